Background: an optimization exercise with open tools, aiming at small area. Do not read the settings as production practice.
At most, simulation tests tie the RTL to the original design; equivalence was not proved.
The runs stand in the order in which they began. Some may have run side by side, so a run need not build on the results above it, and the first need not be the original design.
Not every run is shown, and edits may drop behaviour that the tests do not exercise.
Only the layout flow was run in runs 3 to 5; the RTL was not checked for function there.
Power figures rest on the tool's default switching activity, not on a simulated workload.

$ cat design/flow/design.v
package dm;
  localparam logic [3:0] DbgVersion013 = 4'h2;
  localparam logic [4:0] ProgBufSize   = 5'h8;
  localparam logic [3:0] DataCount     = 4'h2;
  localparam logic [63:0] HaltAddress = 64'h800;
  localparam logic [63:0] ResumeAddress = HaltAddress + 8;
  localparam logic [63:0] ExceptionAddress = HaltAddress + 16;
  localparam logic [11:0] DataAddr = 12'h380;  
  typedef enum logic [7:0] {
    Data0        = 8'h04,
    Data1        = 8'h05,
    Data2        = 8'h06,
    Data3        = 8'h07,
    Data4        = 8'h08,
    Data5        = 8'h09,
    Data6        = 8'h0A,
    Data7        = 8'h0B,
    Data8        = 8'h0C,
    Data9        = 8'h0D,
    Data10       = 8'h0E,
    Data11       = 8'h0F,
    DMControl    = 8'h10,
    DMStatus     = 8'h11,  
    Hartinfo     = 8'h12,
    HaltSum1     = 8'h13,
    HAWindowSel  = 8'h14,
    HAWindow     = 8'h15,
    AbstractCS   = 8'h16,
    Command      = 8'h17,
    AbstractAuto = 8'h18,
    DevTreeAddr0 = 8'h19,
    DevTreeAddr1 = 8'h1A,
    DevTreeAddr2 = 8'h1B,
    DevTreeAddr3 = 8'h1C,
    NextDM       = 8'h1D,
    ProgBuf0     = 8'h20,
    ProgBuf1     = 8'h21,
    ProgBuf2     = 8'h22,
    ProgBuf3     = 8'h23,
    ProgBuf4     = 8'h24,
    ProgBuf5     = 8'h25,
    ProgBuf6     = 8'h26,
    ProgBuf7     = 8'h27,
    ProgBuf8     = 8'h28,
    ProgBuf9     = 8'h29,
    ProgBuf10    = 8'h2A,
    ProgBuf11    = 8'h2B,
    ProgBuf12    = 8'h2C,
    ProgBuf13    = 8'h2D,
    ProgBuf14    = 8'h2E,
    ProgBuf15    = 8'h2F,
    AuthData     = 8'h30,
    HaltSum2     = 8'h34,
    HaltSum3     = 8'h35,
    SBAddress3   = 8'h37,
    SBCS         = 8'h38,
    SBAddress0   = 8'h39,
    SBAddress1   = 8'h3A,
    SBAddress2   = 8'h3B,
    SBData0      = 8'h3C,
    SBData1      = 8'h3D,
    SBData2      = 8'h3E,
    SBData3      = 8'h3F,
    HaltSum0     = 8'h40
  } dm_csr_e;
  localparam logic [2:0] CauseBreakpoint = 3'h1;
  localparam logic [2:0] CauseTrigger    = 3'h2;
  localparam logic [2:0] CauseRequest    = 3'h3;
  localparam logic [2:0] CauseSingleStep = 3'h4;
  typedef struct packed {
    logic [31:23] zero1;
    logic         impebreak;
    logic [21:20] zero0;
    logic         allhavereset;
    logic         anyhavereset;
    logic         allresumeack;
    logic         anyresumeack;
    logic         allnonexistent;
    logic         anynonexistent;
    logic         allunavail;
    logic         anyunavail;
    logic         allrunning;
    logic         anyrunning;
    logic         allhalted;
    logic         anyhalted;
    logic         authenticated;
    logic         authbusy;
    logic         hasresethaltreq;
    logic         devtreevalid;
    logic [3:0]   version;
  } dmstatus_t;
  typedef struct packed {
    logic         haltreq;
    logic         resumereq;
    logic         hartreset;
    logic         ackhavereset;
    logic         zero1;
    logic         hasel;
    logic [25:16] hartsello;
    logic [15:6]  hartselhi;
    logic [5:4]   zero0;
    logic         setresethaltreq;
    logic         clrresethaltreq;
    logic         ndmreset;
    logic         dmactive;
  } dmcontrol_t;
  typedef struct packed {
    logic [31:24] zero1;
    logic [23:20] nscratch;
    logic [19:17] zero0;
    logic         dataaccess;
    logic [15:12] datasize;
    logic [11:0]  dataaddr;
  } hartinfo_t;
  typedef enum logic [2:0] {
    CmdErrNone, CmdErrBusy, CmdErrNotSupported,
    CmdErrorException, CmdErrorHaltResume,
    CmdErrorBus, CmdErrorOther = 7
  } cmderr_e;
  typedef struct packed {
    logic [31:29] zero3;
    logic [28:24] progbufsize;
    logic [23:13] zero2;
    logic         busy;
    logic         zero1;
    cmderr_e      cmderr;
    logic [7:4]   zero0;
    logic [3:0]   datacount;
  } abstractcs_t;
  typedef enum logic [7:0] {
    AccessRegister = 8'h0,
    QuickAccess    = 8'h1,
    AccessMemory   = 8'h2
  } cmd_e;
  typedef struct packed {
    cmd_e        cmdtype;
    logic [23:0] control;
  } command_t;
  typedef struct packed {
    logic [31:16] autoexecprogbuf;
    logic [15:12] zero0;
    logic [11:0]  autoexecdata;
  } abstractauto_t;
  typedef struct packed {
    logic         zero1;
    logic [22:20] aarsize;
    logic         aarpostincrement;
    logic         postexec;
    logic         transfer;
    logic         write;
    logic [15:0]  regno;
  } ac_ar_cmd_t;
  typedef enum logic [1:0] {
    DTM_NOP   = 2'h0,
    DTM_READ  = 2'h1,
    DTM_WRITE = 2'h2
  } dtm_op_e;
  typedef enum logic [1:0] {
    DTM_SUCCESS = 2'h0,
    DTM_ERR     = 2'h2,
    DTM_BUSY    = 2'h3
  } dtm_op_status_e;
  typedef struct packed {
    logic [31:29] sbversion;
    logic [28:23] zero0;
    logic         sbbusyerror;
    logic         sbbusy;
    logic         sbreadonaddr;
    logic [19:17] sbaccess;
    logic         sbautoincrement;
    logic         sbreadondata;
    logic [14:12] sberror;
    logic [11:5]  sbasize;
    logic         sbaccess128;
    logic         sbaccess64;
    logic         sbaccess32;
    logic         sbaccess16;
    logic         sbaccess8;
  } sbcs_t;
  typedef struct packed {
    logic [6:0]  addr;
    dtm_op_e     op;
    logic [31:0] data;
  } dmi_req_t;
  typedef struct packed  {
    logic [31:0] data;
    dtm_op_status_e  resp;  
  } dmi_resp_t;
  typedef struct packed {
    logic [31:18] zero1;
    logic         dmihardreset;
    logic         dmireset;
    logic         zero0;
    logic [14:12] idle;
    logic [11:10] dmistat;
    logic [9:4]   abits;
    logic [3:0]   version;
  } dtmcs_t;
  typedef enum logic[1:0] {
    PRIV_LVL_M = 2'b11,
    PRIV_LVL_S = 2'b01,
    PRIV_LVL_U = 2'b00
  } priv_lvl_t;
  typedef struct packed {
    logic [31:28]     xdebugver;
    logic [27:16]     zero2;
    logic             ebreakm;
    logic             zero1;
    logic             ebreaks;
    logic             ebreaku;
    logic             stepie;
    logic             stopcount;
    logic             stoptime;
    logic [8:6]       cause;
    logic             zero0;
    logic             mprven;
    logic             nmip;
    logic             step;
    priv_lvl_t        prv;
  } dcsr_t;
  typedef enum logic [11:0] {
    CSR_FFLAGS         = 12'h001,
    CSR_FRM            = 12'h002,
    CSR_FCSR           = 12'h003,
    CSR_FTRAN          = 12'h800,
    CSR_SSTATUS        = 12'h100,
    CSR_SIE            = 12'h104,
    CSR_STVEC          = 12'h105,
    CSR_SCOUNTEREN     = 12'h106,
    CSR_SSCRATCH       = 12'h140,
    CSR_SEPC           = 12'h141,
    CSR_SCAUSE         = 12'h142,
    CSR_STVAL          = 12'h143,
    CSR_SIP            = 12'h144,
    CSR_SATP           = 12'h180,
    CSR_MSTATUS        = 12'h300,
    CSR_MISA           = 12'h301,
    CSR_MEDELEG        = 12'h302,
    CSR_MIDELEG        = 12'h303,
    CSR_MIE            = 12'h304,
    CSR_MTVEC          = 12'h305,
    CSR_MCOUNTEREN     = 12'h306,
    CSR_MSCRATCH       = 12'h340,
    CSR_MEPC           = 12'h341,
    CSR_MCAUSE         = 12'h342,
    CSR_MTVAL          = 12'h343,
    CSR_MIP            = 12'h344,
    CSR_PMPCFG0        = 12'h3A0,
    CSR_PMPADDR0       = 12'h3B0,
    CSR_MVENDORID      = 12'hF11,
    CSR_MARCHID        = 12'hF12,
    CSR_MIMPID         = 12'hF13,
    CSR_MHARTID        = 12'hF14,
    CSR_MCYCLE         = 12'hB00,
    CSR_MINSTRET       = 12'hB02,
    CSR_DCACHE         = 12'h701,
    CSR_ICACHE         = 12'h700,
    CSR_TSELECT        = 12'h7A0,
    CSR_TDATA1         = 12'h7A1,
    CSR_TDATA2         = 12'h7A2,
    CSR_TDATA3         = 12'h7A3,
    CSR_TINFO          = 12'h7A4,
    CSR_DCSR           = 12'h7b0,
    CSR_DPC            = 12'h7b1,
    CSR_DSCRATCH0      = 12'h7b2,  
    CSR_DSCRATCH1      = 12'h7b3,  
    CSR_CYCLE          = 12'hC00,
    CSR_TIME           = 12'hC01,
    CSR_INSTRET        = 12'hC02
  } csr_reg_t;
  typedef enum logic [2:0] {
    Idle,
    Read,
    Write,
    WaitRead,
    WaitWrite
  } sba_state_e;
endpackage : dm
module cdc_stage_req (
  input  logic         clk_i,
  input  logic         rst_ni,
  input  dm::dmi_req_t dmi_req_i,
  input  logic         dmi_req_valid_i,
  output logic         dmi_req_ready_o,
  output dm::dmi_req_t dmi_req_o,
  output logic         dmi_req_valid_o,
  input  logic         dmi_req_ready_i
);
  dm::dmi_req_t req_q;
  logic         valid_q;
  assign dmi_req_ready_o = ~valid_q || (valid_q && dmi_req_ready_i);
  assign dmi_req_o       = req_q;
  assign dmi_req_valid_o = valid_q;
  always_ff @(posedge clk_i) begin
    if (!rst_ni) begin
      valid_q <= 1'b0;
      req_q   <= '0;
    end else begin
      if (dmi_req_ready_o && dmi_req_valid_i) begin
        req_q   <= dmi_req_i;
        valid_q <= 1'b1;
      end else if (dmi_req_ready_i && valid_q) begin
        valid_q <= 1'b0;
      end
    end
  end
endmodule
module cdc_stage_resp (
  input  logic          tck_i,
  input  logic          trst_ni,
  input  dm::dmi_resp_t dmi_resp_i,
  input  logic          dmi_resp_valid_i,
  output logic          dmi_resp_ready_o,
  output dm::dmi_resp_t dmi_resp_o,
  output logic          dmi_resp_valid_o,
  input  logic          dmi_resp_ready_i
);
  dm::dmi_resp_t resp_q;
  logic          valid_q;
  assign dmi_resp_ready_o = ~valid_q || (valid_q && dmi_resp_ready_i);
  assign dmi_resp_o       = resp_q;
  assign dmi_resp_valid_o = valid_q;
  always_ff @(posedge tck_i) begin
    if (!trst_ni) begin
      valid_q <= 1'b0;
      resp_q  <= '0;
    end else begin
      if (dmi_resp_ready_o && dmi_resp_valid_i) begin
        resp_q  <= dmi_resp_i;
        valid_q <= 1'b1;
      end else if (dmi_resp_ready_i && valid_q) begin
        valid_q <= 1'b0;
      end
    end
  end
endmodule
module dtm_cdc (
  input  logic         tck,
  input  logic         trst_ni,
  input  logic         clk,
  input  logic         rst_ni,
  input  logic             jtag_dmi_clear_i,
  input  dm::dmi_req_t     jtag_dmi_req_i,
  input  logic             jtag_dmi_req_valid_i,
  output logic             jtag_dmi_req_ready_o,
  output dm::dmi_resp_t    jtag_dmi_resp_o,
  input  logic             jtag_dmi_resp_ready_i,
  output logic             jtag_dmi_resp_valid_o,
  output logic             dbg_dmi_clear_o,
  output dm::dmi_req_t     dbg_dmi_req_o,
  output logic             dbg_dmi_req_valid_o,
  input  logic             dbg_dmi_req_ready_i,
  input  dm::dmi_resp_t    dbg_dmi_resp_i,
  output logic             dbg_dmi_resp_ready_o,
  input  logic             dbg_dmi_resp_valid_i
);
  logic [1:0] dmi_clear_sync;
  always_ff @(posedge clk or negedge rst_ni) begin
    if (!rst_ni)
      dmi_clear_sync <= 2'b00;
    else
      dmi_clear_sync <= {dmi_clear_sync[0], jtag_dmi_clear_i};
  end
  assign dbg_dmi_clear_o = dmi_clear_sync[1];
  dm::dmi_req_t dmi_req_mid;
  logic         dmi_req_valid_mid, dmi_req_ready_mid;
  dm::dmi_resp_t dmi_resp_mid_1, dmi_resp_mid_2;
  logic          dmi_resp_valid_mid_1, dmi_resp_ready_mid_1;
  logic          dmi_resp_valid_mid_2, dmi_resp_ready_mid_2;
  cdc_stage_req stage_req_0 (
    .clk_i           (clk),
    .rst_ni          (rst_ni),
    .dmi_req_i       (jtag_dmi_req_i),
    .dmi_req_valid_i (jtag_dmi_req_valid_i),
    .dmi_req_ready_o (jtag_dmi_req_ready_o),
    .dmi_req_o       (dmi_req_mid),
    .dmi_req_valid_o (dmi_req_valid_mid),
    .dmi_req_ready_i (dmi_req_ready_mid)
  );
  cdc_stage_req stage_req_1 (
    .clk_i           (clk),
    .rst_ni          (rst_ni),
    .dmi_req_i       (dmi_req_mid),
    .dmi_req_valid_i (dmi_req_valid_mid),
    .dmi_req_ready_o (dmi_req_ready_mid),
    .dmi_req_o       (dbg_dmi_req_o),
    .dmi_req_valid_o (dbg_dmi_req_valid_o),
    .dmi_req_ready_i (dbg_dmi_req_ready_i)
  );
  cdc_stage_resp stage_resp_0 (
    .tck_i            (tck),
    .trst_ni          (trst_ni),
    .dmi_resp_i       (dbg_dmi_resp_i),
    .dmi_resp_valid_i (dbg_dmi_resp_valid_i),
    .dmi_resp_ready_o (dbg_dmi_resp_ready_o),
    .dmi_resp_o       (dmi_resp_mid_1),
    .dmi_resp_valid_o (dmi_resp_valid_mid_1),
    .dmi_resp_ready_i (dmi_resp_ready_mid_1)
  );
  cdc_stage_resp stage_resp_1 (
    .tck_i            (tck),
    .trst_ni          (trst_ni),
    .dmi_resp_i       (dmi_resp_mid_1),
    .dmi_resp_valid_i (dmi_resp_valid_mid_1),
    .dmi_resp_ready_o (dmi_resp_ready_mid_1),
    .dmi_resp_o       (dmi_resp_mid_2),
    .dmi_resp_valid_o (dmi_resp_valid_mid_2),
    .dmi_resp_ready_i (dmi_resp_ready_mid_2)
  );
  cdc_stage_resp stage_resp_2 (
    .tck_i            (tck),
    .trst_ni          (trst_ni),
    .dmi_resp_i       (dmi_resp_mid_2),
    .dmi_resp_valid_i (dmi_resp_valid_mid_2),
    .dmi_resp_ready_o (dmi_resp_ready_mid_2),
    .dmi_resp_o       (jtag_dmi_resp_o),
    .dmi_resp_valid_o (jtag_dmi_resp_valid_o),
    .dmi_resp_ready_i (jtag_dmi_resp_ready_i)
  );
endmodule
module dtm_jtag_tap  #(
    parameter [31:0] IdCodeValue = 32'h00000001
)
(
    input logic tck_i,
    input logic tms_i,
    input logic td_i,
    input logic trst_ni,
    output logic td_o,
    output logic tdo_oe_o,
    output logic dmi_clear_o,
    output logic update_o,
    output logic capture_o,
    output logic shift_o,
    output logic tdi_o,
    output logic tck_o,
    output logic dtmcs_select_o,
    input logic dtmcs_tdo_i,
    output logic dmi_select_o,
    input logic dmi_tdo_i
);
typedef enum logic [3:0] {
    TestLogicReset, RunTestIdle, SelectDrScan, CaptureDr, 
    ShiftDr, Exit1Dr, PauseDr, Exit2Dr, UpdateDr, SelectIrScan, 
    CaptureIr, ShiftIr, Exit1Ir, PauseIr, Exit2Ir, UpdateIr
} tap_state_e;
typedef enum logic [4:0] {
    BYPASS0 = 'h0,
    IDCODE = 'h1,
    DTMCSR = 'h10,
    DMIACCESS = 'h11,
    BYPASS1 = 'h1f  
} ir_reg_e;
logic [4:0] jtag_ir_shift_d, jtag_ir_shift_q;
ir_reg_e jtag_ir_d, jtag_ir_q;
logic shift_ir, capture_ir, test_logic_reset, update_ir;
logic bypass_select, idcode_select;
logic shift_dr, capture_dr, update_dr;
logic tdo_sel;
tap_state_e tap_state_d, tap_state_q;
always_comb begin : ir_update
    jtag_ir_shift_d = jtag_ir_shift_q;
    jtag_ir_d = jtag_ir_q;
    if (capture_ir) begin 
        jtag_ir_shift_d = 5'b00101;  
    end
    if (shift_ir) begin
        jtag_ir_shift_d = {td_i, jtag_ir_shift_q [4:1]};  
    end
    if (update_ir) begin
        jtag_ir_d = ir_reg_e'(jtag_ir_shift_q);  
    end
    if (test_logic_reset) begin
        jtag_ir_shift_d = '0;
        jtag_ir_d = IDCODE;
    end
end
always_ff @(posedge tck_i or negedge trst_ni) begin
    if(!trst_ni) begin
        jtag_ir_shift_q <= '0;
        jtag_ir_q <= IDCODE;
    end
    else begin
        jtag_ir_shift_q <= jtag_ir_shift_d;
        jtag_ir_q <= jtag_ir_d;
    end
end
logic [31:0] idcode_d, idcode_q;
logic        bypass_d, bypass_q; 
always_comb begin
  idcode_d = idcode_q;
  bypass_d = bypass_q;
  if (test_logic_reset) begin
    idcode_d = IdCodeValue;
    bypass_d = 1'b0;
  end else begin
    if (capture_dr) begin
      if (idcode_select) idcode_d = IdCodeValue;
      if (bypass_select) bypass_d = 1'b0;
    end
    if (shift_dr) begin
      if (idcode_select)  idcode_d = {td_i, idcode_q[31:1]};
      if (bypass_select)  bypass_d = td_i;
    end
  end
end
always_comb begin: dr_selection
    dtmcs_select_o = 1'b0;
    dmi_select_o = 1'b0;
    bypass_select = 1'b0;
    idcode_select = 1'b0;
    unique case (jtag_ir_q)
        BYPASS0: bypass_select = 1'b1;
        IDCODE: idcode_select  = 1'b1;
        DTMCSR: dtmcs_select_o = 1'b1;
        DMIACCESS: dmi_select_o = 1'b1;
        BYPASS1: bypass_select = 1'b1;
        default: bypass_select = 1'b1;
    endcase
end
always_comb begin: output_selection
    if (shift_ir) begin
        tdo_sel = jtag_ir_shift_q [0];
    end
    else begin
        unique case (jtag_ir_q)
            IDCODE: tdo_sel = idcode_q[0];
            DTMCSR: tdo_sel = dtmcs_tdo_i;
            DMIACCESS: tdo_sel = dmi_tdo_i;
            default: tdo_sel = bypass_q;
        endcase
    end
end
always_ff @(posedge tck_i, negedge trst_ni) begin : tdo_regs
    if (!trst_ni) begin
      td_o     <= 1'b0;
      tdo_oe_o <= 1'b0;
    end else begin
      td_o     <= tdo_sel;
      tdo_oe_o <= (shift_ir | shift_dr);
    end
end
always_comb begin: tap_fsm
    tap_state_d = tap_state_q;
    test_logic_reset = 1'b0;
    update_ir = 1'b0;
    shift_ir = 1'b0;
    capture_ir = 1'b0;
    update_dr = 1'b0;
    shift_dr = 1'b0;
    capture_dr = 1'b0;
    unique case (tap_state_q)
      TestLogicReset: begin
        tap_state_d = (tms_i) ? TestLogicReset : RunTestIdle;
        test_logic_reset = 1'b1;
      end
      RunTestIdle: begin
        tap_state_d = (tms_i) ? SelectDrScan : RunTestIdle;
      end
      SelectDrScan: begin
        tap_state_d = (tms_i) ? SelectIrScan : CaptureDr;
      end
      CaptureDr: begin
        capture_dr = 1'b1;
        tap_state_d = (tms_i) ? Exit1Dr : ShiftDr;
      end
      ShiftDr: begin
        shift_dr = 1'b1;
        tap_state_d = (tms_i) ? Exit1Dr : ShiftDr;
      end
      Exit1Dr: begin
        tap_state_d = (tms_i) ? UpdateDr : PauseDr;
      end
      PauseDr: begin
        tap_state_d = (tms_i) ? Exit2Dr : PauseDr;
      end
      Exit2Dr: begin
        tap_state_d = (tms_i) ? UpdateDr : ShiftDr;
      end
      UpdateDr: begin
        update_dr = 1'b1;
        tap_state_d = (tms_i) ? SelectDrScan : RunTestIdle;
      end
      SelectIrScan: begin
        tap_state_d = (tms_i) ? TestLogicReset : CaptureIr;
      end
      CaptureIr: begin
        capture_ir = 1'b1;
        tap_state_d = (tms_i) ? Exit1Ir : ShiftIr;
      end
      ShiftIr: begin
        shift_ir = 1'b1;
        tap_state_d = (tms_i) ? Exit1Ir : ShiftIr;
      end
      Exit1Ir: begin
        tap_state_d = (tms_i) ? UpdateIr : PauseIr;
      end
      PauseIr: begin
        tap_state_d = (tms_i) ? Exit2Ir : PauseIr;
      end
      Exit2Ir: begin
        tap_state_d = (tms_i) ? UpdateIr : ShiftIr;
      end
      UpdateIr: begin
        update_ir = 1'b1;
        tap_state_d = (tms_i) ? SelectDrScan : RunTestIdle;
      end
      default: ;  
    endcase
end
always_ff @(posedge tck_i or negedge trst_ni) begin : update_value 
    if (!trst_ni) begin
      tap_state_q <= TestLogicReset;
      idcode_q    <= IdCodeValue;
      bypass_q    <= 1'b0;
    end else begin
      tap_state_q <= tap_state_d;
      idcode_q    <= idcode_d;
      bypass_q    <= bypass_d;
    end
end
assign tck_o = tck_i;
assign tdi_o = td_i;
assign update_o = update_dr;
assign shift_o = shift_dr;
assign capture_o = capture_dr;
assign dmi_clear_o = test_logic_reset;
endmodule
module dtm_registers(
    input logic tck_i,
    input logic trst_ni,
    input logic update,
    input logic capture,
    input logic shift,
    input logic tdi,
    input logic dmi_select,
    input logic dtmcs_select,
    input logic jtag_dmi_clear,
    output logic dmi_tdo,
    output logic dtmcs_tdo,
    output logic tck_o,
    output logic dmi_clear,
    output dm::dmi_req_t dmi_req_o,
    input logic dmi_req_ready,
    output logic dmi_req_valid,
    input dm::dmi_resp_t dmi_resp,
    output logic dmi_resp_ready,
    input dmi_resp_valid
);
typedef enum logic [1:0] {
    DMINoError = 2'h0, DMIReservedError = 2'h1,
    DMIOPFailed = 2'h2, DMIBusy = 2'h3
} dmi_error_e;
typedef enum logic [2:0] { Idle, Read, WaitReadValid, Write, WaitWriteValid } state_e;
state_e state_d, state_q;
dmi_error_e error_d, error_q;
dm::dtm_op_e op_d, op_q;
dm::dtmcs_t dtmcs_d, dtmcs_q;
logic [6:0] address_d, address_q;
logic [31:0] data_d, data_q;
logic [31:0] resp_data_d, resp_data_q; 
logic [40:0] dmiaccess_d, dmiaccess_q;
logic error_dmi_busy, error_dmi_op_failed;
typedef struct packed {
    logic [6:0] address;
    logic [31:0] data;
    logic [1:0] op;
} dmi_t;
dmi_t dmi;
assign dmi = dmi_t'(dmiaccess_q);
assign dmi_req_o.addr = address_q;
assign dmi_req_o.data = data_q;
assign dmi_req_o.op = op_q;
assign dmi_resp_ready = 1'b1;
assign dmi_clear = jtag_dmi_clear || (dtmcs_select && update && dtmcs_q.dmihardreset);
assign tck_o = tck_i;
assign dmi_tdo = dmiaccess_q[0];
always_comb begin
    dtmcs_d = dtmcs_q;
    if (dtmcs_select && capture) begin
        dtmcs_d = '0;
        dtmcs_d.idle = 3'd1;
        dtmcs_d.dmistat = error_q;
        dtmcs_d.abits = 6'd7;
        dtmcs_d.version = 4'd1;
    end else if (dtmcs_select && shift) begin
        dtmcs_d = {tdi, dtmcs_q[31:1]};
    end
end
assign dtmcs_tdo = dtmcs_q[0];
always_ff @(posedge tck_i or negedge trst_ni) begin
    if (!trst_ni) dtmcs_q <= '0;
    else dtmcs_q <= dtmcs_d;
end
always_comb begin : p_fsm
    address_d = address_q;
    data_d = data_q;
    op_d = op_q;
    error_d = error_q;
    state_d = state_q;
    resp_data_d = resp_data_q;
    dmi_req_valid = 1'b0;
    error_dmi_busy = 1'b0;
    error_dmi_op_failed = 1'b0;
    if (dmi_clear) begin
        address_d = 7'h00;
        data_d = '0;
        resp_data_d = '0;
        state_d = Idle;
        error_d = DMINoError;
    end else begin
        unique case (state_q)
            Idle: begin
                if (dmi_select && update && error_q == DMINoError) begin
                    address_d = dmi.address;
                    data_d = dmi.data;
                    op_d = dm::dtm_op_e'(dmi.op);
                    if (op_d == dm::DTM_READ) state_d = Read;
                    else if (op_d == dm::DTM_WRITE) state_d = Write;
                end
            end
            Read: begin
                dmi_req_valid = 1'b1;
                if (dmi_req_ready) state_d = WaitReadValid;
            end
            WaitReadValid: begin
                if (dmi_resp_valid) begin
                    unique case (dmi_resp.resp)
                        dm::DTM_SUCCESS: resp_data_d = dmi_resp.data;  
                        dm::DTM_BUSY: begin data_d = 32'hB051B051; error_dmi_busy = 1'b1; end
                        dm::DTM_ERR: begin data_d = 32'hDEADBEEF; error_dmi_op_failed = 1'b1; end
                        default: data_d = 32'hBAADC0DE;  
                    endcase
                    state_d = Idle;
                end
            end
            Write: begin
                dmi_req_valid = 1'b1;
                if (dmi_req_ready) state_d = WaitWriteValid;
            end
            WaitWriteValid: begin
                if (dmi_resp_valid) begin
                    unique case (dmi_resp.resp)
                        dm::DTM_SUCCESS: resp_data_d = dmi_resp.data;  
                        dm::DTM_BUSY: begin data_d = 32'hDEADBEEF; error_dmi_busy = 1'b1; end
                        dm::DTM_ERR: begin data_d = 32'hB051B051; error_dmi_op_failed = 1'b1; end
                        default: ;
                    endcase
                    state_d = Idle;
                end
            end
        endcase
        if (update && state_q != Idle)
            error_dmi_busy = 1'b1;
        if (capture && (state_q == Read || state_q == WaitReadValid))
            error_dmi_busy = 1'b1;
        if (error_dmi_busy && error_q == DMINoError) error_d = DMIBusy;
        if (error_dmi_op_failed && error_q == DMINoError) error_d = DMIOPFailed;
    end
end
always_comb begin: choose_dmiaccess
    dmiaccess_d = dmiaccess_q;
    if (dmi_clear) begin
        dmiaccess_d = '0;
    end else if (capture && dmi_select) begin
        dmiaccess_d = {address_q, resp_data_q, error_q};  
    end else if (shift && dmi_select) begin
        dmiaccess_d = {tdi, dmiaccess_q[40:1]};
    end
end
always_ff @(posedge tck_i or negedge trst_ni) begin
    if (!trst_ni) begin
        dmiaccess_q <= '0;
        address_q <= '0;
        data_q <= '0;
        resp_data_q <= '0;
        op_q <= dm::DTM_NOP;  
        error_q <= DMINoError;
        state_q <= Idle;
    end else begin
        dmiaccess_q <= dmiaccess_d;
        address_q <= address_d;
        data_q <= data_d;
        resp_data_q <= resp_data_d;
        op_q <= op_d;
        error_q <= error_d;
        state_q <= state_d;
    end
end
endmodule
module dmi_jtag (
  input  logic         tck_i,
  input  logic         tms_i,
  input  logic         td_i,
  input  logic         trst_ni,
  output logic         td_o,
  output logic         tdo_oe_o,
  input  logic         clk,          
  input  logic         rst_ni,   
  output logic         dbg_dmi_clear_o,
  output dm::dmi_req_t dbg_dmi_req_o,
  output logic         dbg_dmi_req_valid_o,
  input  logic         dbg_dmi_req_ready_i,
  input  dm::dmi_resp_t dbg_dmi_resp_i,
  output logic         dbg_dmi_resp_ready_o,
  input  logic         dbg_dmi_resp_valid_i
);
  logic update, capture, shift;
  logic dmi_select, dtmcs_select;
  logic dmi_tdo, dtmcs_tdo;
  logic tdi;
  logic tck;
  logic jtag_dmi_clear;
  dm::dmi_req_t jtag_dmi_req;
  logic jtag_dmi_req_valid;
  logic jtag_dmi_req_ready;
  dm::dmi_resp_t jtag_dmi_resp;
  logic jtag_dmi_resp_ready;
  logic jtag_dmi_resp_valid;
  dtm_jtag_tap #(
    .IdCodeValue(32'hDEAD_BEEF)
  ) i_tap (
    .tck_i,
    .tms_i,
    .td_i,
    .trst_ni,
    .td_o,
    .tdo_oe_o,
    .dmi_clear_o(jtag_dmi_clear),
    .update_o(update),
    .capture_o(capture),
    .shift_o(shift),
    .tdi_o(tdi),
    .tck_o(tck),
    .dtmcs_select_o(dtmcs_select),
    .dtmcs_tdo_i(dtmcs_tdo),
    .dmi_select_o(dmi_select),
    .dmi_tdo_i(dmi_tdo)
  );
  dtm_registers i_dtm_regs (
    .tck_i(tck),
    .trst_ni,
    .update(update),
    .capture(capture),
    .shift(shift),
    .tdi(tdi),
    .dmi_select(dmi_select),
    .dtmcs_select(dtmcs_select),
    .jtag_dmi_clear(jtag_dmi_clear),
    .dmi_tdo(dmi_tdo),
    .dtmcs_tdo(dtmcs_tdo),
    .tck_o(),
    .dmi_clear(),
    .dmi_req_o(jtag_dmi_req),
    .dmi_req_ready(jtag_dmi_req_ready),
    .dmi_req_valid(jtag_dmi_req_valid),
    .dmi_resp(jtag_dmi_resp),
    .dmi_resp_ready(jtag_dmi_resp_ready),
    .dmi_resp_valid(jtag_dmi_resp_valid)
  );
  dtm_cdc i_dtm_cdc (
    .tck(tck),
    .trst_ni(trst_ni),
    .clk(clk),
    .rst_ni(rst_ni),
    .jtag_dmi_clear_i(jtag_dmi_clear),
    .jtag_dmi_req_i(jtag_dmi_req),
    .jtag_dmi_req_valid_i(jtag_dmi_req_valid),
    .jtag_dmi_req_ready_o(jtag_dmi_req_ready),
    .jtag_dmi_resp_o(jtag_dmi_resp),
    .jtag_dmi_resp_ready_i(jtag_dmi_resp_ready),
    .jtag_dmi_resp_valid_o(jtag_dmi_resp_valid),
    .dbg_dmi_clear_o(dbg_dmi_clear_o),
    .dbg_dmi_req_o(dbg_dmi_req_o),
    .dbg_dmi_req_valid_o(dbg_dmi_req_valid_o),
    .dbg_dmi_req_ready_i(dbg_dmi_req_ready_i),
    .dbg_dmi_resp_i(dbg_dmi_resp_i),
    .dbg_dmi_resp_ready_o(dbg_dmi_resp_ready_o),
    .dbg_dmi_resp_valid_i(dbg_dmi_resp_valid_i)
  );
endmodule
module dm_sba_control (
    input  logic         clk_i,
    input  logic         rst_ni,
    input  logic         dmactive_i,
    output logic         master_req_o,
    output logic [31:0]  master_add_o,
    output logic         master_we_o,
    output logic [31:0]  master_wdata_o,
    output logic [3:0]   master_be_o,
    input  logic         master_gnt_i,
    input  logic         master_r_valid_i,
    input  logic         master_r_err_i,
    input  logic         master_r_other_err_i,
    input  logic [31:0]  master_r_rdata_i,
    input  logic [31:0]  sbaddress_i,
    input  logic         sbaddress_write_valid_i,
    input  logic         sbreadonaddr_i,
    output logic [31:0]  sbaddress_o,
    input  logic         sbautoincrement_i,
    input  logic [2:0]   sbaccess_i,
    input  logic         sbreadondata_i,
    input  logic [31:0]  sbdata_i,
    input  logic         sbdata_read_valid_i,
    input  logic         sbdata_write_valid_i,
    output logic [31:0]  sbdata_o,
    output logic         sbdata_valid_o,
    output logic         sbbusy_o,
    output logic         sberror_valid_o,
    output logic [2:0]   sberror_o
);
localparam int BeIdxWidth = 2;
dm::sba_state_e state_d, state_q;
logic [31:0] address;
logic        req, gnt, we;
logic [3:0]  be, be_mask;
logic [1:0]  be_idx;
assign sbbusy_o = (state_q != dm::Idle);
always_comb begin : p_be_mask
    be_mask = '0;
    unique case (sbaccess_i)
        3'b000: be_mask[be_idx] = 1'b1;
        3'b001: begin
            if (be_idx[1] == 1'b1) begin
                be_mask[3:2] = 2'b11;
            end else begin
                be_mask[1:0] = 2'b11;
            end
        end
        3'b010: be_mask = 4'b1111;
        default: ;
    endcase
end
logic [31:0] sbaccess_mask;
assign sbaccess_mask = 32'hFFFFFFFF << sbaccess_i;
logic addr_incr_en;
logic [31:0] addr_incr;
assign addr_incr   = (addr_incr_en) ? (32'(1) << sbaccess_i) : 32'b0;
assign sbaddress_o = sbaddress_i + addr_incr;
always_comb begin : p_fsm
    req     = 1'b0;
    address = sbaddress_i;
    we      = 1'b0;
    be      = 4'b0000;
    be_idx  = sbaddress_i[BeIdxWidth-1:0];
    sberror_o       = 3'b000;
    sberror_valid_o = 1'b0;
    addr_incr_en    = 1'b0;
    state_d         = state_q;
    unique case (state_q)
        dm::Idle: begin
            if (sbaddress_write_valid_i && sbreadonaddr_i)
                state_d = dm::Read;
            else if (sbdata_write_valid_i)
                state_d = dm::Write;
            else if (sbdata_read_valid_i && sbreadondata_i)
                state_d = dm::Read;
        end
        dm::Read: begin
            req = 1'b1;
            be  = be_mask;
            if (gnt) state_d = dm::WaitRead;
        end
        dm::Write: begin
            req = 1'b1;
            we  = 1'b1;
            be  = be_mask;
            if (gnt) state_d = dm::WaitWrite;
        end
        dm::WaitRead: begin
            if (master_r_valid_i) begin
                state_d = dm::Idle;
                addr_incr_en = sbautoincrement_i;
                if (master_r_other_err_i) begin
                    sberror_valid_o = 1'b1;
                    sberror_o = 3'd7;
                end else if (master_r_err_i) begin
                    sberror_valid_o = 1'b1;
                    sberror_o = 3'd2;
                end
            end
        end
        dm::WaitWrite: begin
            if (master_r_valid_i) begin
                state_d = dm::Idle;
                addr_incr_en = sbautoincrement_i;
                if (master_r_other_err_i) begin
                    sberror_valid_o = 1'b1;
                    sberror_o = 3'd7;
                end else if (master_r_err_i) begin
                    sberror_valid_o = 1'b1;
                    sberror_o = 3'd2;
                end
            end
        end
        default: state_d = dm::Idle;
    endcase
    if ((sbaccess_i > BeIdxWidth) && (state_q != dm::Idle)) begin
        req             = 1'b0;
        state_d         = dm::Idle;
        sberror_valid_o = 1'b1;
        sberror_o       = 3'd4;
    end
    if ((|(sbaddress_i & ~sbaccess_mask)) && (state_q != dm::Idle)) begin
        req             = 1'b0;
        state_d         = dm::Idle;
        sberror_valid_o = 1'b1;
        sberror_o       = 3'd3;
    end
end
always_ff @(posedge clk_i or negedge rst_ni) begin : p_regs
    if (!rst_ni)
        state_q <= dm::Idle;
    else
        state_q <= state_d;
end
logic [1:0] be_idx_masked;
assign be_idx_masked   = be_idx & sbaccess_mask[1:0];
assign master_req_o    = req;
assign master_add_o    = address;
assign master_we_o     = we;
assign master_wdata_o  = sbdata_i << (8 * be_idx_masked);
assign master_be_o     = be;
assign gnt             = master_gnt_i;
assign sbdata_valid_o  = master_r_valid_i && (state_q == dm::WaitRead);
assign sbdata_o        = master_r_rdata_i >> (8 * be_idx_masked);
endmodule
module dm_sba_registers (
  input  logic              clk_i,
  input  logic              rst_ni,
  input  logic [31:0]       dmi_req_data_i,
  input  logic [6:0]        dmi_req_addr_i,
  input  logic [1:0]        dmi_req_op_i,
  output logic [31:0]       sbaddress_o,
  input  logic [31:0]       sbaddress_i,
  input  logic [31:0]       sbdata_i,
  output logic [31:0]       sbdata_o,
  input  logic              sbdata_valid_i,
  input  logic              sberror_valid_i,
  output logic              sbautoincrement_o,
  output logic              sbreadondata_o,
  output logic              sbreadonaddress_o,
  output logic [2:0]        sbaccess_o,
  input  logic              sbbusy_i,
  input  logic [2:0]        sberror_i,
  output logic              sbaddress_write_valid_o,
  output logic              sbdata_read_valid_o,
  output logic              sbdata_write_valid_o,
  output dm::dmi_resp_t     sba_dmi_resp_o
);
  dm::sbcs_t sbcs_d, sbcs_q;
  logic [63:0] sbdata_d, sbdata_q;
  logic [63:0] sbaddr_d, sbaddr_q;
  dm::dtm_op_e  dmi_op;
  dm::dm_csr_e  dm_csr_addr;
  dm::sbcs_t    sbcs;  
  assign dmi_op = dm::dtm_op_e'(dmi_req_op_i);  
  assign dm_csr_addr  = dm::dm_csr_e'({1'b0, dmi_req_addr_i});  
  assign sbautoincrement_o = sbcs_q.sbautoincrement;
  assign sbreadondata_o    = sbcs_q.sbreadondata;
  assign sbreadonaddress_o = sbcs_q.sbreadonaddr;
  assign sbaccess_o        = sbcs_q.sbaccess;
  assign sbdata_o          = sbdata_q[31:0];
  assign sbaddress_o       = sbaddr_q[31:0];
  always_comb begin
    sbcs_d                  = sbcs_q;
    sbaddr_d                = {sbaddr_q[63:32], sbaddress_i};
    sbdata_d                = sbdata_q;
    sbaddress_write_valid_o = 1'b0;
    sbdata_read_valid_o     = 1'b0;
    sbdata_write_valid_o    = 1'b0;
    sba_dmi_resp_o.data     = '0;
    sba_dmi_resp_o.resp     = dm::DTM_SUCCESS;
    sbcs = '0;
    if (dmi_op == dm::DTM_READ) begin
      unique case (dm_csr_addr)
        dm::SBCS:      sba_dmi_resp_o.data = sbcs_q;
        dm::SBAddress0: sba_dmi_resp_o.data = sbaddr_q[31:0];
        dm::SBAddress1: sba_dmi_resp_o.data = sbaddr_q[63:32];
        dm::SBData0: begin
          if (sbbusy_i) begin
            sbcs_d.sbbusyerror = 1'b1;
            sba_dmi_resp_o.resp = dm::DTM_BUSY;
          end else begin
            sba_dmi_resp_o.data = sbdata_q[31:0];
            sbdata_read_valid_o = (sbcs_q.sberror == 3'b000);
          end
        end
        dm::SBData1: begin
          if (sbbusy_i) begin
            sbcs_d.sbbusyerror = 1'b1;
            sba_dmi_resp_o.resp = dm::DTM_BUSY;
          end else begin
            sba_dmi_resp_o.data = sbdata_q[63:32];
          end
        end
        default:;
      endcase
    end
    if (dmi_op == dm::DTM_WRITE) begin
      unique case (dm_csr_addr)
        dm::SBCS: begin
          if (sbbusy_i) begin
            sbcs_d.sbbusyerror = 1'b1;
            sba_dmi_resp_o.resp = dm::DTM_BUSY;
          end else begin
            sbcs = dm::sbcs_t'(dmi_req_data_i);
            sbcs_d = sbcs;
            sbcs_d.sbbusyerror = sbcs_q.sbbusyerror & ~sbcs.sbbusyerror;
            sbcs_d.sberror     = (|sbcs.sberror) ? 3'b000 : sbcs_q.sberror;  
          end
        end
        dm::SBAddress0: begin
          if (sbbusy_i) begin
            sbcs_d.sbbusyerror = 1'b1;
            sba_dmi_resp_o.resp = dm::DTM_BUSY;
          end else begin
            sbaddr_d[31:0] = dmi_req_data_i;
            sbaddress_write_valid_o = (sbcs_q.sberror == 3'b000);
          end
        end
        dm::SBAddress1: begin
          if (sbbusy_i) begin
            sbcs_d.sbbusyerror = 1'b1;
            sba_dmi_resp_o.resp = dm::DTM_BUSY;
          end else begin
            sbaddr_d[63:32] = dmi_req_data_i;
          end
        end
        dm::SBData0: begin
          if (sbbusy_i) begin
            sbcs_d.sbbusyerror = 1'b1;
            sba_dmi_resp_o.resp = dm::DTM_BUSY;
          end else begin
            sbdata_d[31:0] = dmi_req_data_i;
            sbdata_write_valid_o = (sbcs_q.sberror == 3'b000);
          end
        end
        dm::SBData1: begin
          if (sbbusy_i) begin
            sbcs_d.sbbusyerror = 1'b1;
            sba_dmi_resp_o.resp = dm::DTM_BUSY;
          end else begin
            sbdata_d[63:32] = dmi_req_data_i;
          end
        end
        default:;
      endcase
    end
    if (sberror_valid_i) begin
      sbcs_d.sberror = sberror_i;
    end
    if (sbdata_valid_i) begin
      sbdata_d = {32'h0, sbdata_i};   
    end 
  end
  always_ff @(posedge clk_i or negedge rst_ni) begin
    if (!rst_ni) begin
      sbcs_q   <= '0;
      sbaddr_q <= '0;
      sbdata_q <= '0;
    end else begin
      sbcs_q   <= sbcs_d;
      sbaddr_q <= sbaddr_d;
      sbdata_q <= sbdata_d;
    end
  end
endmodule
module dm_sba_top (
  input  logic              clk_i,
  input  logic              rst_ni,
  input  logic              dmactive_i,
  input  logic [31:0]       dmi_req_data_i,
  input  logic [6:0]        dmi_req_addr_i,
  input  logic [1:0]        dmi_req_op_i,
  output dm::dmi_resp_t     sba_dmi_resp_o,
  output logic              master_req_o,
  output logic [31:0]       master_add_o,
  output logic              master_we_o,
  output logic [31:0]       master_wdata_o,
  output logic [3:0]        master_be_o,
  input  logic              master_gnt_i,
  input  logic              master_r_valid_i,
  input  logic              master_r_err_i,
  input  logic              master_r_other_err_i,
  input  logic [31:0]       master_r_rdata_i
);
  logic [31:0] sbaddress_ctrl, sbaddress_regs;
  logic [31:0] sbdata_regs, sbdata_ctrl;
  logic [2:0]  sbaccess;
  logic        sbautoincrement, sbreadondata, sbreadonaddress;
  logic        sbdata_valid, sbaddress_write_valid;
  logic        sbdata_read_valid, sbdata_write_valid;
  logic        sbbusy, sberror_valid;
  logic [2:0]  sberror;
  dm_sba_control u_sba_ctrl (
    .clk_i(clk_i),
    .rst_ni(rst_ni),
    .dmactive_i(dmactive_i),
    .master_req_o(master_req_o),
    .master_add_o(master_add_o),
    .master_we_o(master_we_o),
    .master_wdata_o(master_wdata_o),
    .master_be_o(master_be_o),
    .master_gnt_i(master_gnt_i),
    .master_r_valid_i(master_r_valid_i),
    .master_r_err_i(master_r_err_i),
    .master_r_other_err_i(master_r_other_err_i),
    .master_r_rdata_i(master_r_rdata_i),
    .sbaddress_i(sbaddress_regs),
    .sbaddress_write_valid_i(sbaddress_write_valid),
    .sbreadonaddr_i(sbreadonaddress),
    .sbaddress_o(sbaddress_ctrl),
    .sbautoincrement_i(sbautoincrement),
    .sbaccess_i(sbaccess),
    .sbreadondata_i(sbreadondata),
    .sbdata_i(sbdata_regs),
    .sbdata_read_valid_i(sbdata_read_valid),
    .sbdata_write_valid_i(sbdata_write_valid),
    .sbdata_o(sbdata_ctrl),
    .sbdata_valid_o(sbdata_valid),
    .sbbusy_o(sbbusy),
    .sberror_valid_o(sberror_valid),
    .sberror_o(sberror)
  );
  dm_sba_registers u_sba_regs (
    .clk_i(clk_i),
    .rst_ni(rst_ni),
    .dmi_req_data_i(dmi_req_data_i),
    .dmi_req_addr_i(dmi_req_addr_i),
    .dmi_req_op_i(dmi_req_op_i),
    .sba_dmi_resp_o(sba_dmi_resp_o),
    .sbaddress_o(sbaddress_regs),
    .sbaddress_i(sbaddress_ctrl),
    .sbdata_i(sbdata_ctrl),
    .sbdata_o(sbdata_regs),
    .sbdata_valid_i(sbdata_valid),
    .sberror_valid_i(sberror_valid),
    .sbautoincrement_o(sbautoincrement),
    .sbreadondata_o(sbreadondata),
    .sbreadonaddress_o(sbreadonaddress),
    .sbaccess_o(sbaccess),
    .sbbusy_i(sbbusy),
    .sberror_i(sberror),
    .sbaddress_write_valid_o(sbaddress_write_valid),
    .sbdata_read_valid_o(sbdata_read_valid),
    .sbdata_write_valid_o(sbdata_write_valid)
  );
endmodule
module jtag_sba_top (
  input  logic        tck_i,
  input  logic        tms_i,
  input  logic        td_i,
  input  logic        trst_ni,
  output logic        td_o,
  output logic        tdo_oe_o,
  output logic        dmi_clear_o,
  output logic        master_req_o,
  output logic [31:0] master_add_o,
  output logic        master_we_o,
  output logic [31:0] master_wdata_o,
  output logic [3:0]  master_be_o,
  input  logic        master_gnt_i,
  input  logic        master_r_valid_i,
  input  logic        master_r_err_i,
  input  logic        master_r_other_err_i,
  input  logic [31:0] master_r_rdata_i
);
  dm::dmi_req_t  dmi_req;
  logic          dmi_req_valid;
  dm::dmi_resp_t sba_resp, dmi_resp_q;
  logic          dmi_resp_valid_q;
  dmi_jtag i_dmi_jtag (
    .tck_i                (tck_i),
    .tms_i                (tms_i),
    .td_i                 (td_i),
    .trst_ni              (trst_ni),
    .td_o                 (td_o),
    .tdo_oe_o             (tdo_oe_o),
    .clk                  (tck_i),
    .rst_ni               (trst_ni),
    .dbg_dmi_clear_o      (dmi_clear_o),
    .dbg_dmi_req_o        (dmi_req),
    .dbg_dmi_req_valid_o  (dmi_req_valid),
    .dbg_dmi_req_ready_i  (1'b1),
    .dbg_dmi_resp_i       (dmi_resp_q),
    .dbg_dmi_resp_ready_o (),
    .dbg_dmi_resp_valid_i (dmi_resp_valid_q)
  );
  dm_sba_top i_sba (
    .clk_i                (tck_i),
    .rst_ni               (trst_ni),
    .dmactive_i           (1'b1),
    .dmi_req_data_i       (dmi_req.data),
    .dmi_req_addr_i       (dmi_req.addr),
    .dmi_req_op_i         (dmi_req_valid ? dmi_req.op : dm::DTM_NOP),
    .sba_dmi_resp_o       (sba_resp),
    .master_req_o         (master_req_o),
    .master_add_o         (master_add_o),
    .master_we_o          (master_we_o),
    .master_wdata_o       (master_wdata_o),
    .master_be_o          (master_be_o),
    .master_gnt_i         (master_gnt_i),
    .master_r_valid_i     (master_r_valid_i),
    .master_r_err_i       (master_r_err_i),
    .master_r_other_err_i (master_r_other_err_i),
    .master_r_rdata_i     (master_r_rdata_i)
  );
  always_ff @(posedge tck_i or negedge trst_ni) begin
    if (!trst_ni) begin
      dmi_resp_q       <= '0;
      dmi_resp_valid_q <= 1'b0;
    end else begin
      dmi_resp_valid_q <= dmi_req_valid;
      if (dmi_req_valid) dmi_resp_q <= sba_resp;
    end
  end
endmodule
$ cat design/flow/run.sh
#!/bin/bash
# synth_recipe.tcl (not shown) runs the flow's synth.tcl, then flattens the netlist and writes it again
# the make line also repeats each setting of config.mk as NAME=value (left out here)
make -C /OpenROAD-flow-scripts/flow DESIGN_CONFIG=/design/flow/config.mk WORK_HOME=/design/flow/orfs CLKGATE_MAP_FILE= SYNTH_SCRIPT=/design/flow/synth_recipe.tcl finish
$ cat design/flow/config.mk
export PLATFORM = sky130hd
export DESIGN_NAME = jtag_sba_top
export DESIGN_NICKNAME = jtag_sba_top
export VERILOG_FILES = /design/flow/design.v
export SDC_FILE = /design/flow/constraint.sdc
export NUM_CORES = 4
export LEC_CHECK = 0
export CAP_MARGIN = 20
export CORE_MARGIN = 2
export CORE_UTILIZATION = 40
export PLACE_DENSITY = 0.6
export SLEW_MARGIN = 20
$ cat design/flow/constraint.sdc
create_clock -name core_clock -period 10.0 [get_ports {tck_i}]
set_input_delay 2.0000 -clock core_clock [delete_from_list [all_inputs] [get_ports {tck_i}]]
set_output_delay 2.0000 -clock core_clock [all_outputs]
set_load 0.01 [all_outputs]
==> flow_metrics.env, run 1 <==
export IMPL_status="timing/DRC/antenna clean"
export IMPL_period_share_pct=54.8
export IMPL_rsz0062_at_grt="no"
export IMPL_setup_viol=0
export IMPL_grt_ovfl_total=0
export IMPL_htreeDepth=3
export IMPL_finClkSkew_ns=0.0155
export IMPL_dieArea_sq_um=69500
export IMPL_finalNetCount=2761
export IMPL_num_vias=19964
export IMPL_place_congestion=0.907
export IMPL_core_rowCount=95
export IMPL_yosysSeqAreaShare_pct=50.9
export IMPL_wl_per_cell_um=20.6
export IMPL_fillers=6260
export IMPL_clk_pin_slew_ns=0.06
export IMPL_die_w_um=264
export IMPL_maxCapViolations=0
export IMPL_most_common_layout_cells="377 x nand2_1, 372 x dfrtp_1, 284 x mux2i_1"
export IMPL_synthDistinctLibCells=82
export IMPL_synth_warnings=8
export IMPL_cp_arrival_ns=3.48
export IMPL_insertion_delay_ns=0.60
export IMPL_cts_sinks=584
export IMPL_critPathKind="reg -> out"
export IMPL_core_sq_um=66900
export IMPL_worst_slew_pin_slew_ns=1.15
export IMPL_via_per_inst=5.49
export IMPL_syn_avg_cell_area_sq_um=9.84
export IMPL_area_delta_synth_final_pct=14.0
export IMPL_cts_buffers=66
export IMPL_max_stage_delay_ns=0.78
export IMPL_startpoint_type="register"
export IMPL_final_cells=3637
export IMPL_setup_tns_ns=0
export IMPL_synthArstFlopShare_pct=68.2
export IMPL_grt_first_pass_wirelength_um=118000
export IMPL_grt_max_degree=134
export IMPL_multi_input_area_sq_um=12200
export IMPL_cts_resized=0
export IMPL_end_kind="output pin"
export IMPL_required_ns=8.00
export IMPL_wirelength_um=75000
export IMPL_synth_fp_nets=2789
export IMPL_ys_flop_type="dfrtp_1"
export IMPL_antenna_cells=0
export IMPL_p_per_area_nw_per_um2=197
export IMPL_grtUsageTotal_pct=21.5
export IMPL_synth_top_cell_area_share_pct=34.6
export IMPL_cts_root_buf="clkbuf_16"
export IMPL_fin_crit_ns=5.48
export IMPL_firstDrtPassIters=5
export IMPL_port_buffers=112
export IMPL_syn_area_sq_um=27000
export IMPL_layout_drive_gt1_share_pct=10.9
export IMPL_antenna_found_initial=0
export IMPL_leakage_nw=12.5
export IMPL_finalHoldViolCount=0
export IMPL_dp_cells=3516
export IMPL_regArea_sq_um=13700
export IMPL_layout_commonest_cell="nand2_1"
export IMPL_cts_max_path_buffers=3
export IMPL_yosysTopAreaCell="dfrtp_1"
export IMPL_grt_pass1_vias=20081
export IMPL_die_y_um=264
export IMPL_vdd_ir_drop_max_mv=0.164
export IMPL_path_max_fanout=49
export IMPL_max_freq_ghz=0.182
export IMPL_slew_headroom_pct=23.5
export IMPL_drt_iter0_markers=1592
export IMPL_cp_cell_sequence="nor2_1, and2_2, nor2_2, and2_1, clkdlybuf4s50_1"
export IMPL_yosys_top_cells_area="dfrtp_1 35%, dfxtp_1 14%, mux2i_1 11%, nand2_1 5.3%, o21ai_0 4.4%"
export IMPL_dp_hpwl_um=50000
export IMPL_initial_core_util_pct=40.3
export IMPL_io_pin_count=113
export IMPL_ant_nets=0
export IMPL_slew_violations=0
export IMPL_crit_slowest_cell="nor2_2"
export IMPL_synth_edf_count=0
export IMPL_route_detailed_drc=0
export IMPL_postCtsHoldBufs=0
export IMPL_post_cts_setup_buffers=0
export IMPL_hp_class="reg -> reg"
export IMPL_cts_tree="yes"
export IMPL_synth_ff_latch_count=584
export IMPL_synth_cells=2740
## power breakdown
part / internal, mW / switching [mW] / total [mW]
clock: 1.50 / 0.984 / 2.48
sequential: 2.51 / 0.207 / 2.72
combinational: 0.335 / 0.520 / 0.855
total: 4.34 / 1.71 / 6.05
## critical path: cells and delay by family (launching register included)
family / cells / cell delay [ns]
DFF: 1 / 0.63
and+or+nand+nor: 4 / 1.70
buffers and inverters: 1 / 0.53
## cells by family after synthesis
kind of cell / Yosys count / share of synthesized area (%)
AO/OA/AOI/OAI: 589 / 13.1
multiplexers: 377 / 14.4
adder cells (fa/ha/maj): 9 / 0.446
buffers and inverters: 259 / 4.29
AND/OR/NAND/NOR: 889 / 15.8
XOR/XNOR: 33 / 1.07
flip-flops: 584 / 50.9
## layer usage
layer  GRT usage, %  vias up  part of all wire (%)
li1               -     9504                     -
met5              0        -                     0
met4           8.91        0                   4.0
met3           3.29      156                   4.7
met2           33.5      513                    45
met1           29.9     9791                    46
## synthesized netlist by cell type (all sizes together), types with 3 or more instances
library cell	number
nand2	379
dfrtp	373
mux2i	284
o21ai	240
dfxtp	186
nor2b	157
clkbuf	155
a21oi	137
nor2	123
nand3	121
mux2	93
buf	86
a22oi	44
o22ai	36
o2bb2ai	32
nor3	30
dfstp	25
xnor2	25
a211oi	24
inv	17
and2	16
nand2b	11
or3	11
a31o	10
a31oi	8
ha	8
o211ai	8
xor2	8
a21o	7
nand3b	7
nand4	7
nor3b	7
a22o	6
o32ai	6
a221oi	4
and3	4
nor4	4
o21a	4
or2	4
o21bai	3
o221ai	3
## area by class of cell
| type | instances | share of cell area [%] |
|---|---|---|
| inverters | 18 | 0.220 |
| clock buffers | 103 | 6.42 |
| well taps | 873 | 3.55 |
| clock inverters | 17 | 0.818 |
| multi-input cells | 1897 | 39.7 |
| flip-flops and latches | 584 | 44.7 |
| repair buffers | 145 | 4.60 |
## final timing paths
path / slack, ns / cells past startpoint / to / startpoint
max reg2reg: 5.57 / 8 / i_dmi_jtag.i_dtm_regs.data_q[27]$_DFFE_PN0P_ / i_dmi_jtag.i_tap.tap_state_q[3]$_DFF_PN0_
min reg2reg: 0.35 / 0 / i_dmi_jtag.i_dtm_cdc.dmi_clear_sync[1]$_DFF_PN0_ / i_dmi_jtag.i_dtm_cdc.dmi_clear_sync[0]$_DFF_PN0_
max in group asynchronous: 6.95 / 2 / dmi_resp_q[10]$_DFFE_PN0P_ / trst_ni
min: 0.35 / 0 / i_dmi_jtag.i_dtm_cdc.dmi_clear_sync[1]$_DFF_PN0_ / i_dmi_jtag.i_dtm_cdc.dmi_clear_sync[0]$_DFF_PN0_
max: 4.52 / 5 / master_wdata_o[4] / i_sba.u_sba_regs.sbcs_q[18]$_DFFE_PN0P_
min in group asynchronous: 1.42 / 1 / i_sba.u_sba_regs.sbdata_q[6]$_DFFE_PN0P_ / trst_ni
## flip-flops by register name (all words and copies together) (netlist names), 41 cells and up
signal and cells:
i_sba.u_sba_regs.sbdata_q 64, i_dmi_jtag.i_dtm_regs.dmiaccess_q 41, i_dmi_jtag.i_dtm_cdc.stage_req_0.req_q 41, i_dmi_jtag.i_dtm_cdc.stage_req_1.req_q 41, i_sba.u_sba_regs.sbaddr_q 64
## through the flow
stage          hold WS, ns  utilization [%]  worst slack [ns]  instance area, sq um  power, mW
2_1_floorplan        0.331                -              5.63                 27000       3.24
3_3_place_gp         0.336             42.5              4.70                 28500       3.58
3_5_place_dp         0.336             42.6              4.73                 28500       3.61
4_1_cts              0.352             45.9              4.52                 30700       6.10
5_1_grt              0.345             45.9              4.36                 30700       6.30
6_report             0.345             45.9              4.52                 30700       6.05
==> inputs of run 2 (changes only) <==
==> design/flow/design.v (replaced) <==
module jtag_sba_top (
  input  logic        tck_i,
  input  logic        tms_i,
  input  logic        td_i,
  input  logic        trst_ni,
  output logic        td_o,
  output logic        tdo_oe_o,
  output logic        dmi_clear_o,
  output logic        master_req_o,
  output logic [31:0] master_add_o,
  output logic        master_we_o,
  output logic [31:0] master_wdata_o,
  output logic [3:0]  master_be_o,
  input  logic        master_gnt_i,
  input  logic        master_r_valid_i,
  input  logic        master_r_err_i,
  input  logic        master_r_other_err_i,
  input  logic [31:0] master_r_rdata_i
);
  localparam logic [3:0] TLR  = 4'hF, RTI  = 4'hC, SDR  = 4'h7, CDR  = 4'h6,
                         SHDR = 4'h2, E1DR = 4'h1, PDR  = 4'h3, E2DR = 4'h0,
                         UDR  = 4'h5, SIR  = 4'h4, CIR  = 4'hE, SHIR = 4'hA,
                         E1IR = 4'h9, PIR  = 4'hB, E2IR = 4'h8, UIR  = 4'hD;
  localparam logic [1:0] IR_BYP = 2'd0, IR_ID = 2'd1, IR_DTMCS = 2'd2, IR_DMI = 2'd3;
  logic [3:0] tap_q, tap_d;
  logic [1:0] ir_q;
  logic [40:0] sr_q, sr_d;
  logic        tdo_oe_q, clr1_q, clr2_q;
  logic tlr, capture_dr, shift_dr, update_dr, capture_ir, shift_ir, update_ir;
  assign tlr        = (tap_q == TLR);
  assign capture_dr = (tap_q == CDR);
  assign shift_dr   = (tap_q == SHDR);
  assign update_dr  = (tap_q == UDR);
  assign capture_ir = (tap_q == CIR);
  assign shift_ir   = (tap_q == SHIR);
  assign update_ir  = (tap_q == UIR);
  always_comb begin
    tap_d = tap_q;
    unique case (tap_q)
      TLR:  tap_d = tms_i ? TLR  : RTI;
      RTI:  tap_d = tms_i ? SDR  : RTI;
      SDR:  tap_d = tms_i ? SIR  : CDR;
      CDR:  tap_d = tms_i ? E1DR : SHDR;
      SHDR: tap_d = tms_i ? E1DR : SHDR;
      E1DR: tap_d = tms_i ? UDR  : PDR;
      PDR:  tap_d = tms_i ? E2DR : PDR;
      E2DR: tap_d = tms_i ? UDR  : SHDR;
      UDR:  tap_d = tms_i ? SDR  : RTI;
      SIR:  tap_d = tms_i ? TLR  : CIR;
      CIR:  tap_d = tms_i ? E1IR : SHIR;
      SHIR: tap_d = tms_i ? E1IR : SHIR;
      E1IR: tap_d = tms_i ? UIR  : PIR;
      PIR:  tap_d = tms_i ? E2IR : PIR;
      E2IR: tap_d = tms_i ? UIR  : SHIR;
      UIR:  tap_d = tms_i ? SDR  : RTI;
      default: tap_d = tap_q;
    endcase
  end
  logic is_dmi, is_dtmcs, is_byp;
  assign is_dmi   = (ir_q == IR_DMI);
  assign is_dtmcs = (ir_q == IR_DTMCS);
  assign is_byp   = (ir_q == IR_BYP);
  always_ff @(posedge tck_i or negedge trst_ni) begin
    if (!trst_ni) begin
      tap_q    <= TLR;
      ir_q     <= IR_ID;
      tdo_oe_q <= 1'b0;
      clr1_q   <= 1'b0;
      clr2_q   <= 1'b0;
    end else begin
      tap_q    <= tap_d;
      tdo_oe_q <= shift_ir | shift_dr;
      clr1_q   <= tlr;
      clr2_q   <= clr1_q;
      if (tlr) ir_q <= IR_ID;
      else if (update_ir) begin
        unique case (sr_q[4:0])
          5'h01:   ir_q <= IR_ID;
          5'h10:   ir_q <= IR_DTMCS;
          5'h11:   ir_q <= IR_DMI;
          default: ir_q <= IR_BYP;
        endcase
      end
    end
  end
  assign tdo_oe_o    = tdo_oe_q;
  assign dmi_clear_o = clr2_q;
  logic [6:0]  address_q;
  logic [31:0] data_q;       
  logic [31:0] resp_data_q;
  logic        err_q;        
  logic [2:0]  cnt_q;        
  logic        rd_q;         
  logic        rbusy_q;      
  localparam logic [31:0] IdCode = 32'hDEAD_BEEF;
  logic [31:0] dtmcs_cap;
  assign dtmcs_cap = {17'b0, 3'd1, err_q, err_q, 6'd7, 4'd1};
  always_comb begin
    sr_d = sr_q;
    if (shift_ir || shift_dr) begin
      sr_d = {td_i, sr_q[40:1]};
      if (!is_dmi) sr_d[31] = td_i;
      if (shift_ir) sr_d[4] = td_i;
      if (shift_dr && is_byp) sr_d[0] = td_i;
    end
    if (capture_ir) sr_d[4:0] = 5'b00101;
    if (capture_dr) begin
      unique case (ir_q)
        IR_DMI:   sr_d = {address_q, resp_data_q, err_q, err_q};
        IR_DTMCS: sr_d = {address_q, resp_data_q[31:30], dtmcs_cap};
        IR_ID:    sr_d = {address_q, resp_data_q[31:30], IdCode};
        default:  sr_d = {address_q, resp_data_q[31:30], IdCode[31:1], 1'b0};
      endcase
    end
  end
  always_ff @(posedge tck_i) begin
    sr_q <= sr_d;
    td_o <= sr_q[0];
  end
  logic dmi_clear, upd_ok, start, ev_busy, sba_valid;
  assign dmi_clear = tlr || (is_dtmcs && update_dr && sr_q[17]);
  assign upd_ok    = is_dmi && update_dr && !err_q && (cnt_q == 3'd0);
  assign start     = upd_ok && (sr_q[1] ^ sr_q[0]);
  assign sba_valid = (cnt_q == 3'd3);
  logic [31:0] sba_rdata;
  logic        sba_rbusy;
  assign ev_busy = (update_dr && (cnt_q != 3'd0))
                || (capture_dr && (cnt_q != 3'd0) && rd_q)
                || ((cnt_q == 3'd7) && rbusy_q);
  always_ff @(posedge tck_i or negedge trst_ni) begin
    if (!trst_ni) begin
      address_q   <= '0;
      resp_data_q <= '0;
      err_q       <= 1'b0;
      cnt_q       <= 3'd0;
    end else if (dmi_clear) begin
      address_q   <= '0;
      resp_data_q <= '0;
      err_q       <= 1'b0;
      cnt_q       <= 3'd0;
    end else begin
      if (upd_ok) address_q <= sr_q[40:34];
      if ((cnt_q == 3'd7) && !rbusy_q) resp_data_q <= data_q;
      if (ev_busy) err_q <= 1'b1;
      if (cnt_q != 3'd0) cnt_q <= cnt_q + 3'd1;
      else if (start)    cnt_q <= 3'd1;
    end
  end
  always_ff @(posedge tck_i) begin
    if (upd_ok) begin
      data_q <= sr_q[33:2];
      rd_q   <= ~sr_q[1];
    end else if (sba_valid) begin
      data_q  <= sba_rdata;
      rbusy_q <= sba_rbusy;
    end
  end
  localparam logic [2:0] S_IDLE = 3'b000, S_READ = 3'b100, S_WRITE = 3'b101,
                         S_WREAD = 3'b110, S_WWRITE = 3'b111;
  logic [2:0]  sst_q;
  logic [31:0] sbcs_q, sbaddr0_q, sbaddr1_q, sbdata0_q, sbdata1_q;
  logic [2:0] sbaccess;
  logic [2:0] sberror;
  assign sbaccess = sbcs_q[19:17];
  assign sberror  = sbcs_q[14:12];
  logic busy, req_ph, wait_ph;
  assign busy    = sst_q[2];
  assign req_ph  = sst_q[2] & ~sst_q[1];
  assign wait_ph = sst_q[2] &  sst_q[1];
  logic op_rd, op_wr;
  logic a38, a39, a3a, a3c, a3d;
  assign op_rd = sba_valid &  rd_q;
  assign op_wr = sba_valid & ~rd_q;
  assign a38 = (address_q == 7'h38);
  assign a39 = (address_q == 7'h39);
  assign a3a = (address_q == 7'h3a);
  assign a3c = (address_q == 7'h3c);
  assign a3d = (address_q == 7'h3d);
  assign sba_rbusy = busy & (a3c | a3d | (~rd_q & (a38 | a39 | a3a)));
  always_comb begin
    sba_rdata = '0;
    if (op_rd) begin
      if (a38) sba_rdata = sbcs_q;
      if (a39) sba_rdata = sbaddr0_q;
      if (a3a) sba_rdata = sbaddr1_q;
      if (a3c && !busy) sba_rdata = sbdata0_q;
      if (a3d && !busy) sba_rdata = sbdata1_q;
    end
  end
  logic misaligned, badsize, errc;
  always_comb begin
    unique case (sbaccess)
      3'd0:    misaligned = 1'b0;
      3'd1:    misaligned = sbaddr0_q[0];
      3'd2:    misaligned = |sbaddr0_q[1:0];
      3'd3:    misaligned = |sbaddr0_q[2:0];
      3'd4:    misaligned = |sbaddr0_q[3:0];
      3'd5:    misaligned = |sbaddr0_q[4:0];
      3'd6:    misaligned = |sbaddr0_q[5:0];
      default: misaligned = |sbaddr0_q[6:0];
    endcase
  end
  assign badsize = sbaccess[2] | (sbaccess[1] & sbaccess[0]);
  assign errc    = misaligned | badsize;
  assign master_req_o = req_ph & ~errc;
  assign master_we_o  = sst_q[0];
  assign master_add_o = sbaddr0_q;
  always_comb begin
    unique case (sbaccess[1:0])
      2'd0:    master_be_o = 4'b0001 << sbaddr0_q[1:0];
      2'd1:    master_be_o = sbaddr0_q[1] ? 4'b1100 : 4'b0011;
      default: master_be_o = 4'b1111;
    endcase
  end
  assign master_wdata_o = sbdata0_q << {sbaddr0_q[1:0], 3'b000};
  logic [31:0] addr_inc;
  assign addr_inc = sbaddr0_q + {29'b0, sbaccess[1], sbaccess[0], ~(sbaccess[1] | sbaccess[0])};
  logic done, ok_wr, go_addr, go_wdata, go_rdata;
  assign done     = wait_ph & master_r_valid_i;
  assign ok_wr    = op_wr & ~busy;
  assign go_addr  = ok_wr & a39 & (sberror == 3'd0) & sbcs_q[20];
  assign go_wdata = ok_wr & a3c & (sberror == 3'd0);
  assign go_rdata = op_rd & a3c & ~busy & (sberror == 3'd0) & sbcs_q[15];
  always_ff @(posedge tck_i or negedge trst_ni) begin
    if (!trst_ni) begin
      sst_q     <= S_IDLE;
      sbcs_q    <= '0;
      sbaddr0_q <= '0;
      sbaddr1_q <= '0;
      sbdata0_q <= '0;
      sbdata1_q <= '0;
    end else begin
      if (!busy) begin
        if (go_addr)       sst_q <= S_READ;
        else if (go_wdata) sst_q <= S_WRITE;
        else if (go_rdata) sst_q <= S_READ;
      end else if (req_ph) begin
        if (errc)              sst_q <= S_IDLE;
        else if (master_gnt_i) sst_q <= {2'b11, sst_q[0]};
      end else if (master_r_valid_i) begin
        sst_q <= S_IDLE;
      end
      if (ok_wr && a38) begin
        sbcs_q <= data_q;
        sbcs_q[22] <= sbcs_q[22] & ~data_q[22];
        sbcs_q[14:12] <= (|data_q[14:12]) ? 3'b000 : sberror;
      end
      if (sba_valid && busy && (a3c | a3d | (~rd_q & (a38 | a39 | a3a))))
        sbcs_q[22] <= 1'b1;
      if (req_ph && errc)
        sbcs_q[14:12] <= misaligned ? 3'd3 : 3'd4;
      if (done && master_r_other_err_i)
        sbcs_q[14:12] <= 3'd7;
      else if (done && master_r_err_i)
        sbcs_q[14:12] <= 3'd2;
      if (ok_wr && a39) sbaddr0_q <= data_q;
      else if (done && sbcs_q[16]) sbaddr0_q <= addr_inc;
      if (ok_wr && a3a) sbaddr1_q <= data_q;
      if (ok_wr && a3c) sbdata0_q <= data_q;
      else if (done && !sst_q[0]) sbdata0_q <= master_r_rdata_i >> {sbaddr0_q[1:0], 3'b000};
      if (ok_wr && a3d) sbdata1_q <= data_q;
      else if (done && !sst_q[0]) sbdata1_q <= '0;
    end
  end
endmodule
==> flow_metrics.env, run 2 <==
export IMPL_syn_avg_cell_area_sq_um=9.46
export IMPL_synth_commonest_cells="361 x nand2_1, 210 x dfrtp_1, 135 x a21oi_1"
export IMPL_fin_util_pct=47.7
export IMPL_status="timing/DRC/antenna clean"
export IMPL_cts_max_path_buffers=3
export IMPL_setup_viol=0
export IMPL_cts_root_buf="clkbuf_16"
export IMPL_setup_tns_ns=0
export IMPL_finalNetCount=1702
export IMPL_via_per_inst=5.88
export IMPL_ant_nets=0
export IMPL_yosysTopAreaCell="dfrtp_1"
export IMPL_met2_usage_pct=38.0
export IMPL_synth_ff_latch_count=291
export IMPL_place_congestion=0.894
export IMPL_synth_top_cell_area_share_pct=34.6
export IMPL_slew_headroom_pct=30.2
export IMPL_wl_per_cell_um=23.0
export IMPL_cts_buffers=35
export IMPL_drt_iter0_markers=1295
export IMPL_area_delta_synth_final_pct=17.8
export IMPL_syn_area_sq_um=15200
export IMPL_synth_edf_count=75
export IMPL_grt_first_pass_wirelength_um=76600
export IMPL_worst_slew_pin_slew_ns=1.05
export IMPL_p_int_mw=2.61
export IMPL_crit_slowest_cell="dfrtp_4"
export IMPL_antenna_found_initial=0
export IMPL_grtUsageTotal_pct=25.7
export IMPL_period_share_pct=49.2
export IMPL_vdd_ir_drop_max_mv=0.171
export IMPL_path_depth=4
export IMPL_port_buffers=112
export IMPL_core_rowCount=71
export IMPL_grt_max_degree=84
export IMPL_postCtsHoldBufs=0
export IMPL_p_per_area_nw_per_um2=212
export IMPL_finClkSkew_ns=0.0260
export IMPL_cp_buffers_inverters=2
export IMPL_maxCapViolations=0
export IMPL_max_stage_delay_ns=0.63
export IMPL_synthDistinctLibCells=76
export IMPL_grt_ovfl_total=0
export IMPL_initial_core_util_pct=40.5
export IMPL_leakage_nw=7.21
export IMPL_ys_flop_type="dfrtp_1"
export IMPL_min_delay_path_depth=0
export IMPL_yosysSeqAreaShare_pct=50.5
export IMPL_dp_hpwl_um=34500
export IMPL_htreeDepth=2
export IMPL_startpoint_type="register"
export IMPL_insertion_delay_ns=0.52
export IMPL_num_vias=12843
export IMPL_p_sw_mw=1.17
export IMPL_dieArea_sq_um=39500
export IMPL_combPwrFrac_pct=17.1
export IMPL_hp_class="reg -> reg"
export IMPL_required_ns=8.00
export IMPL_layout_commonest_cell="nand2_1"
export IMPL_regMostFlops="sr_q"
export IMPL_pwr_share_seq_pct=46.2
export IMPL_cts_resized=0
export IMPL_clk_pin_slew_ns=0.06
export IMPL_synth_warnings=1
export IMPL_wirelength_um=50300
export IMPL_slew_violations=0
export IMPL_largest_reg_flops=41
export IMPL_max_freq_ghz=0.203
export IMPL_grt_met3_usage_pct=4.90
export IMPL_synth_fp_nets=1658
export IMPL_cts_tree="yes"
export IMPL_finalHoldViolCount=0
export IMPL_use_met1_pct=37.4
export IMPL_synth_cells=1603
export IMPL_critPathKind="reg -> out"
export IMPL_most_common_layout_cells="361 x nand2_1, 207 x dfrtp_1, 134 x a21oi_1"
export IMPL_layout_drive_gt1_share_pct=8.97
export IMPL_path_max_fanout=50
export IMPL_firstDrtPassIters=5
export IMPL_fin_crit_ns=4.92
export IMPL_yosys_top_cells_area="dfrtp_1 35%, edfxtp_1 15%, nand2_1 8.9%, mux2i_1 5.8%, a21oi_1 4.5%"
export IMPL_io_pin_count=113
export IMPL_cp_cell_sequence="buf_4, mux2i_1, o21ai_0, clkdlybuf4s50_1"
export IMPL_p_clk_share_pct=36.6
export IMPL_cp_arrival_ns=2.92
export IMPL_cts_sinks=291
export IMPL_die_y_um=199
export IMPL_cp_top_family="buffers and inverters"
export IMPL_core_sq_um=37500
export IMPL_die_w_um=199
export IMPL_route_detailed_drc=0
export IMPL_post_cts_setup_buffers=0
export IMPL_synthArstFlopShare_pct=73.9
export IMPL_grt_pass1_vias=12125
export IMPL_synth_most_common_cell="nand2_1"
export IMPL_switching_share_pct=31.0
export IMPL_rsz0062_at_grt="no"
export IMPL_end_kind="output pin"
export IMPL_busiest_layer="met2"
export IMPL_fillers=3517
export IMPL_rr_worst_depth=8
export IMPL_antenna_cells=0
-- run 2: changes by cell type after synthesis, sizes merged, moves of 35 or more --
cell,change
nor2b,-131
nand3,-98
nor2,-35
edfxtp,+75
o21ai,-139
dfxtp,-185
dfrtp,-163
clkbuf,-72
mux2i,-196
buf,-46
mux2,-52
-- run 2: path summary, 6_finish.rpt --
path / slack (ns) / startpoint / end
setup / recovery: 5.08 / sbaddr0_q[0]$_DFFE_PN0P_ / master_wdata_o[17]
hold / removal: 0.35 / clr1_q$_DFF_PN0_ / clr2_q$_DFF_PN0_
min in group asynchronous: 1.47 / trst_ni / sbcs_q[2]$_DFFE_PN0P_
max in group asynchronous: 7.02 / trst_ni / address_q[0]$_DFFE_PN0P_
hold reg to reg: 0.35 / clr1_q$_DFF_PN0_ / clr2_q$_DFF_PN0_
setup reg to reg: 6.56 / sbaddr0_q[1]$_DFFE_PN0P_ / sbaddr0_q[28]$_DFFE_PN0P_
-- run 2: final cells by class --
type / count / area (sq um) / share of cell area, %
flip-flops and latches: 291 / 7670 / 42.9
clock inverters: 13 / 231 / 1.30
clock buffers: 49 / 1020 / 5.71
well taps: 511 / 639 / 3.58
repair buffers: 130 / 1260 / 7.06
inverters: 31 / 116 / 0.651
multi-input cells: 1158 / 6940 / 38.8
-- run 2: layer usage --
layer | share of wire [%] | wire, um
met5 | 0 | 0
met4 | 3.8 | 1890
met3 | 9.0 | 4540
met2 | 43 | 21800
met1 | 44 | 22100
-- run 2: worst reg2reg max path, cell delays in order (launching register included) --
cell	delay, ns
dfrtp_2	0.36
buf_4	0.52
inv_1	0.48
fa_1	0.56
nor2b_1	0.20
o211a_1	0.41
nand4_2	0.25
or2_1	0.32
o311ai_1	0.22
-- run 2: stage by stage --
stage | hold slack [ns] | area [sq um] | cells | total power, mW | setup WS, ns
global placement | 0.343 | 16600 | 2121 | 2.39 | 5.63
global route | 0.367 | 17900 | 2183 | 3.95 | 4.97
detailed placement | 0.339 | 16600 | 2121 | 2.41 | 5.56
CTS | 0.356 | 17900 | 2183 | 3.80 | 5.10
floorplan | 0.331 | 15200 | 1603 | 2.05 | 6.24
finish | 0.354 | 17900 | 2183 | 3.78 | 5.08
-- run 2: power groups by stage --
stage	Clock [mW]	Sequential [mW]	Combinational, mW
after floorplan	0	1.62	0.431
after global placement	0	1.75	0.635
after detailed placement	0	1.76	0.652
after CTS	1.41	1.74	0.657
after global routing	1.46	1.77	0.728
final	1.38	1.75	0.648
-- run 2: logic make-up after synthesis --
kind of cell             synth area share, %
AO/OA/AOI/OAI                           17.8
buffers and inverters                   4.10
XOR/XNOR                               0.346
adder cells (fa/ha/maj)                 1.29
AND/OR/NAND/NOR                         17.1
flip-flops                              50.5
multiplexers                            8.85
==> inputs of run 3 (changes only) <==
--- a/design/flow/design.v
+++ b/design/flow/design.v
@@ -17,13 +17,13 @@
   input  logic        master_r_other_err_i,
   input  logic [31:0] master_r_rdata_i
 );
-  localparam logic [3:0] TLR  = 4'hF, RTI  = 4'hC, SDR  = 4'h7, CDR  = 4'h6,
-                         SHDR = 4'h2, E1DR = 4'h1, PDR  = 4'h3, E2DR = 4'h0,
-                         UDR  = 4'h5, SIR  = 4'h4, CIR  = 4'hE, SHIR = 4'hA,
-                         E1IR = 4'h9, PIR  = 4'hB, E2IR = 4'h8, UIR  = 4'hD;
-  localparam logic [1:0] IR_BYP = 2'd0, IR_ID = 2'd1, IR_DTMCS = 2'd2, IR_DMI = 2'd3;
-  logic [3:0] tap_q, tap_d;
-  logic [1:0] ir_q;
+  localparam logic [3:0] TLR  = 4'h0, RTI  = 4'h3, SDR  = 4'h8, CDR  = 4'h9,
+                         SHDR = 4'hD, E1DR = 4'hE, PDR  = 4'hC, E2DR = 4'hF,
+                         UDR  = 4'hA, SIR  = 4'hB, CIR  = 4'h1, SHIR = 4'h5,
+                         E1IR = 4'h6, PIR  = 4'h4, E2IR = 4'h7, UIR  = 4'h2;
+  localparam logic [1:0] IR_ID = 2'd0, IR_BYP = 2'd1, IR_DTMCS = 2'd2, IR_DMI = 2'd3;
+  logic [3:0]  tap_q, tap_d;
+  logic [1:0]  ir_q;
   logic [40:0] sr_q, sr_d;
   logic        tdo_oe_q, clr1_q, clr2_q;
   logic tlr, capture_dr, shift_dr, update_dr, capture_ir, shift_ir, update_ir;
@@ -86,15 +86,28 @@
   assign tdo_oe_o    = tdo_oe_q;
   assign dmi_clear_o = clr2_q;
   logic [6:0]  address_q;
+  logic        addr_v_q;     
   logic [31:0] data_q;       
   logic [31:0] resp_data_q;
+  logic        resp_v_q;     
   logic        err_q;        
   logic [2:0]  cnt_q;        
   logic        rd_q;         
   logic        rbusy_q;      
   localparam logic [31:0] IdCode = 32'hDEAD_BEEF;
-  logic [31:0] dtmcs_cap;
+  logic [31:0] dtmcs_cap, low_cap, resp_cap;
+  logic [6:0]  addr_cap;
   assign dtmcs_cap = {17'b0, 3'd1, err_q, err_q, 6'd7, 4'd1};
+  assign resp_cap  = resp_data_q & {32{resp_v_q}};
+  assign addr_cap  = address_q & {7{addr_v_q}};
+  always_comb begin
+    unique case (ir_q)
+      IR_DMI:   low_cap = {resp_cap[29:0], err_q, err_q};
+      IR_DTMCS: low_cap = dtmcs_cap;
+      IR_ID:    low_cap = IdCode;
+      default:  low_cap = {IdCode[31:1], 1'b0};
+    endcase
+  end
   always_comb begin
     sr_d = sr_q;
     if (shift_ir || shift_dr) begin
@@ -104,24 +117,18 @@
       if (shift_dr && is_byp) sr_d[0] = td_i;
     end
     if (capture_ir) sr_d[4:0] = 5'b00101;
-    if (capture_dr) begin
-      unique case (ir_q)
-        IR_DMI:   sr_d = {address_q, resp_data_q, err_q, err_q};
-        IR_DTMCS: sr_d = {address_q, resp_data_q[31:30], dtmcs_cap};
-        IR_ID:    sr_d = {address_q, resp_data_q[31:30], IdCode};
-        default:  sr_d = {address_q, resp_data_q[31:30], IdCode[31:1], 1'b0};
-      endcase
-    end
+    if (capture_dr) sr_d = {addr_cap, resp_cap[31:30], low_cap};
   end
   always_ff @(posedge tck_i) begin
     sr_q <= sr_d;
     td_o <= sr_q[0];
   end
-  logic dmi_clear, upd_ok, start, ev_busy, sba_valid;
+  logic dmi_clear, upd_ok, start, ev_busy, sba_valid, resp_ok;
   assign dmi_clear = tlr || (is_dtmcs && update_dr && sr_q[17]);
   assign upd_ok    = is_dmi && update_dr && !err_q && (cnt_q == 3'd0);
   assign start     = upd_ok && (sr_q[1] ^ sr_q[0]);
   assign sba_valid = (cnt_q == 3'd3);
+  assign resp_ok   = (cnt_q == 3'd7) && !rbusy_q;
   logic [31:0] sba_rdata;
   logic        sba_rbusy;
   assign ev_busy = (update_dr && (cnt_q != 3'd0))
@@ -129,24 +136,26 @@
                 || ((cnt_q == 3'd7) && rbusy_q);
   always_ff @(posedge tck_i or negedge trst_ni) begin
     if (!trst_ni) begin
-      address_q   <= '0;
-      resp_data_q <= '0;
-      err_q       <= 1'b0;
-      cnt_q       <= 3'd0;
+      addr_v_q <= 1'b0;
+      resp_v_q <= 1'b0;
+      err_q    <= 1'b0;
+      cnt_q    <= 3'd0;
     end else if (dmi_clear) begin
-      address_q   <= '0;
-      resp_data_q <= '0;
-      err_q       <= 1'b0;
-      cnt_q       <= 3'd0;
+      addr_v_q <= 1'b0;
+      resp_v_q <= 1'b0;
+      err_q    <= 1'b0;
+      cnt_q    <= 3'd0;
     end else begin
-      if (upd_ok) address_q <= sr_q[40:34];
-      if ((cnt_q == 3'd7) && !rbusy_q) resp_data_q <= data_q;
+      if (upd_ok) addr_v_q <= 1'b1;
+      if (resp_ok) resp_v_q <= rd_q;
       if (ev_busy) err_q <= 1'b1;
       if (cnt_q != 3'd0) cnt_q <= cnt_q + 3'd1;
       else if (start)    cnt_q <= 3'd1;
     end
   end
   always_ff @(posedge tck_i) begin
+    if (upd_ok) address_q <= sr_q[40:34];
+    if (resp_ok && rd_q) resp_data_q <= data_q;
     if (upd_ok) begin
       data_q <= sr_q[33:2];
       rd_q   <= ~sr_q[1];
@@ -155,10 +164,16 @@
       rbusy_q <= sba_rbusy;
     end
   end
-  localparam logic [2:0] S_IDLE = 3'b000, S_READ = 3'b100, S_WRITE = 3'b101,
-                         S_WREAD = 3'b110, S_WWRITE = 3'b111;
+  localparam logic [2:0] S_IDLE = 3'b000, S_READ = 3'b100, S_WRITE = 3'b101;
   logic [2:0]  sst_q;
   logic [31:0] sbcs_q, sbaddr0_q, sbaddr1_q, sbdata0_q, sbdata1_q;
+  logic        cs_bbe_q;     
+  logic [8:0]  cs_fn_q;      
+  logic [21:0] cs_st_q;      
+  assign sbcs_q = {cs_st_q[21:13], cs_bbe_q, cs_st_q[12], cs_fn_q, cs_st_q[11:0]};
+  logic        sbcs_v_q, a1_v_q, d0_v_q, d1_v_q;
+  logic [1:0]  d0_sh_q;      
+  localparam logic [31:0] CsStore = 32'hFFA0_0FFF;
   logic [2:0] sbaccess;
   logic [2:0] sberror;
   assign sbaccess = sbcs_q[19:17];
@@ -177,14 +192,24 @@
   assign a3c = (address_q == 7'h3c);
   assign a3d = (address_q == 7'h3d);
   assign sba_rbusy = busy & (a3c | a3d | (~rd_q & (a38 | a39 | a3a)));
+  logic [31:0] sbcs_rd, d0_rd;
+  assign sbcs_rd = sbcs_q & (~CsStore | {32{sbcs_v_q}});
+  always_comb begin
+    unique case (d0_sh_q)
+      2'd0:    d0_rd = sbdata0_q;
+      2'd1:    d0_rd = {8'b0,  sbdata0_q[31:8]};
+      2'd2:    d0_rd = {16'b0, sbdata0_q[31:16]};
+      default: d0_rd = {24'b0, sbdata0_q[31:24]};
+    endcase
+  end
   always_comb begin
     sba_rdata = '0;
     if (op_rd) begin
-      if (a38) sba_rdata = sbcs_q;
+      if (a38) sba_rdata = sbcs_rd;
       if (a39) sba_rdata = sbaddr0_q;
-      if (a3a) sba_rdata = sbaddr1_q;
-      if (a3c && !busy) sba_rdata = sbdata0_q;
-      if (a3d && !busy) sba_rdata = sbdata1_q;
+      if (a3a && a1_v_q) sba_rdata = sbaddr1_q;
+      if (a3c && !busy && d0_v_q) sba_rdata = d0_rd;
+      if (a3d && !busy && d1_v_q) sba_rdata = sbdata1_q;
     end
   end
   logic misaligned, badsize, errc;
@@ -215,8 +240,9 @@
   assign master_wdata_o = sbdata0_q << {sbaddr0_q[1:0], 3'b000};
   logic [31:0] addr_inc;
   assign addr_inc = sbaddr0_q + {29'b0, sbaccess[1], sbaccess[0], ~(sbaccess[1] | sbaccess[0])};
-  logic done, ok_wr, go_addr, go_wdata, go_rdata;
+  logic done, rdone, ok_wr, go_addr, go_wdata, go_rdata;
   assign done     = wait_ph & master_r_valid_i;
+  assign rdone    = done & ~sst_q[0];
   assign ok_wr    = op_wr & ~busy;
   assign go_addr  = ok_wr & a39 & (sberror == 3'd0) & sbcs_q[20];
   assign go_wdata = ok_wr & a3c & (sberror == 3'd0);
@@ -224,11 +250,13 @@
   always_ff @(posedge tck_i or negedge trst_ni) begin
     if (!trst_ni) begin
       sst_q     <= S_IDLE;
-      sbcs_q    <= '0;
+      sbcs_v_q  <= 1'b0;
+      a1_v_q    <= 1'b0;
+      d0_v_q    <= 1'b0;
+      d1_v_q    <= 1'b0;
       sbaddr0_q <= '0;
-      sbaddr1_q <= '0;
-      sbdata0_q <= '0;
-      sbdata1_q <= '0;
+      cs_bbe_q  <= 1'b0;
+      cs_fn_q   <= '0;
     end else begin
       if (!busy) begin
         if (go_addr)       sst_q <= S_READ;
@@ -241,25 +269,37 @@
         sst_q <= S_IDLE;
       end
       if (ok_wr && a38) begin
-        sbcs_q <= data_q;
-        sbcs_q[22] <= sbcs_q[22] & ~data_q[22];
-        sbcs_q[14:12] <= (|data_q[14:12]) ? 3'b000 : sberror;
+        sbcs_v_q      <= 1'b1;
+        cs_bbe_q      <= sbcs_q[22] & ~data_q[22];
+        cs_fn_q[8:3]  <= data_q[20:15];
+        cs_fn_q[2:0]  <= (|data_q[14:12]) ? 3'b000 : sberror;
       end
-      if (sba_valid && busy && (a3c | a3d | (~rd_q & (a38 | a39 | a3a))))
-        sbcs_q[22] <= 1'b1;
+      if (sba_valid && sba_rbusy)
+        cs_bbe_q <= 1'b1;
       if (req_ph && errc)
-        sbcs_q[14:12] <= misaligned ? 3'd3 : 3'd4;
+        cs_fn_q[2:0] <= misaligned ? 3'd3 : 3'd4;
       if (done && master_r_other_err_i)
-        sbcs_q[14:12] <= 3'd7;
+        cs_fn_q[2:0] <= 3'd7;
       else if (done && master_r_err_i)
-        sbcs_q[14:12] <= 3'd2;
+        cs_fn_q[2:0] <= 3'd2;
       if (ok_wr && a39) sbaddr0_q <= data_q;
       else if (done && sbcs_q[16]) sbaddr0_q <= addr_inc;
-      if (ok_wr && a3a) sbaddr1_q <= data_q;
-      if (ok_wr && a3c) sbdata0_q <= data_q;
-      else if (done && !sst_q[0]) sbdata0_q <= master_r_rdata_i >> {sbaddr0_q[1:0], 3'b000};
-      if (ok_wr && a3d) sbdata1_q <= data_q;
-      else if (done && !sst_q[0]) sbdata1_q <= '0;
-    end
+      if (ok_wr && a3a) a1_v_q <= 1'b1;
+      if ((ok_wr && a3c) || rdone) d0_v_q <= 1'b1;
+      if (ok_wr && a3d) d1_v_q <= 1'b1;
+      else if (rdone) d1_v_q <= 1'b0;
+    end
+  end
+  always_ff @(posedge tck_i) begin
+    if (ok_wr && a38) cs_st_q <= {data_q[31:23], data_q[21], data_q[11:0]};
+    if (ok_wr && a3a) sbaddr1_q <= data_q;
+    if (ok_wr && a3c) begin
+      sbdata0_q <= data_q;
+      d0_sh_q   <= 2'd0;
+    end else if (rdone) begin
+      sbdata0_q <= master_r_rdata_i;
+      d0_sh_q   <= sbaddr0_q[1:0];
+    end
+    if (ok_wr && a3d) sbdata1_q <= data_q;
   end
 endmodule
==> design/flow/flow/run.sh (new file) <==
#!/bin/bash
# Standard ORFS layout with smaller port buffers and a leaner clock tree.
set -euo pipefail
export BUFFER_PORTS_ARGS="-buffer_cell sky130_fd_sc_hd__buf_1"
export CTS_ARGS="-sink_clustering_enable -repair_clock_nets -dont_use_dummy_load -buf_list sky130_fd_sc_hd__clkbuf_4 -root_buf sky130_fd_sc_hd__clkbuf_8"
bash standard.sh > standard_flow.log 2>&1
==> design/flow/standard.sh (new file) <==
#!/bin/bash
# synth_recipe.tcl (not shown) runs the flow's synth.tcl, then flattens the netlist and writes it again
# the make line also repeats each setting of config.mk as NAME=value (left out here)
make -C /OpenROAD-flow-scripts/flow DESIGN_CONFIG=/design/flow/config.mk WORK_HOME=/design/flow/orfs CLKGATE_MAP_FILE= SYNTH_SCRIPT=/design/flow/synth_recipe.tcl "${@:-finish}"
removed: design/flow/run.sh
==> flow_metrics.env, run 3 <==
export IMPL_cp_arrival_ns=2.39
export IMPL_htreeDepth=3
export IMPL_layout_drive_gt1_share_pct=12.6
export IMPL_p_per_area_nw_per_um2=188
export IMPL_dp_hpwl_um=32100
export IMPL_synth_cells=1244
export IMPL_insertion_delay_ns=0.59
export IMPL_setup_viol=0
export IMPL_yosys_top_cells_area="edfxtp_1 49%, dfrtp_1 11%, nand2_1 3.6%, o21ai_0 3.5%, mux2_2 3.3%"
export IMPL_muxShareOfSynthArea_pct=5.89
export IMPL_final_cells=1832
export IMPL_setup_tns_ns=0
export IMPL_synth_edf_count=232
export IMPL_syn_avg_cell_area_sq_um=11.5
export IMPL_required_ns=8.00
export IMPL_path_max_fanout=40
export IMPL_yosysSeqAreaShare_pct=60.3
export IMPL_min_delay_path_depth=0
export IMPL_cts_root_buf="clkbuf_8"
export IMPL_route_detailed_drc=0
export IMPL_rsz0062_at_grt="no"
export IMPL_grt_pass1_vias=10540
export IMPL_grt_first_pass_wirelength_um=67500
export IMPL_rr_worst_depth=4
export IMPL_ant_nets=0
export IMPL_startpoint_type="register"
export IMPL_io_pin_count=113
export IMPL_min_from="clr1_q$_DFF_PN0_"
export IMPL_worst_slew_pin_slew_ns=1.10
export IMPL_postCtsHoldBufs=0
export IMPL_regMostFlops="sr_q"
export IMPL_synthArstFlopShare_pct=21.4
export IMPL_syn_area_sq_um=14300
export IMPL_synth_compound_area_share_pct=16.3
export IMPL_slew_violations=0
export IMPL_synthDistinctLibCells=70
export IMPL_vdd_ir_drop_max_mv=0.136
export IMPL_layout_commonest_cell="edfxtp_1"
export IMPL_clk_pin_slew_ns=0.06
export IMPL_end_kind="output pin"
export IMPL_largest_reg_flops=41
export IMPL_wl_per_cell_um=24.9
export IMPL_antenna_found_initial=2
export IMPL_finalHoldViolCount=0
export IMPL_maxCapViolations=0
export IMPL_synth_top_family_by_area="compound AO/OA/AOI/OAI gates"
export IMPL_reg2reg_from="address_q[1]$_DFFE_PP_"
export IMPL_finClkSkew_ns=0.0718
export IMPL_period_share_pct=43.9
export IMPL_antenna_cells=0
export IMPL_status="timing/DRC/antenna clean"
export IMPL_grt_max_degree=65
export IMPL_grt_ovfl_total=0
export IMPL_dieArea_sq_um=37300
export IMPL_whs_endpoint="clr2_q$_DFF_PN0_"
export IMPL_die_w_um=193
export IMPL_cts_tree="yes"
export IMPL_leakage_nw=5.22
export IMPL_critPathKind="reg -> out"
export IMPL_synth_simple_area_share_pct=13.2
export IMPL_area_delta_synth_final_pct=11.0
export IMPL_ff2ff_setup_slack_ns=6.31
export IMPL_core_rowCount=69
export IMPL_num_vias=11213
export IMPL_fin_crit_ns=4.39
export IMPL_synth_top_cell_area_share_pct=48.7
export IMPL_cts_buffers=81
export IMPL_finalNetCount=1423
export IMPL_max_freq_ghz=0.228
export IMPL_port_buffers=112
export IMPL_synthAdderAreaFrac_pct=0.927
export IMPL_cts_sinks=299
export IMPL_hp_class="reg -> reg"
export IMPL_most_common_layout_cells="232 x edfxtp_1, 137 x nand2_1, 111 x buf_1"
export IMPL_worst_r2r_endpoint="sbdata0_q[14]$_DFFE_PP_"
export IMPL_yosysTopAreaCell="edfxtp_1"
export IMPL_fillers=3409
export IMPL_die_y_um=193
export IMPL_synth_xor_area_share_pct=0.306
export IMPL_drt_iter0_markers=1135
export IMPL_synth_ff_latch_count=299
export IMPL_synth_fp_nets=1294
export IMPL_place_congestion=0.942
export IMPL_via_per_inst=6.12
export IMPL_wirelength_um=45600
export IMPL_initial_core_util_pct=40.4
export IMPL_grtUsageTotal_pct=24.7
export IMPL_cts_max_path_buffers=3
export IMPL_core_sq_um=35400
export IMPL_synth_commonest_cells="232 x edfxtp_1, 137 x nand2_1, 101 x o21ai_0"
export IMPL_ys_flop_type="edfxtp_1"
export IMPL_synth_most_common_cell="edfxtp_1"
export IMPL_firstDrtPassIters=7
export IMPL_slew_headroom_pct=25.8
export IMPL_post_cts_setup_buffers=0
export IMPL_dp_cells=1750
export IMPL_synth_warnings=1
export IMPL_cts_resized=0
run 3: area by class of cell:
class / instances / area (sq um) / area share, %
timing repair buffer: 134 / 619 / 3.90
tap: 461 / 577 / 3.63
sequential: 299 / 8630 / 54.3
inverter: 26 / 97.6 / 0.614
multi-input combinational: 831 / 5300 / 33.3
clock buffer: 81 / 664 / 4.18
run 3: worst max-delay path: stages (launching register included):
cell and delay [ns]:
dfrtp_2 0.97, inv_1 0.27, a21oi_1 0.36, nor3_1 0.09, buf_1 0.14
run 3: through the flow:
step	total power [mW]	instance area, sq um	hold WS [ns]	worst slack (ns)	util [%]
6_report	2.98	15900	0.348	5.61	44.9
5_1_grt	3.11	15900	0.354	5.48	44.9
4_1_cts	2.99	15900	0.352	5.57	44.8
3_5_place_dp	2.14	15200	0.339	5.72	42.9
3_3_place_gp	2.11	15200	0.337	5.73	42.9
2_1_floorplan	1.91	14300	0.331	6.31	-
run 3: worst max-delay path by stage:
stage / slack [ns] / cells past startpoint / to / start
floorplan: 6.31 / 6 / sbaddr0_q[31]$_DFFE_PN0P_ / master_r_valid_i
global placement: 5.73 / 6 / sbaddr0_q[31]$_DFFE_PN0P_ / master_r_valid_i
detailed placement: 5.72 / 6 / sbaddr0_q[31]$_DFFE_PN0P_ / master_r_valid_i
CTS: 5.57 / 4 / master_req_o / sbaddr0_q[0]$_DFFE_PN0P_
global route: 5.48 / 4 / master_req_o / sbaddr0_q[0]$_DFFE_PN0P_
finish: 5.61 / 4 / master_req_o / sbaddr0_q[0]$_DFFE_PN0P_
run 3: per-layer routing:
layer / part of all wire (%) / routed length, um / GRT usage [%] / up-vias
met5: 0 / 0 / 0 / -
met4: 2.4 / 1100 / 7.40 / 0
met3: 8.4 / 3820 / 4.51 / 79
met2: 46 / 21200 / 38.8 / 557
met1: 43 / 19500 / 35.1 / 5599
li1: - / - / - / 4978
run 3: where the power goes:
part           switching (mW)  internal, mW
Combinational           0.238         0.127
Sequential              0.201          1.55
Clock                   0.456         0.409
Total                   0.895          2.09
run 3: logic make-up after synthesis:
kind of cell,count (synthesis)
buf+inv,114
xor+xnor,5
fa+ha+maj,10
simple gates,386
mux,79
flops,299
compound gates,351
==> inputs of run 4 (changes only) <==
--- a/design/flow/design.v
+++ b/design/flow/design.v
@@ -156,13 +156,9 @@
   always_ff @(posedge tck_i) begin
     if (upd_ok) address_q <= sr_q[40:34];
     if (resp_ok && rd_q) resp_data_q <= data_q;
-    if (upd_ok) begin
-      data_q <= sr_q[33:2];
-      rd_q   <= ~sr_q[1];
-    end else if (sba_valid) begin
-      data_q  <= sba_rdata;
-      rbusy_q <= sba_rbusy;
-    end
+    if (upd_ok | sba_valid) data_q <= ({32{upd_ok}} & sr_q[33:2]) | sba_rdata;
+    if (upd_ok) rd_q <= ~sr_q[1];
+    if (sba_valid) rbusy_q <= sba_rbusy;
   end
   localparam logic [2:0] S_IDLE = 3'b000, S_READ = 3'b100, S_WRITE = 3'b101;
   logic [2:0]  sst_q;
@@ -172,7 +168,6 @@
   logic [21:0] cs_st_q;      
   assign sbcs_q = {cs_st_q[21:13], cs_bbe_q, cs_st_q[12], cs_fn_q, cs_st_q[11:0]};
   logic        sbcs_v_q, a1_v_q, d0_v_q, d1_v_q;
-  logic [1:0]  d0_sh_q;      
   localparam logic [31:0] CsStore = 32'hFFA0_0FFF;
   logic [2:0] sbaccess;
   logic [2:0] sberror;
@@ -192,26 +187,17 @@
   assign a3c = (address_q == 7'h3c);
   assign a3d = (address_q == 7'h3d);
   assign sba_rbusy = busy & (a3c | a3d | (~rd_q & (a38 | a39 | a3a)));
-  logic [31:0] sbcs_rd, d0_rd;
-  assign sbcs_rd = sbcs_q & (~CsStore | {32{sbcs_v_q}});
-  always_comb begin
-    unique case (d0_sh_q)
-      2'd0:    d0_rd = sbdata0_q;
-      2'd1:    d0_rd = {8'b0,  sbdata0_q[31:8]};
-      2'd2:    d0_rd = {16'b0, sbdata0_q[31:16]};
-      default: d0_rd = {24'b0, sbdata0_q[31:24]};
-    endcase
-  end
-  always_comb begin
-    sba_rdata = '0;
-    if (op_rd) begin
-      if (a38) sba_rdata = sbcs_rd;
-      if (a39) sba_rdata = sbaddr0_q;
-      if (a3a && a1_v_q) sba_rdata = sbaddr1_q;
-      if (a3c && !busy && d0_v_q) sba_rdata = d0_rd;
-      if (a3d && !busy && d1_v_q) sba_rdata = sbdata1_q;
-    end
-  end
+  logic s_cs, s_a0, s_a1, s_d0, s_d1;
+  assign s_cs = op_rd & a38;
+  assign s_a0 = op_rd & a39;
+  assign s_a1 = op_rd & a3a & a1_v_q;
+  assign s_d0 = op_rd & a3c & ~busy & d0_v_q;
+  assign s_d1 = op_rd & a3d & ~busy & d1_v_q;
+  assign sba_rdata = ({32{s_cs}} & sbcs_q & (~CsStore | {32{sbcs_v_q}}))
+                   | ({32{s_a0}} & sbaddr0_q)
+                   | ({32{s_a1}} & sbaddr1_q)
+                   | ({32{s_d0}} & sbdata0_q)
+                   | ({32{s_d1}} & sbdata1_q);
   logic misaligned, badsize, errc;
   always_comb begin
     unique case (sbaccess)
@@ -237,9 +223,30 @@
       default: master_be_o = 4'b1111;
     endcase
   end
-  assign master_wdata_o = sbdata0_q << {sbaddr0_q[1:0], 3'b000};
-  logic [31:0] addr_inc;
-  assign addr_inc = sbaddr0_q + {29'b0, sbaccess[1], sbaccess[0], ~(sbaccess[1] | sbaccess[0])};
+  logic [3:0] boff;
+  assign boff = 4'b0001 << sbaddr0_q[1:0];
+  always_comb begin
+    master_wdata_o = '0;
+    for (int j = 0; j < 4; j++)
+      for (int m = 0; m <= j; m++)
+        master_wdata_o[8*j +: 8] = master_wdata_o[8*j +: 8] | ({8{boff[m]}} & sbdata0_q[8*(j-m) +: 8]);
+  end
+  logic [31:0] rdata_sh;
+  always_comb begin
+    rdata_sh = '0;
+    for (int j = 0; j < 4; j++)
+      for (int m = 0; m + j < 4; m++)
+        rdata_sh[8*j +: 8] = rdata_sh[8*j +: 8] | ({8{boff[m]}} & master_r_rdata_i[8*(j+m) +: 8]);
+  end
+  logic [32:0] inc_c;
+  logic        inc_en;
+  assign inc_en = done & sbcs_q[16];
+  always_comb begin
+    inc_c[0] = inc_en & ~sbaccess[1] & ~sbaccess[0];
+    inc_c[1] = (inc_en & sbaccess[0]) | (inc_c[0] & sbaddr0_q[0]);
+    inc_c[2] = (inc_en & sbaccess[1]) | (inc_c[1] & sbaddr0_q[1]);
+    for (int i = 2; i < 32; i++) inc_c[i+1] = inc_c[i] & sbaddr0_q[i];
+  end
   logic done, rdone, ok_wr, go_addr, go_wdata, go_rdata;
   assign done     = wait_ph & master_r_valid_i;
   assign rdone    = done & ~sst_q[0];
@@ -283,7 +290,7 @@
       else if (done && master_r_err_i)
         cs_fn_q[2:0] <= 3'd2;
       if (ok_wr && a39) sbaddr0_q <= data_q;
-      else if (done && sbcs_q[16]) sbaddr0_q <= addr_inc;
+      else sbaddr0_q <= sbaddr0_q ^ inc_c[31:0];
       if (ok_wr && a3a) a1_v_q <= 1'b1;
       if ((ok_wr && a3c) || rdone) d0_v_q <= 1'b1;
       if (ok_wr && a3d) d1_v_q <= 1'b1;
@@ -293,13 +300,8 @@
   always_ff @(posedge tck_i) begin
     if (ok_wr && a38) cs_st_q <= {data_q[31:23], data_q[21], data_q[11:0]};
     if (ok_wr && a3a) sbaddr1_q <= data_q;
-    if (ok_wr && a3c) begin
-      sbdata0_q <= data_q;
-      d0_sh_q   <= 2'd0;
-    end else if (rdone) begin
-      sbdata0_q <= master_r_rdata_i;
-      d0_sh_q   <= sbaddr0_q[1:0];
-    end
+    if (ok_wr && a3c) sbdata0_q <= data_q;
+    else if (rdone)   sbdata0_q <= rdata_sh;
     if (ok_wr && a3d) sbdata1_q <= data_q;
   end
 endmodule
==> design/flow/flow/run.sh (replaced) <==
#!/bin/bash
# Standard ORFS layout with smaller port buffers and a leaner clock tree.
set -euo pipefail
export BUFFER_PORTS_ARGS="-buffer_cell sky130_fd_sc_hd__buf_1"
export CTS_ARGS="-sink_clustering_enable -repair_clock_nets -dont_use_dummy_load -buf_list sky130_fd_sc_hd__clkbuf_8 -root_buf sky130_fd_sc_hd__clkbuf_8 -sink_clustering_size 16 -sink_clustering_max_diameter 50"
bash standard.sh > standard_flow.log 2>&1
==> flow_metrics.env, run 4 <==
export IMPL_postCtsHoldBufs=0
export IMPL_route_detailed_drc=0
export IMPL_hp_class="reg -> reg"
export IMPL_leakage_nw=5.30
export IMPL_num_vias=9703
export IMPL_synth_top_cell_area_share_pct=50.6
export IMPL_min_from="clr1_q$_DFF_PN0_"
export IMPL_crit_top_cell="ha_1"
export IMPL_syn_avg_cell_area_sq_um=12.3
export IMPL_antenna_cells=0
export IMPL_maxCapViolations=0
export IMPL_cts_tree="yes"
export IMPL_synth_warnings=1
export IMPL_combPwrFrac_pct=13.6
export IMPL_syn_area_sq_um=13800
export IMPL_synth_fp_nets=1196
export IMPL_post_cts_setup_buffers=0
export IMPL_grt_met3_usage_pct=3.89
export IMPL_finClkSkew_ns=0.115
export IMPL_p_clk_share_pct=23.8
export IMPL_core_sq_um=33700
export IMPL_ys_flop_type="edfxtp_1"
export IMPL_rsz0062_at_grt="no"
export IMPL_grt_pass1_vias=9470
export IMPL_wirelength_um=40600
export IMPL_worst_r2r_endpoint="sbaddr0_q[30]$_DFF_PN0_"
export IMPL_firstDrtPassIters=5
export IMPL_p_total_mw=2.81
export IMPL_fillers=3167
export IMPL_regMostFlops="sr_q"
export IMPL_place_congestion=0.868
export IMPL_slew_headroom_pct=27.7
export IMPL_critPathKind="in -> reg"
export IMPL_reg2reg_from="cs_fn_q[5]$_DFFE_PN0P_"
export IMPL_layout_commonest_cell="edfxtp_1"
export IMPL_clk_pin_slew_ns=0.08
export IMPL_cts_sinks=297
export IMPL_drt_iter0_markers=951
export IMPL_pwr_share_seq_pct=62.6
export IMPL_vdd_ir_drop_max_mv=0.107
export IMPL_p_per_area_nw_per_um2=187
export IMPL_startpoint_type="primary input"
export IMPL_cts_buffers=31
export IMPL_fin_ws_ns=1.40
export IMPL_fin_crit_ns=8.60
export IMPL_synth_commonest_cells="232 x edfxtp_1, 173 x nand2_1, 64 x dfrtp_1"
export IMPL_whs_endpoint="clr2_q$_DFF_PN0_"
export IMPL_area_delta_synth_final_pct=9.27
export IMPL_fin_util_pct=44.7
export IMPL_ff2ff_setup_slack_ns=2.45
export IMPL_finalNetCount=1279
export IMPL_yosysTopAreaCell="edfxtp_1"
export IMPL_cts_max_path_buffers=3
export IMPL_port_buffers=112
export IMPL_core_rowCount=67
export IMPL_insertion_delay_ns=0.65
export IMPL_switching_share_pct=30.3
export IMPL_dp_cells=1617
export IMPL_grt_ovfl_total=0
export IMPL_grt_max_degree=76
export IMPL_grtUsageTotal_pct=22.5
export IMPL_p_int_mw=1.96
export IMPL_synth_ff_latch_count=297
export IMPL_min_delay_path_depth=0
export IMPL_wl_per_cell_um=24.6
export IMPL_htreeDepth=1
export IMPL_p_sw_mw=0.850
export IMPL_met2_usage_pct=34.2
export IMPL_required_ns=10.46
export IMPL_cts_root_buf="clkbuf_8"
export IMPL_die_y_um=190
export IMPL_finalHoldViolCount=0
export IMPL_dp_hpwl_um=26900
export IMPL_setup_tns_ns=0
export IMPL_cp_arrival_ns=9.06
export IMPL_dieArea_sq_um=35900
export IMPL_dp_worst_setup_slack_ns=0.808
export IMPL_worst_slew_pin_slew_ns=1.08
export IMPL_yosysSeqAreaShare_pct=62.3
export IMPL_max_stage_delay_ns=0.27
export IMPL_rr_worst_depth=36
export IMPL_final_cells=1648
export IMPL_io_pin_count=113
export IMPL_yosys_top_cells_area="edfxtp_1 51%, dfrtp_1 12%, nand2_1 4.7%, ha_1 3.4%, mux2_2 3.2%"
export IMPL_period_share_pct=86.0
export IMPL_end_kind="register"
export IMPL_die_w_um=190
export IMPL_synthArstFlopShare_pct=21.5
export IMPL_via_per_inst=5.89
export IMPL_crit_slowest_cell="ha_1"
export IMPL_status="timing/DRC/antenna clean"
export IMPL_max_freq_ghz=0.116
export IMPL_ant_nets=0
export IMPL_cts_resized=0
export IMPL_slew_violations=0
export IMPL_layout_drive_gt1_share_pct=9.67
export IMPL_largest_reg_flops=41
export IMPL_synth_cells=1119
export IMPL_busiest_layer="met2"
export IMPL_setup_viol=0
export IMPL_use_met1_pct=33.2
export IMPL_synthDistinctLibCells=62
export IMPL_initial_core_util_pct=40.9
export IMPL_synth_most_common_cell="edfxtp_1"
export IMPL_synth_edf_count=232
export IMPL_most_common_layout_cells="232 x edfxtp_1, 173 x nand2_1, 111 x buf_1"
export IMPL_grt_first_pass_wirelength_um=60800
export IMPL_path_max_fanout=6
export IMPL_cp_startpoint="master_r_valid_i"
export IMPL_antenna_found_initial=0
## run 4: changes by cell type after synthesis, sizes merged, moves of 14 or more
| cell | delta |
|---|---|
| nor3 | -17 |
| nor2 | -24 |
| a22o | +22 |
| o21ai | -52 |
| a211oi | -14 |
| ha | +28 |
| clkbuf | -33 |
| o211ai | +24 |
| nand2 | +36 |
| a21oi | -17 |
| a22oi | +23 |
| buf | +28 |
## run 4: critical path, delay by kind of cell
kind / cells / cell delay (ns)
AND/OR/NAND/NOR: 2 / 0.46
buffers and inverters: 1 / 0.09
AO/OA/AOI/OAI: 2 / 0.43
multiplexers: 1 / 0.26
adder cells (fa/ha/maj): 31 / 5.79
## run 4: power by group through the flow
stage	Clock [mW]	Sequential, mW	Combinational [mW]
floorplan	0	1.67	0.284
global placement	0	1.78	0.371
detailed placement	0	1.78	0.383
CTS	0.688	1.76	0.383
global route	0.727	1.78	0.426
finish	0.668	1.76	0.381
## run 4: worst max-delay path by stage
| stage | end | slack [ns] | depth (start not counted) |
|---|---|---|---|
| after floorplan | sbaddr0_q[30]$_DFF_PN0_ | 1.37 | 37 |
| after global placement | sbaddr0_q[30]$_DFF_PN0_ | 0.87 | 37 |
| after detailed placement | sbaddr0_q[30]$_DFF_PN0_ | 0.81 | 37 |
| after CTS | sbaddr0_q[30]$_DFF_PN0_ | 1.40 | 37 |
| after global routing | sbaddr0_q[30]$_DFF_PN0_ | 1.02 | 37 |
| final | sbaddr0_q[30]$_DFF_PN0_ | 1.40 | 37 |
## run 4: cell families (layout without fill, tap and decap cells)
group	after synthesis	after routing	share of synthesized area (%)
adders and majority gates	37	37	3.36
AOI/OAI and AO/OA	284	284	14.3
muxes	72	72	5.59
DFF	297	297	62.3
and+or+nand+nor	330	330	11.2
xor gates and xnor gates	1	1	0.0636
buffers and inverters	98	179	3.12
## run 4: layout make-up
class                           count  area (sq um)  area share [%]
Inverter                           15          56.3           0.374
Sequential cell                   297          8590            57.1
Tap cell                          448           561            3.72
Clock buffer                       31           427            2.83
Multi-Input combinational cell    724          4810            32.0
Timing Repair Buffer              133           602            4.00
## run 4: stage by stage
| step | cell area, sq um | hold WS [ns] |
|---|---|---|
| 6_report | 15100 | 0.343 |
| 5_1_grt | 15100 | 0.352 |
| 4_1_cts | 15000 | 0.346 |
| 3_5_place_dp | 14600 | 0.336 |
| 3_3_place_gp | 14600 | 0.333 |
| 2_1_floorplan | 13800 | 0.331 |
## run 4: layer usage
metal	share of wire, %	wire (um)
met5	0	0
met4	3.2	1310
met3	7.4	2980
met2	44	17800
met1	45	18400
==> inputs of run 5 (changes only) <==
==> design/flow/flow/run.sh (replaced) <==
#!/bin/bash
# Standard ORFS layout with smaller port buffers and a leaner clock tree.
set -euo pipefail
export BUFFER_PORTS_ARGS="-buffer_cell sky130_fd_sc_hd__buf_1"
export CTS_ARGS="-sink_clustering_enable -repair_clock_nets -dont_use_dummy_load -buf_list sky130_fd_sc_hd__clkbuf_4 -root_buf sky130_fd_sc_hd__clkbuf_8 -sink_clustering_size 10 -sink_clustering_max_diameter 40"
bash standard.sh > standard_flow.log 2>&1
==> flow_metrics.env, run 5 <==
export IMPL_grt_max_degree=76
export IMPL_post_cts_setup_buffers=0
export IMPL_initial_core_util_pct=40.9
export IMPL_cts_root_buf="clkbuf_8"
export IMPL_yosysSeqAreaShare_pct=62.3
export IMPL_synth_commonest_cells="232 x edfxtp_1, 173 x nand2_1, 64 x dfrtp_1"
export IMPL_pwr_share_seq_pct=63.3
export IMPL_die_y_um=190
export IMPL_grt_ovfl_total=0
export IMPL_cp_startpoint="master_r_valid_i"
export IMPL_layout_commonest_cell="edfxtp_1"
export IMPL_synth_warnings=1
export IMPL_place_congestion=0.868
export IMPL_layout_drive_gt1_share_pct=10.7
export IMPL_antenna_cells=0
export IMPL_num_vias=9874
export IMPL_path_max_fanout=6
export IMPL_synth_edf_count=232
export IMPL_status="timing/DRC/antenna clean"
export IMPL_synthArstFlopShare_pct=21.5
export IMPL_startpoint_type="primary input"
export IMPL_die_w_um=190
export IMPL_core_rowCount=67
export IMPL_setup_tns_ns=0
export IMPL_yosysTopAreaCell="edfxtp_1"
export IMPL_crit_slowest_cell="ha_1"
export IMPL_syn_avg_cell_area_sq_um=12.3
export IMPL_ant_nets=0
export IMPL_slew_headroom_pct=28.3
export IMPL_regMostFlops="sr_q"
export IMPL_cts_max_path_buffers=3
export IMPL_critPathKind="in -> reg"
export IMPL_htreeDepth=2
export IMPL_grtUsageTotal_pct=22.9
export IMPL_fin_ws_ns=1.44
export IMPL_ys_flop_type="edfxtp_1"
export IMPL_route_detailed_drc=0
export IMPL_wl_per_cell_um=24.6
export IMPL_synth_most_common_cell="edfxtp_1"
export IMPL_io_pin_count=113
export IMPL_rr_worst_depth=36
export IMPL_antenna_found_initial=0
export IMPL_largest_reg_flops=41
export IMPL_vdd_ir_drop_max_mv=0.0867
export IMPL_firstDrtPassIters=5
export IMPL_worst_r2r_endpoint="sbaddr0_q[30]$_DFF_PN0_"
export IMPL_cp_top_family="adder cells"
export IMPL_worst_slew_pin_slew_ns=1.07
export IMPL_cp_endpoint="sbaddr0_q[30]$_DFF_PN0_"
export IMPL_synth_cells=1119
export IMPL_postCtsHoldBufs=0
export IMPL_period_share_pct=85.6
export IMPL_dp_hpwl_um=26900
export IMPL_combPwrFrac_pct=13.7
export IMPL_dpl_instance_area_sq_um=14600
export IMPL_p_total_mw=2.78
export IMPL_cp_arrival_ns=9.05
export IMPL_dieArea_sq_um=35900
export IMPL_fin_util_pct=44.5
export IMPL_finalHoldViolCount=0
export IMPL_cts_sinks=297
export IMPL_synth_top_cell_area_share_pct=50.6
export IMPL_yosys_top_cells_area="edfxtp_1 51%, dfrtp_1 12%, nand2_1 4.7%, ha_1 3.4%, mux2_2 3.2%"
export IMPL_slew_violations=0
export IMPL_maxCapViolations=0
export IMPL_crit_top_cell="ha_1"
export IMPL_finalNetCount=1293
export IMPL_cts_tree="yes"
export IMPL_via_per_inst=5.94
export IMPL_area_delta_synth_final_pct=8.85
export IMPL_cts_buffers=45
export IMPL_cp_buffers_inverters=1
export IMPL_p_int_mw=1.92
export IMPL_grt_pass1_vias=9543
export IMPL_insertion_delay_ns=0.61
export IMPL_drt_iter0_markers=896
export IMPL_setup_viol=0
export IMPL_max_stage_delay_ns=0.28
export IMPL_hp_class="reg -> reg"
export IMPL_fin_crit_ns=8.56
export IMPL_synth_fp_nets=1196
export IMPL_switching_share_pct=31.1
export IMPL_final_cell_area_sq_um=15000
export IMPL_syn_area_sq_um=13800
export IMPL_synthDistinctLibCells=62
export IMPL_wirelength_um=40900
export IMPL_leakage_nw=5.29
export IMPL_p_per_area_nw_per_um2=185
export IMPL_end_kind="register"
export IMPL_most_common_layout_cells="232 x edfxtp_1, 173 x nand2_1, 111 x buf_1"
export IMPL_port_buffers=112
export IMPL_path_depth=37
export IMPL_clk_pin_slew_ns=0.11
export IMPL_reg2reg_from="sst_q[2]$_DFF_PN0_"
export IMPL_rsz0062_at_grt="no"
export IMPL_synth_ff_latch_count=297
export IMPL_finClkSkew_ns=0.0747
export IMPL_grt_first_pass_wirelength_um=61300
export IMPL_cts_resized=0
export IMPL_p_clk_share_pct=22.9
export IMPL_dp_worst_setup_slack_ns=0.808
export IMPL_max_freq_ghz=0.117
export IMPL_core_sq_um=33700
export IMPL_ff2ff_setup_slack_ns=2.45
export IMPL_p_sw_mw=0.865
export IMPL_required_ns=10.49
## run 5: changes by cell type in the layout (fill, tap and decap cells not counted), sizes merged
cell and change:
clkbuf +14
## run 5: kinds of logic after synthesis
family | Yosys count | synth area share (%)
AOI/OAI and AO/OA | 284 | 14.3
xor gates and xnor gates | 1 | 0.0636
adders and majority gates | 37 | 3.36
buffers and inverters | 98 | 3.12
DFF | 297 | 62.3
muxes | 72 | 5.59
and+or+nand+nor | 330 | 11.2
## run 5: power by group through the flow
stage | registers, mW | clock network (mW) | logic, mW
2_1_floorplan | 1.67 | 0 | 0.284
3_3_place_gp | 1.78 | 0 | 0.371
3_5_place_dp | 1.78 | 0 | 0.383
4_1_cts | 1.76 | 0.652 | 0.383
5_1_grt | 1.78 | 0.701 | 0.425
6_report | 1.76 | 0.637 | 0.382
## run 5: final cells by class
cell class	instances	area, sq um
Clock buffer	45	369
Fill cell	3191	18700
Inverter	15	56.3
Multi-Input combinational cell	724	4810
Sequential cell	297	8590
Tap cell	448	561
Timing Repair Buffer	133	602
## run 5: worst min path at each step
stage	start	endpoint	slack [ns]	cells after the start
2_1_floorplan	clr1_q$_DFF_PN0_	clr2_q$_DFF_PN0_	0.33	0
4_1_cts	clr1_q$_DFF_PN0_	clr2_q$_DFF_PN0_	0.35	0
5_1_grt	clr1_q$_DFF_PN0_	clr2_q$_DFF_PN0_	0.36	0
3_5_place_dp	clr1_q$_DFF_PN0_	clr2_q$_DFF_PN0_	0.34	0
3_3_place_gp	clr1_q$_DFF_PN0_	clr2_q$_DFF_PN0_	0.33	0
6_report	clr1_q$_DFF_PN0_	clr2_q$_DFF_PN0_	0.35	0
## run 5: per-stage QoR
stage          hold slack, ns  std cells
6_report                0.350       1662
5_1_grt                 0.361       1662
4_1_cts                 0.354       1662
3_5_place_dp            0.336       1617
3_3_place_gp            0.333       1616
2_1_floorplan           0.331       1119
## run 5: routing by layer
layer	routed length (um)	GRT usage, %	vias up	share of wire [%]
met4	1050	7.54	0	2.6
met5	0	0	-	0
met2	18200	34.5	463	45
met1	18200	33.6	4928	44
met3	3430	3.89	69	8.4
li1	-	-	4414	-
==> inputs of run 6 (changes only) <==
--- a/design/flow/design.v
+++ b/design/flow/design.v
@@ -108,17 +108,20 @@
       default:  low_cap = {IdCode[31:1], 1'b0};
     endcase
   end
-  always_comb begin
-    sr_d = sr_q;
-    if (shift_ir || shift_dr) begin
-      sr_d = {td_i, sr_q[40:1]};
-      if (!is_dmi) sr_d[31] = td_i;
-      if (shift_ir) sr_d[4] = td_i;
-      if (shift_dr && is_byp) sr_d[0] = td_i;
-    end
-    if (capture_ir) sr_d[4:0] = 5'b00101;
-    if (capture_dr) sr_d = {addr_cap, resp_cap[31:30], low_cap};
-  end
+  logic        shift_any, sr_hold;
+  logic [40:0] sh_in;
+  assign shift_any = shift_ir | shift_dr;
+  assign sr_hold   = ~(shift_any | capture_dr | capture_ir);
+  always_comb begin
+    sh_in     = {td_i, sr_q[40:1]};
+    sh_in[31] = (is_dmi & sr_q[32]) | (~is_dmi & td_i);
+    sh_in[4]  = (shift_ir & td_i) | (~shift_ir & sr_q[5]);
+    sh_in[0]  = (shift_dr & is_byp & td_i) | (~(shift_dr & is_byp) & sr_q[1]);
+  end
+  assign sr_d = ({41{shift_any}}  & sh_in)
+              | ({41{capture_dr}} & {addr_cap, resp_cap[31:30], low_cap})
+              | ({41{capture_ir}} & 41'b00101)
+              | ({41{sr_hold}}    & sr_q);
   always_ff @(posedge tck_i) begin
     sr_q <= sr_d;
     td_o <= sr_q[0];
@@ -156,7 +159,7 @@
   always_ff @(posedge tck_i) begin
     if (upd_ok) address_q <= sr_q[40:34];
     if (resp_ok && rd_q) resp_data_q <= data_q;
-    if (upd_ok | sba_valid) data_q <= ({32{upd_ok}} & sr_q[33:2]) | sba_rdata;
+    data_q <= ({32{upd_ok}} & sr_q[33:2]) | sba_rdata | ({32{~(upd_ok | sba_valid)}} & data_q);
     if (upd_ok) rd_q <= ~sr_q[1];
     if (sba_valid) rbusy_q <= sba_rbusy;
   end
@@ -236,7 +239,7 @@
     rdata_sh = '0;
     for (int j = 0; j < 4; j++)
       for (int m = 0; m + j < 4; m++)
-        rdata_sh[8*j +: 8] = rdata_sh[8*j +: 8] | ({8{boff[m]}} & master_r_rdata_i[8*(j+m) +: 8]);
+        rdata_sh[8*j +: 8] = rdata_sh[8*j +: 8] | ({8{rdone & boff[m]}} & master_r_rdata_i[8*(j+m) +: 8]);
   end
   logic [32:0] inc_c;
   logic        inc_en;
@@ -300,8 +303,7 @@
   always_ff @(posedge tck_i) begin
     if (ok_wr && a38) cs_st_q <= {data_q[31:23], data_q[21], data_q[11:0]};
     if (ok_wr && a3a) sbaddr1_q <= data_q;
-    if (ok_wr && a3c) sbdata0_q <= data_q;
-    else if (rdone)   sbdata0_q <= rdata_sh;
+    sbdata0_q <= ({32{ok_wr & a3c}} & data_q) | rdata_sh | ({32{~((ok_wr & a3c) | rdone)}} & sbdata0_q);
     if (ok_wr && a3d) sbdata1_q <= data_q;
   end
 endmodule
==> design/flow/flow/run.sh (replaced) <==
#!/bin/bash
# The standard ORFS layout, with three changes:
# - ABC maps the logic for area (flow/my_synth.tcl, flow/abc_area.script);
# - ports get the smallest buffer (buf_1) instead of clkdlybuf4s50_1;
# - a leaner clock tree (clkbuf_4 leaves, no dummy loads).
set -euo pipefail
W=$(pwd)
export FLOW_WORK=$W
export FLOW_ABC_SCRIPT=$W/flow/abc_area.script
export BUFFER_PORTS_ARGS="-buffer_cell sky130_fd_sc_hd__buf_1"
export CTS_ARGS="-sink_clustering_enable -repair_clock_nets -dont_use_dummy_load -buf_list sky130_fd_sc_hd__clkbuf_4 -root_buf sky130_fd_sc_hd__clkbuf_8 -sink_clustering_size 10 -sink_clustering_max_diameter 40"
bash standard.sh SYNTH_SCRIPT=$W/flow/my_synth.tcl finish > standard_flow.log 2>&1
==> design/flow/flow/abc_area.script (new file) <==
strash
&get -n
&st
&dch
&nf -R 1000
&put
topo
dnsize
==> design/flow/flow/my_synth.tcl (new file) <==
# The standard flow's synthesis script, with ABC mapping the logic for area instead of
# delay (the clock period leaves ample slack). Registers are mapped before
# ABC runs, so they come out as in the standard synthesis.
proc abc {args} {
  set i [lsearch -exact $args -script]
  if {$i >= 0} {
    set args [lreplace $args [expr {$i + 1}] [expr {$i + 1}] $::env(FLOW_ABC_SCRIPT)]
  }
  yosys abc {*}$args
}
source $::env(FLOW_WORK)/synth_recipe.tcl
==> flow_metrics.env, run 6 <==
export IMPL_status="timing/DRC/antenna clean"
export IMPL_maxCapViolations=0
export IMPL_yosysTopAreaCell="edfxtp_1"
export IMPL_synth_top_cell_area_share_pct=31.5
export IMPL_fin_crit_ns=8.74
export IMPL_most_common_layout_cells="170 x nand2_1, 127 x edfxtp_1, 111 x buf_1"
export IMPL_period_share_pct=87.4
export IMPL_htreeDepth=2
export IMPL_ant_nets=0
export IMPL_syn_avg_cell_area_sq_um=12.5
export IMPL_ff2ff_setup_slack_ns=2.38
export IMPL_slew_violations=0
export IMPL_cts_buffers=43
export IMPL_grt_ovfl_total=0
export IMPL_cp_arrival_ns=9.20
export IMPL_critPathKind="in -> reg"
export IMPL_finalHoldViolCount=0
export IMPL_hp_class="reg -> reg"
export IMPL_route_detailed_drc=0
export IMPL_finalNetCount=1228
export IMPL_firstDrtPassIters=8
export IMPL_die_y_um=178
export IMPL_rsz0062_at_grt="no"
export IMPL_io_pin_count=113
export IMPL_syn_area_sq_um=12100
export IMPL_cts_tree="yes"
export IMPL_crit_top_cell="ha_1"
export IMPL_vdd_ir_drop_max_mv=0.121
export IMPL_wl_per_cell_um=25.1
export IMPL_num_vias=9675
export IMPL_synth_warnings=1
export IMPL_wirelength_um=38700
export IMPL_final_cells=1539
export IMPL_hold_ws_ns=0.348
export IMPL_yosysSeqAreaShare_pct=62.2
export IMPL_largest_reg_flops=41
export IMPL_core_rowCount=63
export IMPL_synth_commonest_cells="170 x nand2_1, 127 x edfxtp_1, 106 x dfxtp_1"
export IMPL_antenna_found_initial=0
export IMPL_antenna_cells=0
export IMPL_multi_input_area_sq_um=4540
export IMPL_cts_resized=0
export IMPL_yosys_top_cells_area="edfxtp_1 31%, dfxtp_1 18%, dfrtp_1 13%, a222oi_1 6.4%, nand2_1 5.3%"
export IMPL_crit_slowest_cell="mux2_1"
export IMPL_port_buffers=112
export IMPL_cts_sinks=297
export IMPL_synth_top_family_by_area="compound AO/OA/AOI/OAI gates"
export IMPL_layout_commonest_cell="nand2_1"
export IMPL_place_congestion=0.842
export IMPL_leakage_nw=5.54
export IMPL_grtUsageTotal_pct=24.4
export IMPL_required_ns=10.46
export IMPL_path_max_fanout=7
export IMPL_end_kind="register"
export IMPL_p_per_area_nw_per_um2=207
export IMPL_synthArstFlopShare_pct=21.5
export IMPL_regArea_sq_um=7540
export IMPL_ys_flop_type="edfxtp_1"
export IMPL_synth_cells=972
export IMPL_synthDistinctLibCells=43
export IMPL_slew_headroom_pct=16.2
export IMPL_cts_max_path_buffers=3
export IMPL_synth_fp_nets=1049
export IMPL_fin_util_pct=45.9
export IMPL_grt_max_degree=65
export IMPL_synth_edf_count=127
export IMPL_setup_tns_ns=0
export IMPL_clk_pin_slew_ns=0.10
export IMPL_core_sq_um=29700
export IMPL_regMostFlops="sr_q"
export IMPL_max_freq_ghz=0.114
export IMPL_layout_drive_gt1_share_pct=7.22
export IMPL_finClkSkew_ns=0.0579
export IMPL_fillers=2757
export IMPL_post_cts_setup_buffers=0
export IMPL_drt_iter0_markers=1117
export IMPL_synth_simple_area_share_pct=10.2
export IMPL_synth_ff_latch_count=297
export IMPL_cts_root_buf="clkbuf_8"
export IMPL_area_delta_synth_final_pct=12.6
export IMPL_die_w_um=178
export IMPL_initial_core_util_pct=40.8
export IMPL_synth_most_common_cell="nand2_1"
export IMPL_dp_hpwl_um=24600
export IMPL_dieArea_sq_um=31700
export IMPL_synth_compound_area_share_pct=19.8
export IMPL_muxShareOfSynthArea_pct=2.98
export IMPL_grt_first_pass_wirelength_um=57400
export IMPL_insertion_delay_ns=0.57
export IMPL_worst_slew_pin_slew_ns=1.25
export IMPL_postCtsHoldBufs=0
export IMPL_grt_pass1_vias=9227
export IMPL_dp_cells=1495
export IMPL_startpoint_type="primary input"
export IMPL_synthAdderAreaFrac_pct=3.82
export IMPL_synth_xor_area_share_pct=0.0723
export IMPL_max_stage_delay_ns=0.28
export IMPL_via_per_inst=6.29
export IMPL_setup_viol=0
[run 6: changes by cell type after synthesis, moves of 36 or more]
cell | previous run | this run
edfxtp_1 | 232 | 127
clkbuf_1 | 42 | 0
buf_2 | 36 | 0
a222oi_1 | 7 | 77
o211ai_1 | 37 | 1
dfxtp_1 | 1 | 106
mux2_2 | 39 | 0
[run 6: routing by layer]
metal,track usage (%),vias to the layer above,wire (um)
met2,37.9,485,17600
met3,5.03,93,3080
met1,32.8,4808,16200
met5,0,-,0
met4,11.2,0,1840
li1,-,4289,-
[run 6: report_power, final]
group	total, mW	switching (mW)	leakage, nW	internal [mW]
Sequential	1.64	0.208	2.95	1.43
Combinational	0.576	0.346	2.38	0.231
Clock	0.615	0.394	0.211	0.222
Total	2.83	0.947	5.54	1.88
[run 6: worst paths after layout]
kind                                         from                 endpoint  cells past startpoint
max                              master_r_valid_i  sbaddr0_q[30]$_DFF_PN0_                     37
min                              clr1_q$_DFF_PN0_         clr2_q$_DFF_PN0_                      0
max reg2reg                cs_fn_q[6]$_DFFE_PN0P_  sbaddr0_q[30]$_DFF_PN0_                     36
min reg2reg                      clr1_q$_DFF_PN0_         clr2_q$_DFF_PN0_                      0
max in group asynchronous                 trst_ni     sst_q[0]$_DFFE_PN0P_                      2
min in group asynchronous                 trst_ni   sbaddr0_q[5]$_DFF_PN0_                      2
[run 6: cells by family after synthesis]
group / count (synthesis)
AOI/OAI and AO/OA: 294
xor gates and xnor gates: 1
adders and majority gates: 37
buffers and inverters: 29
DFF: 297
muxes: 32
and+or+nand+nor: 282
[run 6: per-stage QoR]
step / power (mW) / setup slack (ns) / area, sq um
finish: 2.83 / 1.26 / 13600
floorplan: 1.95 / 1.45 / 12100
global route: 2.97 / 0.979 / 13600
global placement: 2.21 / 0.773 / 13200
CTS: 2.83 / 1.26 / 13600
detailed placement: 2.22 / 0.684 / 13200
[run 6: critical path: cells and delay by family]
family | cells | cell delay, ns
AOI/OAI and AO/OA | 2 | 0.39
buffers and inverters | 1 | 0.08
muxes | 1 | 0.28
adders and majority gates | 31 | 6.00
and+or+nand+nor | 2 | 0.48
[run 6: final cells by class]
type	instances	area share [%]
repair buffers	134	4.47
multi-input cells	646	33.3
well taps	390	3.58
inverters	29	0.798
clock buffers	43	2.60
flip-flops and latches	297	55.3
==> inputs of run 7 (changes only) <==
--- a/design/flow/config.mk
+++ b/design/flow/config.mk
@@ -7,6 +7,6 @@
 export LEC_CHECK = 0
 export CAP_MARGIN = 20
 export CORE_MARGIN = 2
-export CORE_UTILIZATION = 40
-export PLACE_DENSITY = 0.6
+export CORE_UTILIZATION = 65
+export PLACE_DENSITY = 0.75
 export SLEW_MARGIN = 20
==> flow_metrics.env, run 7 <==
export IMPL_cts_max_path_buffers=3
export IMPL_largest_reg_flops=41
export IMPL_core_rowCount=49
export IMPL_combPwrFrac_pct=20.4
export IMPL_synth_commonest_cells="170 x nand2_1, 127 x edfxtp_1, 106 x dfxtp_1"
export IMPL_area_delta_synth_final_pct=10.7
export IMPL_p_sw_mw=0.931
export IMPL_p_per_area_nw_per_um2=209
export IMPL_end_kind="register"
export IMPL_firstDrtPassIters=7
export IMPL_cts_resized=0
export IMPL_setup_viol=0
export IMPL_initial_core_util_pct=66.7
export IMPL_regMostFlops="sr_q"
export IMPL_maxCapViolations=0
export IMPL_cts_buffers=40
export IMPL_die_w_um=141
export IMPL_grt_ovfl_total=0
export IMPL_startpoint_type="primary input"
export IMPL_period_share_pct=88.0
export IMPL_route_detailed_drc=0
export IMPL_finalHoldViolCount=0
export IMPL_synth_cells=972
export IMPL_p_int_mw=1.87
export IMPL_port_buffers=112
export IMPL_wl_per_cell_um=26.6
export IMPL_htreeDepth=2
export IMPL_vdd_ir_drop_max_mv=0.126
export IMPL_insertion_delay_ns=0.55
export IMPL_fillers=1253
export IMPL_syn_area_sq_um=12100
export IMPL_die_y_um=141
export IMPL_setup_tns_ns=0
export IMPL_cp_arrival_ns=9.18
export IMPL_fin_crit_ns=8.80
export IMPL_required_ns=10.39
export IMPL_max_stage_delay_ns=0.27
export IMPL_dp_worst_setup_slack_ns=0.756
export IMPL_synth_edf_count=127
export IMPL_leakage_nw=5.52
export IMPL_grt_pass1_vias=9404
export IMPL_synth_fp_nets=1049
export IMPL_path_max_fanout=7
export IMPL_synth_top_cell_area_share_pct=31.5
export IMPL_crit_top_cell="ha_1"
export IMPL_synth_most_common_cell="nand2_1"
export IMPL_critPathKind="in -> reg"
export IMPL_finClkSkew_ns=0.0547
export IMPL_wirelength_um=36500
export IMPL_core_sq_um=18100
export IMPL_io_pin_count=113
export IMPL_ys_flop_type="edfxtp_1"
export IMPL_drt_iter0_markers=1516
export IMPL_rsz0062_at_grt="no"
export IMPL_place_congestion=0.889
export IMPL_yosys_top_cells_area="edfxtp_1 31%, dfxtp_1 18%, dfrtp_1 13%, a222oi_1 6.4%, nand2_1 5.3%"
export IMPL_antenna_found_initial=2
export IMPL_switching_share_pct=33.3
export IMPL_p_clk_share_pct=20.9
export IMPL_synthDistinctLibCells=43
export IMPL_grt_max_degree=65
export IMPL_postCtsHoldBufs=0
export IMPL_dp_hpwl_um=23300
export IMPL_hp_class="reg -> reg"
export IMPL_via_per_inst=7.17
export IMPL_pwr_share_seq_pct=58.6
export IMPL_cts_sinks=297
export IMPL_dieArea_sq_um=19700
export IMPL_cp_buffers_inverters=1
export IMPL_cts_tree="yes"
export IMPL_fin_ws_ns=1.20
export IMPL_synth_warnings=1
export IMPL_most_common_layout_cells="170 x nand2_1, 127 x edfxtp_1, 111 x buf_1"
export IMPL_yosysTopAreaCell="edfxtp_1"
export IMPL_status="timing/DRC/antenna clean"
export IMPL_num_vias=9852
export IMPL_post_cts_setup_buffers=0
export IMPL_grt_first_pass_wirelength_um=55300
export IMPL_grtUsageTotal_pct=37.2
export IMPL_synth_ff_latch_count=297
export IMPL_worst_slew_pin_slew_ns=1.19
export IMPL_clk_pin_slew_ns=0.07
export IMPL_cts_root_buf="clkbuf_8"
export IMPL_max_freq_ghz=0.114
export IMPL_synthArstFlopShare_pct=21.5
export IMPL_p_total_mw=2.80
export IMPL_cp_top_family="adder cells"
export IMPL_ant_nets=0
export IMPL_layout_drive_gt1_share_pct=6.72
export IMPL_slew_headroom_pct=20.5
export IMPL_finalNetCount=1224
export IMPL_slew_violations=0
export IMPL_crit_slowest_cell="mux2_1"
export IMPL_syn_avg_cell_area_sq_um=12.5
export IMPL_layout_commonest_cell="nand2_1"
export IMPL_yosysSeqAreaShare_pct=62.2
run 7: cell counts after synthesis:
Identical to the previous run, type by type.
run 7: final timing paths:
check / from / to / cells after the start / slack [ns]
setup / recovery: master_r_valid_i / sbaddr0_q[30]$_DFF_PN0_ / 37 / 1.20
hold / removal: clr1_q$_DFF_PN0_ / clr2_q$_DFF_PN0_ / 0 / 0.36
setup reg to reg: sst_q[2]$_DFF_PN0_ / sbaddr0_q[30]$_DFF_PN0_ / 36 / 2.28
hold reg to reg: clr1_q$_DFF_PN0_ / clr2_q$_DFF_PN0_ / 0 / 0.36
max in group asynchronous: trst_ni / cs_fn_q[3]$_DFFE_PN0P_ / 2 / 8.06
min in group asynchronous: trst_ni / cnt_q[2]$_DFFE_PN0P_ / 1 / 1.37
run 7: kinds of logic after synthesis:
group           count (synthesis)  share of synthesized area (%)
simple gates                  282                           10.2
compound gates                294                           19.8
fa+ha+maj                      37                           3.82
flops                         297                           62.2
xor+xnor                        1                         0.0723
mux                            32                           2.98
buf+inv                        29                          0.899
run 7: routing by layer:
metal / routed length (um) / track usage [%] / share of wire (%) / vias to the layer above
met5: 0 / 0 / 0 / -
met4: 1480 / 15.9 / 4.1 / 0
met3: 4090 / 7.35 / 11 / 95
met2: 16800 / 58.2 / 46 / 666
met1: 14200 / 51.3 / 39 / 4819
li1: - / - / - / 4272
run 7: through the flow:
stage / instance area [sq um] / hold WS (ns) / cells / util (%)
2_1_floorplan: 12100 / 0.331 / 972 / -
5_1_grt: 13400 / 0.374 / 1375 / 73.9
3_5_place_dp: 13000 / 0.345 / 1333 / 71.8
4_1_cts: 13400 / 0.363 / 1373 / 73.7
6_report: 13400 / 0.359 / 1375 / 73.9
3_3_place_gp: 13000 / 0.341 / 1333 / 71.8
run 7: layout make-up:
cell class / count / area [sq um] / share of cell area (%)
inverter: 29 / 109 / 0.812
multi-input combinational: 646 / 4530 / 33.8
clock buffer: 40 / 332 / 2.47
sequential: 297 / 7540 / 56.2
tap: 229 / 287 / 2.14
timing repair buffer: 133 / 602 / 4.49
antenna: 1 / 2.50 / 0.0187
run 7: power by group through the flow:
stage          registers, mW  clock network (mW)  logic, mW
3_3_place_gp            1.65                   0      0.543
4_1_cts                 1.63               0.591      0.563
2_1_floorplan           1.57                   0      0.381
5_1_grt                 1.65               0.635      0.628
3_5_place_dp            1.65                   0      0.561
6_report                1.64               0.586      0.572
run 7: worst register-to-register path: cells and delay by family (launching register included):
kind	cells	cell delay [ns]
multiplexers	1	0.27
AND/OR/NAND/NOR	2	0.49
adder cells (fa/ha/maj)	31	5.96
flip-flops	1	0.46
AO/OA/AOI/OAI	2	0.38
==> inputs of run 8 (changes only) <==
==> design/flow/config.mk (replaced) <==
export PLATFORM = sky130hd
export DESIGN_NAME = jtag_sba_top
export DESIGN_NICKNAME = jtag_sba_top
export VERILOG_FILES = /design/flow/design.v
export SDC_FILE = /design/flow/constraint.sdc
export NUM_CORES = 4
export LEC_CHECK = 0
export CAP_MARGIN = 0
export CORE_MARGIN = 2
export CORE_UTILIZATION = 40
export PLACE_DENSITY = 0.6
export SLEW_MARGIN = 0
==> flow_metrics.env, run 8 <==
export IMPL_die_y_um=178
export IMPL_antenna_found_initial=0
export IMPL_wirelength_um=38600
export IMPL_rsz0062_at_grt="no"
export IMPL_synth_fp_nets=1049
export IMPL_clk_pin_slew_ns=0.10
export IMPL_crit_slowest_cell="mux2_1"
export IMPL_dp_cells=1495
export IMPL_core_rowCount=63
export IMPL_syn_area_sq_um=12100
export IMPL_cts_buffers=43
export IMPL_synthDistinctLibCells=43
export IMPL_grt_ovfl_total=0
export IMPL_combPwrFrac_pct=20.3
export IMPL_finalNetCount=1227
export IMPL_required_ns=10.45
export IMPL_slew_headroom_pct=15.0
export IMPL_p_int_mw=1.88
export IMPL_worst_slew_pin_slew_ns=1.27
export IMPL_grt_max_degree=65
export IMPL_place_congestion=0.842
export IMPL_yosysTopAreaCell="edfxtp_1"
export IMPL_dieArea_sq_um=31700
export IMPL_layout_commonest_cell="nand2_1"
export IMPL_leakage_nw=5.53
export IMPL_layout_drive_gt1_share_pct=6.97
export IMPL_core_sq_um=29700
export IMPL_postCtsHoldBufs=0
export IMPL_via_per_inst=6.27
export IMPL_p_clk_share_pct=21.8
export IMPL_insertion_delay_ns=0.57
export IMPL_grt_pass1_vias=9227
export IMPL_grtUsageTotal_pct=24.4
export IMPL_most_common_layout_cells="170 x nand2_1, 127 x edfxtp_1, 111 x buf_1"
export IMPL_yosys_top_cells_area="edfxtp_1 31%, dfxtp_1 18%, dfrtp_1 13%, a222oi_1 6.4%, nand2_1 5.3%"
export IMPL_synth_edf_count=127
export IMPL_ys_flop_type="edfxtp_1"
export IMPL_synth_ff_latch_count=297
export IMPL_synthArstFlopShare_pct=21.5
export IMPL_final_cells=1538
export IMPL_cp_arrival_ns=9.19
export IMPL_synth_top_cell_area_share_pct=31.5
export IMPL_status="timing/DRC/antenna clean"
export IMPL_setup_tns_ns=0
export IMPL_regMostFlops="sr_q"
export IMPL_cts_tree="yes"
export IMPL_firstDrtPassIters=9
export IMPL_largest_reg_flops=41
export IMPL_io_pin_count=113
export IMPL_vdd_ir_drop_max_mv=0.121
export IMPL_reg2reg_from="cs_fn_q[6]$_DFFE_PN0P_"
export IMPL_ant_nets=0
export IMPL_syn_avg_cell_area_sq_um=12.5
export IMPL_p_per_area_nw_per_um2=208
export IMPL_setup_viol=0
export IMPL_switching_share_pct=33.5
export IMPL_cp_endpoint="sbaddr0_q[30]$_DFF_PN0_"
export IMPL_post_cts_setup_buffers=0
export IMPL_yosysSeqAreaShare_pct=62.2
export IMPL_critPathKind="in -> reg"
export IMPL_cts_sinks=297
export IMPL_finalHoldViolCount=0
export IMPL_num_vias=9647
export IMPL_area_delta_synth_final_pct=12.3
export IMPL_fin_crit_ns=8.74
export IMPL_synth_cells=972
export IMPL_end_kind="register"
export IMPL_synth_warnings=1
export IMPL_p_sw_mw=0.947
export IMPL_antenna_cells=0
export IMPL_cts_resized=0
export IMPL_dp_hpwl_um=24600
export IMPL_finClkSkew_ns=0.0634
export IMPL_cp_startpoint="master_r_valid_i"
export IMPL_drt_iter0_markers=1146
export IMPL_synth_commonest_cells="170 x nand2_1, 127 x edfxtp_1, 106 x dfxtp_1"
export IMPL_grt_first_pass_wirelength_um=57400
export IMPL_cts_root_buf="clkbuf_8"
export IMPL_max_stage_delay_ns=0.28
export IMPL_hp_class="reg -> reg"
export IMPL_die_w_um=178
export IMPL_worst_r2r_endpoint="sbaddr0_q[30]$_DFF_PN0_"
export IMPL_cts_max_path_buffers=3
export IMPL_slew_violations=0
export IMPL_initial_core_util_pct=40.8
export IMPL_htreeDepth=2
export IMPL_ff2ff_setup_slack_ns=2.40
export IMPL_path_max_fanout=7
export IMPL_period_share_pct=87.4
export IMPL_route_detailed_drc=0
export IMPL_maxCapViolations=0
export IMPL_startpoint_type="primary input"
export IMPL_pwr_share_seq_pct=57.9
export IMPL_rr_worst_depth=36
export IMPL_synth_most_common_cell="nand2_1"
export IMPL_port_buffers=112
export IMPL_wl_per_cell_um=25.1
export IMPL_crit_top_cell="ha_1"
export IMPL_max_freq_ghz=0.114
-- run 8: cell types whose count changed in the layout (fill, tap and decap cells not counted) --
cell      previous run  this run
nor2_2               6         7
nor2_4               2         1
buf_4               20        21
clkbuf_4            36        39
buf_16               1         0
diode_2              1         0
-- run 8: cell type report --
class | instances | area, sq um
fill | 2760 | 16100
sequential | 297 | 7540
multi-input combinational | 646 | 4530
timing repair buffer | 133 | 582
tap | 390 | 488
clock buffer | 43 | 354
inverter | 29 | 109
-- run 8: critical path: cells and delay by family --
kind	cells	cell delay, ns
fa+ha+maj	31	5.98
simple gates	2	0.48
compound gates	2	0.39
mux	1	0.28
buf+inv	1	0.08
-- run 8: metal layers --
metal  GRT usage, %  share of wire [%]  up-vias
met1           32.8                 42     4786
met3           5.03                8.2       93
li1               -                  -     4283
met4           11.2                4.7        0
met5              0                  0        -
met2           37.9                 45      485
-- run 8: worst min-delay path by stage --
stage          slack (ns)  cells past startpoint          endpoint        startpoint
2_1_floorplan        0.33                      0  clr2_q$_DFF_PN0_  clr1_q$_DFF_PN0_
3_3_place_gp         0.33                      0  clr2_q$_DFF_PN0_  clr1_q$_DFF_PN0_
3_5_place_dp         0.34                      0  clr2_q$_DFF_PN0_  clr1_q$_DFF_PN0_
4_1_cts              0.35                      0  clr2_q$_DFF_PN0_  clr1_q$_DFF_PN0_
5_1_grt              0.36                      0  clr2_q$_DFF_PN0_  clr1_q$_DFF_PN0_
6_report             0.35                      0  clr2_q$_DFF_PN0_  clr1_q$_DFF_PN0_
-- run 8: cells by family (layout without fill, tap and decap cells) --
group | Yosys count | count (layout) | share of synthesized area (%)
simple gates | 282 | 282 | 10.2
compound gates | 294 | 294 | 19.8
mux | 32 | 32 | 2.98
buf+inv | 29 | 205 | 0.899
fa+ha+maj | 37 | 37 | 3.82
xor+xnor | 1 | 1 | 0.0723
flops | 297 | 297 | 62.2
-- run 8: through the flow --
stage	util (%)	hold slack, ns	instance area [sq um]	power, mW	setup WS [ns]
final	45.8	0.348	13600	2.83	1.26
after floorplan	-	0.331	12100	1.95	1.45
after detailed placement	44.6	0.336	13200	2.22	0.684
after global routing	45.8	0.355	13600	2.97	0.979
after CTS	45.8	0.351	13600	2.83	1.26
after global placement	44.6	0.334	13200	2.21	0.773
-- run 8: power groups by stage --
| stage | combinational, mW | sequential, mW | clock [mW] |
|---|---|---|---|
| floorplan | 0.381 | 1.57 | 0 |
| detailed placement | 0.572 | 1.65 | 0 |
| finish | 0.575 | 1.64 | 0.615 |
| global placement | 0.561 | 1.65 | 0 |
| global route | 0.640 | 1.65 | 0.682 |
| CTS | 0.575 | 1.63 | 0.630 |
==> inputs of run 9 (changes only) <==
==> design/flow/flow/run.sh (replaced) <==
#!/bin/bash
# The standard ORFS layout, with three changes:
# - ABC maps the logic for area (flow/my_synth.tcl, flow/abc_area.script);
# - ports get the smallest buffer (buf_1) instead of clkdlybuf4s50_1;
# - a leaner clock tree (clkbuf_4 leaves, no dummy loads).
set -euo pipefail
W=$(pwd)
export FLOW_WORK=$W
export FLOW_ABC_SCRIPT=$W/flow/abc_area.script
export BUFFER_PORTS_ARGS="-buffer_cell sky130_fd_sc_hd__buf_1"
export CTS_ARGS="-sink_clustering_enable -repair_clock_nets -dont_use_dummy_load -buf_list {sky130_fd_sc_hd__clkbuf_2 sky130_fd_sc_hd__clkbuf_4 sky130_fd_sc_hd__clkbuf_8} -root_buf sky130_fd_sc_hd__clkbuf_8 -sink_clustering_size 10 -sink_clustering_max_diameter 40"
bash standard.sh SYNTH_SCRIPT=$W/flow/my_synth.tcl finish > standard_flow.log 2>&1
--- a/design/flow/config.mk
+++ b/design/flow/config.mk
@@ -5,8 +5,8 @@
 export SDC_FILE = /design/flow/constraint.sdc
 export NUM_CORES = 4
 export LEC_CHECK = 0
-export CAP_MARGIN = 0
+export CAP_MARGIN = 20
 export CORE_MARGIN = 2
 export CORE_UTILIZATION = 40
 export PLACE_DENSITY = 0.6
-export SLEW_MARGIN = 0
+export SLEW_MARGIN = 20
==> flow_metrics.env, run 9 <==
export IMPL_status="timing/DRC/antenna clean"
export IMPL_cts_root_buf="clkbuf_8"
export IMPL_via_per_inst=6.24
export IMPL_initial_core_util_pct=40.8
export IMPL_wl_per_cell_um=25.0
export IMPL_wirelength_um=38400
export IMPL_synthArstFlopShare_pct=21.5
export IMPL_maxCapViolations=0
export IMPL_reg2reg_from="sst_q[2]$_DFF_PN0_"
export IMPL_firstDrtPassIters=8
export IMPL_grt_ovfl_total=0
export IMPL_muxShareOfSynthArea_pct=2.98
export IMPL_most_common_layout_cells="170 x nand2_1, 127 x edfxtp_1, 111 x buf_1"
export IMPL_combPwrFrac_pct=19.1
export IMPL_switching_share_pct=32.1
export IMPL_die_w_um=178
export IMPL_final_cells=1540
export IMPL_startpoint_type="primary input"
export IMPL_yosys_top_cells_area="edfxtp_1 31%, dfxtp_1 18%, dfrtp_1 13%, a222oi_1 6.4%, nand2_1 5.3%"
export IMPL_synth_cells=972
export IMPL_dp_cells=1495
export IMPL_syn_area_sq_um=12100
export IMPL_rr_worst_depth=36
export IMPL_largest_reg_flops=41
export IMPL_synthAdderAreaFrac_pct=3.82
export IMPL_dp_hpwl_um=24600
export IMPL_finalNetCount=1229
export IMPL_cts_buffers=43
export IMPL_ant_nets=0
export IMPL_p_per_area_nw_per_um2=217
export IMPL_route_detailed_drc=0
export IMPL_die_y_um=178
export IMPL_antenna_cells=0
export IMPL_finalHoldViolCount=0
export IMPL_grtUsageTotal_pct=24.3
export IMPL_critPathKind="in -> reg"
export IMPL_setup_viol=0
export IMPL_p_int_mw=2.04
export IMPL_hold_ws_ns=0.344
export IMPL_yosysSeqAreaShare_pct=62.2
export IMPL_crit_top_cell="ha_1"
export IMPL_max_freq_ghz=0.115
export IMPL_worst_slew_pin_slew_ns=1.25
export IMPL_fin_crit_ns=8.73
export IMPL_pwr_share_seq_pct=54.4
export IMPL_synthDistinctLibCells=43
export IMPL_synth_edf_count=127
export IMPL_synth_top_family_by_area="compound AO/OA/AOI/OAI gates"
export IMPL_yosysTopAreaCell="edfxtp_1"
export IMPL_core_sq_um=29700
export IMPL_synth_commonest_cells="170 x nand2_1, 127 x edfxtp_1, 106 x dfxtp_1"
export IMPL_path_max_fanout=7
export IMPL_htreeDepth=2
export IMPL_area_delta_synth_final_pct=14.6
export IMPL_busiest_layer="met2"
export IMPL_place_congestion=0.842
export IMPL_setup_tns_ns=0
export IMPL_met2_usage_pct=38.0
export IMPL_insertion_delay_ns=0.56
export IMPL_core_rowCount=63
export IMPL_syn_avg_cell_area_sq_um=12.5
export IMPL_synth_most_common_cell="nand2_1"
export IMPL_hp_class="reg -> reg"
export IMPL_regMostFlops="sr_q"
export IMPL_crit_slowest_cell="mux2_1"
export IMPL_synth_fp_nets=1049
export IMPL_cp_arrival_ns=9.17
export IMPL_required_ns=10.44
export IMPL_clk_pin_slew_ns=0.07
export IMPL_layout_drive_gt1_share_pct=7.13
export IMPL_p_clk_share_pct=26.5
export IMPL_io_pin_count=113
export IMPL_grt_met3_usage_pct=4.99
export IMPL_cp_startpoint="master_r_valid_i"
export IMPL_grt_pass1_vias=9215
export IMPL_cts_max_path_buffers=3
export IMPL_period_share_pct=87.3
export IMPL_rsz0062_at_grt="no"
export IMPL_leakage_nw=5.64
export IMPL_ys_flop_type="edfxtp_1"
export IMPL_synth_xor_area_share_pct=0.0723
export IMPL_dieArea_sq_um=31700
export IMPL_synth_ff_latch_count=297
export IMPL_synth_warnings=1
export IMPL_use_met1_pct=32.6
export IMPL_grt_first_pass_wirelength_um=57400
export IMPL_synth_compound_area_share_pct=19.8
export IMPL_synth_top_cell_area_share_pct=31.5
export IMPL_slew_headroom_pct=16.7
export IMPL_p_sw_mw=0.966
export IMPL_num_vias=9615
export IMPL_drt_iter0_markers=1141
export IMPL_ff2ff_setup_slack_ns=2.40
export IMPL_max_stage_delay_ns=0.28
export IMPL_slew_violations=0
export IMPL_cp_endpoint="sbaddr0_q[30]$_DFF_PN0_"
export IMPL_vdd_ir_drop_max_mv=0.0946
export IMPL_postCtsHoldBufs=0
export IMPL_cts_resized=0
export IMPL_grt_max_degree=65
export IMPL_port_buffers=112
export IMPL_cts_tree="yes"
export IMPL_post_cts_setup_buffers=0
export IMPL_end_kind="register"
export IMPL_layout_commonest_cell="nand2_1"
export IMPL_finClkSkew_ns=0.0321
export IMPL_worst_r2r_endpoint="sbaddr0_q[30]$_DFF_PN0_"
export IMPL_cts_sinks=297
export IMPL_antenna_found_initial=0
export IMPL_synth_simple_area_share_pct=10.2
==> run 9: per-stage QoR <==
step | power (mW) | utilization [%] | instance area, sq um | setup WS (ns)
global route | 3.16 | 46.7 | 13900 | 0.965
floorplan | 1.95 | - | 12100 | 1.45
global placement | 2.21 | 44.6 | 13200 | 0.773
detailed placement | 2.22 | 44.6 | 13200 | 0.684
CTS | 3.02 | 46.6 | 13800 | 1.25
finish | 3.01 | 46.7 | 13900 | 1.27
==> run 9: cell families (layout without fill, tap and decap cells) <==
group | Yosys count | count (layout)
compound gates | 294 | 294
xor+xnor | 1 | 1
fa+ha+maj | 37 | 37
mux | 32 | 32
simple gates | 282 | 282
flops | 297 | 297
buf+inv | 29 | 207
==> run 9: worst min path at each step <==
stage                     start                to  slack (ns)  cells past startpoint
2_1_floorplan  clr1_q$_DFF_PN0_  clr2_q$_DFF_PN0_        0.33                      0
3_3_place_gp   clr1_q$_DFF_PN0_  clr2_q$_DFF_PN0_        0.33                      0
3_5_place_dp   clr1_q$_DFF_PN0_  clr2_q$_DFF_PN0_        0.34                      0
4_1_cts        clr1_q$_DFF_PN0_  clr2_q$_DFF_PN0_        0.35                      0
5_1_grt        clr1_q$_DFF_PN0_  clr2_q$_DFF_PN0_        0.35                      0
6_report       clr1_q$_DFF_PN0_  clr2_q$_DFF_PN0_        0.34                      0
==> run 9: cell type report <==
type	instances	area, sq um
Multi-Input combinational cell	646	4530
Clock buffer	43	592
Fill cell	2722	15800
Timing Repair Buffer	135	624
Tap cell	390	488
Sequential cell	297	7540
Inverter	29	109
==> run 9: worst max-delay path, delay by kind of cell <==
family	cells	cell delay [ns]
adder cells (fa/ha/maj)	31	5.95
AND/OR/NAND/NOR	2	0.48
buffers and inverters	1	0.08
AO/OA/AOI/OAI	2	0.39
multiplexers	1	0.28
==> run 9: power groups by stage <==
stage	logic (mW)	registers (mW)	clock network, mW
after global placement	0.561	1.65	0
after global routing	0.641	1.65	0.862
after detailed placement	0.572	1.65	0
final	0.575	1.64	0.796
after CTS	0.576	1.63	0.812
after floorplan	0.381	1.57	0
==> run 9: per-layer routing <==
layer | up-vias | part of all wire (%)
met1 | 4751 | 41
met4 | 0 | 4.8
li1 | 4270 | -
met2 | 497 | 45
met3 | 97 | 9.1
met5 | - | 0
==> inputs of run 10 (changes only) <==
==> design/flow/flow/run.sh (replaced) <==
#!/bin/bash
# The standard ORFS layout, with three changes:
# - ABC maps the logic for area (flow/my_synth.tcl, flow/abc_area.script);
# - ports get the smallest buffer (buf_1) instead of clkdlybuf4s50_1;
# - a leaner clock tree (clkbuf_4 leaves, no dummy loads).
set -euo pipefail
W=$(pwd)
export FLOW_WORK=$W
export FLOW_ABC_SCRIPT=$W/flow/abc_area.script
export BUFFER_PORTS_ARGS="-buffer_cell sky130_fd_sc_hd__buf_1"
export CTS_ARGS="-sink_clustering_enable -repair_clock_nets -dont_use_dummy_load -buf_list sky130_fd_sc_hd__clkbuf_4 -root_buf sky130_fd_sc_hd__clkbuf_8 -sink_clustering_size 10 -sink_clustering_max_diameter 40"
bash standard.sh SYNTH_SCRIPT=$W/flow/my_synth.tcl finish > standard_flow.log 2>&1
--- a/design/flow/config.mk
+++ b/design/flow/config.mk
@@ -5,8 +5,9 @@
 export SDC_FILE = /design/flow/constraint.sdc
 export NUM_CORES = 4
 export LEC_CHECK = 0
-export CAP_MARGIN = 20
+export CAP_MARGIN = 0
 export CORE_MARGIN = 2
 export CORE_UTILIZATION = 40
+export GPL_TIMING_DRIVEN = 0
 export PLACE_DENSITY = 0.6
-export SLEW_MARGIN = 20
+export SLEW_MARGIN = 0
==> flow_metrics.env, run 10 <==
export IMPL_grt_pass1_vias=9399
export IMPL_maxCapViolations=0
export IMPL_p_int_mw=1.91
export IMPL_path_max_fanout=7
export IMPL_cts_tree="yes"
export IMPL_syn_area_sq_um=12100
export IMPL_regMostFlops="sr_q"
export IMPL_dp_cells=1494
export IMPL_cts_buffers=46
export IMPL_largest_reg_flops=41
export IMPL_period_share_pct=90.4
export IMPL_p_per_area_nw_per_um2=207
export IMPL_grt_met3_usage_pct=4.43
export IMPL_synth_fp_nets=1049
export IMPL_synth_warnings=1
export IMPL_synthArstFlopShare_pct=21.5
export IMPL_grt_max_degree=36
export IMPL_rsz0062_at_grt="no"
export IMPL_setup_tns_ns=0
export IMPL_synth_commonest_cells="170 x nand2_1, 127 x edfxtp_1, 106 x dfxtp_1"
export IMPL_synth_simple_area_share_pct=10.2
export IMPL_via_per_inst=6.26
export IMPL_crit_top_cell="ha_1"
export IMPL_yosysSeqAreaShare_pct=62.2
export IMPL_die_w_um=178
export IMPL_fin_ws_ns=0.956
export IMPL_dieArea_sq_um=31700
export IMPL_layout_drive_gt1_share_pct=7.57
export IMPL_synth_cells=972
export IMPL_firstDrtPassIters=7
export IMPL_finalNetCount=1229
export IMPL_required_ns=10.41
export IMPL_route_detailed_drc=0
export IMPL_synth_top_cell_area_share_pct=31.5
export IMPL_synth_most_common_cell="nand2_1"
export IMPL_met2_usage_pct=38.5
export IMPL_synth_compound_area_share_pct=19.8
export IMPL_regArea_sq_um=7540
export IMPL_end_kind="register"
export IMPL_max_freq_ghz=0.111
export IMPL_io_pin_count=113
export IMPL_clk_pin_slew_ns=0.08
export IMPL_status="timing/DRC/antenna clean"
export IMPL_startpoint_type="primary input"
export IMPL_ys_flop_type="edfxtp_1"
export IMPL_max_stage_delay_ns=0.27
export IMPL_htreeDepth=2
export IMPL_critPathKind="in -> reg"
export IMPL_port_buffers=112
export IMPL_postCtsHoldBufs=0
export IMPL_p_total_mw=2.86
export IMPL_hold_ws_ns=0.347
export IMPL_cts_sinks=297
export IMPL_synthAdderAreaFrac_pct=3.82
export IMPL_multi_input_area_sq_um=4570
export IMPL_yosysTopAreaCell="edfxtp_1"
export IMPL_crit_slowest_cell="mux2_1"
export IMPL_die_y_um=178
export IMPL_wl_per_cell_um=24.6
export IMPL_num_vias=9640
export IMPL_cts_root_buf="clkbuf_8"
export IMPL_core_rowCount=63
export IMPL_place_congestion=0.823
export IMPL_core_sq_um=29700
export IMPL_slew_headroom_pct=9.72
export IMPL_synth_top_family_by_area="compound AO/OA/AOI/OAI gates"
export IMPL_switching_share_pct=33.3
export IMPL_cp_arrival_ns=9.45
export IMPL_synth_xor_area_share_pct=0.0723
export IMPL_layout_commonest_cell="nand2_1"
export IMPL_pwr_share_seq_pct=57.3
export IMPL_insertion_delay_ns=0.58
export IMPL_synth_edf_count=127
export IMPL_fin_crit_ns=9.04
export IMPL_p_sw_mw=0.954
export IMPL_dp_worst_setup_slack_ns=0.391
export IMPL_cts_resized=0
export IMPL_muxShareOfSynthArea_pct=2.98
export IMPL_initial_core_util_pct=40.8
export IMPL_slew_violations=0
export IMPL_drt_iter0_markers=1065
export IMPL_finClkSkew_ns=0.0792
export IMPL_final_cells=1541
export IMPL_ant_nets=0
export IMPL_fillers=2756
export IMPL_leakage_nw=5.60
export IMPL_grt_ovfl_total=0
export IMPL_setup_viol=0
export IMPL_wirelength_um=38000
export IMPL_busiest_layer="met2"
export IMPL_cts_max_path_buffers=3
export IMPL_synthDistinctLibCells=43
export IMPL_hp_class="reg -> reg"
export IMPL_most_common_layout_cells="170 x nand2_1, 127 x edfxtp_1, 111 x buf_1"
export IMPL_antenna_found_initial=0
export IMPL_combPwrFrac_pct=20.8
export IMPL_syn_avg_cell_area_sq_um=12.5
export IMPL_dp_hpwl_um=25800
export IMPL_grt_first_pass_wirelength_um=57400
export IMPL_area_delta_synth_final_pct=14.3
export IMPL_finalHoldViolCount=0
export IMPL_grtUsageTotal_pct=24.1
export IMPL_p_clk_share_pct=21.9
export IMPL_yosys_top_cells_area="edfxtp_1 31%, dfxtp_1 18%, dfrtp_1 13%, a222oi_1 6.4%, nand2_1 5.3%"
export IMPL_use_met1_pct=31.8
export IMPL_worst_slew_pin_slew_ns=1.35
export IMPL_synth_ff_latch_count=297
export IMPL_post_cts_setup_buffers=0
export IMPL_vdd_ir_drop_max_mv=0.122
run 10: cells by family after synthesis:
group,count (synthesis)
AOI/OAI and AO/OA,294
xor gates and xnor gates,1
adders and majority gates,37
buffers and inverters,29
DFF,297
muxes,32
and+or+nand+nor,282
run 10: through the flow:
step	utilization, %	cell area, sq um
3_3_place_gp	43.8	13000
4_1_cts	46.6	13800
5_1_grt	46.6	13800
2_1_floorplan	-	12100
6_report	46.6	13800
3_5_place_dp	45.3	13500
run 10: area by class of cell:
type	count	area share (%)
antenna	1	0.0181
clock buffer	46	2.72
inverter	29	0.786
multi-input combinational	646	33.0
sequential	297	54.4
tap	390	3.52
timing repair buffer	132	5.50
run 10: layer usage:
metal	vias up	wire length (um)
li1	4288	-
met1	4772	15400
met2	494	17700
met3	86	3290
met4	0	1570
met5	-	0
run 10: worst max-delay path, delay by kind of cell:
kind	cells	cell delay, ns
multiplexers	1	0.27
AND/OR/NAND/NOR	2	0.48
adder cells (fa/ha/maj)	31	6.21
AO/OA/AOI/OAI	2	0.40
buffers and inverters	1	0.08
run 10: power groups by stage:
stage / sequential [mW] / clock, mW / combinational (mW)
after floorplan: 1.57 / 0 / 0.381
after global placement: 1.65 / 0 / 0.543
after detailed placement: 1.66 / 0 / 0.589
after CTS: 1.63 / 0.647 / 0.593
after global routing: 1.65 / 0.699 / 0.654
final: 1.64 / 0.628 / 0.595
run 10: worst paths after layout:
| path | startpoint | endpoint | slack [ns] | cells after the start |
|---|---|---|---|---|
| hold / removal | clr1_q$_DFF_PN0_ | clr2_q$_DFF_PN0_ | 0.35 | 0 |
| hold reg to reg | clr1_q$_DFF_PN0_ | clr2_q$_DFF_PN0_ | 0.35 | 0 |
| setup reg to reg | cs_fn_q[6]$_DFFE_PN0P_ | sbaddr0_q[30]$_DFF_PN0_ | 2.02 | 36 |
| min in group asynchronous | trst_ni | sbaddr0_q[26]$_DFF_PN0_ | 1.37 | 1 |
| setup / recovery | master_r_valid_i | sbaddr0_q[30]$_DFF_PN0_ | 0.96 | 37 |
| max in group asynchronous | trst_ni | cs_fn_q[1]$_DFFE_PN0P_ | 7.86 | 3 |
==> inputs of run 11 (changes only) <==
==> design/flow/flow/run.sh (replaced) <==
#!/bin/bash
# The standard ORFS layout, with three changes:
# - ABC maps the logic for area (flow/my_synth.tcl, flow/abc_area.script);
# - ports get the smallest buffer (buf_1) instead of clkdlybuf4s50_1;
# - a leaner clock tree (clkbuf_4 leaves, no dummy loads).
set -euo pipefail
W=$(pwd)
export FLOW_WORK=$W
export FLOW_ABC_SCRIPT=$W/flow/abc_area.script
export BUFFER_PORTS_ARGS="-buffer_cell sky130_fd_sc_hd__buf_1"
export CTS_ARGS="-sink_clustering_enable -repair_clock_nets -dont_use_dummy_load -buf_list sky130_fd_sc_hd__clkbuf_4 -root_buf sky130_fd_sc_hd__clkbuf_8 -sink_clustering_size 13 -sink_clustering_max_diameter 35"
bash standard.sh SYNTH_SCRIPT=$W/flow/my_synth.tcl finish > standard_flow.log 2>&1
--- a/design/flow/config.mk
+++ b/design/flow/config.mk
@@ -8,6 +8,5 @@
 export CAP_MARGIN = 0
 export CORE_MARGIN = 2
 export CORE_UTILIZATION = 40
-export GPL_TIMING_DRIVEN = 0
 export PLACE_DENSITY = 0.6
 export SLEW_MARGIN = 0
==> flow_metrics.env, run 11 <==
export IMPL_status="timing/DRC/antenna clean"
export IMPL_ys_flop_type="edfxtp_1"
export IMPL_path_depth=37
export IMPL_postCtsHoldBufs=0
export IMPL_ant_nets=0
export IMPL_cp_top_family="adder cells"
export IMPL_firstDrtPassIters=9
export IMPL_die_w_um=178
export IMPL_grt_first_pass_wirelength_um=57400
export IMPL_synth_top_cell_area_share_pct=31.5
export IMPL_fin_crit_ns=8.80
export IMPL_finClkSkew_ns=0.0629
export IMPL_min_delay_path_depth=0
export IMPL_drt_iter0_markers=1116
export IMPL_io_pin_count=113
export IMPL_synth_commonest_cells="170 x nand2_1, 127 x edfxtp_1, 106 x dfxtp_1"
export IMPL_cp_buffers_inverters=1
export IMPL_cts_root_buf="clkbuf_8"
export IMPL_area_delta_synth_final_pct=12.6
export IMPL_dp_worst_setup_slack_ns=0.684
export IMPL_dieArea_sq_um=31700
export IMPL_max_freq_ghz=0.114
export IMPL_layout_commonest_cell="nand2_1"
export IMPL_cts_sinks=297
export IMPL_synth_edf_count=127
export IMPL_core_sq_um=29700
export IMPL_post_cts_setup_buffers=0
export IMPL_die_y_um=178
export IMPL_most_common_layout_cells="170 x nand2_1, 127 x edfxtp_1, 111 x buf_1"
export IMPL_route_detailed_drc=0
export IMPL_initial_core_util_pct=40.8
export IMPL_required_ns=10.40
export IMPL_cts_resized=0
export IMPL_grt_pass1_vias=9264
export IMPL_num_vias=9654
export IMPL_finalHoldViolCount=0
export IMPL_syn_area_sq_um=12100
export IMPL_worst_slew_pin_slew_ns=1.25
export IMPL_antenna_cells=0
export IMPL_cts_max_path_buffers=3
export IMPL_wirelength_um=38400
export IMPL_path_max_fanout=7
export IMPL_cts_buffers=48
export IMPL_max_stage_delay_ns=0.27
export IMPL_dp_hpwl_um=24600
export IMPL_grt_ovfl_total=0
export IMPL_maxCapViolations=0
export IMPL_yosysTopAreaCell="edfxtp_1"
export IMPL_period_share_pct=88.0
export IMPL_regMostFlops="sr_q"
export IMPL_htreeDepth=2
export IMPL_cp_endpoint="sbaddr0_q[30]$_DFF_PN0_"
export IMPL_antenna_found_initial=0
export IMPL_fillers=2750
export IMPL_slew_headroom_pct=16.7
export IMPL_crit_slowest_cell="and3_1"
export IMPL_via_per_inst=6.26
export IMPL_ff2ff_setup_slack_ns=2.33
export IMPL_end_kind="register"
export IMPL_vdd_ir_drop_max_mv=0.102
export IMPL_rsz0062_at_grt="no"
export IMPL_hp_class="reg -> reg"
export IMPL_synthArstFlopShare_pct=21.5
export IMPL_place_congestion=0.842
export IMPL_grt_max_degree=65
export IMPL_yosysSeqAreaShare_pct=62.2
export IMPL_cp_startpoint="master_r_valid_i"
export IMPL_p_per_area_nw_per_um2=208
export IMPL_setup_viol=0
export IMPL_cts_tree="yes"
export IMPL_synth_cells=972
export IMPL_critPathKind="in -> reg"
export IMPL_synth_ff_latch_count=297
export IMPL_cp_arrival_ns=9.21
export IMPL_leakage_nw=5.55
export IMPL_reg2reg_from="sst_q[2]$_DFF_PN0_"
export IMPL_worst_r2r_endpoint="sbaddr0_q[30]$_DFF_PN0_"
export IMPL_core_rowCount=63
export IMPL_wl_per_cell_um=24.9
export IMPL_synth_fp_nets=1049
export IMPL_synth_warnings=1
export IMPL_slew_violations=0
export IMPL_rr_worst_depth=36
export IMPL_synth_most_common_cell="nand2_1"
export IMPL_yosys_top_cells_area="edfxtp_1 31%, dfxtp_1 18%, dfrtp_1 13%, a222oi_1 6.4%, nand2_1 5.3%"
export IMPL_syn_avg_cell_area_sq_um=12.5
export IMPL_synthDistinctLibCells=43
export IMPL_startpoint_type="primary input"
export IMPL_setup_tns_ns=0
export IMPL_finalNetCount=1232
export IMPL_largest_reg_flops=41
export IMPL_layout_drive_gt1_share_pct=7.37
export IMPL_fin_ws_ns=1.20
export IMPL_insertion_delay_ns=0.56
export IMPL_clk_pin_slew_ns=0.06
export IMPL_port_buffers=112
export IMPL_crit_top_cell="ha_1"
export IMPL_grtUsageTotal_pct=24.2
==> run 11: changes by cell type in the layout (fill, tap and decap cells not counted), moves of 3 or more <==
cell / previous run / this run
buf_16: 3 / 0
clkbuf_4: 41 / 44
nor2_4: 6 / 1
buf_12: 8 / 0
buf_8: 4 / 0
buf_4: 5 / 21
nor2_2: 2 / 7
==> run 11: worst min path at each step <==
stage                          start                to  slack [ns]
floorplan           clr1_q$_DFF_PN0_  clr2_q$_DFF_PN0_        0.33
global placement    clr1_q$_DFF_PN0_  clr2_q$_DFF_PN0_        0.33
detailed placement  clr1_q$_DFF_PN0_  clr2_q$_DFF_PN0_        0.34
CTS                 clr1_q$_DFF_PN0_  clr2_q$_DFF_PN0_        0.35
global route        clr1_q$_DFF_PN0_  clr2_q$_DFF_PN0_        0.36
finish              clr1_q$_DFF_PN0_  clr2_q$_DFF_PN0_        0.35
==> run 11: logic make-up after synthesis <==
family | synth area share (%)
flip-flops | 62.2
AO/OA/AOI/OAI | 19.8
AND/OR/NAND/NOR | 10.2
adder cells (fa/ha/maj) | 3.82
multiplexers | 2.98
buffers and inverters | 0.899
XOR/XNOR | 0.0723
==> run 11: cell type report <==
class                           count  area [sq um]  share of cell area, %
Sequential cell                   297          7540                   55.3
Multi-Input combinational cell    646          4530                   33.2
Timing Repair Buffer              133           582                   4.27
Tap cell                          390           488                   3.58
Clock buffer                       48           392                   2.87
Inverter                           29           109                  0.798
==> run 11: routing by layer <==
layer	wire length (um)	vias to the layer above	track usage, %
met5	0	-	0
li1	-	4299	-
met4	1400	0	9.02
met3	2990	76	5.01
met1	16100	4788	32.5
met2	17800	491	38.8
==> run 11: power breakdown <==
group / internal [mW] / switching (mW) / total (mW)
clock: 0.244 / 0.389 / 0.634
combinational: 0.230 / 0.344 / 0.574
sequential: 1.43 / 0.207 / 1.63
total: 1.90 / 0.940 / 2.84
==> run 11: worst register-to-register path, delay by kind of cell (launching register included) <==
kind	cells	cell delay (ns)
fa+ha+maj	31	6.01
mux	1	0.27
compound gates	2	0.39
flops	1	0.44
simple gates	2	0.48
==> run 11: stage by stage <==
stage               area, sq um  total power, mW  hold WS, ns  util (%)  cells
finish                    13600             2.84        0.348      45.9   1543
detailed placement        13200             2.22        0.336      44.6   1495
global placement          13200             2.21        0.334      44.6   1495
floorplan                 12100             1.95        0.331         -    972
CTS                       13600             2.85        0.351      45.9   1543
global route              13600             2.99        0.355      45.9   1543
==> inputs of run 12 (changes only) <==
--- a/design/flow/design.v
+++ b/design/flow/design.v
@@ -159,7 +159,7 @@
   always_ff @(posedge tck_i) begin
     if (upd_ok) address_q <= sr_q[40:34];
     if (resp_ok && rd_q) resp_data_q <= data_q;
-    data_q <= ({32{upd_ok}} & sr_q[33:2]) | sba_rdata | ({32{~(upd_ok | sba_valid)}} & data_q);
+    data_q <= sba_rdata | ({32{~sba_valid}} & data_q);
     if (upd_ok) rd_q <= ~sr_q[1];
     if (sba_valid) rbusy_q <= sba_rbusy;
   end
@@ -239,7 +239,7 @@
     rdata_sh = '0;
     for (int j = 0; j < 4; j++)
       for (int m = 0; m + j < 4; m++)
-        rdata_sh[8*j +: 8] = rdata_sh[8*j +: 8] | ({8{rdone & boff[m]}} & master_r_rdata_i[8*(j+m) +: 8]);
+        rdata_sh[8*j +: 8] = rdata_sh[8*j +: 8] | ({8{rdone & ~(ew & a3c) & boff[m]}} & master_r_rdata_i[8*(j+m) +: 8]);
   end
   logic [32:0] inc_c;
   logic        inc_en;
@@ -251,6 +251,31 @@
     for (int i = 2; i < 32; i++) inc_c[i+1] = inc_c[i] & sbaddr0_q[i];
   end
   logic done, rdone, ok_wr, go_addr, go_wdata, go_rdata;
+  logic [2:0] sst_d;
+  always_comb begin
+    sst_d = sst_q;
+    if (!busy) begin
+      if (go_addr)       sst_d = S_READ;
+      else if (go_wdata) sst_d = S_WRITE;
+      else if (go_rdata) sst_d = S_READ;
+    end else if (req_ph) begin
+      if (errc)              sst_d = S_IDLE;
+      else if (master_gnt_i) sst_d = {2'b11, sst_q[0]};
+    end else if (master_r_valid_i) begin
+      sst_d = S_IDLE;
+    end
+  end
+  logic ew;
+  logic [31:0] wd;
+  assign ew = (cnt_q == 3'd2) & ~rd_q & ~sst_d[2];
+  assign wd = sr_q[33:2];
+  logic [2:0] serr_ev;
+  always_comb begin
+    serr_ev = sberror;
+    if (req_ph && errc) serr_ev = misaligned ? 3'd3 : 3'd4;
+    if (done && master_r_other_err_i) serr_ev = 3'd7;
+    else if (done && master_r_err_i) serr_ev = 3'd2;
+  end
   assign done     = wait_ph & master_r_valid_i;
   assign rdone    = done & ~sst_q[0];
   assign ok_wr    = op_wr & ~busy;
@@ -268,42 +293,28 @@
       cs_bbe_q  <= 1'b0;
       cs_fn_q   <= '0;
     end else begin
-      if (!busy) begin
-        if (go_addr)       sst_q <= S_READ;
-        else if (go_wdata) sst_q <= S_WRITE;
-        else if (go_rdata) sst_q <= S_READ;
-      end else if (req_ph) begin
-        if (errc)              sst_q <= S_IDLE;
-        else if (master_gnt_i) sst_q <= {2'b11, sst_q[0]};
-      end else if (master_r_valid_i) begin
-        sst_q <= S_IDLE;
-      end
-      if (ok_wr && a38) begin
+      sst_q <= sst_d;
+      cs_fn_q[2:0] <= serr_ev;
+      if (ew && a38) begin
         sbcs_v_q      <= 1'b1;
-        cs_bbe_q      <= sbcs_q[22] & ~data_q[22];
-        cs_fn_q[8:3]  <= data_q[20:15];
-        cs_fn_q[2:0]  <= (|data_q[14:12]) ? 3'b000 : sberror;
+        cs_bbe_q      <= sbcs_q[22] & ~wd[22];
+        cs_fn_q[8:3]  <= wd[20:15];
+        cs_fn_q[2:0]  <= (|wd[14:12]) ? 3'b000 : serr_ev;
       end
       if (sba_valid && sba_rbusy)
         cs_bbe_q <= 1'b1;
-      if (req_ph && errc)
-        cs_fn_q[2:0] <= misaligned ? 3'd3 : 3'd4;
-      if (done && master_r_other_err_i)
-        cs_fn_q[2:0] <= 3'd7;
-      else if (done && master_r_err_i)
-        cs_fn_q[2:0] <= 3'd2;
-      if (ok_wr && a39) sbaddr0_q <= data_q;
+      if (ew && a39) sbaddr0_q <= wd;
       else sbaddr0_q <= sbaddr0_q ^ inc_c[31:0];
-      if (ok_wr && a3a) a1_v_q <= 1'b1;
-      if ((ok_wr && a3c) || rdone) d0_v_q <= 1'b1;
-      if (ok_wr && a3d) d1_v_q <= 1'b1;
+      if (ew && a3a) a1_v_q <= 1'b1;
+      if ((ew && a3c) || rdone) d0_v_q <= 1'b1;
+      if (ew && a3d) d1_v_q <= 1'b1;
       else if (rdone) d1_v_q <= 1'b0;
     end
   end
   always_ff @(posedge tck_i) begin
-    if (ok_wr && a38) cs_st_q <= {data_q[31:23], data_q[21], data_q[11:0]};
-    if (ok_wr && a3a) sbaddr1_q <= data_q;
-    sbdata0_q <= ({32{ok_wr & a3c}} & data_q) | rdata_sh | ({32{~((ok_wr & a3c) | rdone)}} & sbdata0_q);
-    if (ok_wr && a3d) sbdata1_q <= data_q;
+    if (ew && a38) cs_st_q <= {wd[31:23], wd[21], wd[11:0]};
+    if (ew && a3a) sbaddr1_q <= wd;
+    sbdata0_q <= ({32{ew & a3c}} & wd) | rdata_sh | ({32{~((ew & a3c) | rdone)}} & sbdata0_q);
+    if (ew && a3d) sbdata1_q <= wd;
   end
 endmodule
==> design/flow/flow/run.sh (replaced) <==
#!/bin/bash
# The standard ORFS layout, with three changes:
# - ABC maps the logic for area (flow/my_synth.tcl, flow/abc_area.script);
# - ports get the smallest buffer (buf_1) instead of clkdlybuf4s50_1;
# - a leaner clock tree (clkbuf_4 leaves, no dummy loads).
set -euo pipefail
W=$(pwd)
export FLOW_WORK=$W
export FLOW_ABC_SCRIPT=$W/flow/abc_area.script
export BUFFER_PORTS_ARGS="-buffer_cell sky130_fd_sc_hd__buf_1"
export CTS_ARGS="-sink_clustering_enable -repair_clock_nets -dont_use_dummy_load -buf_list sky130_fd_sc_hd__clkbuf_4 -root_buf sky130_fd_sc_hd__clkbuf_8 -sink_clustering_size 10 -sink_clustering_max_diameter 40"
bash standard.sh SYNTH_SCRIPT=$W/flow/my_synth.tcl finish > standard_flow.log 2>&1
==> design/flow/flow/abc_area.script (replaced) <==
strash
balance
rewrite
refactor
balance
rewrite
rewrite -z
balance
refactor -z
rewrite -z
balance
&get -n
&st
&dch -f
&nf -R 1000 -a
&put
topo
dnsize
--- a/design/flow/config.mk
+++ b/design/flow/config.mk
@@ -5,8 +5,8 @@
 export SDC_FILE = /design/flow/constraint.sdc
 export NUM_CORES = 4
 export LEC_CHECK = 0
-export CAP_MARGIN = 0
+export CAP_MARGIN = 20
 export CORE_MARGIN = 2
 export CORE_UTILIZATION = 40
 export PLACE_DENSITY = 0.6
-export SLEW_MARGIN = 0
+export SLEW_MARGIN = 20
==> flow_metrics.env, run 12 <==
export IMPL_ant_nets=0
export IMPL_period_share_pct=85.5
export IMPL_layout_commonest_cell="nand2_1"
export IMPL_postCtsHoldBufs=0
export IMPL_worst_r2r_endpoint="sbaddr0_q[30]$_DFF_PN0_"
export IMPL_crit_slowest_cell="mux2_1"
export IMPL_busiest_layer="met2"
export IMPL_synth_xor_area_share_pct=0.0728
export IMPL_final_cell_area_sq_um=13500
export IMPL_ff2ff_setup_slack_ns=2.57
export IMPL_regArea_sq_um=7540
export IMPL_path_max_fanout=5
export IMPL_place_congestion=0.854
export IMPL_drt_iter0_markers=1489
export IMPL_p_per_area_nw_per_um2=213
export IMPL_wirelength_um=39600
export IMPL_setup_tns_ns=0
export IMPL_synthAdderAreaFrac_pct=3.95
export IMPL_finalNetCount=1245
export IMPL_yosysTopAreaCell="edfxtp_1"
export IMPL_initial_core_util_pct=40.6
export IMPL_insertion_delay_ns=0.57
export IMPL_hp_class="reg -> reg"
export IMPL_muxShareOfSynthArea_pct=2.99
export IMPL_synth_edf_count=127
export IMPL_grt_met3_usage_pct=4.65
export IMPL_fin_util_pct=45.7
export IMPL_synth_simple_area_share_pct=11.2
export IMPL_post_cts_setup_buffers=0
export IMPL_p_total_mw=2.89
export IMPL_yosys_top_cells_area="edfxtp_1 32%, dfxtp_1 18%, dfrtp_1 13%, nand2_1 6.1%, a222oi_1 4.6%"
export IMPL_min_delay_path_depth=0
export IMPL_maxCapViolations=0
export IMPL_synth_ff_latch_count=297
export IMPL_synth_commonest_cells="196 x nand2_1, 127 x edfxtp_1, 106 x dfxtp_1"
export IMPL_synth_compound_area_share_pct=18.4
export IMPL_leakage_nw=5.45
export IMPL_fillers=2820
export IMPL_setup_viol=0
export IMPL_whs_endpoint="clr2_q$_DFF_PN0_"
export IMPL_via_per_inst=6.21
export IMPL_cts_sinks=297
export IMPL_cts_tree="yes"
export IMPL_slew_violations=0
export IMPL_max_freq_ghz=0.117
export IMPL_slew_headroom_pct=24.1
export IMPL_end_kind="register"
export IMPL_synth_warnings=1
export IMPL_ys_flop_type="edfxtp_1"
export IMPL_die_y_um=177
export IMPL_area_delta_synth_final_pct=12.5
export IMPL_required_ns=10.44
export IMPL_regMostFlops="sr_q"
export IMPL_grtUsageTotal_pct=25.1
export IMPL_use_met1_pct=36.5
export IMPL_synth_top_family_by_area="compound AO/OA/AOI/OAI gates"
export IMPL_synth_top_cell_area_share_pct=31.7
export IMPL_most_common_layout_cells="196 x nand2_1, 127 x edfxtp_1, 111 x buf_1"
export IMPL_antenna_cells=0
export IMPL_cts_resized=0
export IMPL_dp_hpwl_um=24900
export IMPL_crit_top_cell="ha_1"
export IMPL_grt_first_pass_wirelength_um=58300
export IMPL_grt_ovfl_total=0
export IMPL_cp_buffers_inverters=1
export IMPL_status="timing/DRC/antenna clean"
export IMPL_yosysSeqAreaShare_pct=62.6
export IMPL_syn_area_sq_um=12000
export IMPL_synth_cells=987
export IMPL_vdd_ir_drop_max_mv=0.0864
export IMPL_multi_input_area_sq_um=4480
export IMPL_die_w_um=177
export IMPL_syn_avg_cell_area_sq_um=12.2
export IMPL_num_vias=9662
export IMPL_antenna_found_initial=0
export IMPL_rsz0062_at_grt="no"
export IMPL_synthArstFlopShare_pct=21.5
export IMPL_cp_top_family="adder cells"
export IMPL_startpoint_type="primary input"
export IMPL_hold_ws_ns=0.358
export IMPL_finalHoldViolCount=0
export IMPL_rr_worst_depth=37
export IMPL_met2_usage_pct=36.9
export IMPL_worst_slew_pin_slew_ns=1.13
export IMPL_synth_most_common_cell="nand2_1"
export IMPL_cts_root_buf="clkbuf_8"
export IMPL_synthDistinctLibCells=40
export IMPL_io_pin_count=113
export IMPL_dieArea_sq_um=31500
export IMPL_min_from="clr1_q$_DFF_PN0_"
export IMPL_dpl_instance_area_sq_um=13200
export IMPL_firstDrtPassIters=8
export IMPL_grt_pass1_vias=9144
export IMPL_largest_reg_flops=41
export IMPL_cts_buffers=45
export IMPL_cp_arrival_ns=9.00
export IMPL_finClkSkew_ns=0.0632
export IMPL_critPathKind="in -> reg"
export IMPL_htreeDepth=2
export IMPL_grt_max_degree=65
export IMPL_port_buffers=112
export IMPL_wl_per_cell_um=25.5
export IMPL_core_sq_um=29600
export IMPL_clk_pin_slew_ns=0.10
export IMPL_cts_max_path_buffers=3
export IMPL_synth_fp_nets=1065
export IMPL_layout_drive_gt1_share_pct=6.95
export IMPL_route_detailed_drc=0
export IMPL_fin_crit_ns=8.55
export IMPL_core_rowCount=63
export IMPL_reg2reg_from="sst_q[2]$_DFF_PN0_"
export IMPL_max_stage_delay_ns=0.28
==> run 12: cell types whose count changed after synthesis, moves of 5 or more <==
cell	change
nor2_1	+9
clkinv_1	-6
a221o_1	+21
a22o_1	-29
a222oi_1	-22
nand2_1	+26
nand3_1	+10
a22oi_1	+5
a221oi_1	-11
a32o_1	+14
o21ai_0	+17
==> run 12: final cells by class <==
| cell class | count | area share, % |
|---|---|---|
| sequential | 297 | 55.7 |
| timing repair buffer | 133 | 4.30 |
| clock buffer | 45 | 2.73 |
| multi-input combinational | 667 | 33.1 |
| tap | 390 | 3.60 |
| inverter | 23 | 0.638 |
==> run 12: metrics by stage <==
stage | std cells | worst slack [ns]
2_1_floorplan | 987 | 1.54
3_3_place_gp | 1510 | 0.984
3_5_place_dp | 1510 | 0.890
4_1_cts | 1555 | 1.48
5_1_grt | 1555 | 1.16
6_report | 1555 | 1.45
==> run 12: kinds of logic (layout without fill, tap and decap cells) <==
kind of cell,count (synthesis),in the layout
mux,32,32
compound gates,279,279
simple gates,317,317
flops,297,297
fa+ha+maj,38,38
buf+inv,23,201
xor+xnor,1,1
==> run 12: how the worst max path moves through the flow <==
stage / from / endpoint / slack (ns) / cells past startpoint
2_1_floorplan: master_r_valid_i / sbaddr0_q[30]$_DFF_PN0_ / 1.54 / 37
3_3_place_gp: master_r_valid_i / sbaddr0_q[30]$_DFF_PN0_ / 0.98 / 38
3_5_place_dp: master_r_valid_i / sbaddr0_q[30]$_DFF_PN0_ / 0.89 / 38
4_1_cts: master_r_valid_i / sbaddr0_q[30]$_DFF_PN0_ / 1.48 / 38
5_1_grt: master_r_valid_i / sbaddr0_q[30]$_DFF_PN0_ / 1.16 / 38
6_report: master_r_valid_i / sbaddr0_q[30]$_DFF_PN0_ / 1.45 / 38
==> run 12: worst reg2reg max path: cells and delay by family (launching register included) <==
kind            cells  cell delay (ns)
compound gates      2             0.33
mux                 1             0.29
simple gates        3             0.41
flops               1             0.46
fa+ha+maj          31             5.86
==> run 12: layer usage <==
metal,vias to the layer above,wire (um)
li1,4259,-
met1,4782,17300
met2,543,17300
met3,78,3640
met4,0,1330
met5,-,0
==> run 12: power breakdown <==
part | internal (mW) | switching [mW] | total, mW
Sequential | 1.46 | 0.287 | 1.75
Clock | 0.231 | 0.396 | 0.627
Combinational | 0.206 | 0.309 | 0.515

## separate check: timing with driven ports
How much do the figures lean on ideal ports? The routed layouts below were timed once more, with nothing changed but the port constraints.
Step 1 sets driving cells, clkbuf_16 on the clock port and buf_2 on the other inputs (assumed; they add their load-dependent delay and slew).
Step 2 also shifts input and output timing later by t, the mid clock arrival at the registers, as if the neighbouring blocks saw the same clock.
Three values: ideal ports, drivers, drivers and shift; two values: the first two.
run	t (ns)	setup WS [ns]	worst hold slack (ns)	worst data-port slew with drivers (ns)	pins driven straight from the clock port
run 1	0.653	4.520 / 4.458 / 4.633	0.345 / 0.345 / 0.345	0.07	1
run 2	0.566	5.083 / 5.028 / 5.456	0.354 / 0.354 / 0.354	0.06	1
run 3	0.607	5.613 / 5.564 / 5.650	0.348 / 0.348 / 0.348	0.04	1
run 4	0.635	1.403 / 1.399 / 0.764	0.343 / 0.343 / 0.343	0.06	1
run 5	0.625	1.436 / 1.434 / 0.809	0.350 / 0.350 / 0.350	0.07	1
run 6	0.585	1.260 / 1.280 / 0.695	0.348 / 0.348 / 0.348	0.04	1
run 7	0.570	1.204 / 1.222 / 0.653	0.359 / 0.359 / 0.359	0.04	1
run 8	0.582	1.257 / 1.278 / 0.696	0.348 / 0.348 / 0.348	0.04	1
run 9	0.587	1.274 / 1.293 / 0.706	0.344 / 0.344 / 0.344	0.04	1
run 10	0.582	0.956 / 0.977 / 0.396	0.347 / 0.347 / 0.347	0.04	1
run 11	0.575	1.195 / 1.217 / 0.643	0.348 / 0.348 / 0.348	0.04	1
run 12	0.578	1.446 / 1.470 / 0.893	0.358 / 0.358 / 0.358	0.04	1
After both steps setup and hold are still met in every run listed. For run 4, which loses most, drivers alone change the setup slack by -0.004 ns; drivers and shift together by -0.639 ns.
